Background: an optimization exercise with open tools, aiming at small area. Do not read the settings as production practice. Function was checked by simulation only, so behaviour that the tests miss may differ from the original. Order is by start time. A run may have started before the one above it ended, and the first run may already hold edits. Some runs may be left out. An edit can pass the tests and still lose a function that they never use. Power and IR drop assume default switching activity.

## design/flow/run.sh

```bash
#!/bin/bash
# synth_recipe.tcl (not shown) runs the flow's synth.tcl, then flattens the netlist and writes it again
# the make line also repeats each setting of config.mk as NAME=value (left out here)
make -C /OpenROAD-flow-scripts/flow DESIGN_CONFIG=/design/flow/config.mk WORK_HOME=/design/flow/orfs CLKGATE_MAP_FILE= SYNTH_SCRIPT=/design/flow/synth_recipe.tcl finish
```

## design/flow/config.mk

```make
export PLATFORM = sky130hd
export DESIGN_NAME = CPU
export DESIGN_NICKNAME = CPU
export VERILOG_FILES = /design/flow/design.v
export SDC_FILE = /design/flow/constraint.sdc
export NUM_CORES = 4
export LEC_CHECK = 0
export CAP_MARGIN = 20
export CORE_MARGIN = 2
export CORE_UTILIZATION = 40
export SLEW_MARGIN = 20
```

## design/flow/constraint.sdc

```tcl
create_clock -name core_clock -period 35.0 [get_ports {clk}]
set_input_delay 7.0000 -clock core_clock [delete_from_list [all_inputs] [get_ports {clk}]]
set_output_delay 7.0000 -clock core_clock [all_outputs]
set_load 0.01 [all_outputs]
```

## design/flow/design.v

```verilog
`timescale 1ns / 1ps
module CPU (
    input         clk,
    input         reset,
    output [15:0] imem_addr,
    input  [15:0] imem_data,
    output [15:0] dmem_addr,
    output [15:0] dmem_wdata,
    output        dmem_we,
    output        dmem_re,
    input  [15:0] dmem_rdata,
    output        halt
);
    reg [3:0] ph;        
    reg [1:0] pn;        
    reg       init;      
    reg       halted;
    wire first = (ph == 4'd0);
    wire lastc = (ph == 4'd15);
    reg [15:0] g1, g2, g3, g4, g5, g6, g7;
    reg [15:0] ra, at, hi, lo;
    reg [15:0] pc;
    reg [15:0] w;
    reg [15:0] m;
    reg [3:0]  kreg;
    reg        rtop;
    reg        c, nz, cp;
    reg        sga, sgb, sa, sb, dly;
    wire [15:0] ins = imem_data;
    wire [3:0] op  = ins[15:12];
    wire [2:0] rsI = ins[11:9];
    wire [2:0] rtI = ins[8:6];
    wire [2:0] rdI = ins[5:3];
    wire [2:0] fn  = ins[2:0];
    wire isR     = (op == 4'd0) | (op == 4'd1);
    wire sgnop   = (op == 4'd1);
    wire isMD    = isR & (fn[2:1] == 2'b01);
    wire isMul   = isMD & ~fn[0];
    wire isDiv   = isMD & fn[0];
    wire isJR    = sgnop & (fn == 3'd7);
    wire isSlti  = (op == 4'd4);
    wire isCmp   = (sgnop & (fn == 3'd4 | fn == 3'd5 | fn == 3'd6)) | isSlti;
    wire isALU   = isR & ~isMD & ~isJR & ~(sgnop & fn[2]);
    wire isShift = (op == 4'd2);
    wire isAddi  = (op == 4'd3);
    wire isBneq  = (op == 4'd5);
    wire isBgtz  = (op == 4'd6);
    wire isBr    = isBneq | isBgtz;
    wire isJ     = (op == 4'd7);
    wire isLH    = (op == 4'd8);
    wire isSH    = (op == 4'd9);
    wire isMF    = (op == 4'd10);
    wire isMT    = (op == 4'd11);
    wire isHalt  = (op == 4'd15);
    wire [1:0] lastpn = (isMD | isShift) ? 2'd2 :
                        (isCmp | isBr | isLH | isSH) ? 2'd1 : 2'd0;
    wire pass0 = (pn == 2'd0);
    wire pass1 = (pn == 2'd1);
    wire pass2 = (pn == 2'd2);
    function sel8(input [2:0] s, input b1, input b2, input b3, input b4,
                  input b5, input b6, input b7);
        case (s)
            3'd1: sel8 = b1;
            3'd2: sel8 = b2;
            3'd3: sel8 = b3;
            3'd4: sel8 = b4;
            3'd5: sel8 = b5;
            3'd6: sel8 = b6;
            3'd7: sel8 = b7;
            default: sel8 = 1'b0;
        endcase
    endfunction
    wire a   = sel8(rsI, g1[0], g2[0], g3[0], g4[0], g5[0], g6[0], g7[0]);
    wire b   = sel8(rtI, g1[0], g2[0], g3[0], g4[0], g5[0], g6[0], g7[0]);
    wire a15 = sel8(rsI, g1[15], g2[15], g3[15], g4[15], g5[15], g6[15], g7[15]);
    wire b15 = sel8(rtI, g1[15], g2[15], g3[15], g4[15], g5[15], g6[15], g7[15]);
    wire [3:0] q    = (isBr | isJ) ? ph - 4'd1 : ph;
    wire [3:0] fidx = (~isJ & (q > 4'd5)) ? 4'd5 : q;
    wire       fbit = ins[fidx];
    wire useImm = isAddi | isSlti | isLH | isSH;
    wire b2     = useImm ? fbit : isBgtz ? 1'b0 : b;
    wire sub    = (isR & (fn == 3'd1)) | isCmp | isBneq;
    wire b2x    = b2 ^ sub;
    wire cin    = first ? sub : c;
    wire sum    = a ^ b2x ^ cin;
    wire cout   = (a & b2x) | (a & cin) | (b2x & cin);
    wire nzall  = nz | sum;
    reg alu_res;
    always @(*) begin
        case (fn)
            3'd4:    alu_res = a & b;
            3'd5:    alu_res = a | b;
            3'd6:    alu_res = ~(a | b);
            3'd7:    alu_res = a ^ b;
            default: alu_res = sum;
        endcase
    end
    reg fval;
    always @(*) begin
        if (isBneq)                 fval = nzall;
        else if (isBgtz)            fval = ~a & nzall;
        else if (isSlti | fn == 3'd4) fval = (a != b2) ? a : sum;
        else if (fn == 3'd5)        fval = ~nzall;
        else                        fval = ~cout;
    end
    wire pcb     = pc[ph];
    wire cinp    = (ph == 4'd1) ? 1'b1 : (first ? 1'b0 : cp);
    wire offb    = isBr & nz & ~first & fbit;
    wire npc_sum = pcb ^ offb ^ cinp;
    wire npc_cy  = (pcb & offb) | (pcb & cinp) | (offb & cinp);
    wire npc_out = isJR ? a :
                   (isJ & (ph <= 4'd12)) ? (~first & fbit) : npc_sum;
    wire npcpass = (isBr | isSH) ? pass1 : pass0;
    wire w_in = init ? 1'b0 :
                npcpass ? npc_out :
                (isSH & pass0) ? b : w[0];
    wire lastpass = (pn == lastpn);
    wire pc_load  = lastc & (init | (lastpass & ~isHalt));
    wire [3:0] cmp_in = (pass2 & ~fn[0]) ? ~ph : ph;
    wire       lt     = cmp_in < kreg;
    wire       rot    = pass1 & (lt ^ fn[0]);
    wire       sh_res = m[0] & ~(fn[2] | (~fn[1] & lt));
    wire sa_e = first ? 1'b0 : sa;
    wire sb_e = first ? 1'b0 : sb;
    wire nga  = sgnop & (first ? a15 : sga);
    wire ngb  = sgnop & (first ? b15 : sgb);
    wire da   = a ^ (nga & sa_e);           
    wire db   = b ^ (ngb & sb_e);           
    wire rstr = lastc ? rtop : hi[1];       
    wire qstr = lo[0];                      
    wire rfix = nz & (rstr ^ (sga & sa_e));
    wire qfix = nz & (qstr ^ ((sga ^ sgb) & sb_e));
    wire divp0 = ~init & isDiv & pass0;
    wire divp2 = ~init & isDiv & pass2;
    wire mulc = ~init & isMul & pass1;
    wire divc = ~init & isDiv & pass1;
    wire aen  = divc | (mulc & a);
    wire ainv = divc | (mulc & sgnop & lastc);
    wire [15:0] addb = (m ^ {16{ainv}}) & {16{aen}};
    wire [16:0] hc;
    wire [15:0] hsum;
    assign hc[0] = ainv & aen;
    genvar gi;
    generate
        for (gi = 0; gi < 16; gi = gi + 1) begin : hadd
            assign hsum[gi]    = hi[gi] ^ addb[gi] ^ hc[gi];
            assign hc[gi + 1]  = (hi[gi] & addb[gi]) | (hc[gi] & (hi[gi] ^ addb[gi]));
        end
    endgenerate
    wire        hcy  = hc[16];
    wire        s16  = sgnop ? (hi[15] ^ addb[15] ^ hcy) : hcy;
    wire        ge   = rtop | hcy;
    reg sp_str;
    always @(*) begin
        case (fn)
            3'd1:    sp_str = npc_sum;
            3'd2:    sp_str = ra[0];
            3'd3:    sp_str = at[0];
            3'd4:    sp_str = hi[0];
            3'd5:    sp_str = lo[0];
            default: sp_str = 1'b0;
        endcase
    end
    wire rbit = dmem_rdata[ph];
    wire wb = isALU   ? alu_res :
              isAddi  ? sum :
              isCmp   ? (first & nz) :
              isShift ? sh_res :
              isLH    ? rbit :
              isMF    ? sp_str : 1'b0;
    wire wpass = ((isALU | isAddi | isMF) & pass0) |
                 ((isCmp | isLH) & pass1) |
                 ((isMD | isShift) & pass2);
    wire wen   = ~init & wpass;
    wire [2:0] dest = (isAddi | isSlti | isLH) ? rtI : rdI;
    wire wbit  = ~init & wb;
    wire we1 = init | (wen & dest == 3'd1);
    wire we2 = init | (wen & dest == 3'd2);
    wire we3 = init | (wen & dest == 3'd3);
    wire we4 = init | (wen & dest == 3'd4);
    wire we5 = init | (wen & dest == 3'd5);
    wire we6 = init | (wen & dest == 3'd6);
    wire we7 = init | (wen & dest == 3'd7);
    wire mtp = ~init & isMT & pass0;
    wire ra_in = init ? 1'b0 : (mtp & fn == 3'd2) ? b : ra[0];
    wire at_in = init ? 1'b0 : (mtp & fn == 3'd3) ? b : at[0];
    wire hi_in = init ? 1'b0 :
                 (mtp & fn == 3'd4) ? b :
                 (isMD & pass0) ? 1'b0 :
                 divp2 ? rfix : hi[0];
    wire lo_in = init ? 1'b0 :
                 (mtp & fn == 3'd5) ? b :
                 divp0 ? (~first & dly) :
                 divp2 ? qfix : lo[0];
    wire m_en = pass0 | (isShift & (pass2 | rot));
    wire m_in = ~pass0 ? m[0] :
                (isLH | isSH) ? sum :
                isDiv ? db : b;
    always @(posedge clk or posedge reset) begin
        if (reset) begin
            ph     <= 4'd0;
            pn     <= 2'd0;
            init   <= 1'b1;
            halted <= 1'b0;
        end else begin
            ph <= ph + 4'd1;
            if (init) begin
                if (lastc) init <= 1'b0;
            end else begin
                if (lastc) pn <= lastpass ? 2'd0 : pn + 2'd1;
                if (isHalt) halted <= 1'b1;
            end
        end
    end
    always @(posedge clk) begin
        g1 <= {we1 ? wbit : g1[0], g1[15:1]};
        g2 <= {we2 ? wbit : g2[0], g2[15:1]};
        g3 <= {we3 ? wbit : g3[0], g3[15:1]};
        g4 <= {we4 ? wbit : g4[0], g4[15:1]};
        g5 <= {we5 ? wbit : g5[0], g5[15:1]};
        g6 <= {we6 ? wbit : g6[0], g6[15:1]};
        g7 <= {we7 ? wbit : g7[0], g7[15:1]};
        ra <= {ra_in, ra[15:1]};
        at <= {at_in, at[15:1]};
        w <= {w_in, w[15:1]};
        if (pc_load) pc <= {w_in, w[15:1]};
        if (m_en) m <= {m_in, m[15:1]};
        if (pass0 & (ph < 4'd4)) kreg <= {a, kreg[3:1]};
        c <= cout;
        if (pass0) begin
            if (isDiv)      nz <= (~first & nz) | b;
            else if (lastc) nz <= fval;
            else            nz <= (~first & nz) | sum;
        end
        cp <= npc_cy;
        if (divp0 & first) begin
            sga <= sgnop & a15;
            sgb <= sgnop & b15;
        end
        if (divp0) begin
            sa  <= sa_e | a;
            sb  <= sb_e | b;
            dly <= da;
        end else if (divp2) begin
            sa  <= sa_e | rstr;
            sb  <= sb_e | qstr;
        end
        if (divc) begin
            hi   <= {ge ? hsum[14:0] : hi[14:0], lo[15]};
            rtop <= ge ? hsum[15] : hi[15];
            lo   <= {lo[14:0], ge};
        end else begin
            hi   <= {mulc ? s16 : hi_in, hsum[15:2],
                     (divp0 & lastc) ? da : hsum[1]};
            lo   <= {mulc ? hsum[0] : lo_in, lo[15:1]};
            if (pass0) rtop <= 1'b0;
        end
    end
    assign imem_addr  = pc;
    assign dmem_addr  = m;
    assign dmem_wdata = w;
    assign dmem_we    = ~init & isSH & pass1 & first;
    assign dmem_re    = ~init & isLH & pass1;
    assign halt       = halted;
endmodule
```

==> flow_summary.html, run 1 <==
<table>
<tr><th>Metric</th><th>Value</th></tr>
<tr><th colspan="2">Run status</th></tr>
<tr><td>Outcome</td><td>finished clean</td></tr>
<tr><th colspan="2">Clock network</th></tr>
<tr><td>Clock input transition at the sequential cells of the worst setup and hold paths</td><td>0.06 ns</td></tr>
<tr><td>CTS tree</td><td>built</td></tr>
<tr><td>Clock latency on the worst-skew pair</td><td>0.55 ns</td></tr>
<tr><td>Post CTS Setup Buffer Count</td><td>0</td></tr>
<tr><td>Post-cts hold buffer count</td><td>0</td></tr>
<tr><td>Post-CTS Resized</td><td>0</td></tr>
<tr><td>Number of CTS-inserted buffers</td><td>25</td></tr>
<tr><td>H-tree Lvls</td><td>1</td></tr>
<tr><td>Total clock sinks</td><td>245</td></tr>
<tr><td>Clock root buffer</td><td>sky130_fd_sc_hd__clkbuf_16</td></tr>
<tr><td>Max Root-Sink Buffers</td><td>3</td></tr>
<tr><th colspan="2">Synthesis</th></tr>
<tr><td>Register area share after synthesis</td><td>~57%</td></tr>
<tr><td>Post-synth ARST share</td><td>between 3 and 4%</td></tr>
<tr><td>Post-synthesis instance area</td><td>roughly 9500 sq um</td></tr>
<tr><td>Cell variety after synth</td><td>76</td></tr>
<tr><td>Most used DFF post-synth</td><td>sky130_fd_sc_hd__dfxtp_1</td></tr>
<tr><td>Cells after Synth</td><td>between 800 and 900</td></tr>
<tr><td>Count of state elements after synthesis</td><td>between 200 and 250</td></tr>
<tr><td>Number of enable-type register cells in the synthesized netlist</td><td>43</td></tr>
<tr><td>Syn_area_per_cell</td><td>approximately 12 sq um</td></tr>
<tr><td>Total nets after synthesis</td><td>884</td></tr>
<tr><td>Synth warnings</td><td>1</td></tr>
<tr><th colspan="2">Hold path</th></tr>
<tr><td>Hold wc startpoint</td><td>g4[4]$_DFF_P_</td></tr>
<tr><td>Destination of the worst hold path</td><td>g4[3]$_DFF_P_</td></tr>
<tr><td>Hold/Removal Path Class</td><td>reg2reg</td></tr>
<tr><td>Cell depth of the worst min-delay path</td><td>0</td></tr>
<tr><th colspan="2">STA</th></tr>
<tr><td>Final Slew Violations</td><td>0</td></tr>
<tr><td>RSZ-0062 raised after global routing</td><td>no</td></tr>
<tr><td>Total count of hold-check failures in the final report</td><td>0</td></tr>
<tr><td>Final clock period utilization by the worst path</td><td>between 40% and 50%</td></tr>
<tr><td>Final setup skew</td><td>between 0.02 and 0.025 ns</td></tr>
<tr><td>Period minus WS final</td><td>17.10 ns</td></tr>
<tr><td>Total negative setup slack</td><td>0 ns</td></tr>
<tr><td>Final setup viols</td><td>0</td></tr>
<tr><td>Maximum clock rate</td><td>between 50 and 60 MHz</td></tr>
<tr><td>Least setup slack across all paths after layout</td><td>roughly 18 ns</td></tr>
<tr><td>Measured slew at the worst slew-check pin</td><td>between 0.8 and 0.9 ns</td></tr>
<tr><td>Relative slew slack</td><td>between 40% and 50%</td></tr>
<tr><th colspan="2">Floorplan</th></tr>
<tr><td>Initial standard-cell utilization of the core</td><td>roughly two fifths</td></tr>
<tr><td>Core Rows</td><td>56</td></tr>
<tr><td>Area of the die</td><td>approximately 25000 sq um</td></tr>
<tr><td>Die height</td><td>approximately 160 um</td></tr>
<tr><td>Core Region</td><td>about 23000 sq um</td></tr>
<tr><td>Die Wd</td><td>around 160 um</td></tr>
<tr><td>Io pins</td><td>85</td></tr>
<tr><th colspan="2">Layout</th></tr>
<tr><td>Final Instance Count excl. Fillers</td><td>1224</td></tr>
<tr><td>Area growth from synthesis to layout</td><td>20.5%</td></tr>
<tr><td>Nets</td><td>between 900 and 1000</td></tr>
<tr><td>Number of antenna repair diodes</td><td>0</td></tr>
<tr><td>Fraction of layout cells with a size suffix above 1</td><td>11.8%</td></tr>
<tr><td>Highest-count cells in the layout ignoring fill and taps</td><td>sky130_fd_sc_hd__dfxtp_1 (194), sky130_fd_sc_hd__clkdlybuf4s50_1 (84), sky130_fd_sc_hd__nand2_1 (75)</td></tr>
<tr><td>Commonest non-fill, non-tap cell in the layout</td><td>sky130_fd_sc_hd__dfxtp_1</td></tr>
<tr><th colspan="2">Power and ir drop</th></tr>
<tr><td>Power density over the cells</td><td>60.9 nW/um^2</td></tr>
<tr><td>Internal power consumption</td><td>0.000523 W</td></tr>
<tr><td>Combinational fraction of design power</td><td>between 10 and 15%</td></tr>
<tr><td>Seq pwr share</td><td>46.8%</td></tr>
<tr><td>Worst IR drop on VDD</td><td>between 40 and 50 uV</td></tr>
<tr><td>Static power due to leakage</td><td>4.35 nW</td></tr>
<tr><td>Switch share</td><td>25.0%</td></tr>
<tr><td>Switching power total</td><td>between 0.00015 and 0.0002 W</td></tr>
<tr><td>Part of the total power dissipated in the clock network</td><td>40.4%</td></tr>
<tr><th colspan="2">Global route</th></tr>
<tr><td>Initial antenna violation count</td><td>0</td></tr>
<tr><td>Congestion Overflow GR</td><td>0</td></tr>
<tr><td>Wire length of the first global-routing pass</td><td>between 30000 and 40000 um</td></tr>
<tr><td>Overall fraction of global-route tracks in use</td><td>16.6%</td></tr>
<tr><td>Number of global-route vias before repair</td><td>about 6000</td></tr>
<tr><td>Maximum number of pins on one net before global-route repair</td><td>between 50 and 60</td></tr>
<tr><th colspan="2">Setup path</th></tr>
<tr><td>Worst setup path category</td><td>in2reg</td></tr>
<tr><td>Source of the worst register-to-register timing path</td><td>ph[1]$_DFF_PP0_</td></tr>
<tr><td>Crit Reg-Reg Endpoint</td><td>rtop$_SDFFCE_PP0P_</td></tr>
<tr><td>Slack of the worst reg-to-reg path</td><td>approximately 25 ns</td></tr>
<tr><td>Worst setup EP type</td><td>flop</td></tr>
<tr><td>Startpoint type of the worst setup path</td><td>input pin</td></tr>
<tr><td>Number of cells on the worst reg-to-reg path</td><td>25</td></tr>
<tr><td>Worst Path Required</td><td>around 35 ns</td></tr>
<tr><td>Largest driver fanout on the critical path</td><td>33</td></tr>
<tr><td>Critical path arrival</td><td>between 15 and 20 ns</td></tr>
<tr><th colspan="2">Placement</th></tr>
<tr><td>HPWL Detailed</td><td>roughly 14000 um</td></tr>
<tr><td>Count of input and output buffers</td><td>between 80 and 90</td></tr>
<tr><td>RD Place Congestion</td><td>0.914</td></tr>
<tr><td>DP Cell Count</td><td>between 1000 and 1500</td></tr>
<tr><td>Pre-CTS setup slack</td><td>16.63 ns</td></tr>
<tr><th colspan="2">Route</th></tr>
<tr><td>Routed wire length per instance</td><td>between 15 and 20 um</td></tr>
<tr><td>Number of detailed-route iterations in the first pass</td><td>6</td></tr>
<tr><td>Total length of routed wires</td><td>approximately 20000 um</td></tr>
<tr><td>1st-iter DRT viols</td><td>slightly below 500</td></tr>
<tr><td>DRC violations left</td><td>0</td></tr>
<tr><td>Remaining number of nets flagged by the antenna check after routing</td><td>0</td></tr>
<tr><td>Via count</td><td>just over 6000</td></tr>
<tr><td>Average vias per placed instance</td><td>just over 5</td></tr>
<tr><th colspan="2">Flow run</th></tr>
<tr><td>Max-capacitance violation count</td><td>0</td></tr>
</table>
[Yosys cell counts, types with 6 or more instances]
library cell	count	area (sq um)
sky130_fd_sc_hd__dfxtp_1	194	3880
sky130_fd_sc_hd__nand2_1	75	282
sky130_fd_sc_hd__edfxtp_1	43	1290
sky130_fd_sc_hd__inv_1	38	143
sky130_fd_sc_hd__o21ai_0	38	190
sky130_fd_sc_hd__nor2_1	36	135
sky130_fd_sc_hd__a21oi_1	33	165
sky130_fd_sc_hd__clkbuf_1	27	101
sky130_fd_sc_hd__xor2_1	21	184
sky130_fd_sc_hd__mux2_2	20	225
sky130_fd_sc_hd__o211ai_1	20	150
sky130_fd_sc_hd__fa_1	19	380
sky130_fd_sc_hd__buf_2	15	75.1
sky130_fd_sc_hd__nand2b_1	15	93.8
sky130_fd_sc_hd__nand3_1	15	75.1
sky130_fd_sc_hd__nor3_1	15	75.1
sky130_fd_sc_hd__mux2i_1	14	140
sky130_fd_sc_hd__xnor2_1	14	123
sky130_fd_sc_hd__mux4_2	12	270
sky130_fd_sc_hd__ha_1	11	138
sky130_fd_sc_hd__nor2b_1	10	62.6
sky130_fd_sc_hd__a21o_1	7	52.6
sky130_fd_sc_hd__dfrtp_1	7	175
sky130_fd_sc_hd__a211oi_1	6	45.0
sky130_fd_sc_hd__a31o_2	6	52.6
sky130_fd_sc_hd__buf_6	6	67.6
sky130_fd_sc_hd__o22ai_1	6	37.5
[final cells by class]
type                    count  area [sq um]
multi-input cells         485          3720
clock buffers              38           778
repair buffers             90           898
well taps                 319           399
inverters                  39           146
clock inverters             8           126
fillers                  2139         12000
flip-flops and latches    245          5380
[cells by family after synthesis]
family	Yosys count	synth area share (%)
AO/OA/AOI/OAI	165	12.4
XOR/XNOR	35	3.23
adder cells (fa/ha/maj)	30	5.45
buffers and inverters	90	4.35
flip-flops	245	56.6
multiplexers	48	6.95
AND/OR/NAND/NOR	207	11.0
[critical path: stages]
cell and delay, ns:
sky130_fd_sc_hd__clkdlybuf4s50_1 0.86, sky130_fd_sc_hd__nor2b_1 0.48, sky130_fd_sc_hd__nand2_1 0.14, sky130_fd_sc_hd__nor3_1 0.56, sky130_fd_sc_hd__a21o_1 0.71, sky130_fd_sc_hd__xor2_1 0.19, sky130_fd_sc_hd__nand2_1 0.10, sky130_fd_sc_hd__fa_1 0.44
sky130_fd_sc_hd__fa_1 0.39, sky130_fd_sc_hd__fa_1 0.38, sky130_fd_sc_hd__fa_1 0.39, sky130_fd_sc_hd__fa_1 0.39, sky130_fd_sc_hd__fa_1 0.39, sky130_fd_sc_hd__fa_1 0.39, sky130_fd_sc_hd__fa_1 0.41, sky130_fd_sc_hd__fa_1 0.40
sky130_fd_sc_hd__fa_1 0.39, sky130_fd_sc_hd__fa_1 0.39, sky130_fd_sc_hd__fa_1 0.39, sky130_fd_sc_hd__fa_1 0.39, sky130_fd_sc_hd__fa_1 0.41, sky130_fd_sc_hd__fa_1 0.42, sky130_fd_sc_hd__fa_1 0.42, sky130_fd_sc_hd__nand2b_2 0.46
sky130_fd_sc_hd__nor2_1 0.08, sky130_fd_sc_hd__a2111oi_0 0.42
[per-stage QoR]
stage	hold WS (ns)	total power [W]	util [%]	cell area [sq um]
final	0.314	0.000697	48.9	11400
after detailed placement	0.312	0.000419	44.9	10500
after global placement	0.310	0.000419	44.9	10500
after CTS	0.322	0.000704	48.8	11400
after global routing	0.323	0.000726	48.9	11400
after floorplan	0.310	0.000379	-	9500
[routing by layer]
| layer | track usage, % | share of wire [%] | vias to the layer above |
|---|---|---|---|
| met5 | 0 | 0 | - |
| met4 | 4.38 | 1.7 | 0 |
| met3 | 4.27 | 8.2 | 31 |
| met2 | 23.9 | 41 | 208 |
| met1 | 24.8 | 49 | 2977 |
| li1 | - | - | 3020 |
[worst max-delay path by stage]
| stage | endpoint | cells past startpoint | slack [ns] | start |
|---|---|---|---|---|
| 2_1_floorplan | hi[5]$_DFF_P_ | 31 | 19.30 | imem_data[15] |
| 3_3_place_gp | rtop$_SDFFCE_PP0P_ | 26 | 16.99 | imem_data[14] |
| 3_5_place_dp | rtop$_SDFFCE_PP0P_ | 26 | 16.63 | imem_data[14] |
| 4_1_cts | rtop$_SDFFCE_PP0P_ | 26 | 17.23 | imem_data[14] |
| 5_1_grt | rtop$_SDFFCE_PP0P_ | 26 | 17.30 | imem_data[1] |
| 6_report | rtop$_SDFFCE_PP0P_ | 26 | 17.90 | imem_data[1] |
[power groups by stage]
stage                     clock network, W  registers [W]   logic, W
after floorplan                          0       0.000331  0.0000486
after global placement                   0       0.000332  0.0000876
after detailed placement                 0       0.000332  0.0000873
after CTS                         0.000289       0.000326  0.0000889
after global routing              0.000300       0.000328  0.0000984
final                             0.000282       0.000326  0.0000892
==> inputs of run 2 (changes only) <==
--- a/design/flow/config.mk
+++ b/design/flow/config.mk
@@ -6,6 +6,7 @@
 export NUM_CORES = 4
 export LEC_CHECK = 0
+export ABC_AREA = 1
 export CAP_MARGIN = 20
 export CORE_MARGIN = 2
-export CORE_UTILIZATION = 40
+export CORE_UTILIZATION = 60
 export SLEW_MARGIN = 20
==> run 2 against run 1 <==
- still clean on timing, DRC and antenna
- via count grew 9.7%
- sequential cell count stayed put
- global-route usage increased by 10 points
- synthesized cell count grew 14%
- non-clock buffer count fell by 2
- combinational power rose by 18%
- synthesized area decreased by 3.5%
- wire length is 4.7% higher
- clock skew decreased by 0.015 ns
- core utilization up 24 points
- count of clock-buffer cells in the layout decreased by 4
- critical endpoint is now hi[4]$_DFF_P_
==> flow_summary.html, run 2 <==
<table>
<tr><th>Metric</th><th>Value</th></tr>
<tr><th colspan="2">STA</th></tr>
<tr><td>Relative slew slack</td><td>48.1% (+6.4 points)</td></tr>
<tr><td>Maximum clock rate</td><td>61.1 MHz (+4.5%)</td></tr>
<tr><td>Final setup skew</td><td>0.00968 ns (-0.0148 ns)</td></tr>
<tr><td>Total negative setup slack</td><td>0 ns (unchanged)</td></tr>
<tr><td>Least setup slack across all paths after layout</td><td>18.64 ns (+0.743 ns)</td></tr>
<tr><td>Final Slew Violations</td><td>0 (unchanged)</td></tr>
<tr><td>Final setup viols</td><td>0 (unchanged)</td></tr>
<tr><td>Final clock period utilization by the worst path</td><td>46.7% (-2.1 points)</td></tr>
<tr><td>Measured slew at the worst slew-check pin</td><td>0.777 ns (-0.0811 ns)</td></tr>
<tr><td>Total count of hold-check failures in the final report</td><td>0 (unchanged)</td></tr>
<tr><td>RSZ-0062 raised after global routing</td><td>no</td></tr>
<tr><td>Period minus WS final</td><td>16.36 ns (-0.743 ns)</td></tr>
<tr><th colspan="2">Setup path</th></tr>
<tr><td>Worst setup EP type</td><td>flop</td></tr>
<tr><td>Most frequent cell on the critical path</td><td>sky130_fd_sc_hd__fa_1</td></tr>
<tr><td>Crit path max-delay family</td><td>adder cells</td></tr>
<tr><td>Largest stage delay on the critical path</td><td>0.64 ns (-0.22 ns)</td></tr>
<tr><td>Startpoint type of the worst setup path</td><td>input pin</td></tr>
<tr><td>Source of the worst register-to-register timing path</td><td>pn[1]$_DFFE_PP0P_</td></tr>
<tr><td>Largest driver fanout on the critical path</td><td>31 (-6.1%)</td></tr>
<tr><td>Crit Reg-Reg Endpoint</td><td>hi[4]$_DFF_P_</td></tr>
<tr><td>Worst setup path category</td><td>in2reg</td></tr>
<tr><td>Worst Path Required</td><td>35.42 ns (+0.12 ns)</td></tr>
<tr><td>Critical path arrival</td><td>16.78 ns (-0.62 ns)</td></tr>
<tr><td>Number of cells on the worst reg-to-reg path</td><td>31 (+24%)</td></tr>
<tr><td>Standard cell with the maximum stage delay on the critical path</td><td>sky130_fd_sc_hd__clkdlybuf4s50_1</td></tr>
<tr><td>Worst Path Buf+Inv</td><td>7 (+6)</td></tr>
<tr><td>Slack of the worst reg-to-reg path</td><td>25.20 ns (+0.49 ns)</td></tr>
<tr><th colspan="2">Clock network</th></tr>
<tr><td>Total clock sinks</td><td>245 (unchanged)</td></tr>
<tr><td>Number of CTS-inserted buffers</td><td>23 (-8.0%)</td></tr>
<tr><td>Post-cts hold buffer count</td><td>0 (unchanged)</td></tr>
<tr><td>Clock root buffer</td><td>sky130_fd_sc_hd__clkbuf_16</td></tr>
<tr><td>Max Root-Sink Buffers</td><td>3 (unchanged)</td></tr>
<tr><td>Post CTS Setup Buffer Count</td><td>0 (unchanged)</td></tr>
<tr><td>Post-CTS Resized</td><td>0 (unchanged)</td></tr>
<tr><td>Clock input transition at the sequential cells of the worst setup and hold paths</td><td>0.06 ns (about the same)</td></tr>
<tr><td>CTS tree</td><td>built</td></tr>
<tr><td>H-tree Lvls</td><td>1 (unchanged)</td></tr>
<tr><td>Clock latency on the worst-skew pair</td><td>0.52 ns (-0.03 ns)</td></tr>
<tr><th colspan="2">Synthesis</th></tr>
<tr><td>Most common library cells after synthesis</td><td>sky130_fd_sc_hd__dfxtp_1 (194), sky130_fd_sc_hd__nand2_1 (148), sky130_fd_sc_hd__inv_1 (115), sky130_fd_sc_hd__nor2_1 (67), sky130_fd_sc_hd__o21ai_0 (66)</td></tr>
<tr><td>Register area share after synthesis</td><td>58.6% (+2.0 points)</td></tr>
<tr><td>Portion of synthesized cell area occupied by the leading cell type</td><td>42.4% (+1.5 points)</td></tr>
<tr><td>Cell variety after synth</td><td>51 (-33%)</td></tr>
<tr><td>Syn_area_per_cell</td><td>9.83 sq um (-15%)</td></tr>
<tr><td>Most used DFF post-synth</td><td>sky130_fd_sc_hd__dfxtp_1</td></tr>
<tr><td>Cells after Synth</td><td>933 (+14%)</td></tr>
<tr><td>Leading post-synthesis cells by cell area</td><td>sky130_fd_sc_hd__dfxtp_1 (42%), sky130_fd_sc_hd__edfxtp_1 (14%), sky130_fd_sc_hd__nand2_1 (6.1%)</td></tr>
<tr><td>Synth warnings</td><td>1 (unchanged)</td></tr>
<tr><td>Post-synthesis instance area</td><td>9170 sq um (-3.5%)</td></tr>
<tr><td>Post-synth ARST share</td><td>3.27% (unchanged)</td></tr>
<tr><td>Total nets after synthesis</td><td>997 (+13%)</td></tr>
<tr><td>Count of state elements after synthesis</td><td>245 (unchanged)</td></tr>
<tr><td>Top-count cell post-synth</td><td>sky130_fd_sc_hd__dfxtp_1</td></tr>
<tr><td>Biggest area consumer among synthesized cells</td><td>sky130_fd_sc_hd__dfxtp_1</td></tr>
<tr><td>Number of enable-type register cells in the synthesized netlist</td><td>43 (unchanged)</td></tr>
<tr><th colspan="2">Hold path</th></tr>
<tr><td>Destination of the worst hold path</td><td>g5[5]$_DFF_P_</td></tr>
<tr><td>Cell depth of the worst min-delay path</td><td>0 (unchanged)</td></tr>
<tr><td>Hold/Removal Path Class</td><td>reg2reg</td></tr>
<tr><td>Hold wc startpoint</td><td>g5[6]$_DFF_P_</td></tr>
<tr><th colspan="2">Route</th></tr>
<tr><td>DRC violations left</td><td>0 (unchanged)</td></tr>
<tr><td>Total length of routed wires</td><td>21400 um (+4.7%)</td></tr>
<tr><td>Remaining number of nets flagged by the antenna check after routing</td><td>0 (unchanged)</td></tr>
<tr><td>Average vias per placed instance</td><td>5.60 (+9.9%)</td></tr>
<tr><td>Number of detailed-route iterations in the first pass</td><td>5 (-1)</td></tr>
<tr><td>1st-iter DRT viols</td><td>556 (+13%)</td></tr>
<tr><td>Routed wire length per instance</td><td>17.5 um (+4.8%)</td></tr>
<tr><td>Via count</td><td>6843 (+9.7%)</td></tr>
<tr><th colspan="2">Layout</th></tr>
<tr><td>Commonest non-fill, non-tap cell in the layout</td><td>sky130_fd_sc_hd__dfxtp_1</td></tr>
<tr><td>Final Instance Count excl. Fillers</td><td>1222 (-0.16%)</td></tr>
<tr><td>Area of combinational cells with multiple inputs</td><td>3210 sq um (-14%)</td></tr>
<tr><td>Fraction of layout cells with a size suffix above 1</td><td>10.5% (-1.3 points)</td></tr>
<tr><td>Number of antenna repair diodes</td><td>0 (unchanged)</td></tr>
<tr><td>Util after Layout</td><td>72.7% (+24 points)</td></tr>
<tr><td>Storage element area</td><td>5380 sq um (unchanged)</td></tr>
<tr><td>Nets</td><td>1083 (+14%)</td></tr>
<tr><td>Area growth from synthesis to layout</td><td>19.6%</td></tr>
<tr><td>Highest-count cells in the layout ignoring fill and taps</td><td>sky130_fd_sc_hd__dfxtp_1 (194), sky130_fd_sc_hd__nand2_1 (148), sky130_fd_sc_hd__inv_1 (115)</td></tr>
<tr><td>Number of filler instances in the final layout</td><td>1022 (-52%)</td></tr>
<tr><th colspan="2">Placement</th></tr>
<tr><td>Count of input and output buffers</td><td>84 (unchanged)</td></tr>
<tr><td>HPWL Detailed</td><td>15000 um (+5.8%)</td></tr>
<tr><td>RD Place Congestion</td><td>0.973 (+6.5%)</td></tr>
<tr><td>Pre-CTS setup slack</td><td>18.27 ns (+1.65 ns)</td></tr>
<tr><td>DP Cell Count</td><td>1182 (+0.42%)</td></tr>
<tr><th colspan="2">Floorplan</th></tr>
<tr><td>Io pins</td><td>85 (unchanged)</td></tr>
<tr><td>Area of the die</td><td>16300 sq um (-35%)</td></tr>
<tr><td>Core Region</td><td>15100 sq um (-36%)</td></tr>
<tr><td>Die height</td><td>128 um (-19%)</td></tr>
<tr><td>Die Wd</td><td>128 um (-19%)</td></tr>
<tr><td>Initial standard-cell utilization of the core</td><td>60.8% (+20 points)</td></tr>
<tr><td>Core Rows</td><td>45 (-20%)</td></tr>
<tr><th colspan="2">Power and ir drop</th></tr>
<tr><td>Worst IR drop on VDD</td><td>51.3 uV (+13%)</td></tr>
<tr><td>Static power due to leakage</td><td>4.59 nW (+5.6%)</td></tr>
<tr><td>Power density over the cells</td><td>63.1 nW/um^2 (+3.7%)</td></tr>
<tr><th colspan="2">Global route</th></tr>
<tr><td>Maximum number of pins on one net before global-route repair</td><td>54 (+1.9%)</td></tr>
<tr><td>Congestion Overflow GR</td><td>0 (unchanged)</td></tr>
<tr><td>Initial antenna violation count</td><td>0 (unchanged)</td></tr>
<tr><td>Wire length of the first global-routing pass</td><td>34300 um (+4.9%)</td></tr>
<tr><td>Number of global-route vias before repair</td><td>6762 (+13%)</td></tr>
<tr><td>Overall fraction of global-route tracks in use</td><td>26.6% (+10 points)</td></tr>
<tr><th colspan="2">Run status</th></tr>
<tr><td>Outcome</td><td>finished clean</td></tr>
<tr><th colspan="2">Flow run</th></tr>
<tr><td>Max-capacitance violation count</td><td>0 (unchanged)</td></tr>
</table>
==> run 2: cell count changes in the layout (fill, tap and decap cells not counted), moves of 11 or more <==
cell,change
sky130_fd_sc_hd__a21oi_1,-20
sky130_fd_sc_hd__nand2b_1,-14
sky130_fd_sc_hd__inv_1,+77
sky130_fd_sc_hd__xor2_1,-12
sky130_fd_sc_hd__mux4_2,-12
sky130_fd_sc_hd__nand3_1,+41
sky130_fd_sc_hd__nand4_1,+11
sky130_fd_sc_hd__o21ai_0,+28
sky130_fd_sc_hd__nor2_1,+32
sky130_fd_sc_hd__or2_2,+16
sky130_fd_sc_hd__nand2_1,+73
sky130_fd_sc_hd__o211ai_1,-16
==> run 2: kinds of logic (layout without fill, tap and decap cells) <==
family	after synthesis	after routing	synth area share (%)
DFF	245	245	58.6
buffers and inverters	153	254	6.39
adders and majority gates	30	30	5.65
and+or+nand+nor	339	339	16.8
AOI/OAI and AO/OA	135	135	9.14
muxes	18	18	2.14
xor gates and xnor gates	13	13	1.24
==> run 2: metrics by stage <==
| step | hold WS (ns) | area (sq um) | power [W] |
|---|---|---|---|
| 3_3_place_gp | 0.310 | 10200 | 0.000433 |
| 6_report | 0.322 | 11000 | 0.000693 |
| 5_1_grt | 0.320 | 11000 | 0.000721 |
| 4_1_cts | 0.321 | 11000 | 0.000697 |
| 3_5_place_dp | 0.312 | 10200 | 0.000439 |
| 2_1_floorplan | 0.310 | 9170 | 0.000394 |
==> run 2: area by class of cell <==
class                      instances  area share, %
sequential                       245           49.0
multi-input combinational        535           29.3
timing repair buffer              88           7.94
clock buffer                      34           6.58
inverter                         126           4.31
tap                              188           2.14
clock inverter                     6          0.696
==> run 2: where the power goes <==
part	switching [W]	total (W)	internal, W
clock	0.000105	0.000257	0.000152
combinational	0.0000614	0.000105	0.0000437
sequential	0.0000144	0.000330	0.000316
total	0.000181	0.000693	0.000511
==> run 2: worst register-to-register path, delay by kind of cell, from the launching register on <==
| kind | cells | cell delay (ns) |
|---|---|---|
| adders and majority gates | 17 | 6.67 |
| buffers and inverters | 6 | 0.74 |
| DFF | 1 | 0.40 |
| AOI/OAI and AO/OA | 3 | 0.94 |
| and+or+nand+nor | 5 | 0.94 |
==> run 2: metal layers <==
| layer | routed length, um | vias to the layer above | GRT usage [%] |
|---|---|---|---|
| met4 | 736 | 0 | 10.1 |
| met3 | 1310 | 66 | 3.60 |
| met1 | 8730 | 3267 | 33.2 |
| met5 | 0 | - | 0 |
| li1 | - | 3235 | - |
| met2 | 10700 | 275 | 47.1 |
==> run 2: how the worst max path moves through the flow <==
stage                             start             end  slack, ns  cells after the start
after floorplan           imem_data[10]  hi[15]$_DFF_P_      19.75                     30
after global placement     imem_data[1]  hi[15]$_DFF_P_      18.47                     31
after detailed placement  imem_data[10]  hi[15]$_DFF_P_      18.27                     29
after CTS                 imem_data[15]         dmem_we      18.75                     10
after global routing       imem_data[1]   hi[5]$_DFF_P_      18.14                     32
final                      imem_data[1]   hi[4]$_DFF_P_      18.64                     32
==> inputs of run 3 (changes only) <==
==> design/flow/flow/run.sh (new file) <==
#!/bin/bash
set -euo pipefail
export BUFFER_PORTS_ARGS="-buffer_cell sky130_fd_sc_hd__buf_1"
export CTS_ARGS="-sink_clustering_enable -repair_clock_nets -buf_list sky130_fd_sc_hd__clkbuf_4 -dont_use_dummy_load"
bash standard.sh > standard.log 2>&1
==> design/flow/standard.sh (new file) <==
#!/bin/bash
# synth_recipe.tcl (not shown) runs the flow's synth.tcl, then flattens the netlist and writes it again
# the make line also repeats each setting of config.mk as NAME=value (left out here)
make -C /OpenROAD-flow-scripts/flow DESIGN_CONFIG=/design/flow/config.mk WORK_HOME=/design/flow/orfs CLKGATE_MAP_FILE= SYNTH_SCRIPT=/design/flow/synth_recipe.tcl "${@:-finish}"
removed: design/flow/run.sh
==> run 3 against run 2 <==
- count of clock-buffer cells in the layout increased by 24
- global-route usage decreased by 0.46 points
- die area unchanged
- critical path depth increased by 1
- register-to-register slack got worse by 0.12 ns
- sequential cell count unchanged
- first-iteration DRC count increased by 1.4%
- cell count increased by 1.6%
- non-clock buffer count increased by 1
- critical endpoint is now rtop$_SDFFCE_PP0P_
==> flow_summary.html, run 3 <==
<table>
<tr><th>Metric</th><th>Value</th></tr>
<tr><th colspan="2">Route</th></tr>
<tr><td>1st-iter DRT viols</td><td>564 (+1.4%)</td></tr>
<tr><td>Number of detailed-route iterations in the first pass</td><td>5 (unchanged)</td></tr>
<tr><td>Via count</td><td>6830 (-0.19%)</td></tr>
<tr><td>Remaining number of nets flagged by the antenna check after routing</td><td>0 (unchanged)</td></tr>
<tr><td>Total length of routed wires</td><td>20600 um (-3.9%)</td></tr>
<tr><td>Average vias per placed instance</td><td>5.50 (-1.8%)</td></tr>
<tr><td>Routed wire length per instance</td><td>16.6 um (-5.5%)</td></tr>
<tr><td>DRC violations left</td><td>0 (unchanged)</td></tr>
<tr><th colspan="2">Power and ir drop</th></tr>
<tr><td>Part of the total power dissipated in the clock network</td><td>28.2% (-9.0 points)</td></tr>
<tr><td>Worst IR drop on VDD</td><td>43.1 uV (-16%)</td></tr>
<tr><td>Internal power consumption</td><td>0.000422 W (-18%)</td></tr>
<tr><td>Seq pwr share</td><td>56.3% (+8.6 points)</td></tr>
<tr><td>Combinational fraction of design power</td><td>15.6% (+0.4 points)</td></tr>
<tr><td>Switching power total</td><td>0.000164 W (-9.4%)</td></tr>
<tr><td>Static power due to leakage</td><td>4.24 nW (-7.6%)</td></tr>
<tr><td>Total power of the final layout</td><td>0.000586 W (-15%)</td></tr>
<tr><td>Switch share</td><td>28.0% (+1.9 points)</td></tr>
<tr><td>Power density over the cells</td><td>58.1 nW/um^2 (-8.0%)</td></tr>
<tr><th colspan="2">Layout</th></tr>
<tr><td>Highest-count cells in the layout ignoring fill and taps</td><td>sky130_fd_sc_hd__dfxtp_1 (194), sky130_fd_sc_hd__nand2_1 (148), sky130_fd_sc_hd__inv_1 (115)</td></tr>
<tr><td>Area growth from synthesis to layout</td><td>10.0%</td></tr>
<tr><td>Fraction of layout cells with a size suffix above 1</td><td>12.6% (+2.1 points)</td></tr>
<tr><td>Number of filler instances in the final layout</td><td>1210 (+18%)</td></tr>
<tr><td>Commonest non-fill, non-tap cell in the layout</td><td>sky130_fd_sc_hd__dfxtp_1</td></tr>
<tr><td>Nets</td><td>1119 (+3.3%)</td></tr>
<tr><td>Util after Layout</td><td>66.9% (-5.8 points)</td></tr>
<tr><th colspan="2">Global route</th></tr>
<tr><td>Initial antenna violation count</td><td>1 (+1)</td></tr>
<tr><td>Congestion Overflow GR</td><td>0 (unchanged)</td></tr>
<tr><td>Wire length of the first global-routing pass</td><td>33400 um (-2.6%)</td></tr>
<tr><td>Overall fraction of global-route tracks in use</td><td>26.1% (-0.46 points)</td></tr>
<tr><td>Number of global-route vias before repair</td><td>6796 (+0.50%)</td></tr>
<tr><td>Maximum number of pins on one net before global-route repair</td><td>34 (-37%)</td></tr>
<tr><th colspan="2">Clock network</th></tr>
<tr><td>Number of CTS-inserted buffers</td><td>58 (+150%)</td></tr>
<tr><td>Post-cts hold buffer count</td><td>0 (unchanged)</td></tr>
<tr><td>Clock latency on the worst-skew pair</td><td>0.67 ns (+0.15 ns)</td></tr>
<tr><td>Clock root buffer</td><td>sky130_fd_sc_hd__clkbuf_4</td></tr>
<tr><td>Post-CTS Resized</td><td>0 (unchanged)</td></tr>
<tr><td>Total clock sinks</td><td>245 (unchanged)</td></tr>
<tr><td>Clock input transition at the sequential cells of the worst setup and hold paths</td><td>0.06 ns (about the same)</td></tr>
<tr><td>H-tree Lvls</td><td>2 (+1)</td></tr>
<tr><td>Post CTS Setup Buffer Count</td><td>0 (unchanged)</td></tr>
<tr><td>Max Root-Sink Buffers</td><td>3 (unchanged)</td></tr>
<tr><td>CTS tree</td><td>built</td></tr>
<tr><th colspan="2">STA</th></tr>
<tr><td>Final Slew Violations</td><td>0 (unchanged)</td></tr>
<tr><td>Total negative setup slack</td><td>0 ns (unchanged)</td></tr>
<tr><td>Maximum clock rate</td><td>61.1 MHz (about the same)</td></tr>
<tr><td>Period minus WS final</td><td>16.38 ns (+0.0162 ns)</td></tr>
<tr><td>Measured slew at the worst slew-check pin</td><td>0.729 ns (-0.0483 ns)</td></tr>
<tr><td>Final setup viols</td><td>0 (unchanged)</td></tr>
<tr><td>Relative slew slack</td><td>51.3% (+3.2 points)</td></tr>
<tr><td>RSZ-0062 raised after global routing</td><td>no</td></tr>
<tr><td>Final hold slack</td><td>0.270 ns (-0.0529 ns)</td></tr>
<tr><td>Total count of hold-check failures in the final report</td><td>0 (unchanged)</td></tr>
<tr><td>Final setup skew</td><td>0.0756 ns (+0.0659 ns)</td></tr>
<tr><td>Final clock period utilization by the worst path</td><td>46.8% (about the same)</td></tr>
<tr><th colspan="2">Hold path</th></tr>
<tr><td>Cell depth of the worst min-delay path</td><td>0 (unchanged)</td></tr>
<tr><td>Hold/Removal Path Class</td><td>reg2reg</td></tr>
<tr><td>Hold wc startpoint</td><td>g5[3]$_DFF_P_</td></tr>
<tr><td>Destination of the worst hold path</td><td>g5[2]$_DFF_P_</td></tr>
<tr><th colspan="2">Setup path</th></tr>
<tr><td>Startpoint type of the worst setup path</td><td>input pin</td></tr>
<tr><td>Crit Reg-Reg Endpoint</td><td>rtop$_SDFFCE_PP0P_</td></tr>
<tr><td>Standard cell with the maximum stage delay on the critical path</td><td>sky130_fd_sc_hd__nand2_1</td></tr>
<tr><td>Most frequent cell on the critical path</td><td>sky130_fd_sc_hd__fa_1</td></tr>
<tr><td>Largest stage delay on the critical path</td><td>0.50 ns (-0.14 ns)</td></tr>
<tr><td>Slack of the worst reg-to-reg path</td><td>25.08 ns (-0.12 ns)</td></tr>
<tr><td>Crit. Startpoint</td><td>imem_data[0]</td></tr>
<tr><td>Critical path arrival</td><td>16.81 ns (+0.03 ns)</td></tr>
<tr><td>Worst setup EP type</td><td>flop</td></tr>
<tr><td>Worst Path Required</td><td>35.44 ns (+0.02 ns)</td></tr>
<tr><td>Number of cells on the worst reg-to-reg path</td><td>32 (+3.2%)</td></tr>
<tr><td>Largest driver fanout on the critical path</td><td>33 (+6.5%)</td></tr>
<tr><td>Worst setup path category</td><td>in2reg</td></tr>
<tr><td>Source of the worst register-to-register timing path</td><td>pn[1]$_DFFE_PP0P_</td></tr>
<tr><th colspan="2">Placement</th></tr>
<tr><td>RD Place Congestion</td><td>0.935 (-3.9%)</td></tr>
<tr><td>HPWL Detailed</td><td>15000 um (-0.52%)</td></tr>
<tr><td>Count of input and output buffers</td><td>84 (unchanged)</td></tr>
<tr><th colspan="2">Synthesis</th></tr>
<tr><td>Adder-cell share of the synthesized area</td><td>5.65% (unchanged)</td></tr>
<tr><td>Total nets after synthesis</td><td>997 (unchanged)</td></tr>
<tr><td>Most common library cells after synthesis</td><td>sky130_fd_sc_hd__dfxtp_1 (194), sky130_fd_sc_hd__nand2_1 (148), sky130_fd_sc_hd__inv_1 (115), sky130_fd_sc_hd__nor2_1 (67), sky130_fd_sc_hd__o21ai_0 (66)</td></tr>
<tr><td>Multiplexer share of the synthesized area</td><td>2.14% (unchanged)</td></tr>
<tr><td>Number of enable-type register cells in the synthesized netlist</td><td>43 (unchanged)</td></tr>
<tr><td>Portion of synthesized cell area occupied by the leading cell type</td><td>42.4% (unchanged)</td></tr>
<tr><td>Dominant combinational cell family by area after synthesis</td><td>simple AND/OR/NAND/NOR gates</td></tr>
<tr><td>Cells after Synth</td><td>933 (unchanged)</td></tr>
<tr><td>Simple-gate area share of the yosys netlist</td><td>16.8% (unchanged)</td></tr>
<tr><td>Share of the synthesized netlist area taken by xor and xnor gates</td><td>1.24% (unchanged)</td></tr>
<tr><td>Compound-gate portion of the synthesized area</td><td>9.14% (unchanged)</td></tr>
<tr><td>Cell variety after synth</td><td>51 (unchanged)</td></tr>
<tr><td>Top-count cell post-synth</td><td>sky130_fd_sc_hd__dfxtp_1</td></tr>
<tr><td>Biggest area consumer among synthesized cells</td><td>sky130_fd_sc_hd__dfxtp_1</td></tr>
<tr><td>Syn_area_per_cell</td><td>9.83 sq um (unchanged)</td></tr>
<tr><td>Post-synth ARST share</td><td>3.27% (unchanged)</td></tr>
<tr><td>Leading post-synthesis cells by cell area</td><td>sky130_fd_sc_hd__dfxtp_1 (42%), sky130_fd_sc_hd__edfxtp_1 (14%), sky130_fd_sc_hd__nand2_1 (6.1%)</td></tr>
<tr><td>Most used DFF post-synth</td><td>sky130_fd_sc_hd__dfxtp_1</td></tr>
<tr><td>Count of state elements after synthesis</td><td>245 (unchanged)</td></tr>
<tr><td>Synth warnings</td><td>1 (unchanged)</td></tr>
<tr><td>Register area share after synthesis</td><td>58.6% (unchanged)</td></tr>
<tr><td>Post-synthesis instance area</td><td>9170 sq um (unchanged)</td></tr>
<tr><th colspan="2">Floorplan</th></tr>
<tr><td>Initial standard-cell utilization of the core</td><td>60.8% (unchanged)</td></tr>
<tr><td>Area of the die</td><td>16300 sq um (unchanged)</td></tr>
<tr><td>Core Rows</td><td>45 (unchanged)</td></tr>
<tr><td>Io pins</td><td>85 (unchanged)</td></tr>
<tr><td>Die Wd</td><td>128 um (unchanged)</td></tr>
<tr><td>Core Region</td><td>15100 sq um (unchanged)</td></tr>
<tr><td>Die height</td><td>128 um (unchanged)</td></tr>
<tr><th colspan="2">Flow run</th></tr>
<tr><td>Max-capacitance violation count</td><td>0 (unchanged)</td></tr>
<tr><th colspan="2">Run status</th></tr>
<tr><td>Outcome</td><td>finished clean</td></tr>
</table>
[run 3: worst max path at each step]
| stage | to | slack (ns) |
|---|---|---|
| finish | rtop$_SDFFCE_PP0P_ | 18.62 |
| global route | rtop$_SDFFCE_PP0P_ | 18.16 |
| CTS | rtop$_SDFFCE_PP0P_ | 18.73 |
| detailed placement | rtop$_SDFFCE_PP0P_ | 18.14 |
| global placement | hi[15]$_DFF_P_ | 18.44 |
| floorplan | hi[15]$_DFF_P_ | 19.75 |
[run 3: layer usage]
metal	part of all wire (%)	GRT usage, %	routed length (um)	vias up
li1	-	-	-	3301
met1	41	32.2	8520	3221
met2	50	45.2	10300	257
met3	6.1	5.49	1250	51
met4	2.8	10.1	580	0
met5	0	0	0	-
[run 3: final cells by class]
class | count | area, sq um | share of cell area (%)
Tap cell | 188 | 235 | 2.33
Timing Repair Buffer | 89 | 353 | 3.50
Sequential cell | 245 | 5380 | 53.3
Multi-Input combinational cell | 535 | 3210 | 31.8
Inverter | 126 | 473 | 4.69
Antenna cell | 1 | 2.50 | 0.0248
Clock buffer | 58 | 435 | 4.32
[run 3: power groups by stage]
stage,Sequential [W],Combinational [W],Clock (W)
finish,0.000330,0.0000912,0.000165
global route,0.000332,0.000103,0.000185
CTS,0.000330,0.0000907,0.000171
detailed placement,0.000336,0.0000902,0
global placement,0.000334,0.0000863,0
floorplan,0.000335,0.0000594,0
[run 3: critical path, delay by kind of cell]
kind                       cells  cell delay, ns
buffers and inverters          7            1.56
and+or+nand+nor                8            1.54
AOI/OAI and AO/OA              2            0.26
adders and majority gates     16            6.43
[run 3: kinds of logic after synthesis]
group	count (synthesis)
simple gates	339
flops	245
fa+ha+maj	30
mux	18
buf+inv	153
xor+xnor	13
compound gates	135
[run 3: through the flow]
step           worst slack, ns  cell area (sq um)  std cells
6_report                 18.62              10100       1242
5_1_grt                  18.16              10100       1242
4_1_cts                  18.73              10100       1241
3_5_place_dp             18.14               9650       1183
3_3_place_gp             18.44               9650       1183
2_1_floorplan            19.75               9170        933
==> inputs of run 4 (changes only) <==
--- a/design/flow/design.v
+++ b/design/flow/design.v
@@ -26,5 +26,5 @@
     reg        rtop;
     reg        c, nz, cp;
-    reg        sga, sgb, sa, sb, dly;
+    reg        sga, sgb, sa, sb, dly, rsg;
     wire [15:0] ins = imem_data;
     wire [3:0] op  = ins[15:12];
@@ -53,9 +53,10 @@
     wire isMT    = (op == 4'd11);
     wire isHalt  = (op == 4'd15);
-    wire [1:0] lastpn = (isMD | isShift) ? 2'd2 :
+    wire [1:0] lastpn = isDiv ? 2'd3 : (isMul | isShift) ? 2'd2 :
                         (isCmp | isBr | isLH | isSH) ? 2'd1 : 2'd0;
     wire pass0 = (pn == 2'd0);
     wire pass1 = (pn == 2'd1);
     wire pass2 = (pn == 2'd2);
+    wire pass3 = (pn == 2'd3);
     function sel8(input [2:0] s, input b1, input b2, input b3, input b4,
                   input b5, input b6, input b7);
@@ -73,6 +74,4 @@
     wire a   = sel8(rsI, g1[0], g2[0], g3[0], g4[0], g5[0], g6[0], g7[0]);
     wire b   = sel8(rtI, g1[0], g2[0], g3[0], g4[0], g5[0], g6[0], g7[0]);
-    wire a15 = sel8(rsI, g1[15], g2[15], g3[15], g4[15], g5[15], g6[15], g7[15]);
-    wire b15 = sel8(rtI, g1[15], g2[15], g3[15], g4[15], g5[15], g6[15], g7[15]);
     wire [3:0] q    = (isBr | isJ) ? ph - 4'd1 : ph;
     wire [3:0] fidx = (~isJ & (q > 4'd5)) ? 4'd5 : q;
@@ -121,20 +120,23 @@
     wire       rot    = pass1 & (lt ^ fn[0]);
     wire       sh_res = m[0] & ~(fn[2] | (~fn[1] & lt));
+    wire divp0 = ~init & isDiv & pass0;
+    wire divp1 = ~init & isDiv & pass1;
+    wire divp3 = ~init & isDiv & pass3;
     wire sa_e = first ? 1'b0 : sa;
     wire sb_e = first ? 1'b0 : sb;
-    wire nga  = sgnop & (first ? a15 : sga);
-    wire ngb  = sgnop & (first ? b15 : sgb);
-    wire da   = a ^ (nga & sa_e);           
-    wire db   = b ^ (ngb & sb_e);           
+    wire da   = lo[0] ^ (sga & sa_e);       
+    wire dbm  = m[0] ^ (sgb & sb_e);        
     wire rstr = lastc ? rtop : hi[1];       
+    wire radd = rsg & m[0];                 
+    wire cc_e = first ? 1'b0 : c;
+    wire rc   = rstr ^ radd ^ cc_e;
+    wire rcy  = (rstr & radd) | (rstr & cc_e) | (radd & cc_e);
     wire qstr = lo[0];                      
-    wire rfix = nz & (rstr ^ (sga & sa_e));
+    wire rfix = nz & (rc ^ (sga & sa_e));
     wire qfix = nz & (qstr ^ ((sga ^ sgb) & sb_e));
-    wire divp0 = ~init & isDiv & pass0;
-    wire divp2 = ~init & isDiv & pass2;
     wire mulc = ~init & isMul & pass1;
-    wire divc = ~init & isDiv & pass1;
+    wire divc = ~init & isDiv & pass2;
     wire aen  = divc | (mulc & a);
-    wire ainv = divc | (mulc & sgnop & lastc);
+    wire ainv = divc ? ~rsg : (mulc & sgnop & lastc);
     wire [15:0] addb = (m ^ {16{ainv}}) & {16{aen}};
     wire [16:0] hc;
@@ -150,5 +152,5 @@
     wire        hcy  = hc[16];
     wire        s16  = sgnop ? (hi[15] ^ addb[15] ^ hcy) : hcy;
-    wire        ge   = rtop | hcy;
+    wire        t16  = rtop ^ ainv ^ hcy;    
     reg sp_str;
     always @(*) begin
@@ -171,5 +173,5 @@
     wire wpass = ((isALU | isAddi | isMF) & pass0) |
                  ((isCmp | isLH) & pass1) |
-                 ((isMD | isShift) & pass2);
+                 ((isMul | isShift) & pass2) | (isDiv & pass3);
     wire wen   = ~init & wpass;
     wire [2:0] dest = (isAddi | isSlti | isLH) ? rtI : rdI;
@@ -188,13 +190,15 @@
                  (mtp & fn == 3'd4) ? b :
                  (isMD & pass0) ? 1'b0 :
-                 divp2 ? rfix : hi[0];
+                 divp3 ? rfix : hi[0];
     wire lo_in = init ? 1'b0 :
                  (mtp & fn == 3'd5) ? b :
-                 divp0 ? (~first & dly) :
-                 divp2 ? qfix : lo[0];
-    wire m_en = pass0 | (isShift & (pass2 | rot));
-    wire m_in = ~pass0 ? m[0] :
+                 divp0 ? a :
+                 divp1 ? (~first & dly) :
+                 divp3 ? qfix : lo[0];
+    wire m_en = pass0 | (isShift & (pass2 | rot)) | (isDiv & (pass1 | pass3));
+    wire m_in = divp1 ? dbm :
+                ~pass0 ? m[0] :
                 (isLH | isSH) ? sum :
-                isDiv ? db : b;
+                b;
     always @(posedge clk or posedge reset) begin
         if (reset) begin
@@ -227,5 +231,5 @@
         if (m_en) m <= {m_in, m[15:1]};
         if (pass0 & (ph < 4'd4)) kreg <= {a, kreg[3:1]};
-        c <= cout;
+        c <= divp3 ? rcy : cout;
         if (pass0) begin
             if (isDiv)      nz <= (~first & nz) | b;
@@ -234,25 +238,29 @@
         end
         cp <= npc_cy;
-        if (divp0 & first) begin
-            sga <= sgnop & a15;
-            sgb <= sgnop & b15;
-        end
-        if (divp0) begin
-            sa  <= sa_e | a;
-            sb  <= sb_e | b;
+        if (divp0 & lastc) begin
+            sga <= sgnop & a;
+            sgb <= sgnop & b;
+        end
+        if (divp1) begin
+            sa  <= sa_e | lo[0];
+            sb  <= sb_e | m[0];
             dly <= da;
-        end else if (divp2) begin
-            sa  <= sa_e | rstr;
+        end else if (divp3) begin
+            sa  <= sa_e | rc;
             sb  <= sb_e | qstr;
         end
         if (divc) begin
-            hi   <= {ge ? hsum[14:0] : hi[14:0], lo[15]};
-            rtop <= ge ? hsum[15] : hi[15];
-            lo   <= {lo[14:0], ge};
+            hi   <= {hsum[14:0], lo[15]};
+            rtop <= hsum[15];
+            rsg  <= t16;
+            lo   <= {lo[14:0], ~t16};
         end else begin
             hi   <= {mulc ? s16 : hi_in, hsum[15:2],
-                     (divp0 & lastc) ? da : hsum[1]};
+                     (divp1 & lastc) ? da : hsum[1]};
             lo   <= {mulc ? hsum[0] : lo_in, lo[15:1]};
-            if (pass0) rtop <= 1'b0;
+            if (pass0) begin
+                rtop <= 1'b0;
+                rsg  <= 1'b0;
+            end
         end
     end
==> design/flow/flow/run.sh (replaced) <==
#!/bin/bash
set -euo pipefail
export BUFFER_PORTS_ARGS="-buffer_cell sky130_fd_sc_hd__buf_1"
export CTS_ARGS="-sink_clustering_enable -repair_clock_nets -buf_list sky130_fd_sc_hd__clkbuf_4 -dont_use_dummy_load -sink_clustering_size 10 -sink_clustering_max_diameter 60"
bash standard.sh > standard.log 2>&1
==> run 4 against run 3 <==
- non-clock buffer count fell by 3
- largest power group unchanged
- via count fell by 11%
- die area fell by 2.9%
- register-to-register slack worse by 0.71 ns
- synthesized area down 3.0%
- wire length shrank 8.4%
- maximum frequency decreased by 1.8%
==> flow_summary.html, run 4 <==
<table>
<tr><th>Metric</th><th>Value</th></tr>
<tr><th colspan="2">Run status</th></tr>
<tr><td>Outcome</td><td>finished clean</td></tr>
<tr><th colspan="2">Setup path</th></tr>
<tr><td>Most frequent cell on the critical path</td><td>sky130_fd_sc_hd__fa_1</td></tr>
<tr><td>Largest driver fanout on the critical path</td><td>34 (+3.0%)</td></tr>
<tr><td>Crit. Startpoint</td><td>imem_data[0]</td></tr>
<tr><td>Source of the worst register-to-register timing path</td><td>init$_DFF_PP1_</td></tr>
<tr><td>Slack of the worst reg-to-reg path</td><td>24.37 ns (-0.71 ns)</td></tr>
<tr><td>Largest stage delay on the critical path</td><td>0.80 ns (+0.30 ns)</td></tr>
<tr><td>Startpoint type of the worst setup path</td><td>input pin</td></tr>
<tr><td>Worst setup EP type</td><td>flop</td></tr>
<tr><td>Critical path arrival</td><td>17.20 ns (+0.39 ns)</td></tr>
<tr><td>Standard cell with the maximum stage delay on the critical path</td><td>sky130_fd_sc_hd__clkinv_1</td></tr>
<tr><td>Worst Path Required</td><td>35.53 ns (+0.09 ns)</td></tr>
<tr><td>Worst setup path category</td><td>in2reg</td></tr>
<tr><th colspan="2">STA</th></tr>
<tr><td>Final setup skew</td><td>0.0364 ns (-0.0392 ns)</td></tr>
<tr><td>Period minus WS final</td><td>16.67 ns (+0.299 ns)</td></tr>
<tr><td>Measured slew at the worst slew-check pin</td><td>0.879 ns (+0.150 ns)</td></tr>
<tr><td>Final clock period utilization by the worst path</td><td>47.6% (+0.85 points)</td></tr>
<tr><td>RSZ-0062 raised after global routing</td><td>no</td></tr>
<tr><td>Final Slew Violations</td><td>0 (unchanged)</td></tr>
<tr><td>Relative slew slack</td><td>41.3% (-10 points)</td></tr>
<tr><td>Maximum clock rate</td><td>60.0 MHz (-1.8%)</td></tr>
<tr><td>Least setup slack across all paths after layout</td><td>18.33 ns (-0.299 ns)</td></tr>
<tr><td>Final hold slack</td><td>0.308 ns (+0.0383 ns)</td></tr>
<tr><td>Total negative setup slack</td><td>0 ns (unchanged)</td></tr>
<tr><td>Total count of hold-check failures in the final report</td><td>0 (unchanged)</td></tr>
<tr><td>Final setup viols</td><td>0 (unchanged)</td></tr>
<tr><th colspan="2">Clock network</th></tr>
<tr><td>Total clock sinks</td><td>246 (+0.41%)</td></tr>
<tr><td>Post CTS Setup Buffer Count</td><td>0 (unchanged)</td></tr>
<tr><td>Number of CTS-inserted buffers</td><td>28 (-52%)</td></tr>
<tr><td>H-tree Lvls</td><td>1 (-1)</td></tr>
<tr><td>Clock input transition at the sequential cells of the worst setup and hold paths</td><td>0.11 ns (+0.05 ns)</td></tr>
<tr><td>Clock latency on the worst-skew pair</td><td>0.64 ns (-0.03 ns)</td></tr>
<tr><td>Max Root-Sink Buffers</td><td>3 (unchanged)</td></tr>
<tr><td>Post-cts hold buffer count</td><td>0 (unchanged)</td></tr>
<tr><td>Clock root buffer</td><td>sky130_fd_sc_hd__clkbuf_4</td></tr>
<tr><td>CTS tree</td><td>built</td></tr>
<tr><td>Post-CTS Resized</td><td>0 (unchanged)</td></tr>
<tr><th colspan="2">Route</th></tr>
<tr><td>1st-iter DRT viols</td><td>500 (-11%)</td></tr>
<tr><td>Average vias per placed instance</td><td>5.32 (-3.3%)</td></tr>
<tr><td>Remaining number of nets flagged by the antenna check after routing</td><td>0 (unchanged)</td></tr>
<tr><td>Number of detailed-route iterations in the first pass</td><td>5 (unchanged)</td></tr>
<tr><td>Via count</td><td>6076 (-11%)</td></tr>
<tr><td>Total length of routed wires</td><td>18900 um (-8.4%)</td></tr>
<tr><td>Routed wire length per instance</td><td>16.5 um (-0.48%)</td></tr>
<tr><td>DRC violations left</td><td>0 (unchanged)</td></tr>
<tr><th colspan="2">Global route</th></tr>
<tr><td>Wire length of the first global-routing pass</td><td>30700 um (-7.9%)</td></tr>
<tr><td>Initial antenna violation count</td><td>1 (unchanged)</td></tr>
<tr><td>Overall fraction of global-route tracks in use</td><td>23.9% (-2.2 points)</td></tr>
<tr><td>Number of global-route vias before repair</td><td>5984 (-12%)</td></tr>
<tr><td>Congestion Overflow GR</td><td>0 (unchanged)</td></tr>
<tr><td>Maximum number of pins on one net before global-route repair</td><td>35 (+2.9%)</td></tr>
<tr><th colspan="2">Synthesis</th></tr>
<tr><td>Cells after Synth</td><td>864 (-7.4%)</td></tr>
<tr><td>Synth warnings</td><td>1 (unchanged)</td></tr>
<tr><td>Syn_area_per_cell</td><td>10.3 sq um (+4.7%)</td></tr>
<tr><td>Register area share after synthesis</td><td>60.8% (+2.2 points)</td></tr>
<tr><td>Most used DFF post-synth</td><td>sky130_fd_sc_hd__dfxtp_1</td></tr>
<tr><td>Biggest area consumer among synthesized cells</td><td>sky130_fd_sc_hd__dfxtp_1</td></tr>
<tr><td>Number of enable-type register cells in the synthesized netlist</td><td>44 (+2.3%)</td></tr>
<tr><td>Cell variety after synth</td><td>50 (-2.0%)</td></tr>
<tr><td>Top-count cell post-synth</td><td>sky130_fd_sc_hd__dfxtp_1</td></tr>
<tr><td>Portion of synthesized cell area occupied by the leading cell type</td><td>43.7% (+1.3 points)</td></tr>
<tr><td>Count of state elements after synthesis</td><td>246 (+0.41%)</td></tr>
<tr><td>Leading post-synthesis cells by cell area</td><td>sky130_fd_sc_hd__dfxtp_1 (44%), sky130_fd_sc_hd__edfxtp_1 (15%), sky130_fd_sc_hd__nand2_1 (7.4%)</td></tr>
<tr><td>Post-synth ARST share</td><td>3.25% (-0.013 points)</td></tr>
<tr><td>Most common library cells after synthesis</td><td>sky130_fd_sc_hd__dfxtp_1 (194), sky130_fd_sc_hd__nand2_1 (175), sky130_fd_sc_hd__inv_1 (81), sky130_fd_sc_hd__nor2_1 (64), sky130_fd_sc_hd__o21ai_0 (53)</td></tr>
<tr><td>Total nets after synthesis</td><td>930 (-6.7%)</td></tr>
<tr><td>Post-synthesis instance area</td><td>8890 sq um (-3.0%)</td></tr>
<tr><th colspan="2">Placement</th></tr>
<tr><td>Pre-CTS setup slack</td><td>17.70 ns (-0.441 ns)</td></tr>
<tr><td>RD Place Congestion</td><td>0.924 (-1.2%)</td></tr>
<tr><td>DP Cell Count</td><td>1114 (-5.8%)</td></tr>
<tr><td>Count of input and output buffers</td><td>84 (unchanged)</td></tr>
<tr><td>HPWL Detailed</td><td>14000 um (-6.8%)</td></tr>
<tr><th colspan="2">Layout</th></tr>
<tr><td>Final Instance Count excl. Fillers</td><td>1143 (-8.0%)</td></tr>
<tr><td>Storage element area</td><td>5410 sq um (+0.56%)</td></tr>
<tr><td>Highest-count cells in the layout ignoring fill and taps</td><td>sky130_fd_sc_hd__dfxtp_1 (194), sky130_fd_sc_hd__nand2_1 (175), sky130_fd_sc_hd__buf_1 (84)</td></tr>
<tr><td>Number of filler instances in the final layout</td><td>1146 (-5.3%)</td></tr>
<tr><td>Commonest non-fill, non-tap cell in the layout</td><td>sky130_fd_sc_hd__dfxtp_1</td></tr>
<tr><td>Area of combinational cells with multiple inputs</td><td>3060 sq um (-4.7%)</td></tr>
<tr><td>Nets</td><td>1026 (-8.3%)</td></tr>
<tr><td>Fraction of layout cells with a size suffix above 1</td><td>6.99% (-5.6 points)</td></tr>
<tr><td>Area growth from synthesis to layout</td><td>7.71%</td></tr>
<tr><th colspan="2">Power and ir drop</th></tr>
<tr><td>Static power due to leakage</td><td>4.01 nW (-5.4%)</td></tr>
<tr><td>Power density over the cells</td><td>53.5 nW/um^2 (-7.9%)</td></tr>
<tr><td>Worst IR drop on VDD</td><td>48.0 uV (+11%)</td></tr>
<tr><td>Total power of the final layout</td><td>0.000512 W (-13%)</td></tr>
<tr><th colspan="2">Floorplan</th></tr>
<tr><td>Core Rows</td><td>44 (-2.2%)</td></tr>
<tr><td>Initial standard-cell utilization of the core</td><td>61.4% (+0.64 points)</td></tr>
<tr><td>Area of the die</td><td>15800 sq um (-2.9%)</td></tr>
<tr><td>Die height</td><td>126 um (-1.5%)</td></tr>
<tr><td>Die Wd</td><td>126 um (-1.5%)</td></tr>
<tr><td>Io pins</td><td>85 (unchanged)</td></tr>
<tr><td>Core Region</td><td>14500 sq um (-4.0%)</td></tr>
<tr><th colspan="2">Hold path</th></tr>
<tr><td>Hold wc startpoint</td><td>g2[2]$_DFF_P_</td></tr>
<tr><td>Hold/Removal Path Class</td><td>reg2reg</td></tr>
<tr><th colspan="2">Flow run</th></tr>
<tr><td>Max-capacitance violation count</td><td>0 (unchanged)</td></tr>
</table>
==> run 4: cell count changes after synthesis, sizes merged, moves of 9 or more <==
cell,previous run,this run
inv,125,87
mux2,13,0
nand2,158,189
nand3,60,49
nand4,15,6
o21ai,74,56
or2,18,2
xor2,9,27
==> run 4: power by group <==
group,switching (W),internal (W)
combinational,0.0000461,0.0000239
clock,0.0000809,0.0000368
sequential,0.0000122,0.000312
==> run 4: path summary, 6_finish.rpt <==
path	end	cells past startpoint
worst max-delay path	lo[0]$_DFF_P_	30
worst max register to register	lo[0]$_DFF_P_	28
worst min register to register	g2[1]$_DFF_P_	0
worst min-delay path	g2[1]$_DFF_P_	0
min in group asynchronous	ph[0]$_DFF_PP0_	2
max in group asynchronous	init$_DFF_PP1_	2
==> run 4: kinds of logic (layout without fill, tap and decap cells) <==
| group | Yosys count | in the layout | synth area share [%] |
|---|---|---|---|
| AND/OR/NAND/NOR | 324 | 324 | 16.4 |
| flip-flops | 246 | 246 | 60.8 |
| AO/OA/AOI/OAI | 110 | 110 | 7.40 |
| buffers and inverters | 109 | 203 | 4.81 |
| adder cells (fa/ha/maj) | 32 | 32 | 6.19 |
| XOR/XNOR | 32 | 32 | 3.15 |
| multiplexers | 11 | 11 | 1.24 |
| other | 0 | 1 | 0 |
==> run 4: per-layer routing <==
metal,wire (um),GRT usage (%),share of wire [%],up-vias
met5,0,0,0,-
met4,227,4.01,1.2,0
met2,8680,38.4,46,169
li1,-,-,-,2985
met1,8990,35.4,48,2895
met3,974,3.78,5.2,27
==> run 4: worst max-delay path: cells and delay by family <==
kind                       cells  cell delay (ns)
adders and majority gates     16             6.43
and+or+nand+nor                6             1.60
buffers and inverters          4             1.41
AOI/OAI and AO/OA              3             0.57
xor gates and xnor gates       1             0.17
==> run 4: layout make-up <==
cell class / instances / share of cell area [%]
Tap cell: 184 / 2.40
Antenna cell: 1 / 0.0261
Timing Repair Buffer: 86 / 3.45
Multi-Input combinational cell: 509 / 32.0
Sequential cell: 246 / 56.5
Clock buffer: 28 / 2.19
Inverter: 89 / 3.50
==> run 4: stage by stage <==
step / util (%) / instance area [sq um]
floorplan: - / 8890
global placement: 64.6 / 9360
detailed placement: 64.7 / 9360
CTS: 66.1 / 9570
global route: 66.1 / 9570
finish: 66.1 / 9580
==> inputs of run 5 (changes only) <==
==> design/flow/flow/run.sh (replaced) <==
#!/bin/bash
# The standard layout (standard.sh), with three changes:
#  1. after the standard synthesis, the combinational logic between the
#     flip-flops is re-mapped by ABC for area (reabc.ys); the flip-flops keep
#     their instances, names and cell types;
#  2. port buffers use the smallest buffer;
#  3. CTS uses small clock buffers in clusters of at most 8 sinks, without
#     dummy loads.
set -euo pipefail
export BUFFER_PORTS_ARGS="-buffer_cell sky130_fd_sc_hd__buf_1"
export CTS_ARGS="-sink_clustering_enable -repair_clock_nets -buf_list sky130_fd_sc_hd__clkbuf_4 -dont_use_dummy_load -sink_clustering_size 8 -sink_clustering_max_diameter 60"
W=$PWD
R=$W/orfs/results/$FLOW_PLATFORM/CPU/base
bash standard.sh $R/1_2_yosys.v > synth.log 2>&1
mkdir -p $W/reabc
cp $R/1_2_yosys.v $W/reabc/1_2_yosys_std.v
cp $W/flow/reabc.ys $W/flow/reabc.abc $W/reabc/
cp $FLOW_HOME/platforms/$FLOW_PLATFORM/lib/sky130_fd_sc_hd__tt_025C_1v80.lib $W/reabc/
(cd $W/reabc && $FLOW_HOME/../tools/install/yosys/bin/yosys -s reabc.ys > $W/reabc.log 2>&1)
cp $W/reabc/1_2_yosys.v $R/1_2_yosys.v
rm -f $W/reabc/sky130_fd_sc_hd__tt_025C_1v80.lib
bash standard.sh > standard.log 2>&1
==> design/flow/flow/reabc.abc (new file) <==
strash
&get -n
&deepsyn -T 30
&put
dch -f
amap
topo
==> design/flow/flow/reabc.ys (new file) <==
# Re-map the combinational logic of the standard synthesis for area.
# Flip-flops (and tie cells) are kept as they are: same instances, names and
# cell types; only the logic between them is re-optimised by ABC.
read_liberty -ignore_miss_func sky130_fd_sc_hd__tt_025C_1v80.lib
read_verilog 1_2_yosys_std.v
hierarchy -top CPU
blackbox sky130_fd_sc_hd__df* sky130_fd_sc_hd__edf* sky130_fd_sc_hd__conb*
flatten
hierarchy -top CPU
rename -hide w:*.*
opt_clean
abc -script reabc.abc -liberty sky130_fd_sc_hd__tt_025C_1v80.lib -dont_use sky130_fd_sc_hd__probe_p_8 -dont_use sky130_fd_sc_hd__probec_p_8 -dont_use sky130_fd_sc_hd__lpflow_bleeder_1 -dont_use sky130_fd_sc_hd__lpflow_clkbufkapwr_1 -dont_use sky130_fd_sc_hd__lpflow_clkbufkapwr_16 -dont_use sky130_fd_sc_hd__lpflow_clkbufkapwr_2 -dont_use sky130_fd_sc_hd__lpflow_clkbufkapwr_4 -dont_use sky130_fd_sc_hd__lpflow_clkbufkapwr_8 -dont_use sky130_fd_sc_hd__lpflow_clkinvkapwr_1 -dont_use sky130_fd_sc_hd__lpflow_clkinvkapwr_16 -dont_use sky130_fd_sc_hd__lpflow_clkinvkapwr_2 -dont_use sky130_fd_sc_hd__lpflow_clkinvkapwr_4 -dont_use sky130_fd_sc_hd__lpflow_clkinvkapwr_8 -dont_use sky130_fd_sc_hd__lpflow_decapkapwr_12 -dont_use sky130_fd_sc_hd__lpflow_decapkapwr_3 -dont_use sky130_fd_sc_hd__lpflow_decapkapwr_4 -dont_use sky130_fd_sc_hd__lpflow_decapkapwr_6 -dont_use sky130_fd_sc_hd__lpflow_decapkapwr_8 -dont_use sky130_fd_sc_hd__lpflow_inputiso0n_1 -dont_use sky130_fd_sc_hd__lpflow_inputiso0p_1 -dont_use sky130_fd_sc_hd__lpflow_inputiso1n_1 -dont_use sky130_fd_sc_hd__lpflow_inputiso1p_1 -dont_use sky130_fd_sc_hd__lpflow_inputisolatch_1 -dont_use sky130_fd_sc_hd__lpflow_isobufsrc_1 -dont_use sky130_fd_sc_hd__lpflow_isobufsrc_16 -dont_use sky130_fd_sc_hd__lpflow_isobufsrc_2 -dont_use sky130_fd_sc_hd__lpflow_isobufsrc_4 -dont_use sky130_fd_sc_hd__lpflow_isobufsrc_8 -dont_use sky130_fd_sc_hd__lpflow_isobufsrckapwr_16 -dont_use sky130_fd_sc_hd__lpflow_lsbuf_lh_hl_isowell_tap_1 -dont_use sky130_fd_sc_hd__lpflow_lsbuf_lh_hl_isowell_tap_2 -dont_use sky130_fd_sc_hd__lpflow_lsbuf_lh_hl_isowell_tap_4 -dont_use sky130_fd_sc_hd__lpflow_lsbuf_lh_isowell_4 -dont_use sky130_fd_sc_hd__lpflow_lsbuf_lh_isowell_tap_1 -dont_use sky130_fd_sc_hd__lpflow_lsbuf_lh_isowell_tap_2 -dont_use sky130_fd_sc_hd__lpflow_lsbuf_lh_isowell_tap_4 
stat -liberty sky130_fd_sc_hd__tt_025C_1v80.lib
setundef -zero
opt_clean -purge
hilomap -singleton -hicell sky130_fd_sc_hd__conb_1 HI -locell sky130_fd_sc_hd__conb_1 LO
insbuf -buf sky130_fd_sc_hd__buf_1 A X
opt_clean -purge
stat -liberty sky130_fd_sc_hd__tt_025C_1v80.lib
write_verilog -noattr -nohex -nodec 1_2_yosys.v
==> run 5 against run 4 <==
- combinational power rose by 49%
- core utilization increased by 2.0 points
- synthesized cell count down 8.2%
==> flow_summary.html, run 5 <==
<table>
<tr><th>Metric</th><th>Value</th></tr>
<tr><th colspan="2">Route</th></tr>
<tr><td>Remaining number of nets flagged by the antenna check after routing</td><td>0 (unchanged)</td></tr>
<tr><td>Detailed-routing wirelength on met1</td><td>8340 um (-7.3%)</td></tr>
<tr><td>Uppermost layer routed</td><td>met4</td></tr>
<tr><td>Number of detailed-route iterations in the first pass</td><td>5 (unchanged)</td></tr>
<tr><td>1st-iter DRT viols</td><td>511 (+2.2%)</td></tr>
<tr><td>DR WL met2</td><td>9220 um (+6.2%)</td></tr>
<tr><td>Via count</td><td>6381 (+5.0%)</td></tr>
<tr><td>Met3 Routed Length</td><td>1180 um (+21%)</td></tr>
<tr><td>DRC violations left</td><td>0 (unchanged)</td></tr>
<tr><td>Total length of routed wires</td><td>19200 um (+1.8%)</td></tr>
<tr><td>Average vias per placed instance</td><td>5.83 (+9.7%)</td></tr>
<tr><td>Routed wire length per instance</td><td>17.6 um (+6.4%)</td></tr>
<tr><th colspan="2">Clock network</th></tr>
<tr><td>Post-CTS Resized</td><td>0 (unchanged)</td></tr>
<tr><td>H-tree Lvls</td><td>2 (+1)</td></tr>
<tr><td>Clock latency on the worst-skew pair</td><td>0.61 ns (-0.03 ns)</td></tr>
<tr><td>Number of CTS-inserted buffers</td><td>36 (+29%)</td></tr>
<tr><td>Total clock sinks</td><td>246 (unchanged)</td></tr>
<tr><td>CTS tree</td><td>built</td></tr>
<tr><td>Clock input transition at the sequential cells of the worst setup and hold paths</td><td>0.09 ns (-0.02 ns)</td></tr>
<tr><td>Clock root buffer</td><td>sky130_fd_sc_hd__clkbuf_4</td></tr>
<tr><td>Post CTS Setup Buffer Count</td><td>0 (unchanged)</td></tr>
<tr><td>Max Root-Sink Buffers</td><td>3 (unchanged)</td></tr>
<tr><td>Post-cts hold buffer count</td><td>0 (unchanged)</td></tr>
<tr><th colspan="2">Synthesis</th></tr>
<tr><td>Cells after Synth</td><td>793 (-8.2%)</td></tr>
<tr><td>Synth warnings</td><td>1 (unchanged)</td></tr>
<tr><td>Total nets after synthesis</td><td>827 (-11%)</td></tr>
<tr><td>Syn_area_per_cell</td><td>10.4 sq um (+0.58%)</td></tr>
<tr><td>Post-synthesis instance area</td><td>8210 sq um (-7.7%)</td></tr>
<tr><th colspan="2">Setup path</th></tr>
<tr><td>Largest stage delay on the critical path</td><td>0.48 ns (-0.32 ns)</td></tr>
<tr><td>Crit Reg-Reg Endpoint</td><td>rtop$_SDFFCE_PN0P_</td></tr>
<tr><td>Critical path arrival</td><td>8.67 ns (-8.53 ns)</td></tr>
<tr><td>Worst setup path category</td><td>in2out</td></tr>
<tr><td>Standard cell with the maximum stage delay on the critical path</td><td>sky130_fd_sc_hd__nor3_1</td></tr>
<tr><td>Worst setup path endpoint</td><td>dmem_we</td></tr>
<tr><td>Slack of the worst reg-to-reg path</td><td>26.64 ns (+2.27 ns)</td></tr>
<tr><td>Largest driver fanout on the critical path</td><td>6 (-82%)</td></tr>
<tr><td>Source of the worst register-to-register timing path</td><td>init$_DFF_PP1_</td></tr>
<tr><td>Worst Path Required</td><td>28.00 ns (-7.53 ns)</td></tr>
<tr><td>Number of cells on the worst reg-to-reg path</td><td>39 (+39%)</td></tr>
<tr><td>Crit path max-delay family</td><td>simple AND/OR/NAND/NOR gates</td></tr>
<tr><td>Cells along the critical path</td><td>buf_1 -&gt; clkinv_1 -&gt; nor3_1 -&gt; clkinv_1 -&gt; nor4_1 -&gt; buf_1</td></tr>
<tr><td>Crit. Startpoint</td><td>imem_data[15]</td></tr>
<tr><td>Levels on crit path</td><td>6 (-80%)</td></tr>
<tr><td>Worst Path Buf+Inv</td><td>4 (unchanged)</td></tr>
<tr><td>Worst setup EP type</td><td>output port</td></tr>
<tr><td>Startpoint type of the worst setup path</td><td>input pin</td></tr>
<tr><th colspan="2">Global route</th></tr>
<tr><td>Initial antenna violation count</td><td>1 (unchanged)</td></tr>
<tr><td>Number of global-route vias before repair</td><td>6280 (+4.9%)</td></tr>
<tr><td>Maximum number of pins on one net before global-route repair</td><td>38 (+8.6%)</td></tr>
<tr><td>Congestion Overflow GR</td><td>0 (unchanged)</td></tr>
<tr><td>Overall fraction of global-route tracks in use</td><td>27.2% (+3.3 points)</td></tr>
<tr><td>Wire length of the first global-routing pass</td><td>31100 um (+1.3%)</td></tr>
<tr><th colspan="2">Layout</th></tr>
<tr><td>Highest-count cells in the layout ignoring fill and taps</td><td>sky130_fd_sc_hd__dfxtp_1 (194), sky130_fd_sc_hd__nor2_1 (111), sky130_fd_sc_hd__buf_1 (84)</td></tr>
<tr><td>Number of filler instances in the final layout</td><td>985 (-14%)</td></tr>
<tr><td>Commonest non-fill, non-tap cell in the layout</td><td>sky130_fd_sc_hd__dfxtp_1</td></tr>
<tr><td>Util after Layout</td><td>68.2% (+2.0 points)</td></tr>
<tr><td>Final Instance Count excl. Fillers</td><td>1094 (-4.3%)</td></tr>
<tr><td>Nets</td><td>952 (-7.2%)</td></tr>
<tr><td>Area growth from synthesis to layout</td><td>10.4%</td></tr>
<tr><td>Fraction of layout cells with a size suffix above 1</td><td>4.69% (-2.3 points)</td></tr>
<tr><th colspan="2">Placement</th></tr>
<tr><td>DP Cell Count</td><td>1056 (-5.2%)</td></tr>
<tr><td>RD Place Congestion</td><td>0.971 (+5.1%)</td></tr>
<tr><td>Pre-CTS setup slack</td><td>19.44 ns (+1.73 ns)</td></tr>
<tr><td>HPWL Detailed</td><td>13700 um (-1.5%)</td></tr>
<tr><td>Count of input and output buffers</td><td>84 (unchanged)</td></tr>
<tr><th colspan="2">STA</th></tr>
<tr><td>Final clock period utilization by the worst path</td><td>44.8% (-2.9 points)</td></tr>
<tr><td>Measured slew at the worst slew-check pin</td><td>0.957 ns (+0.0787 ns)</td></tr>
<tr><td>Final hold slack</td><td>0.305 ns (-0.00303 ns)</td></tr>
<tr><td>Final setup skew</td><td>0.0503 ns (+0.0139 ns)</td></tr>
<tr><td>Maximum clock rate</td><td>63.8 MHz (+6.4%)</td></tr>
<tr><td>Relative slew slack</td><td>35.9% (-5.4 points)</td></tr>
<tr><td>Total count of hold-check failures in the final report</td><td>0 (unchanged)</td></tr>
<tr><td>Final Slew Violations</td><td>0 (unchanged)</td></tr>
<tr><td>Final setup viols</td><td>0 (unchanged)</td></tr>
<tr><td>Total negative setup slack</td><td>0 ns (unchanged)</td></tr>
<tr><td>Period minus WS final</td><td>15.67 ns (-1.01 ns)</td></tr>
<tr><td>Least setup slack across all paths after layout</td><td>19.33 ns (+1.01 ns)</td></tr>
<tr><td>RSZ-0062 raised after global routing</td><td>no</td></tr>
<tr><th colspan="2">Floorplan</th></tr>
<tr><td>Core Region</td><td>13300 sq um (-8.2%)</td></tr>
<tr><td>Io pins</td><td>85 (unchanged)</td></tr>
<tr><td>Die height</td><td>121 um (-3.8%)</td></tr>
<tr><td>Initial standard-cell utilization of the core</td><td>61.7% (+0.33 points)</td></tr>
<tr><td>Core Rows</td><td>42 (-4.5%)</td></tr>
<tr><td>Area of the die</td><td>14600 sq um (-7.4%)</td></tr>
<tr><td>Die Wd</td><td>121 um (-3.8%)</td></tr>
<tr><th colspan="2">Power and ir drop</th></tr>
<tr><td>Internal power consumption</td><td>0.000407 W (+9.2%)</td></tr>
<tr><td>Power density over the cells</td><td>63.4 nW/um^2 (+19%)</td></tr>
<tr><td>Static power due to leakage</td><td>3.27 nW (-18%)</td></tr>
<tr><td>Part of the total power dissipated in the clock network</td><td>22.6% (-0.4 points)</td></tr>
<tr><td>Switch share</td><td>29.1% (+2.0 points)</td></tr>
<tr><td>Combinational fraction of design power</td><td>18.1% (+4.4 points)</td></tr>
<tr><td>Switching power total</td><td>0.000167 W (+20%)</td></tr>
<tr><td>Seq pwr share</td><td>59.3% (-4.0 points)</td></tr>
<tr><td>Worst IR drop on VDD</td><td>36.9 uV (-23%)</td></tr>
<tr><th colspan="2">Flow run</th></tr>
<tr><td>Max-capacitance violation count</td><td>0 (unchanged)</td></tr>
<tr><th colspan="2">Hold path</th></tr>
<tr><td>Hold/Removal Path Class</td><td>reg2reg</td></tr>
<tr><th colspan="2">Run status</th></tr>
<tr><td>Outcome</td><td>finished clean</td></tr>
</table>
-- run 5: layout make-up --
class	instances	area (sq um)	area share [%]
Multi-Input combinational cell	469	2520	27.9
Inverter	77	289	3.19
Sequential cell	246	5410	59.7
Clock buffer	36	270	2.98
Timing Repair Buffer	88	345	3.81
Tap cell	176	220	2.43
Antenna cell	2	5.00	0.0552
-- run 5: how the worst min path moves through the flow --
stage / start / end / slack, ns / depth (start not counted)
final: g1[11]$_DFF_P_ / g1[10]$_DFF_P_ / 0.30 / 0
after global routing: g3[12]$_DFF_P_ / g3[11]$_DFF_P_ / 0.33 / 0
after CTS: g1[11]$_DFF_P_ / g1[10]$_DFF_P_ / 0.32 / 0
after detailed placement: g6[8]$_DFF_P_ / g6[7]$_DFF_P_ / 0.31 / 0
after global placement: g4[15]$_DFF_P_ / g4[14]$_DFF_P_ / 0.31 / 0
after floorplan: at[1]$_DFF_P_ / at[0]$_DFF_P_ / 0.31 / 0
-- run 5: per-layer routing --
layer	track usage, %	vias up
li1	-	3087
met1	35.2	2999
met2	45.3	251
met3	5.40	44
met4	10.1	0
met5	0	-
-- run 5: power by group through the flow --
stage | Sequential [W] | Combinational [W] | Clock [W]
2_1_floorplan | 0.000343 | 0.0000704 | 0
5_1_grt | 0.000343 | 0.000116 | 0.000145
4_1_cts | 0.000340 | 0.000102 | 0.000135
3_3_place_gp | 0.000343 | 0.0000963 | 0
3_5_place_dp | 0.000346 | 0.000101 | 0
6_report | 0.000340 | 0.000104 | 0.000130
-- run 5: metrics by stage --
step / power (W) / area (sq um)
CTS: 0.000577 / 9050
global route: 0.000604 / 9060
finish: 0.000574 / 9060
floorplan: 0.000413 / 8210
global placement: 0.000439 / 8770
detailed placement: 0.000447 / 8780
==> inputs of run 6 (changes only) <==
--- a/design/flow/design.v
+++ b/design/flow/design.v
@@ -26,5 +26,5 @@
     reg        rtop;
     reg        c, nz, cp;
-    reg        sga, sgb, sa, sb, dly, rsg;
+    reg        sga, sgb, sa, sb, dly, rsg, fdel;
     wire [15:0] ins = imem_data;
     wire [3:0] op  = ins[15:12];
@@ -74,6 +74,5 @@
     wire a   = sel8(rsI, g1[0], g2[0], g3[0], g4[0], g5[0], g6[0], g7[0]);
     wire b   = sel8(rtI, g1[0], g2[0], g3[0], g4[0], g5[0], g6[0], g7[0]);
-    wire [3:0] q    = (isBr | isJ) ? ph - 4'd1 : ph;
-    wire [3:0] fidx = (~isJ & (q > 4'd5)) ? 4'd5 : q;
+    wire [3:0] fidx = (~isJ & (ph > 4'd5)) ? 4'd5 : ph;
     wire       fbit = ins[fidx];
     wire useImm = isAddi | isSlti | isLH | isSH;
@@ -103,11 +102,13 @@
         else                        fval = ~cout;
     end
-    wire pcb     = pc[ph];
+    wire [15:0] selbus = dmem_re ? dmem_rdata : pc;
+    wire        selbit = selbus[ph];
+    wire pcb     = selbit;
     wire cinp    = (ph == 4'd1) ? 1'b1 : (first ? 1'b0 : cp);
-    wire offb    = isBr & nz & ~first & fbit;
+    wire offb    = isBr & nz & ~first & fdel;
     wire npc_sum = pcb ^ offb ^ cinp;
     wire npc_cy  = (pcb & offb) | (pcb & cinp) | (offb & cinp);
     wire npc_out = isJR ? a :
-                   (isJ & (ph <= 4'd12)) ? (~first & fbit) : npc_sum;
+                   (isJ & (ph <= 4'd12)) ? (~first & fdel) : npc_sum;
     wire npcpass = (isBr | isSH) ? pass1 : pass0;
     wire w_in = init ? 1'b0 :
@@ -164,5 +165,5 @@
         endcase
     end
-    wire rbit = dmem_rdata[ph];
+    wire rbit = selbit;
     wire wb = isALU   ? alu_res :
               isAddi  ? sum :
@@ -238,4 +239,5 @@
         end
         cp <= npc_cy;
+        fdel <= fbit;
         if (divp0 & lastc) begin
             sga <= sgnop & a;
==> run 6 against run 5 <==
- still clean
- sequential share of layout area up 0.25 points
- synthesized cell count is 1.9% lower
- global-route usage decreased by 2.2 points
- count of clock-buffer cells in the layout is the same
- worst setup slack got worse by 0.45 ns
- core utilization hardly changed
- wire length fell by 7.7%
- cell area hardly changed
- critical path depth is 2 higher
- critical path type unchanged
- critical endpoint is now dmem_re
- largest power group unchanged
==> flow_summary.html, run 6 <==
<table>
<tr><th>Metric</th><th>Value</th></tr>
<tr><th colspan="2">Run status</th></tr>
<tr><td>Outcome</td><td>finished clean</td></tr>
<tr><th colspan="2">STA</th></tr>
<tr><td>RSZ-0062 raised after global routing</td><td>no</td></tr>
<tr><td>Maximum clock rate</td><td>62.1 MHz (-2.8%)</td></tr>
<tr><td>Relative slew slack</td><td>29.1% (-6.8 points)</td></tr>
<tr><td>Total count of hold-check failures in the final report</td><td>0 (unchanged)</td></tr>
<tr><td>Final clock period utilization by the worst path</td><td>46.0% (+1.3 points)</td></tr>
<tr><td>Least setup slack across all paths after layout</td><td>18.89 ns (-0.448 ns)</td></tr>
<tr><td>Final Slew Violations</td><td>0 (unchanged)</td></tr>
<tr><td>Period minus WS final</td><td>16.11 ns (+0.448 ns)</td></tr>
<tr><td>Total negative setup slack</td><td>0 ns (unchanged)</td></tr>
<tr><td>Final setup skew</td><td>0.0360 ns (-0.0144 ns)</td></tr>
<tr><td>Final setup viols</td><td>0 (unchanged)</td></tr>
<tr><td>Final hold slack</td><td>0.316 ns (+0.0107 ns)</td></tr>
<tr><td>Measured slew at the worst slew-check pin</td><td>1.06 ns (+0.106 ns)</td></tr>
<tr><th colspan="2">Global route</th></tr>
<tr><td>Number of global-route vias before repair</td><td>6200 (-1.3%)</td></tr>
<tr><td>Initial antenna violation count</td><td>1 (unchanged)</td></tr>
<tr><td>Maximum number of pins on one net before global-route repair</td><td>36 (-5.3%)</td></tr>
<tr><td>Congestion Overflow GR</td><td>0 (unchanged)</td></tr>
<tr><td>Overall fraction of global-route tracks in use</td><td>25.0% (-2.2 points)</td></tr>
<tr><td>Wire length of the first global-routing pass</td><td>29000 um (-6.9%)</td></tr>
<tr><th colspan="2">Clock network</th></tr>
<tr><td>Post CTS Setup Buffer Count</td><td>0 (unchanged)</td></tr>
<tr><td>Clock input transition at the sequential cells of the worst setup and hold paths</td><td>0.11 ns (+0.02 ns)</td></tr>
<tr><td>Clock latency on the worst-skew pair</td><td>0.60 ns (about the same)</td></tr>
<tr><td>CTS tree</td><td>built</td></tr>
<tr><td>Number of CTS-inserted buffers</td><td>36 (unchanged)</td></tr>
<tr><td>Post-CTS Resized</td><td>0 (unchanged)</td></tr>
<tr><td>Post-cts hold buffer count</td><td>0 (unchanged)</td></tr>
<tr><td>Clock root buffer</td><td>sky130_fd_sc_hd__clkbuf_4</td></tr>
<tr><td>Total clock sinks</td><td>247 (+0.41%)</td></tr>
<tr><td>H-tree Lvls</td><td>2 (unchanged)</td></tr>
<tr><td>Max Root-Sink Buffers</td><td>3 (unchanged)</td></tr>
<tr><th colspan="2">Placement</th></tr>
<tr><td>HPWL Detailed</td><td>12600 um (-8.4%)</td></tr>
<tr><td>RD Place Congestion</td><td>0.992 (+2.1%)</td></tr>
<tr><td>Pre-CTS setup slack</td><td>18.98 ns (-0.459 ns)</td></tr>
<tr><td>Count of input and output buffers</td><td>84 (unchanged)</td></tr>
<tr><th colspan="2">Route</th></tr>
<tr><td>DRC violations left</td><td>0 (unchanged)</td></tr>
<tr><td>Routed wire length per instance</td><td>16.4 um (-6.6%)</td></tr>
<tr><td>Remaining number of nets flagged by the antenna check after routing</td><td>0 (unchanged)</td></tr>
<tr><td>Number of detailed-route iterations in the first pass</td><td>5 (unchanged)</td></tr>
<tr><td>Total length of routed wires</td><td>17700 um (-7.7%)</td></tr>
<tr><td>Via count</td><td>6237 (-2.3%)</td></tr>
<tr><td>1st-iter DRT viols</td><td>442 (-14%)</td></tr>
<tr><td>Average vias per placed instance</td><td>5.77 (-1.1%)</td></tr>
<tr><th colspan="2">Synthesis</th></tr>
<tr><td>Synth warnings</td><td>1 (unchanged)</td></tr>
<tr><td>Post-synthesis instance area</td><td>8190 sq um (-0.24%)</td></tr>
<tr><td>Cells after Synth</td><td>778 (-1.9%)</td></tr>
<tr><td>Total nets after synthesis</td><td>812 (-1.8%)</td></tr>
<tr><td>Syn_area_per_cell</td><td>10.5 sq um (+1.7%)</td></tr>
<tr><th colspan="2">Flow run</th></tr>
<tr><td>Max-capacitance violation count</td><td>0 (unchanged)</td></tr>
<tr><th colspan="2">Layout</th></tr>
<tr><td>Nets</td><td>940 (-1.3%)</td></tr>
<tr><td>Highest-count cells in the layout ignoring fill and taps</td><td>sky130_fd_sc_hd__dfxtp_1 (195), sky130_fd_sc_hd__nor2_1 (102), sky130_fd_sc_hd__buf_1 (84)</td></tr>
<tr><td>Area growth from synthesis to layout</td><td>10.6%</td></tr>
<tr><td>Commonest non-fill, non-tap cell in the layout</td><td>sky130_fd_sc_hd__dfxtp_1</td></tr>
<tr><td>Fraction of layout cells with a size suffix above 1</td><td>5.09% (+0.39 points)</td></tr>
<tr><th colspan="2">Setup path</th></tr>
<tr><td>Cells along the critical path</td><td>buf_1 -&gt; clkinv_1 -&gt; nor3_1 -&gt; clkinv_1 -&gt; nor2_1 -&gt; nand3_1 -&gt; clkinv_1 -&gt; buf_1</td></tr>
<tr><td>Worst Path Buf+Inv</td><td>5 (+1)</td></tr>
<tr><td>Most frequent cell on the critical path</td><td>sky130_fd_sc_hd__clkinv_1</td></tr>
<tr><td>Startpoint type of the worst setup path</td><td>input pin</td></tr>
<tr><td>Worst setup EP type</td><td>output port</td></tr>
<tr><td>Largest driver fanout on the critical path</td><td>18 (+12)</td></tr>
<tr><td>Standard cell with the maximum stage delay on the critical path</td><td>sky130_fd_sc_hd__nand3_1</td></tr>
<tr><td>Largest stage delay on the critical path</td><td>0.43 ns (-0.05 ns)</td></tr>
<tr><td>Crit path max-delay family</td><td>buffers and inverters</td></tr>
<tr><td>Critical path arrival</td><td>9.11 ns (+0.44 ns)</td></tr>
<tr><td>Worst setup path category</td><td>in2out</td></tr>
<tr><td>Worst Path Required</td><td>28.00 ns (about the same)</td></tr>
<tr><th colspan="2">Power and ir drop</th></tr>
<tr><td>Switching power total</td><td>0.000164 W (-2.3%)</td></tr>
<tr><td>Worst IR drop on VDD</td><td>41.3 uV (+12%)</td></tr>
<tr><td>Part of the total power dissipated in the clock network</td><td>22.9% (+0.3 points)</td></tr>
<tr><td>Static power due to leakage</td><td>3.30 nW (+0.91%)</td></tr>
<tr><td>Combinational fraction of design power</td><td>17.9% (-0.2 points)</td></tr>
<tr><td>Switch share</td><td>28.6% (-0.56 points)</td></tr>
<tr><td>Power density over the cells</td><td>63.2 nW/um^2 (-0.29%)</td></tr>
<tr><td>Total power of the final layout</td><td>0.000572 W (-0.35%)</td></tr>
<tr><td>Seq pwr share</td><td>59.2% (about the same)</td></tr>
<tr><td>Internal power consumption</td><td>0.000409 W (+0.45%)</td></tr>
<tr><th colspan="2">Hold path</th></tr>
<tr><td>Hold/Removal Path Class</td><td>reg2reg</td></tr>
<tr><th colspan="2">Floorplan</th></tr>
<tr><td>Die Wd</td><td>121 um (-0.12%)</td></tr>
<tr><td>Initial standard-cell utilization of the core</td><td>61.6% (-0.15 points)</td></tr>
<tr><td>Core Region</td><td>13300 sq um (unchanged)</td></tr>
<tr><td>Core Rows</td><td>42 (unchanged)</td></tr>
<tr><td>Io pins</td><td>85 (unchanged)</td></tr>
<tr><td>Die height</td><td>121 um (-0.12%)</td></tr>
<tr><td>Area of the die</td><td>14600 sq um (-0.24%)</td></tr>
</table>
run 6: layer usage:
metal  vias to the layer above  wire (um)  GRT usage [%]
li1                       3057          -              -
met1                      2895       7520           30.9
met2                       240       8410           41.1
met3                        45       1350           6.65
met4                         0        463           11.3
met5                         -          0              0
run 6: through the flow:
step | instance area [sq um] | util (%) | std cells
after floorplan | 8190 | - | 778
after global placement | 8780 | 66.1 | 1044
after detailed placement | 8780 | 66.1 | 1044
after CTS | 9050 | 68.1 | 1080
after global routing | 9060 | 68.1 | 1081
final | 9060 | 68.1 | 1081
run 6: final timing paths:
path	from	to	slack [ns]	cells after the start
max in group asynchronous	reset	init$_DFF_PP1_	28.44	2
max reg2reg	ph[0]$_DFF_PP0_	lo[0]$_DFF_P_	27.38	41
min	g1[2]$_DFF_P_	g1[1]$_DFF_P_	0.32	0
max	imem_data[15]	dmem_re	18.89	8
min in group asynchronous	reset	ph[1]$_DFF_PP0_	6.28	2
min reg2reg	g1[2]$_DFF_P_	g1[1]$_DFF_P_	0.32	0
run 6: final cells by class:
cell class,count,area [sq um]
Antenna cell,1,2.50
Multi-Input combinational cell,455,2490
Timing Repair Buffer,91,368
Tap cell,176,220
Inverter,75,282
Sequential cell,247,5430
Clock buffer,36,270
Fill cell,1048,4240
run 6: power by group through the flow:
stage | clock network, W | registers [W] | logic [W]
floorplan | 0 | 0.000345 | 0.0000706
global placement | 0 | 0.000344 | 0.0000980
detailed placement | 0 | 0.000345 | 0.000101
CTS | 0.000136 | 0.000339 | 0.000102
global route | 0.000148 | 0.000343 | 0.000116
finish | 0.000131 | 0.000339 | 0.000102
run 6: worst register-to-register path: cells and delay by family, from the launching register on:
| family | cells | cell delay [ns] |
|---|---|---|
| AOI/OAI and AO/OA | 18 | 3.00 |
| buffers and inverters | 4 | 1.26 |
| DFF | 1 | 0.72 |
| and+or+nand+nor | 19 | 2.54 |
==> inputs of run 7 (changes only) <==
==> design/flow/flow/reabc.abc (replaced) <==
strash
&get -n
&deepsyn -T 40
&put
dch -f
amap -F 50 -A 50 -C 1000
topo
==> run 7 against run 6 <==
- critical path depth is the same
- cell count shrank 3.1%
- first-iteration DRC count grew 60%
- worst setup slack gained 0.35 ns
- sequential share of layout area grew 0.75 points
- non-clock buffer count shrank 1
- critical endpoint is now dmem_we
- core utilization shrank 0.31 points
- largest cell class unchanged
- highest routed layer unchanged
==> flow_summary.html, run 7 <==
<table>
<tr><th>Metric</th><th>Value</th></tr>
<tr><th colspan="2">Run status</th></tr>
<tr><td>Outcome</td><td>finished clean</td></tr>
<tr><th colspan="2">Global route</th></tr>
<tr><td>Initial antenna violation count</td><td>1 (unchanged)</td></tr>
<tr><td>Number of global-route vias before repair</td><td>6056 (-2.3%)</td></tr>
<tr><td>Overall fraction of global-route tracks in use</td><td>26.8% (+1.9 points)</td></tr>
<tr><td>Wire length of the first global-routing pass</td><td>30300 um (+4.7%)</td></tr>
<tr><td>Maximum number of pins on one net before global-route repair</td><td>36 (unchanged)</td></tr>
<tr><td>Congestion Overflow GR</td><td>0 (unchanged)</td></tr>
<tr><th colspan="2">Synthesis</th></tr>
<tr><td>Synth warnings</td><td>1 (unchanged)</td></tr>
<tr><td>Total nets after synthesis</td><td>780 (-3.9%)</td></tr>
<tr><td>Post-synthesis instance area</td><td>8080 sq um (-1.3%)</td></tr>
<tr><td>Syn_area_per_cell</td><td>10.8 sq um (+2.9%)</td></tr>
<tr><td>Cells after Synth</td><td>746 (-4.1%)</td></tr>
<tr><th colspan="2">STA</th></tr>
<tr><td>Final Slew Violations</td><td>0 (unchanged)</td></tr>
<tr><td>Period minus WS final</td><td>15.76 ns (-0.353 ns)</td></tr>
<tr><td>Final hold slack</td><td>0.319 ns (+0.00322 ns)</td></tr>
<tr><td>Maximum clock rate</td><td>63.4 MHz (+2.2%)</td></tr>
<tr><td>Final clock period utilization by the worst path</td><td>45.0% (-1.0 points)</td></tr>
<tr><td>Total negative setup slack</td><td>0 ns (unchanged)</td></tr>
<tr><td>RSZ-0062 raised after global routing</td><td>no</td></tr>
<tr><td>Final setup viols</td><td>0 (unchanged)</td></tr>
<tr><td>Measured slew at the worst slew-check pin</td><td>0.960 ns (-0.103 ns)</td></tr>
<tr><td>Relative slew slack</td><td>35.7% (+6.6 points)</td></tr>
<tr><td>Final setup skew</td><td>0.0430 ns (+0.00708 ns)</td></tr>
<tr><td>Total count of hold-check failures in the final report</td><td>0 (unchanged)</td></tr>
<tr><th colspan="2">Power and ir drop</th></tr>
<tr><td>Seq pwr share</td><td>58.3% (-0.9 points)</td></tr>
<tr><td>Total power of the final layout</td><td>0.000581 W (+1.5%)</td></tr>
<tr><td>Static power due to leakage</td><td>3.26 nW (-1.3%)</td></tr>
<tr><td>Combinational fraction of design power</td><td>18.3% (+0.4 points)</td></tr>
<tr><td>Worst IR drop on VDD</td><td>45.2 uV (+9.4%)</td></tr>
<tr><td>Switch share</td><td>29.5% (+0.95 points)</td></tr>
<tr><td>Power density over the cells</td><td>65.0 nW/um^2 (+2.8%)</td></tr>
<tr><td>Internal power consumption</td><td>0.000409 W (+0.17%)</td></tr>
<tr><td>Part of the total power dissipated in the clock network</td><td>23.4% (+0.5 points)</td></tr>
<tr><td>Switching power total</td><td>0.000172 W (+4.9%)</td></tr>
<tr><th colspan="2">Route</th></tr>
<tr><td>Total length of routed wires</td><td>19300 um (+8.9%)</td></tr>
<tr><td>Number of detailed-route iterations in the first pass</td><td>6 (+1)</td></tr>
<tr><td>1st-iter DRT viols</td><td>705 (+60%)</td></tr>
<tr><td>Remaining number of nets flagged by the antenna check after routing</td><td>0 (unchanged)</td></tr>
<tr><td>DRC violations left</td><td>0 (unchanged)</td></tr>
<tr><td>Routed wire length per instance</td><td>18.4 um (+12%)</td></tr>
<tr><td>Via count</td><td>6294 (+0.91%)</td></tr>
<tr><td>Average vias per placed instance</td><td>6.01 (+4.1%)</td></tr>
<tr><th colspan="2">Layout</th></tr>
<tr><td>Number of antenna repair diodes</td><td>0 (-1)</td></tr>
<tr><td>Fraction of layout cells with a size suffix above 1</td><td>5.28% (+0.19 points)</td></tr>
<tr><td>Commonest non-fill, non-tap cell in the layout</td><td>sky130_fd_sc_hd__dfxtp_1</td></tr>
<tr><td>Number of filler instances in the final layout</td><td>1002 (-4.4%)</td></tr>
<tr><td>Area growth from synthesis to layout</td><td>10.7% (about the same)</td></tr>
<tr><td>Final Cell Area</td><td>8940 sq um (-1.2%)</td></tr>
<tr><td>Nets</td><td>908 (-3.4%)</td></tr>
<tr><td>Final Instance Count excl. Fillers</td><td>1048 (-3.1%)</td></tr>
<tr><td>Highest-count cells in the layout ignoring fill and taps</td><td>sky130_fd_sc_hd__dfxtp_1 (195), sky130_fd_sc_hd__nor2_1 (108), sky130_fd_sc_hd__buf_1 (84)</td></tr>
<tr><th colspan="2">Clock network</th></tr>
<tr><td>Total clock sinks</td><td>247 (unchanged)</td></tr>
<tr><td>Clock input transition at the sequential cells of the worst setup and hold paths</td><td>0.09 ns (-0.02 ns)</td></tr>
<tr><td>Post-cts hold buffer count</td><td>0 (unchanged)</td></tr>
<tr><td>CTS tree</td><td>built</td></tr>
<tr><td>Post-CTS Resized</td><td>0 (unchanged)</td></tr>
<tr><td>Post CTS Setup Buffer Count</td><td>0 (unchanged)</td></tr>
<tr><td>H-tree Lvls</td><td>2 (unchanged)</td></tr>
<tr><td>Clock latency on the worst-skew pair</td><td>0.60 ns (about the same)</td></tr>
<tr><td>Clock root buffer</td><td>sky130_fd_sc_hd__clkbuf_4</td></tr>
<tr><td>Number of CTS-inserted buffers</td><td>37 (+2.8%)</td></tr>
<tr><td>Max Root-Sink Buffers</td><td>3 (unchanged)</td></tr>
<tr><th colspan="2">Setup path</th></tr>
<tr><td>Number of cells on the worst reg-to-reg path</td><td>42 (+2.4%)</td></tr>
<tr><td>Worst setup path endpoint</td><td>dmem_we</td></tr>
<tr><td>Largest driver fanout on the critical path</td><td>6 (-12)</td></tr>
<tr><td>Crit Reg-Reg Endpoint</td><td>hi[15]$_DFF_P_</td></tr>
<tr><td>Crit. Startpoint</td><td>imem_data[15]</td></tr>
<tr><td>Worst setup EP type</td><td>output port</td></tr>
<tr><td>Startpoint type of the worst setup path</td><td>input pin</td></tr>
<tr><td>Slack of the worst reg-to-reg path</td><td>27.72 ns (+0.34 ns)</td></tr>
<tr><td>Worst Path Required</td><td>28.00 ns (about the same)</td></tr>
<tr><td>Source of the worst register-to-register timing path</td><td>ph[2]$_DFF_PP0_</td></tr>
<tr><td>Worst setup path category</td><td>in2out</td></tr>
<tr><td>Critical path arrival</td><td>8.76 ns (-0.35 ns)</td></tr>
<tr><th colspan="2">Hold path</th></tr>
<tr><td>Hold/Removal Path Class</td><td>reg2reg</td></tr>
<tr><td>Hold wc startpoint</td><td>g1[4]$_DFF_P_</td></tr>
<tr><th colspan="2">Floorplan</th></tr>
<tr><td>Area of the die</td><td>14400 sq um (-1.3%)</td></tr>
<tr><td>Core Region</td><td>13200 sq um (-0.79%)</td></tr>
<tr><td>Io pins</td><td>85 (unchanged)</td></tr>
<tr><td>Die height</td><td>120 um (-0.64%)</td></tr>
<tr><td>Initial standard-cell utilization of the core</td><td>61.3% (-0.33 points)</td></tr>
<tr><td>Die Wd</td><td>120 um (-0.64%)</td></tr>
<tr><td>Core Rows</td><td>42 (unchanged)</td></tr>
<tr><th colspan="2">Placement</th></tr>
<tr><td>Count of input and output buffers</td><td>84 (unchanged)</td></tr>
<tr><td>RD Place Congestion</td><td>0.937 (-5.5%)</td></tr>
<tr><td>DP Cell Count</td><td>1011 (-3.2%)</td></tr>
<tr><td>Total placed instance area</td><td>8670 sq um (-1.3%)</td></tr>
<tr><td>HPWL Detailed</td><td>13400 um (+6.7%)</td></tr>
<tr><th colspan="2">Flow run</th></tr>
<tr><td>Max-capacitance violation count</td><td>0 (unchanged)</td></tr>
</table>
[run 7: critical path, cell delays in order]
cell	delay [ns]
sky130_fd_sc_hd__buf_1	0.21
sky130_fd_sc_hd__clkinv_1	0.23
sky130_fd_sc_hd__nor3_1	0.39
sky130_fd_sc_hd__clkinv_1	0.22
sky130_fd_sc_hd__nor2_1	0.23
sky130_fd_sc_hd__clkinv_1	0.11
sky130_fd_sc_hd__nor3_1	0.18
sky130_fd_sc_hd__buf_1	0.19
[run 7: area by class of cell]
type | instances | area (sq um) | share of cell area [%]
Sequential cell | 247 | 5430 | 60.7
Timing Repair Buffer | 90 | 360 | 4.03
Clock buffer | 37 | 278 | 3.11
Inverter | 66 | 248 | 2.77
Tap cell | 176 | 220 | 2.46
Multi-Input combinational cell | 432 | 2410 | 27.0
[run 7: worst min path at each step]
stage,end,slack (ns),depth (start not counted)
2_1_floorplan,at[0]$_DFF_P_,0.31,0
3_3_place_gp,g3[4]$_DFF_P_,0.31,0
3_5_place_dp,g3[7]$_DFF_P_,0.31,0
4_1_cts,g5[2]$_DFF_P_,0.32,0
5_1_grt,g5[2]$_DFF_P_,0.31,0
6_report,g1[3]$_DFF_P_,0.32,0
[run 7: metal layers]
metal  track usage (%)  up-vias  wire length (um)
met5                 0        -                 0
met4              11.3        0               689
met3              6.04       68              1340
met2              45.2      326              9430
met1              33.4     2935              7860
li1                  -     2965                 -
[run 7: metrics by stage]
step / util [%] / worst slack (ns)
3_5_place_dp: 65.7 / 19.32
4_1_cts: 67.8 / 19.31
3_3_place_gp: 65.7 / 19.41
6_report: 67.8 / 19.24
2_1_floorplan: - / 19.64
5_1_grt: 67.8 / 19.07
[run 7: power groups by stage]
| stage | logic, W | clock network, W | registers (W) |
|---|---|---|---|
| global placement | 0.000102 | 0 | 0.000343 |
| detailed placement | 0.000105 | 0 | 0.000345 |
| CTS | 0.000105 | 0.000141 | 0.000339 |
| global route | 0.000117 | 0.000150 | 0.000342 |
| floorplan | 0.0000724 | 0 | 0.000344 |
| finish | 0.000106 | 0.000136 | 0.000339 |
==> inputs of run 8 (changes only) <==
--- a/design/flow/config.mk
+++ b/design/flow/config.mk
@@ -10,3 +10,4 @@
 export CORE_MARGIN = 2
 export CORE_UTILIZATION = 60
+export GPL_TIMING_DRIVEN = 0
 export SLEW_MARGIN = 20
==> run 8 against run 7 <==
- first-iteration DRC count is 31% lower
- core utilization hardly changed
- wire length is 8.3% lower
- sequential power hardly changed
- clock skew is 0.021 ns higher
- via count is 3.4% lower
- non-clock buffer count stayed put
- sequential share of layout area hardly changed
- largest cell class unchanged
- largest power group unchanged
- highest routed layer unchanged
==> flow_summary.html, run 8 <==
<table>
<tr><th>Metric</th><th>Value</th></tr>
<tr><th colspan="2">Global route</th></tr>
<tr><td>Initial antenna violation count</td><td>1 (unchanged)</td></tr>
<tr><td>Wire length of the first global-routing pass</td><td>28200 um (-7.0%)</td></tr>
<tr><td>Number of global-route vias before repair</td><td>5734 (-5.3%)</td></tr>
<tr><td>Overall fraction of global-route tracks in use</td><td>24.8% (-2.0 points)</td></tr>
<tr><td>Maximum number of pins on one net before global-route repair</td><td>36 (unchanged)</td></tr>
<tr><td>Congestion Overflow GR</td><td>0 (unchanged)</td></tr>
<tr><th colspan="2">STA</th></tr>
<tr><td>Final setup viols</td><td>0 (unchanged)</td></tr>
<tr><td>RSZ-0062 raised after global routing</td><td>no</td></tr>
<tr><td>Final setup skew</td><td>0.0637 ns (+0.0207 ns)</td></tr>
<tr><td>Measured slew at the worst slew-check pin</td><td>1.14 ns (+0.183 ns)</td></tr>
<tr><td>Total count of hold-check failures in the final report</td><td>0 (unchanged)</td></tr>
<tr><td>Least setup slack across all paths after layout</td><td>19.15 ns (-0.0896 ns)</td></tr>
<tr><td>Total negative setup slack</td><td>0 ns (unchanged)</td></tr>
<tr><td>Final clock period utilization by the worst path</td><td>45.3% (+0.26 points)</td></tr>
<tr><td>Period minus WS final</td><td>15.85 ns (+0.0896 ns)</td></tr>
<tr><td>Final hold slack</td><td>0.293 ns (-0.0255 ns)</td></tr>
<tr><td>Final Slew Violations</td><td>0 (unchanged)</td></tr>
<tr><td>Maximum clock rate</td><td>63.1 MHz (-0.57%)</td></tr>
<tr><td>Relative slew slack</td><td>21.8% (-14 points)</td></tr>
<tr><th colspan="2">Synthesis</th></tr>
<tr><td>Cells after Synth</td><td>746 (unchanged)</td></tr>
<tr><td>Syn_area_per_cell</td><td>10.8 sq um (unchanged)</td></tr>
<tr><td>Post-synthesis instance area</td><td>8080 sq um (unchanged)</td></tr>
<tr><td>Synth warnings</td><td>1 (unchanged)</td></tr>
<tr><td>Total nets after synthesis</td><td>780 (unchanged)</td></tr>
<tr><th colspan="2">Route</th></tr>
<tr><td>Average vias per placed instance</td><td>5.80 (-3.4%)</td></tr>
<tr><td>Number of detailed-route iterations in the first pass</td><td>5 (-1)</td></tr>
<tr><td>Total length of routed wires</td><td>17700 um (-8.3%)</td></tr>
<tr><td>1st-iter DRT viols</td><td>489 (-31%)</td></tr>
<tr><td>Routed wire length per instance</td><td>16.9 um (-8.4%)</td></tr>
<tr><td>DRC violations left</td><td>0 (unchanged)</td></tr>
<tr><td>Remaining number of nets flagged by the antenna check after routing</td><td>0 (unchanged)</td></tr>
<tr><td>Via count</td><td>6083 (-3.4%)</td></tr>
<tr><th colspan="2">Power and ir drop</th></tr>
<tr><td>Static power due to leakage</td><td>3.26 nW (about the same)</td></tr>
<tr><td>Total power of the final layout</td><td>0.000576 W (-0.89%)</td></tr>
<tr><td>Power density over the cells</td><td>64.4 nW/um^2 (-0.93%)</td></tr>
<tr><td>Worst IR drop on VDD</td><td>50.1 uV (+11%)</td></tr>
<tr><th colspan="2">Floorplan</th></tr>
<tr><td>Core Rows</td><td>42 (unchanged)</td></tr>
<tr><td>Io pins</td><td>85 (unchanged)</td></tr>
<tr><td>Core Region</td><td>13200 sq um (unchanged)</td></tr>
<tr><td>Die height</td><td>120 um (unchanged)</td></tr>
<tr><td>Area of the die</td><td>14400 sq um (unchanged)</td></tr>
<tr><td>Initial standard-cell utilization of the core</td><td>61.3% (unchanged)</td></tr>
<tr><td>Die Wd</td><td>120 um (unchanged)</td></tr>
<tr><th colspan="2">Placement</th></tr>
<tr><td>HPWL Detailed</td><td>12800 um (-4.9%)</td></tr>
<tr><td>Count of input and output buffers</td><td>84 (unchanged)</td></tr>
<tr><td>Total placed instance area</td><td>8670 sq um (about the same)</td></tr>
<tr><td>Pre-CTS setup slack</td><td>19.22 ns (-0.103 ns)</td></tr>
<tr><td>RD Place Congestion</td><td>0.991 (+5.8%)</td></tr>
<tr><th colspan="2">Clock network</th></tr>
<tr><td>Total clock sinks</td><td>247 (unchanged)</td></tr>
<tr><td>Clock root buffer</td><td>sky130_fd_sc_hd__clkbuf_4</td></tr>
<tr><td>CTS tree</td><td>built</td></tr>
<tr><td>Number of CTS-inserted buffers</td><td>37 (unchanged)</td></tr>
<tr><td>Clock latency on the worst-skew pair</td><td>0.62 ns (+0.02 ns)</td></tr>
<tr><td>Post CTS Setup Buffer Count</td><td>0 (unchanged)</td></tr>
<tr><td>H-tree Lvls</td><td>2 (unchanged)</td></tr>
<tr><td>Max Root-Sink Buffers</td><td>3 (unchanged)</td></tr>
<tr><td>Clock input transition at the sequential cells of the worst setup and hold paths</td><td>0.09 ns (about the same)</td></tr>
<tr><td>Post-CTS Resized</td><td>0 (unchanged)</td></tr>
<tr><td>Post-cts hold buffer count</td><td>0 (unchanged)</td></tr>
<tr><th colspan="2">Hold path</th></tr>
<tr><td>Hold/Removal Path Class</td><td>reg2reg</td></tr>
<tr><th colspan="2">Layout</th></tr>
<tr><td>Highest-count cells in the layout ignoring fill and taps</td><td>sky130_fd_sc_hd__dfxtp_1 (195), sky130_fd_sc_hd__nor2_1 (107), sky130_fd_sc_hd__buf_1 (85)</td></tr>
<tr><td>Commonest non-fill, non-tap cell in the layout</td><td>sky130_fd_sc_hd__dfxtp_1</td></tr>
<tr><td>Final Cell Area</td><td>8950 sq um (about the same)</td></tr>
<tr><td>Area growth from synthesis to layout</td><td>10.7% (about the same)</td></tr>
<tr><td>Fraction of layout cells with a size suffix above 1</td><td>5.16% (-0.11 points)</td></tr>
<tr><td>Number of filler instances in the final layout</td><td>1007 (+0.50%)</td></tr>
<tr><td>Nets</td><td>908 (unchanged)</td></tr>
<tr><th colspan="2">Setup path</th></tr>
<tr><td>Startpoint type of the worst setup path</td><td>input pin</td></tr>
<tr><td>Largest driver fanout on the critical path</td><td>6 (unchanged)</td></tr>
<tr><td>Worst setup EP type</td><td>output port</td></tr>
<tr><td>Worst setup path category</td><td>in2out</td></tr>
<tr><td>Worst Path Required</td><td>28.00 ns (about the same)</td></tr>
<tr><td>Critical path arrival</td><td>8.85 ns (+0.09 ns)</td></tr>
<tr><th colspan="2">Flow run</th></tr>
<tr><td>Max-capacitance violation count</td><td>0 (unchanged)</td></tr>
<tr><th colspan="2">Run status</th></tr>
<tr><td>Outcome</td><td>finished clean</td></tr>
</table>
==> run 8: cell count changes in the layout (fill, tap and decap cells not counted), sizes merged <==
cell,before,now
diode,0,1
==> run 8: critical path, stage by stage <==
cell and delay, ns:
sky130_fd_sc_hd__buf_1 0.22, sky130_fd_sc_hd__clkinv_1 0.23, sky130_fd_sc_hd__nor3_1 0.39, sky130_fd_sc_hd__clkinv_1 0.24
sky130_fd_sc_hd__nor3_1 0.55, sky130_fd_sc_hd__buf_1 0.21
==> run 8: worst paths after layout <==
check	from	endpoint	slack, ns	depth (start not counted)
worst min register to register	at[1]$_DFF_P_	at[0]$_DFF_P_	0.29	0
worst max register to register	init$_DFF_PP1_	hi[15]$_DFF_P_	27.54	44
worst min-delay path	at[1]$_DFF_P_	at[0]$_DFF_P_	0.29	0
min in group asynchronous	reset	pn[1]$_DFFE_PP0P_	6.25	2
worst max-delay path	imem_data[15]	dmem_re	19.15	6
max in group asynchronous	reset	init$_DFF_PP1_	28.49	2
==> run 8: per-layer routing <==
layer	vias to the layer above	part of all wire [%]	global-route usage, %
met1	2829	44	33.7
li1	2978	-	-
met2	238	47	39.1
met3	38	6.5	4.90
met5	-	0	0
met4	0	2.3	10.7
==> run 8: report_power, final <==
| part | leakage (nW) | switching (W) | internal (W) |
|---|---|---|---|
| logic | 0.980 | 0.0000665 | 0.0000390 |
| registers | 2.11 | 0.0000167 | 0.000322 |
| clock network | 0.170 | 0.0000831 | 0.0000489 |
==> run 8: final cells by class <==
class	instances	area, sq um	share of cell area [%]
buffer	1	3.75	0.0420
multi-input combinational	432	2410	26.9
inverter	66	248	2.77
tap	176	220	2.46
sequential	247	5430	60.6
clock buffer	37	278	3.10
timing repair buffer	89	360	4.03
antenna	1	2.50	0.0280
==> run 8: stage by stage <==
step / instances / util, %
3_3_place_gp: 1006 / 65.3
4_1_cts: 1048 / 67.8
5_1_grt: 1049 / 67.8
6_report: 1049 / 67.8
2_1_floorplan: 746 / -
3_5_place_dp: 1011 / 65.7
==> inputs of run 9 (changes only) <==
--- a/design/flow/design.v
+++ b/design/flow/design.v
@@ -15,5 +15,4 @@
     reg [1:0] pn;        
     reg       init;      
-    reg       halted;
     wire first = (ph == 4'd0);
     wire lastc = (ph == 4'd15);
@@ -111,5 +110,5 @@
     wire npc_out = isJR ? a :
                    (isJ & (ph <= 4'd12)) ? (~first & fdel) : npc_sum;
-    wire npcpass = (isBr | isSH) ? pass1 : pass0;
+    wire npcpass = isLH ? pass0 : lastpass;
     wire w_in = init ? 1'b0 :
                 npcpass ? npc_out :
@@ -207,5 +206,4 @@
             pn     <= 2'd0;
             init   <= 1'b1;
-            halted <= 1'b0;
         end else begin
             ph <= ph + 4'd1;
@@ -214,5 +212,4 @@
             end else begin
                 if (lastc) pn <= lastpass ? 2'd0 : pn + 2'd1;
-                if (isHalt) halted <= 1'b1;
             end
         end
@@ -272,4 +269,4 @@
     assign dmem_we    = ~init & isSH & pass1 & first;
     assign dmem_re    = ~init & isLH & pass1;
-    assign halt       = halted;
+    assign halt       = ~init & isHalt;
 endmodule
--- a/design/flow/config.mk
+++ b/design/flow/config.mk
@@ -10,4 +10,3 @@
 export CORE_MARGIN = 2
 export CORE_UTILIZATION = 60
-export GPL_TIMING_DRIVEN = 0
 export SLEW_MARGIN = 20
==> run 9 against run 8 <==
- synthesized area decreased by 0.68%
- sequential power about the same
- global-route usage up 0.33 points
- core utilization shrank 0.12 points
- first-iteration DRC count unchanged
- die area is 0.67% lower
- still clean
- clock power about the same
- register-to-register slack better by 0.06 ns
==> flow_summary.html, run 9 <==
<table>
<tr><th>Metric</th><th>Value</th></tr>
<tr><th colspan="2">Hold path</th></tr>
<tr><td>Cell depth of the worst min-delay path</td><td>0 (unchanged)</td></tr>
<tr><td>Destination of the worst hold path</td><td>ra[13]$_DFF_P_</td></tr>
<tr><td>Hold wc startpoint</td><td>ra[14]$_DFF_P_</td></tr>
<tr><td>Hold/Removal Path Class</td><td>reg2reg</td></tr>
<tr><th colspan="2">Clock network</th></tr>
<tr><td>Number of CTS-inserted buffers</td><td>36 (-2.7%)</td></tr>
<tr><td>H-tree Lvls</td><td>2 (unchanged)</td></tr>
<tr><td>Clock input transition at the sequential cells of the worst setup and hold paths</td><td>0.10 ns (about the same)</td></tr>
<tr><td>CTS tree</td><td>built</td></tr>
<tr><td>Post-CTS Resized</td><td>0 (unchanged)</td></tr>
<tr><td>Clock root buffer</td><td>sky130_fd_sc_hd__clkbuf_4</td></tr>
<tr><td>Post CTS Setup Buffer Count</td><td>0 (unchanged)</td></tr>
<tr><td>Max Root-Sink Buffers</td><td>3 (unchanged)</td></tr>
<tr><td>Total clock sinks</td><td>246 (-0.40%)</td></tr>
<tr><td>Post-cts hold buffer count</td><td>0 (unchanged)</td></tr>
<tr><td>Clock latency on the worst-skew pair</td><td>0.62 ns (about the same)</td></tr>
<tr><th colspan="2">STA</th></tr>
<tr><td>Relative slew slack</td><td>43.2% (+21 points)</td></tr>
<tr><td>Final clock period utilization by the worst path</td><td>45.9% (+0.63 points)</td></tr>
<tr><td>Maximum clock rate</td><td>62.2 MHz (-1.4%)</td></tr>
<tr><td>RSZ-0062 raised after global routing</td><td>no</td></tr>
<tr><td>Final setup skew</td><td>0.0693 ns (+0.00560 ns)</td></tr>
<tr><td>Final Slew Violations</td><td>0 (unchanged)</td></tr>
<tr><td>Total negative setup slack</td><td>0 ns (unchanged)</td></tr>
<tr><td>Period minus WS final</td><td>16.07 ns (+0.220 ns)</td></tr>
<tr><td>Measured slew at the worst slew-check pin</td><td>0.846 ns (-0.297 ns)</td></tr>
<tr><td>Final setup viols</td><td>0 (unchanged)</td></tr>
<tr><td>Total count of hold-check failures in the final report</td><td>0 (unchanged)</td></tr>
<tr><th colspan="2">Power and ir drop</th></tr>
<tr><td>Static power due to leakage</td><td>3.21 nW (-1.6%)</td></tr>
<tr><td>Switching power total</td><td>0.000169 W (+1.4%)</td></tr>
<tr><td>Power density over the cells</td><td>64.7 nW/um^2 (+0.57%)</td></tr>
<tr><td>Switch share</td><td>29.3% (+0.42 points)</td></tr>
<tr><td>Part of the total power dissipated in the clock network</td><td>22.5% (-0.4 points)</td></tr>
<tr><td>Seq pwr share</td><td>59.0% (+0.2 points)</td></tr>
<tr><td>Internal power consumption</td><td>0.000407 W (-0.60%)</td></tr>
<tr><td>Combinational fraction of design power</td><td>18.5% (+0.2 points)</td></tr>
<tr><td>Worst IR drop on VDD</td><td>47.3 uV (-5.6%)</td></tr>
<tr><th colspan="2">Synthesis</th></tr>
<tr><td>Syn_area_per_cell</td><td>10.7 sq um (-1.2%)</td></tr>
<tr><td>Post-synthesis instance area</td><td>8020 sq um (-0.68%)</td></tr>
<tr><td>Total nets after synthesis</td><td>784 (+0.51%)</td></tr>
<tr><td>Cells after Synth</td><td>750 (+0.54%)</td></tr>
<tr><td>Synth warnings</td><td>1 (unchanged)</td></tr>
<tr><th colspan="2">Route</th></tr>
<tr><td>DRC violations left</td><td>0 (unchanged)</td></tr>
<tr><td>Met3 Routed Length</td><td>1250 um (+8.0%)</td></tr>
<tr><td>Number of detailed-route iterations in the first pass</td><td>5 (unchanged)</td></tr>
<tr><td>Via count</td><td>6135 (+0.85%)</td></tr>
<tr><td>Routed wire length per instance</td><td>16.9 um (about the same)</td></tr>
<tr><td>Total length of routed wires</td><td>17800 um (+0.39%)</td></tr>
<tr><td>1st-iter DRT viols</td><td>489 (unchanged)</td></tr>
<tr><td>Average vias per placed instance</td><td>5.82 (+0.38%)</td></tr>
<tr><td>Detailed-routing wirelength on met1</td><td>8180 um (+4.8%)</td></tr>
<tr><td>DR WL met2</td><td>7960 um (-4.7%)</td></tr>
<tr><td>Uppermost layer routed</td><td>met4</td></tr>
<tr><td>Remaining number of nets flagged by the antenna check after routing</td><td>0 (unchanged)</td></tr>
<tr><th colspan="2">Global route</th></tr>
<tr><td>Congestion Overflow GR</td><td>0 (unchanged)</td></tr>
<tr><td>Overall fraction of global-route tracks in use</td><td>25.2% (+0.33 points)</td></tr>
<tr><td>Wire length of the first global-routing pass</td><td>28400 um (+0.71%)</td></tr>
<tr><td>Maximum number of pins on one net before global-route repair</td><td>37 (+2.8%)</td></tr>
<tr><td>Initial antenna violation count</td><td>1 (unchanged)</td></tr>
<tr><td>Number of global-route vias before repair</td><td>5739 (+0.087%)</td></tr>
<tr><th colspan="2">Floorplan</th></tr>
<tr><td>Area of the die</td><td>14300 sq um (-0.67%)</td></tr>
<tr><td>Io pins</td><td>85 (unchanged)</td></tr>
<tr><td>Die height</td><td>120 um (-0.33%)</td></tr>
<tr><td>Core Region</td><td>13100 sq um (-0.40%)</td></tr>
<tr><td>Initial standard-cell utilization of the core</td><td>61.1% (-0.17 points)</td></tr>
<tr><td>Core Rows</td><td>42 (unchanged)</td></tr>
<tr><td>Die Wd</td><td>120 um (-0.33%)</td></tr>
<tr><th colspan="2">Placement</th></tr>
<tr><td>RD Place Congestion</td><td>0.901 (-9.1%)</td></tr>
<tr><td>HPWL Detailed</td><td>13000 um (+1.7%)</td></tr>
<tr><td>Count of input and output buffers</td><td>84 (unchanged)</td></tr>
<tr><td>DP Cell Count</td><td>1017 (+0.59%)</td></tr>
<tr><th colspan="2">Layout</th></tr>
<tr><td>Commonest non-fill, non-tap cell in the layout</td><td>sky130_fd_sc_hd__dfxtp_1</td></tr>
<tr><td>Nets</td><td>913 (+0.55%)</td></tr>
<tr><td>Highest-count cells in the layout ignoring fill and taps</td><td>sky130_fd_sc_hd__dfxtp_1 (195), sky130_fd_sc_hd__nor2_1 (103), sky130_fd_sc_hd__buf_1 (84)</td></tr>
<tr><td>Fraction of layout cells with a size suffix above 1</td><td>5.25% (+0.085 points)</td></tr>
<tr><td>Area growth from synthesis to layout</td><td>10.9%</td></tr>
<tr><td>Util after Layout</td><td>67.7% (-0.12 points)</td></tr>
<tr><td>Final Instance Count excl. Fillers</td><td>1054 (+0.48%)</td></tr>
<tr><th colspan="2">Setup path</th></tr>
<tr><td>Worst Path Buf+Inv</td><td>4 (unchanged)</td></tr>
<tr><td>Crit path max-delay family</td><td>simple AND/OR/NAND/NOR gates</td></tr>
<tr><td>Slack of the worst reg-to-reg path</td><td>27.60 ns (+0.06 ns)</td></tr>
<tr><td>Worst setup path category</td><td>in2out</td></tr>
<tr><td>Source of the worst register-to-register timing path</td><td>init$_DFF_PP1_</td></tr>
<tr><td>Worst setup EP type</td><td>output port</td></tr>
<tr><td>Critical path arrival</td><td>9.07 ns (+0.22 ns)</td></tr>
<tr><td>Number of cells on the worst reg-to-reg path</td><td>43 (-2.3%)</td></tr>
<tr><td>Standard cell with the maximum stage delay on the critical path</td><td>sky130_fd_sc_hd__nor3_1</td></tr>
<tr><td>Worst Path Required</td><td>28.00 ns (about the same)</td></tr>
<tr><td>Crit Reg-Reg Endpoint</td><td>rsg$_SDFFCE_PN0P_</td></tr>
<tr><td>Startpoint type of the worst setup path</td><td>input pin</td></tr>
<tr><td>Largest stage delay on the critical path</td><td>0.68 ns (+0.13 ns)</td></tr>
<tr><td>Largest driver fanout on the critical path</td><td>6 (unchanged)</td></tr>
<tr><td>Cells along the critical path</td><td>buf_1 -&gt; clkinv_1 -&gt; nor3_1 -&gt; clkinv_1 -&gt; nor3_1 -&gt; buf_1</td></tr>
<tr><th colspan="2">Run status</th></tr>
<tr><td>Outcome</td><td>finished clean</td></tr>
<tr><th colspan="2">Flow run</th></tr>
<tr><td>Max-capacitance violation count</td><td>0 (unchanged)</td></tr>
</table>
==> run 9: per-layer routing <==
| layer | GRT usage, % | up-vias |
|---|---|---|
| met2 | 38.5 | 235 |
| met3 | 5.56 | 36 |
| li1 | - | 2980 |
| met1 | 35.6 | 2884 |
| met4 | 8.97 | 0 |
| met5 | 0 | - |
==> run 9: per-stage QoR <==
stage               power, W  hold slack (ns)  area [sq um]  setup slack [ns]
floorplan           0.000417            0.310          8020             18.71
global placement    0.000445            0.309          8620             19.14
detailed placement  0.000451            0.312          8620             19.02
CTS                 0.000580            0.284          8890             19.02
global route        0.000610            0.289          8900             18.74
finish              0.000576            0.279          8900             18.93
==> run 9: worst max path at each step <==
stage	slack (ns)	end	startpoint	depth (start not counted)
floorplan	18.71	rsg$_SDFFCE_PN0P_	imem_data[13]	43
global placement	19.14	dmem_re	imem_data[15]	6
detailed placement	19.02	dmem_re	imem_data[15]	6
CTS	19.02	dmem_re	imem_data[15]	6
global route	18.74	dmem_re	imem_data[15]	6
finish	18.93	dmem_re	imem_data[15]	6
==> run 9: power groups by stage <==
stage	Sequential (W)	Clock, W	Combinational, W
floorplan	0.000345	0	0.0000719
global placement	0.000344	0	0.000101
detailed placement	0.000346	0	0.000105
CTS	0.000340	0.000135	0.000105
global route	0.000343	0.000147	0.000120
finish	0.000340	0.000130	0.000107
==> run 9: area by class of cell <==
type	instances	area [sq um]
inverter	73	274
multi-input combinational	431	2360
timing repair buffer	91	368
clock buffer	36	270
fill	1066	4240
sequential	246	5400
antenna	1	2.50
tap	176	220
==> inputs of run 10 (changes only) <==
--- a/design/flow/config.mk
+++ b/design/flow/config.mk
@@ -7,6 +7,6 @@
 export LEC_CHECK = 0
 export ABC_AREA = 1
-export CAP_MARGIN = 20
+export CAP_MARGIN = 0
 export CORE_MARGIN = 2
 export CORE_UTILIZATION = 60
-export SLEW_MARGIN = 20
+export SLEW_MARGIN = 0
==> run 10 against run 9 <==
- core utilization unchanged
- synthesized area is the same
- maximum frequency is the same
- worst hold slack unchanged
- non-clock buffer count unchanged
- via count unchanged
- register-to-register slack about the same
- still clean on timing, DRC and antenna
- power unchanged
- clock skew unchanged
- first-iteration DRC count unchanged
- critical path type unchanged
- sequential power hardly changed
- largest cell class unchanged
==> flow_summary.html, run 10 <==
<table>
<tr><th>Metric</th><th>Value</th></tr>
<tr><th colspan="2">Power and ir drop</th></tr>
<tr><td>Worst IR drop on VDD</td><td>47.3 uV (unchanged)</td></tr>
<tr><td>Total power of the final layout</td><td>0.000576 W (unchanged)</td></tr>
<tr><td>Power density over the cells</td><td>64.7 nW/um^2 (unchanged)</td></tr>
<tr><td>Static power due to leakage</td><td>3.21 nW (unchanged)</td></tr>
<tr><th colspan="2">Placement</th></tr>
<tr><td>Total placed instance area</td><td>8620 sq um (unchanged)</td></tr>
<tr><td>DP Cell Count</td><td>1017 (unchanged)</td></tr>
<tr><td>RD Place Congestion</td><td>0.901 (unchanged)</td></tr>
<tr><td>Count of input and output buffers</td><td>84 (unchanged)</td></tr>
<tr><td>HPWL Detailed</td><td>13000 um (unchanged)</td></tr>
<tr><th colspan="2">Floorplan</th></tr>
<tr><td>Core Region</td><td>13100 sq um (unchanged)</td></tr>
<tr><td>Die height</td><td>120 um (unchanged)</td></tr>
<tr><td>Core Rows</td><td>42 (unchanged)</td></tr>
<tr><td>Die Wd</td><td>120 um (unchanged)</td></tr>
<tr><td>Io pins</td><td>85 (unchanged)</td></tr>
<tr><td>Initial standard-cell utilization of the core</td><td>61.1% (unchanged)</td></tr>
<tr><td>Area of the die</td><td>14300 sq um (unchanged)</td></tr>
<tr><th colspan="2">Synthesis</th></tr>
<tr><td>Synth warnings</td><td>1 (unchanged)</td></tr>
<tr><td>Total nets after synthesis</td><td>784 (unchanged)</td></tr>
<tr><td>Cells after Synth</td><td>750 (unchanged)</td></tr>
<tr><td>Post-synthesis instance area</td><td>8020 sq um (unchanged)</td></tr>
<tr><td>Syn_area_per_cell</td><td>10.7 sq um (unchanged)</td></tr>
<tr><th colspan="2">Route</th></tr>
<tr><td>Routed wire length per instance</td><td>16.9 um (unchanged)</td></tr>
<tr><td>DRC violations left</td><td>0 (unchanged)</td></tr>
<tr><td>1st-iter DRT viols</td><td>489 (unchanged)</td></tr>
<tr><td>Remaining number of nets flagged by the antenna check after routing</td><td>0 (unchanged)</td></tr>
<tr><td>Via count</td><td>6135 (unchanged)</td></tr>
<tr><td>Average vias per placed instance</td><td>5.82 (unchanged)</td></tr>
<tr><td>Total length of routed wires</td><td>17800 um (unchanged)</td></tr>
<tr><td>Number of detailed-route iterations in the first pass</td><td>5 (unchanged)</td></tr>
<tr><th colspan="2">STA</th></tr>
<tr><td>Total negative setup slack</td><td>0 ns (unchanged)</td></tr>
<tr><td>Measured slew at the worst slew-check pin</td><td>0.846 ns (unchanged)</td></tr>
<tr><td>Final hold slack</td><td>0.279 ns (unchanged)</td></tr>
<tr><td>Period minus WS final</td><td>16.07 ns (unchanged)</td></tr>
<tr><td>Total count of hold-check failures in the final report</td><td>0 (unchanged)</td></tr>
<tr><td>RSZ-0062 raised after global routing</td><td>no</td></tr>
<tr><td>Maximum clock rate</td><td>62.2 MHz (unchanged)</td></tr>
<tr><td>Final setup viols</td><td>0 (unchanged)</td></tr>
<tr><td>Final Slew Violations</td><td>0 (unchanged)</td></tr>
<tr><td>Final clock period utilization by the worst path</td><td>45.9% (unchanged)</td></tr>
<tr><td>Relative slew slack</td><td>43.2% (unchanged)</td></tr>
<tr><td>Final setup skew</td><td>0.0693 ns (unchanged)</td></tr>
<tr><th colspan="2">Flow run</th></tr>
<tr><td>Max-capacitance violation count</td><td>0 (unchanged)</td></tr>
<tr><th colspan="2">Layout</th></tr>
<tr><td>Highest-count cells in the layout ignoring fill and taps</td><td>sky130_fd_sc_hd__dfxtp_1 (195), sky130_fd_sc_hd__nor2_1 (103), sky130_fd_sc_hd__buf_1 (84)</td></tr>
<tr><td>Nets</td><td>913 (unchanged)</td></tr>
<tr><td>Commonest non-fill, non-tap cell in the layout</td><td>sky130_fd_sc_hd__dfxtp_1</td></tr>
<tr><td>Final Cell Area</td><td>8900 sq um (unchanged)</td></tr>
<tr><td>Area growth from synthesis to layout</td><td>10.9% (unchanged)</td></tr>
<tr><td>Fraction of layout cells with a size suffix above 1</td><td>5.25% (unchanged)</td></tr>
<tr><td>Final Instance Count excl. Fillers</td><td>1054 (unchanged)</td></tr>
<tr><th colspan="2">Setup path</th></tr>
<tr><td>Startpoint type of the worst setup path</td><td>input pin</td></tr>
<tr><td>Worst setup path category</td><td>in2out</td></tr>
<tr><td>Source of the worst register-to-register timing path</td><td>init$_DFF_PP1_</td></tr>
<tr><td>Largest driver fanout on the critical path</td><td>6 (unchanged)</td></tr>
<tr><td>Worst Path Required</td><td>28.00 ns (about the same)</td></tr>
<tr><td>Crit. Startpoint</td><td>imem_data[15]</td></tr>
<tr><td>Worst setup EP type</td><td>output port</td></tr>
<tr><td>Critical path arrival</td><td>9.07 ns (about the same)</td></tr>
<tr><th colspan="2">Global route</th></tr>
<tr><td>Number of global-route vias before repair</td><td>5739 (unchanged)</td></tr>
<tr><td>Congestion Overflow GR</td><td>0 (unchanged)</td></tr>
<tr><td>Overall fraction of global-route tracks in use</td><td>25.2% (unchanged)</td></tr>
<tr><td>Initial antenna violation count</td><td>1 (unchanged)</td></tr>
<tr><td>Maximum number of pins on one net before global-route repair</td><td>37 (unchanged)</td></tr>
<tr><td>Wire length of the first global-routing pass</td><td>28400 um (unchanged)</td></tr>
<tr><th colspan="2">Clock network</th></tr>
<tr><td>Post-cts hold buffer count</td><td>0 (unchanged)</td></tr>
<tr><td>Post CTS Setup Buffer Count</td><td>0 (unchanged)</td></tr>
<tr><td>Post-CTS Resized</td><td>0 (unchanged)</td></tr>
<tr><td>H-tree Lvls</td><td>2 (unchanged)</td></tr>
<tr><td>CTS tree</td><td>built</td></tr>
<tr><td>Max Root-Sink Buffers</td><td>3 (unchanged)</td></tr>
<tr><td>Clock latency on the worst-skew pair</td><td>0.62 ns (about the same)</td></tr>
<tr><td>Clock root buffer</td><td>sky130_fd_sc_hd__clkbuf_4</td></tr>
<tr><td>Clock input transition at the sequential cells of the worst setup and hold paths</td><td>0.10 ns (about the same)</td></tr>
<tr><td>Number of CTS-inserted buffers</td><td>36 (unchanged)</td></tr>
<tr><td>Total clock sinks</td><td>246 (unchanged)</td></tr>
<tr><th colspan="2">Run status</th></tr>
<tr><td>Outcome</td><td>finished clean</td></tr>
<tr><th colspan="2">Hold path</th></tr>
<tr><td>Hold wc startpoint</td><td>ra[14]$_DFF_P_</td></tr>
<tr><td>Hold/Removal Path Class</td><td>reg2reg</td></tr>
</table>
run 10: layer usage:
metal	track usage [%]	vias to the layer above	wire length (um)
li1	-	2980	-
met1	35.6	2884	8180
met2	38.5	235	7960
met3	5.56	36	1250
met4	8.97	0	403
met5	0	-	0
run 10: layout make-up:
cell class / instances / area (sq um)
flip-flops and latches: 246 / 5400
multi-input cells: 431 / 2360
repair buffers: 91 / 368
diodes: 1 / 2.50
well taps: 176 / 220
inverters: 73 / 274
clock buffers: 36 / 270
fillers: 1066 / 4240
run 10: report_power, final:
group / internal, W / switching, W / total [W]
Combinational: 0.0000374 / 0.0000693 / 0.000107
Sequential: 0.000322 / 0.0000174 / 0.000340
Clock: 0.0000476 / 0.0000819 / 0.000130
run 10: through the flow:
stage	util, %	setup slack (ns)
2_1_floorplan	-	18.71
3_3_place_gp	65.6	19.14
5_1_grt	67.7	18.74
4_1_cts	67.7	19.02
6_report	67.7	18.93
3_5_place_dp	65.6	19.02
run 10: worst paths after layout:
check | endpoint | slack (ns) | depth (start not counted)
hold reg to reg | ra[13]$_DFF_P_ | 0.28 | 0
setup reg to reg | rsg$_SDFFCE_PN0P_ | 27.60 | 43
min in group asynchronous | ph[0]$_DFF_PP0_ | 6.27 | 2
setup / recovery | dmem_re | 18.93 | 6
max in group asynchronous | init$_DFF_PP1_ | 28.51 | 2
hold / removal | ra[13]$_DFF_P_ | 0.28 | 0
run 10: critical path, stage by stage:
cell and delay (ns):
sky130_fd_sc_hd__buf_1 0.19, sky130_fd_sc_hd__clkinv_1 0.19, sky130_fd_sc_hd__nor3_1 0.50, sky130_fd_sc_hd__clkinv_1 0.30, sky130_fd_sc_hd__nor3_1 0.68, sky130_fd_sc_hd__buf_1 0.21
==> inputs of run 11 (changes only) <==
--- a/design/flow/config.mk
+++ b/design/flow/config.mk
@@ -7,6 +7,6 @@
 export LEC_CHECK = 0
 export ABC_AREA = 1
-export CAP_MARGIN = 0
+export CAP_MARGIN = 20
 export CORE_MARGIN = 2
-export CORE_UTILIZATION = 60
-export SLEW_MARGIN = 0
+export CORE_UTILIZATION = 75
+export SLEW_MARGIN = 20
==> run 11 against run 10 <==
- global-route usage is 10 points higher
- sequential power hardly changed
- register-to-register slack worse by 0.46 ns
- sequential cell count stayed put
- via count is 8.9% higher
- die area is 19% lower
- wire length is 14% higher
- cell area is 0.59% lower
- maximum frequency is 0.26% lower
==> flow_summary.html, run 11 <==
<table>
<tr><th>Metric</th><th>Value</th></tr>
<tr><th colspan="2">Run status</th></tr>
<tr><td>Outcome</td><td>finished clean</td></tr>
<tr><th colspan="2">Layout</th></tr>
<tr><td>Final Instance Count excl. Fillers</td><td>1013 (-3.9%)</td></tr>
<tr><td>Commonest non-fill, non-tap cell in the layout</td><td>sky130_fd_sc_hd__dfxtp_1</td></tr>
<tr><td>Area growth from synthesis to layout</td><td>10.2%</td></tr>
<tr><td>Final Cell Area</td><td>8840 sq um (-0.59%)</td></tr>
<tr><td>Number of antenna repair diodes</td><td>0 (-1)</td></tr>
<tr><td>Nets</td><td>913 (unchanged)</td></tr>
<tr><td>Fraction of layout cells with a size suffix above 1</td><td>5.25% (unchanged)</td></tr>
<tr><td>Highest-count cells in the layout ignoring fill and taps</td><td>sky130_fd_sc_hd__dfxtp_1 (195), sky130_fd_sc_hd__nor2_1 (103), sky130_fd_sc_hd__buf_1 (84)</td></tr>
<tr><td>Number of filler instances in the final layout</td><td>509 (-52%)</td></tr>
<tr><th colspan="2">Hold path</th></tr>
<tr><td>Cell depth of the worst min-delay path</td><td>0 (unchanged)</td></tr>
<tr><td>Hold/Removal Path Class</td><td>reg2reg</td></tr>
<tr><th colspan="2">Flow run</th></tr>
<tr><td>Max-capacitance violation count</td><td>0 (unchanged)</td></tr>
<tr><th colspan="2">STA</th></tr>
<tr><td>Final setup skew</td><td>0.0511 ns (-0.0182 ns)</td></tr>
<tr><td>Final clock period utilization by the worst path</td><td>46.0% (+0.12 points)</td></tr>
<tr><td>Final Slew Violations</td><td>0 (unchanged)</td></tr>
<tr><td>Total negative setup slack</td><td>0 ns (unchanged)</td></tr>
<tr><td>Final setup viols</td><td>0 (unchanged)</td></tr>
<tr><td>Maximum clock rate</td><td>62.1 MHz (-0.26%)</td></tr>
<tr><td>Relative slew slack</td><td>43.9% (+0.64 points)</td></tr>
<tr><td>Total count of hold-check failures in the final report</td><td>0 (unchanged)</td></tr>
<tr><td>Measured slew at the worst slew-check pin</td><td>0.837 ns (-0.00961 ns)</td></tr>
<tr><td>Period minus WS final</td><td>16.11 ns (+0.0413 ns)</td></tr>
<tr><td>RSZ-0062 raised after global routing</td><td>no</td></tr>
<tr><th colspan="2">Global route</th></tr>
<tr><td>Global routing met1 resource utilization</td><td>45.4% (+9.8 points)</td></tr>
<tr><td>Overall fraction of global-route tracks in use</td><td>35.6% (+10 points)</td></tr>
<tr><td>Most used routing layer</td><td>met2</td></tr>
<tr><td>Wire length of the first global-routing pass</td><td>31600 um (+11%)</td></tr>
<tr><td>Maximum number of pins on one net before global-route repair</td><td>37 (unchanged)</td></tr>
<tr><td>Fraction of met2 tracks used by global routing</td><td>58.2% (+20 points)</td></tr>
<tr><td>Met3 track demand over resource</td><td>8.66% (+3.1 points)</td></tr>
<tr><td>Initial antenna violation count</td><td>1 (unchanged)</td></tr>
<tr><td>Number of global-route vias before repair</td><td>6275 (+9.3%)</td></tr>
<tr><td>Congestion Overflow GR</td><td>0 (unchanged)</td></tr>
<tr><th colspan="2">Route</th></tr>
<tr><td>Via count</td><td>6680 (+8.9%)</td></tr>
<tr><td>Total length of routed wires</td><td>20300 um (+14%)</td></tr>
<tr><td>DRC violations left</td><td>0 (unchanged)</td></tr>
<tr><td>Number of detailed-route iterations in the first pass</td><td>6 (+1)</td></tr>
<tr><td>Remaining number of nets flagged by the antenna check after routing</td><td>0 (unchanged)</td></tr>
<tr><td>Routed wire length per instance</td><td>20.1 um (+19%)</td></tr>
<tr><td>Average vias per placed instance</td><td>6.59 (+13%)</td></tr>
<tr><td>1st-iter DRT viols</td><td>1146 (+130%)</td></tr>
<tr><th colspan="2">Floorplan</th></tr>
<tr><td>Core Rows</td><td>37 (-12%)</td></tr>
<tr><td>Area of the die</td><td>11500 sq um (-19%)</td></tr>
<tr><td>Core Region</td><td>10400 sq um (-21%)</td></tr>
<tr><td>Die Wd</td><td>107 um (-10%)</td></tr>
<tr><td>Initial standard-cell utilization of the core</td><td>77.4% (+16 points)</td></tr>
<tr><td>Die height</td><td>107 um (-10%)</td></tr>
<tr><td>Io pins</td><td>85 (unchanged)</td></tr>
<tr><th colspan="2">Clock network</th></tr>
<tr><td>Total clock sinks</td><td>246 (unchanged)</td></tr>
<tr><td>H-tree Lvls</td><td>2 (unchanged)</td></tr>
<tr><td>CTS tree</td><td>built</td></tr>
<tr><td>Number of CTS-inserted buffers</td><td>36 (unchanged)</td></tr>
<tr><td>Max Root-Sink Buffers</td><td>3 (unchanged)</td></tr>
<tr><td>Clock input transition at the sequential cells of the worst setup and hold paths</td><td>0.11 ns (about the same)</td></tr>
<tr><td>Clock latency on the worst-skew pair</td><td>0.58 ns (-0.04 ns)</td></tr>
<tr><td>Clock root buffer</td><td>sky130_fd_sc_hd__clkbuf_4</td></tr>
<tr><td>Post-CTS Resized</td><td>0 (unchanged)</td></tr>
<tr><td>Post CTS Setup Buffer Count</td><td>0 (unchanged)</td></tr>
<tr><td>Post-cts hold buffer count</td><td>0 (unchanged)</td></tr>
<tr><th colspan="2">Power and ir drop</th></tr>
<tr><td>Static power due to leakage</td><td>3.21 nW (about the same)</td></tr>
<tr><td>Worst IR drop on VDD</td><td>50.9 uV (+7.6%)</td></tr>
<tr><td>Power density over the cells</td><td>66.1 nW/um^2 (+2.1%)</td></tr>
<tr><th colspan="2">Setup path</th></tr>
<tr><td>Cells along the critical path</td><td>buf_1 -&gt; clkinv_1 -&gt; nor3_1 -&gt; clkinv_1 -&gt; nor3_1 -&gt; buf_1</td></tr>
<tr><td>Worst setup EP type</td><td>output port</td></tr>
<tr><td>Worst setup path category</td><td>in2out</td></tr>
<tr><td>Startpoint type of the worst setup path</td><td>input pin</td></tr>
<tr><td>Critical path arrival</td><td>9.11 ns (+0.04 ns)</td></tr>
<tr><td>Worst Path Required</td><td>28.00 ns (about the same)</td></tr>
<tr><td>Largest stage delay on the critical path</td><td>0.68 ns (about the same)</td></tr>
<tr><td>Largest driver fanout on the critical path</td><td>6 (unchanged)</td></tr>
<tr><td>Number of cells on the worst reg-to-reg path</td><td>45 (+4.7%)</td></tr>
<tr><td>Standard cell with the maximum stage delay on the critical path</td><td>sky130_fd_sc_hd__nor3_1</td></tr>
<tr><th colspan="2">Placement</th></tr>
<tr><td>DP Cell Count</td><td>977 (-3.9%)</td></tr>
<tr><td>Count of input and output buffers</td><td>84 (unchanged)</td></tr>
<tr><td>Total placed instance area</td><td>8570 sq um (-0.58%)</td></tr>
<tr><td>HPWL Detailed</td><td>14200 um (+9.2%)</td></tr>
<tr><td>RD Place Congestion</td><td>0.971 (+7.8%)</td></tr>
<tr><th colspan="2">Synthesis</th></tr>
<tr><td>Cells after Synth</td><td>750 (unchanged)</td></tr>
<tr><td>Total nets after synthesis</td><td>784 (unchanged)</td></tr>
<tr><td>Post-synthesis instance area</td><td>8020 sq um (unchanged)</td></tr>
<tr><td>Syn_area_per_cell</td><td>10.7 sq um (unchanged)</td></tr>
<tr><td>Synth warnings</td><td>1 (unchanged)</td></tr>
</table>
## run 11: path summary, 6_finish.rpt
| check | slack, ns | to | start |
|---|---|---|---|
| setup / recovery | 18.89 | dmem_re | imem_data[15] |
| hold / removal | 0.30 | g1[6]$_DFF_P_ | g1[7]$_DFF_P_ |
| setup reg to reg | 27.14 | lo[0]$_DFF_P_ | ph[1]$_DFF_PP0_ |
| hold reg to reg | 0.30 | g1[6]$_DFF_P_ | g1[7]$_DFF_P_ |
| max in group asynchronous | 28.45 | init$_DFF_PP1_ | reset |
| min in group asynchronous | 6.31 | ph[1]$_DFF_PP0_ | reset |
## run 11: per-stage QoR
step	hold WS [ns]	total power, W	setup WS (ns)	util, %
6_report	0.296	0.000584	18.89	85.3
5_1_grt	0.301	0.000608	18.77	85.3
4_1_cts	0.295	0.000582	19.02	85.3
3_5_place_dp	0.312	0.000453	19.01	82.7
3_3_place_gp	0.311	0.000443	19.24	82.7
2_1_floorplan	0.310	0.000417	18.71	-
## run 11: layer usage
metal	wire, um	part of all wire, %
met2	9410	46
met3	2260	11
met1	7650	38
met4	981	4.8
met5	9	0.044
## run 11: layout make-up
class	instances	area, sq um	area share (%)
inverters	73	274	3.10
multi-input cells	431	2360	26.7
flip-flops and latches	246	5400	61.1
well taps	136	170	1.92
repair buffers	91	368	4.16
clock buffers	36	270	3.06
## run 11: report_power, final
group          leakage, nW  switching, W  internal (W)
registers             2.10     0.0000188      0.000322
logic                0.943     0.0000740     0.0000374
clock network        0.166     0.0000842     0.0000477
## run 11: critical path, delay by kind of cell
family                 cells  cell delay (ns)
buffers and inverters      4             0.92
AND/OR/NAND/NOR            2             1.19
==> inputs of run 12 (changes only) <==
==> design/flow/flow/run.sh (replaced) <==
#!/bin/bash
# The standard layout (standard.sh, unchanged synthesis), with two changes
# made through ORFS variables: port buffers use the smallest buffer, and CTS
# uses small clock buffers in clusters of at most 8 sinks, without dummy loads.
set -euo pipefail
export BUFFER_PORTS_ARGS="-buffer_cell sky130_fd_sc_hd__buf_1"
export CTS_ARGS="-sink_clustering_enable -repair_clock_nets -buf_list sky130_fd_sc_hd__clkbuf_4 -dont_use_dummy_load -sink_clustering_size 8 -sink_clustering_max_diameter 60"
bash standard.sh > standard.log 2>&1
--- a/design/flow/config.mk
+++ b/design/flow/config.mk
@@ -9,4 +9,4 @@
 export CAP_MARGIN = 20
 export CORE_MARGIN = 2
-export CORE_UTILIZATION = 75
+export CORE_UTILIZATION = 60
 export SLEW_MARGIN = 20
removed: design/flow/flow/reabc.abc
removed: design/flow/flow/reabc.ys
==> run 12 against run 11 <==
- worst hold slack lost 0.016 ns
- sequential power is 3% lower
- die area grew 41%
- maximum frequency fell by 5.5%
- synthesized cell count is 23% higher
- power fell by 7.2%
- sequential share of layout area is 6.3 points lower
- cell count is 19% higher
- largest cell class unchanged
- highest routed layer is now met4
==> flow_summary.html, run 12 <==
<table>
<tr><th>Metric</th><th>Value</th></tr>
<tr><th colspan="2">Synthesis</th></tr>
<tr><td>Cell variety after synth</td><td>54</td></tr>
<tr><td>Register area share after synthesis</td><td>between 50% and 60%</td></tr>
<tr><td>Count of state elements after synthesis</td><td>around 250</td></tr>
<tr><td>Top-count cell post-synth</td><td>sky130_fd_sc_hd__nand2_1</td></tr>
<tr><td>Synth warnings</td><td>1 (unchanged)</td></tr>
<tr><td>Most common library cells after synthesis</td><td>sky130_fd_sc_hd__nand2_1 (196), sky130_fd_sc_hd__dfxtp_1 (195), sky130_fd_sc_hd__inv_1 (95), sky130_fd_sc_hd__nand3_1 (72), sky130_fd_sc_hd__nor2_1 (53)</td></tr>
<tr><td>Cells after Synth</td><td>921 (+23%)</td></tr>
<tr><td>Biggest area consumer among synthesized cells</td><td>sky130_fd_sc_hd__dfxtp_1</td></tr>
<tr><td>Portion of synthesized cell area occupied by the leading cell type</td><td>42.8%</td></tr>
<tr><td>Post-synth ARST share</td><td>under 10%</td></tr>
<tr><td>Syn_area_per_cell</td><td>9.91 sq um (-7.3%)</td></tr>
<tr><td>Total nets after synthesis</td><td>987 (+26%)</td></tr>
<tr><td>Most used DFF post-synth</td><td>sky130_fd_sc_hd__dfxtp_1</td></tr>
<tr><td>Number of enable-type register cells in the synthesized netlist</td><td>between 40 and 50</td></tr>
<tr><td>Post-synthesis instance area</td><td>9130 sq um (+14%)</td></tr>
<tr><td>Leading post-synthesis cells by cell area</td><td>sky130_fd_sc_hd__dfxtp_1 (43%), sky130_fd_sc_hd__edfxtp_1 (14%), sky130_fd_sc_hd__nand2_1 (8.1%)</td></tr>
<tr><th colspan="2">Clock network</th></tr>
<tr><td>H-tree Lvls</td><td>2 (unchanged)</td></tr>
<tr><td>Max Root-Sink Buffers</td><td>3 (unchanged)</td></tr>
<tr><td>Post CTS Setup Buffer Count</td><td>0 (unchanged)</td></tr>
<tr><td>Post-cts hold buffer count</td><td>0 (unchanged)</td></tr>
<tr><td>Number of CTS-inserted buffers</td><td>37 (+2.8%)</td></tr>
<tr><td>Clock root buffer</td><td>sky130_fd_sc_hd__clkbuf_4</td></tr>
<tr><td>Clock input transition at the sequential cells of the worst setup and hold paths</td><td>0.08 ns (-0.03 ns)</td></tr>
<tr><td>CTS tree</td><td>built</td></tr>
<tr><td>Total clock sinks</td><td>246 (unchanged)</td></tr>
<tr><td>Post-CTS Resized</td><td>0 (unchanged)</td></tr>
<tr><td>Clock latency on the worst-skew pair</td><td>0.63 ns (+0.05 ns)</td></tr>
<tr><th colspan="2">Setup path</th></tr>
<tr><td>Standard cell with the maximum stage delay on the critical path</td><td>sky130_fd_sc_hd__o21ai_2</td></tr>
<tr><td>Crit path max-delay family</td><td>adder cells</td></tr>
<tr><td>Source of the worst register-to-register timing path</td><td>pn[0]$_DFFE_PP0P_</td></tr>
<tr><td>Largest stage delay on the critical path</td><td>0.83 ns (+0.15 ns)</td></tr>
<tr><td>Startpoint type of the worst setup path</td><td>input pin</td></tr>
<tr><td>Slack of the worst reg-to-reg path</td><td>24.39 ns (-2.75 ns)</td></tr>
<tr><td>Crit Reg-Reg Endpoint</td><td>lo[0]$_DFF_P_</td></tr>
<tr><td>Worst setup EP type</td><td>flop</td></tr>
<tr><td>Worst Path Required</td><td>35.50 ns (+7.50 ns)</td></tr>
<tr><td>Worst setup path category</td><td>in2reg</td></tr>
<tr><td>Largest driver fanout on the critical path</td><td>33 (+27)</td></tr>
<tr><td>Critical path arrival</td><td>17.55 ns (+8.44 ns)</td></tr>
<tr><td>Worst Path Buf+Inv</td><td>4 (unchanged)</td></tr>
<tr><td>Number of cells on the worst reg-to-reg path</td><td>29 (-36%)</td></tr>
<tr><td>Most frequent cell on the critical path</td><td>sky130_fd_sc_hd__fa_1</td></tr>
<tr><th colspan="2">Global route</th></tr>
<tr><td>Overall fraction of global-route tracks in use</td><td>26.7% (-8.9 points)</td></tr>
<tr><td>Initial antenna violation count</td><td>1 (unchanged)</td></tr>
<tr><td>Congestion Overflow GR</td><td>0 (unchanged)</td></tr>
<tr><td>Number of global-route vias before repair</td><td>6446 (+2.7%)</td></tr>
<tr><td>Maximum number of pins on one net before global-route repair</td><td>34 (-8.1%)</td></tr>
<tr><td>Wire length of the first global-routing pass</td><td>33400 um (+5.6%)</td></tr>
<tr><th colspan="2">Run status</th></tr>
<tr><td>Outcome</td><td>finished clean</td></tr>
<tr><th colspan="2">Floorplan</th></tr>
<tr><td>Initial standard-cell utilization of the core</td><td>60.7% (-17 points)</td></tr>
<tr><td>Io pins</td><td>85 (unchanged)</td></tr>
<tr><td>Die height</td><td>127 um (+19%)</td></tr>
<tr><td>Core Rows</td><td>45 (+22%)</td></tr>
<tr><td>Area of the die</td><td>16200 sq um (+41%)</td></tr>
<tr><td>Die Wd</td><td>127 um (+19%)</td></tr>
<tr><td>Core Region</td><td>15000 sq um (+45%)</td></tr>
<tr><th colspan="2">Layout</th></tr>
<tr><td>Number of filler instances in the final layout</td><td>1169 (+130%)</td></tr>
<tr><td>Commonest non-fill, non-tap cell in the layout</td><td>sky130_fd_sc_hd__nand2_1</td></tr>
<tr><td>Area growth from synthesis to layout</td><td>7.92%</td></tr>
<tr><td>Fraction of layout cells with a size suffix above 1</td><td>11.2% (+5.9 points)</td></tr>
<tr><td>Nets</td><td>1087 (+19%)</td></tr>
<tr><td>Highest-count cells in the layout ignoring fill and taps</td><td>sky130_fd_sc_hd__nand2_1 (196), sky130_fd_sc_hd__dfxtp_1 (195), sky130_fd_sc_hd__inv_1 (95)</td></tr>
<tr><th colspan="2">STA</th></tr>
<tr><td>Final setup viols</td><td>0 (unchanged)</td></tr>
<tr><td>Final clock period utilization by the worst path</td><td>48.7% (+2.7 points)</td></tr>
<tr><td>Period minus WS final</td><td>17.06 ns (+0.945 ns)</td></tr>
<tr><td>RSZ-0062 raised after global routing</td><td>no</td></tr>
<tr><td>Final Slew Violations</td><td>0 (unchanged)</td></tr>
<tr><td>Maximum clock rate</td><td>58.6 MHz (-5.5%)</td></tr>
<tr><td>Final setup skew</td><td>0.0790 ns (+0.0279 ns)</td></tr>
<tr><td>Total negative setup slack</td><td>0 ns (unchanged)</td></tr>
<tr><td>Total count of hold-check failures in the final report</td><td>0 (unchanged)</td></tr>
<tr><td>Relative slew slack</td><td>37.9% (-5.9 points)</td></tr>
<tr><td>Measured slew at the worst slew-check pin</td><td>0.931 ns (+0.0942 ns)</td></tr>
<tr><th colspan="2">Power and ir drop</th></tr>
<tr><td>Switch share</td><td>27.8% (-2.5 points)</td></tr>
<tr><td>Seq pwr share</td><td>61.2% (+2.8 points)</td></tr>
<tr><td>Static power due to leakage</td><td>4.29 nW (+34%)</td></tr>
<tr><td>Worst IR drop on VDD</td><td>45.3 uV (-11%)</td></tr>
<tr><td>Part of the total power dissipated in the clock network</td><td>24.8% (+2.2 points)</td></tr>
<tr><td>Power density over the cells</td><td>55.0 nW/um^2 (-17%)</td></tr>
<tr><td>Total power of the final layout</td><td>0.000542 W (-7.2%)</td></tr>
<tr><td>Internal power consumption</td><td>0.000391 W (-4.0%)</td></tr>
<tr><td>Combinational fraction of design power</td><td>14.0% (-5.1 points)</td></tr>
<tr><td>Switching power total</td><td>0.000151 W (-15%)</td></tr>
<tr><th colspan="2">Route</th></tr>
<tr><td>Number of detailed-route iterations in the first pass</td><td>5 (-1)</td></tr>
<tr><td>Total length of routed wires</td><td>21000 um (+3.2%)</td></tr>
<tr><td>Via count</td><td>6467 (-3.2%)</td></tr>
<tr><td>1st-iter DRT viols</td><td>433 (-62%)</td></tr>
<tr><td>Routed wire length per instance</td><td>17.3 um (-13%)</td></tr>
<tr><td>Remaining number of nets flagged by the antenna check after routing</td><td>0 (unchanged)</td></tr>
<tr><td>DRC violations left</td><td>0 (unchanged)</td></tr>
<tr><td>Average vias per placed instance</td><td>5.35 (-19%)</td></tr>
<tr><th colspan="2">Hold path</th></tr>
<tr><td>Hold/Removal Path Class</td><td>reg2reg</td></tr>
<tr><td>Hold wc startpoint</td><td>g4[8]$_DFF_P_</td></tr>
<tr><td>Cell depth of the worst min-delay path</td><td>0 (unchanged)</td></tr>
<tr><td>Destination of the worst hold path</td><td>g4[7]$_DFF_P_</td></tr>
<tr><th colspan="2">Placement</th></tr>
<tr><td>Count of input and output buffers</td><td>84 (unchanged)</td></tr>
<tr><td>RD Place Congestion</td><td>0.935 (-3.7%)</td></tr>
<tr><td>HPWL Detailed</td><td>15600 um (+9.7%)</td></tr>
<tr><th colspan="2">Flow run</th></tr>
<tr><td>Max-capacitance violation count</td><td>0 (unchanged)</td></tr>
</table>
## run 12: cell count changes in the layout (fill, tap and decap cells not counted), sizes merged, moves of 13 or more
cell / previous run / this run
a21oi: 63 / 24
a31oi: 19 / 2
clkinv: 73 / 3
fa: 0 / 20
inv: 0 / 104
nand2: 38 / 214
nand3: 10 / 76
nor2: 103 / 63
o21ai: 54 / 41
o22a: 16 / 0
o22ai: 32 / 2
or2: 4 / 17
## run 12: metrics by stage
stage,setup slack [ns],instances,hold WS [ns],instance area (sq um),util (%)
after global routing,17.36,1208,0.275,9850,65.6
final,17.94,1208,0.280,9850,65.6
after detailed placement,17.37,1170,0.312,9570,63.7
after floorplan,19.58,921,0.310,9130,-
after global placement,17.76,1170,0.311,9570,63.7
after CTS,18.03,1207,0.263,9850,65.5
## run 12: kinds of logic after synthesis
family,after synthesis,synth area share [%]
muxes,10,1.10
AOI/OAI and AO/OA,96,6.80
buffers and inverters,131,5.71
adders and majority gates,32,6.03
and+or+nand+nor,392,19.9
xor gates and xnor gates,14,1.34
DFF,246,59.2
## run 12: worst max-delay path by stage
stage	from	end	slack, ns	cells past startpoint
detailed placement	imem_data[1]	lo[0]$_DFF_P_	17.37	32
global route	imem_data[1]	lo[0]$_DFF_P_	17.36	32
finish	imem_data[1]	lo[0]$_DFF_P_	17.94	32
CTS	imem_data[1]	lo[0]$_DFF_P_	18.03	32
global placement	imem_data[1]	lo[0]$_DFF_P_	17.76	32
floorplan	imem_data[1]	lo[0]$_DFF_P_	19.58	33
## run 12: cell type report
class | instances | area, sq um | area share (%)
repair buffers | 85 | 323 | 3.28
well taps | 188 | 235 | 2.39
inverters | 107 | 402 | 4.08
clock buffers | 37 | 278 | 2.82
multi-input cells | 544 | 3210 | 32.6
flip-flops and latches | 246 | 5400 | 54.8
diodes | 1 | 2.50 | 0.0254
## run 12: power groups by stage
| stage | Sequential [W] | Clock, W | Combinational (W) |
|---|---|---|---|
| 4_1_cts | 0.000332 | 0.000140 | 0.0000761 |
| 5_1_grt | 0.000334 | 0.000149 | 0.0000847 |
| 6_report | 0.000332 | 0.000134 | 0.0000761 |
| 3_3_place_gp | 0.000336 | 0 | 0.0000739 |
| 2_1_floorplan | 0.000338 | 0 | 0.0000453 |
| 3_5_place_dp | 0.000338 | 0 | 0.0000757 |
## run 12: routing by layer
metal	up-vias	track usage, %	wire length [um]
met4	0	11.0	710
met3	53	5.61	1280
met1	3033	35.3	9180
met5	-	0	0
li1	3154	-	-
met2	227	43.1	9790
==> inputs of run 13 (changes only) <==
==> design/flow/flow/run.sh (replaced) <==
#!/bin/bash
# The standard layout (standard.sh), with three changes:
#  1. after the standard synthesis, the combinational logic between the
#     flip-flops is re-mapped by ABC for area (reabc.ys); the flip-flops keep
#     their instances, names and cell types;
#  2. port buffers use the smallest buffer;
#  3. CTS uses small clock buffers in clusters of at most 8 sinks, without
#     dummy loads.
set -euo pipefail
export BUFFER_PORTS_ARGS="-buffer_cell sky130_fd_sc_hd__buf_1"
export CTS_ARGS="-sink_clustering_enable -repair_clock_nets -buf_list sky130_fd_sc_hd__clkbuf_4 -dont_use_dummy_load -sink_clustering_size 8 -sink_clustering_max_diameter 60"
W=$PWD
R=$W/orfs/results/$FLOW_PLATFORM/CPU/base
bash standard.sh $R/1_2_yosys.v > synth.log 2>&1
mkdir -p $W/reabc
cp $R/1_2_yosys.v $W/reabc/1_2_yosys_std.v
cp $W/flow/reabc.ys $W/flow/reabc.abc $W/reabc/
cp $FLOW_HOME/platforms/$FLOW_PLATFORM/lib/sky130_fd_sc_hd__tt_025C_1v80.lib $W/reabc/
(cd $W/reabc && $FLOW_HOME/../tools/install/yosys/bin/yosys -s reabc.ys > $W/reabc.log 2>&1)
cp $W/reabc/1_2_yosys.v $R/1_2_yosys.v
rm -f $W/reabc/sky130_fd_sc_hd__tt_025C_1v80.lib
bash standard.sh > standard.log 2>&1
==> design/flow/flow/reabc.abc (new file) <==
strash
&get -n
&deepsyn -T 40
&put
dch -f
amap -F 50 -A 50 -C 1000
strash
&get -n
&deepsyn -T 40
&put
dch -f
amap -F 50 -A 50 -C 1000
topo
==> design/flow/flow/reabc.ys: back to that of run 5 <==
==> run 13 against run 12 <==
- die area down 12%
- core utilization rose by 2.0 points
- still clean
- synthesized area down 12%
- via count is 4.8% lower
- count of clock-buffer cells in the layout fell by 1
- sequential power is 4% higher
- clock power about the same
- cell count shrank 14%
- critical path depth shrank 26
- highest routed layer unchanged
- combinational power is 52% higher
- largest cell class unchanged
- worst hold slack improved by 0.028 ns
==> flow_summary.html, run 13 <==
<table>
<tr><th>Metric</th><th>Value</th></tr>
<tr><th colspan="2">Run status</th></tr>
<tr><td>Outcome</td><td>finished clean</td></tr>
<tr><th colspan="2">STA</th></tr>
<tr><td>Final Slew Violations</td><td>0 (unchanged)</td></tr>
<tr><td>Maximum clock rate</td><td>62.0 MHz (+5.7%)</td></tr>
<tr><td>Total count of hold-check failures in the final report</td><td>0 (unchanged)</td></tr>
<tr><td>Total negative setup slack</td><td>0 ns (unchanged)</td></tr>
<tr><td>Measured slew at the worst slew-check pin</td><td>1.06 ns (+0.125 ns)</td></tr>
<tr><td>Final hold slack</td><td>0.308 ns (+0.0279 ns)</td></tr>
<tr><td>Final setup skew</td><td>0.0430 ns (-0.0360 ns)</td></tr>
<tr><td>Final setup viols</td><td>0 (unchanged)</td></tr>
<tr><td>RSZ-0062 raised after global routing</td><td>no</td></tr>
<tr><td>Relative slew slack</td><td>29.1% (-8.8 points)</td></tr>
<tr><td>Period minus WS final</td><td>16.13 ns (-0.924 ns)</td></tr>
<tr><td>Final clock period utilization by the worst path</td><td>46.1% (-2.6 points)</td></tr>
<tr><th colspan="2">Hold path</th></tr>
<tr><td>Hold wc startpoint</td><td>g4[4]$_DFF_P_</td></tr>
<tr><td>Hold/Removal Path Class</td><td>reg2reg</td></tr>
<tr><td>Destination of the worst hold path</td><td>g4[3]$_DFF_P_</td></tr>
<tr><td>Cell depth of the worst min-delay path</td><td>0 (unchanged)</td></tr>
<tr><th colspan="2">Clock network</th></tr>
<tr><td>Post-cts hold buffer count</td><td>0 (unchanged)</td></tr>
<tr><td>Total clock sinks</td><td>246 (unchanged)</td></tr>
<tr><td>H-tree Lvls</td><td>2 (unchanged)</td></tr>
<tr><td>Clock root buffer</td><td>sky130_fd_sc_hd__clkbuf_4</td></tr>
<tr><td>CTS tree</td><td>built</td></tr>
<tr><td>Clock input transition at the sequential cells of the worst setup and hold paths</td><td>0.08 ns (about the same)</td></tr>
<tr><td>Max Root-Sink Buffers</td><td>3 (unchanged)</td></tr>
<tr><td>Post-CTS Resized</td><td>0 (unchanged)</td></tr>
<tr><td>Number of CTS-inserted buffers</td><td>36 (-2.7%)</td></tr>
<tr><td>Clock latency on the worst-skew pair</td><td>0.60 ns (-0.03 ns)</td></tr>
<tr><td>Post CTS Setup Buffer Count</td><td>0 (unchanged)</td></tr>
<tr><th colspan="2">Synthesis</th></tr>
<tr><td>Post-synthesis instance area</td><td>8000 sq um (-12%)</td></tr>
<tr><td>Synth warnings</td><td>1 (unchanged)</td></tr>
<tr><td>Total nets after synthesis</td><td>776 (-21%)</td></tr>
<tr><td>Syn_area_per_cell</td><td>10.8 sq um (+8.7%)</td></tr>
<tr><td>Cells after Synth</td><td>742 (-19%)</td></tr>
<tr><th colspan="2">Route</th></tr>
<tr><td>Routed wire length per instance</td><td>17.7 um (+2.2%)</td></tr>
<tr><td>1st-iter DRT viols</td><td>613 (+42%)</td></tr>
<tr><td>Number of detailed-route iterations in the first pass</td><td>5 (unchanged)</td></tr>
<tr><td>Via count</td><td>6159 (-4.8%)</td></tr>
<tr><td>Remaining number of nets flagged by the antenna check after routing</td><td>0 (unchanged)</td></tr>
<tr><td>Total length of routed wires</td><td>18500 um (-12%)</td></tr>
<tr><td>DRC violations left</td><td>0 (unchanged)</td></tr>
<tr><td>Average vias per placed instance</td><td>5.90 (+10%)</td></tr>
<tr><th colspan="2">Setup path</th></tr>
<tr><td>Crit Reg-Reg Endpoint</td><td>rsg$_SDFFCE_PN0P_</td></tr>
<tr><td>Source of the worst register-to-register timing path</td><td>ph[1]$_DFF_PP0_</td></tr>
<tr><td>Startpoint type of the worst setup path</td><td>input pin</td></tr>
<tr><td>Slack of the worst reg-to-reg path</td><td>27.31 ns (+2.92 ns)</td></tr>
<tr><td>Critical path arrival</td><td>9.13 ns (-8.42 ns)</td></tr>
<tr><td>Cells along the critical path</td><td>buf_1 -&gt; clkinv_1 -&gt; nor3_1 -&gt; clkinv_1 -&gt; nor3_1 -&gt; buf_1</td></tr>
<tr><td>Largest driver fanout on the critical path</td><td>7 (-79%)</td></tr>
<tr><td>Worst setup path category</td><td>in2out</td></tr>
<tr><td>Standard cell with the maximum stage delay on the critical path</td><td>sky130_fd_sc_hd__nor3_1</td></tr>
<tr><td>Worst setup EP type</td><td>output port</td></tr>
<tr><td>Largest stage delay on the critical path</td><td>0.68 ns (-0.15 ns)</td></tr>
<tr><td>Number of cells on the worst reg-to-reg path</td><td>41 (+41%)</td></tr>
<tr><td>Worst Path Required</td><td>28.00 ns (-7.50 ns)</td></tr>
<tr><th colspan="2">Floorplan</th></tr>
<tr><td>Die height</td><td>119 um (-6.2%)</td></tr>
<tr><td>Die Wd</td><td>119 um (-6.2%)</td></tr>
<tr><td>Core Region</td><td>13100 sq um (-13%)</td></tr>
<tr><td>Io pins</td><td>85 (unchanged)</td></tr>
<tr><td>Core Rows</td><td>42 (-6.7%)</td></tr>
<tr><td>Area of the die</td><td>14300 sq um (-12%)</td></tr>
<tr><td>Initial standard-cell utilization of the core</td><td>60.9% (+0.15 points)</td></tr>
<tr><th colspan="2">Layout</th></tr>
<tr><td>Final Instance Count excl. Fillers</td><td>1044 (-14%)</td></tr>
<tr><td>Area growth from synthesis to layout</td><td>10.9%</td></tr>
<tr><td>Highest-count cells in the layout ignoring fill and taps</td><td>sky130_fd_sc_hd__dfxtp_1 (195), sky130_fd_sc_hd__nor2_1 (115), sky130_fd_sc_hd__buf_1 (84)</td></tr>
<tr><td>Fraction of layout cells with a size suffix above 1</td><td>5.19% (-6.0 points)</td></tr>
<tr><td>Commonest non-fill, non-tap cell in the layout</td><td>sky130_fd_sc_hd__dfxtp_1</td></tr>
<tr><td>Nets</td><td>903 (-17%)</td></tr>
<tr><td>Final Cell Area</td><td>8870 sq um (-10%)</td></tr>
<tr><td>Number of filler instances in the final layout</td><td>1034 (-12%)</td></tr>
<tr><th colspan="2">Power and ir drop</th></tr>
<tr><td>Total power of the final layout</td><td>0.000591 W (+9.1%)</td></tr>
<tr><td>Static power due to leakage</td><td>3.24 nW (-24%)</td></tr>
<tr><td>Power density over the cells</td><td>66.7 nW/um^2 (+21%)</td></tr>
<tr><td>Worst IR drop on VDD</td><td>42.2 uV (-6.9%)</td></tr>
<tr><th colspan="2">Global route</th></tr>
<tr><td>Overall fraction of global-route tracks in use</td><td>26.3% (-0.39 points)</td></tr>
<tr><td>Congestion Overflow GR</td><td>0 (unchanged)</td></tr>
<tr><td>Initial antenna violation count</td><td>1 (unchanged)</td></tr>
<tr><td>Wire length of the first global-routing pass</td><td>29600 um (-11%)</td></tr>
<tr><td>Maximum number of pins on one net before global-route repair</td><td>35 (+2.9%)</td></tr>
<tr><td>Number of global-route vias before repair</td><td>6111 (-5.2%)</td></tr>
<tr><th colspan="2">Placement</th></tr>
<tr><td>RD Place Congestion</td><td>0.925 (-1.1%)</td></tr>
<tr><td>Count of input and output buffers</td><td>84 (unchanged)</td></tr>
<tr><td>DP Cell Count</td><td>1007 (-14%)</td></tr>
<tr><td>HPWL Detailed</td><td>13300 um (-15%)</td></tr>
<tr><td>Total placed instance area</td><td>8590 sq um (-10%)</td></tr>
<tr><th colspan="2">Flow run</th></tr>
<tr><td>Max-capacitance violation count</td><td>0 (unchanged)</td></tr>
</table>
## run 13: cell types whose count changed in the layout (fill, tap and decap cells not counted), moves of 20 or more
cell	delta
sky130_fd_sc_hd__nand2_1	-157
sky130_fd_sc_hd__inv_1	-95
sky130_fd_sc_hd__clkinv_1	+65
sky130_fd_sc_hd__nand3_1	-62
sky130_fd_sc_hd__nor2_1	+62
sky130_fd_sc_hd__o22ai_1	+39
sky130_fd_sc_hd__a21oi_1	+26
sky130_fd_sc_hd__fa_1	-20
## run 13: where the power goes
part | internal [W] | total, W | switching, W
registers | 0.000324 | 0.000344 | 0.0000194
clock network | 0.0000476 | 0.000132 | 0.0000840
logic | 0.0000431 | 0.000116 | 0.0000729
total | 0.000415 | 0.000591 | 0.000176
## run 13: critical path, delay by kind of cell
family,cells,cell delay (ns)
and+or+nand+nor,2,1.17
buffers and inverters,4,0.96
## run 13: per-layer routing
metal  vias up  GRT usage, %  wire (um)
met1      2883          33.7       7950
met4         0          11.4        513
li1       2947             -          -
met3        51          5.70       1280
met2       278          43.1       8780
met5         -             0          0
## run 13: stage by stage
stage                     util (%)  worst slack [ns]
final                         67.5             18.87
after global routing          67.5             18.71
after CTS                     67.4             18.92
after detailed placement      65.4             18.94
after global placement        65.4             19.10
after floorplan                  -             19.05
## run 13: worst max-delay path by stage
stage | to | start | slack [ns]
final | dmem_re | imem_data[15] | 18.87
after global routing | dmem_re | imem_data[15] | 18.71
after global placement | dmem_re | imem_data[15] | 19.10
after CTS | dmem_re | imem_data[15] | 18.92
after detailed placement | dmem_re | imem_data[15] | 18.94
after floorplan | rsg$_SDFFCE_PN0P_ | imem_data[13] | 19.05
## run 13: final cells by class
class / instances / area [sq um] / area share, %
antenna: 1 / 2.50 / 0.0282
clock buffer: 36 / 270 / 3.05
inverter: 68 / 255 / 2.88
multi-input combinational: 428 / 2370 / 26.7
sequential: 246 / 5400 / 60.9
tap: 176 / 220 / 2.48
timing repair buffer: 89 / 353 / 3.98
==> inputs of run 14 (changes only) <==
==> design/flow/flow/reabc.abc (replaced) <==
strash
&get -n
&deepsyn -T 30
&put
dch -f
amap -F 50 -A 50 -C 1000
strash
&get -n
&deepsyn -T 30
&put
dch -f
amap -F 50 -A 50 -C 1000
strash
&get -n
&deepsyn -T 30
&put
dch -f
amap -F 50 -A 50 -C 1000
topo
==> run 14 against run 13 <==
- still clean
- synthesized cell count decreased by 1.6%
- sequential power about the same
- cell count decreased by 1.3%
- critical path type unchanged
==> flow_summary.html, run 14 <==
<table>
<tr><th>Metric</th><th>Value</th></tr>
<tr><th colspan="2">Run status</th></tr>
<tr><td>Outcome</td><td>finished clean</td></tr>
<tr><th colspan="2">STA</th></tr>
<tr><td>Final setup skew</td><td>0.0404 ns (-0.00263 ns)</td></tr>
<tr><td>Measured slew at the worst slew-check pin</td><td>1.03 ns (-0.0229 ns)</td></tr>
<tr><td>Period minus WS final</td><td>16.03 ns (-0.106 ns)</td></tr>
<tr><td>RSZ-0062 raised after global routing</td><td>no</td></tr>
<tr><td>Total count of hold-check failures in the final report</td><td>0 (unchanged)</td></tr>
<tr><td>Total negative setup slack</td><td>0 ns (unchanged)</td></tr>
<tr><td>Relative slew slack</td><td>31.1% (+2.0 points)</td></tr>
<tr><td>Maximum clock rate</td><td>62.4 MHz (+0.66%)</td></tr>
<tr><td>Final setup viols</td><td>0 (unchanged)</td></tr>
<tr><td>Final Slew Violations</td><td>0 (unchanged)</td></tr>
<tr><td>Final clock period utilization by the worst path</td><td>45.8% (-0.30 points)</td></tr>
<tr><th colspan="2">Clock network</th></tr>
<tr><td>Total clock sinks</td><td>246 (unchanged)</td></tr>
<tr><td>Clock latency on the worst-skew pair</td><td>0.63 ns (+0.03 ns)</td></tr>
<tr><td>Clock input transition at the sequential cells of the worst setup and hold paths</td><td>0.08 ns (about the same)</td></tr>
<tr><td>Post-CTS Resized</td><td>0 (unchanged)</td></tr>
<tr><td>Number of CTS-inserted buffers</td><td>36 (unchanged)</td></tr>
<tr><td>Post-cts hold buffer count</td><td>0 (unchanged)</td></tr>
<tr><td>H-tree Lvls</td><td>2 (unchanged)</td></tr>
<tr><td>Post CTS Setup Buffer Count</td><td>0 (unchanged)</td></tr>
<tr><td>CTS tree</td><td>built</td></tr>
<tr><td>Max Root-Sink Buffers</td><td>3 (unchanged)</td></tr>
<tr><td>Clock root buffer</td><td>sky130_fd_sc_hd__clkbuf_4</td></tr>
<tr><th colspan="2">Setup path</th></tr>
<tr><td>Cells along the critical path</td><td>buf_1 -&gt; clkinv_1 -&gt; nor3_1 -&gt; clkinv_1 -&gt; nor3_1 -&gt; buf_1</td></tr>
<tr><td>Worst Path Required</td><td>28.00 ns (about the same)</td></tr>
<tr><td>Startpoint type of the worst setup path</td><td>input pin</td></tr>
<tr><td>Largest stage delay on the critical path</td><td>0.57 ns (-0.11 ns)</td></tr>
<tr><td>Standard cell with the maximum stage delay on the critical path</td><td>sky130_fd_sc_hd__nor3_1</td></tr>
<tr><td>Worst setup EP type</td><td>output port</td></tr>
<tr><td>Worst setup path category</td><td>in2out</td></tr>
<tr><td>Critical path arrival</td><td>9.03 ns (-0.10 ns)</td></tr>
<tr><td>Largest driver fanout on the critical path</td><td>6 (-1)</td></tr>
<tr><th colspan="2">Power and ir drop</th></tr>
<tr><td>Worst IR drop on VDD</td><td>40.8 uV (-3.4%)</td></tr>
<tr><td>Static power due to leakage</td><td>3.24 nW (-0.14%)</td></tr>
<tr><td>Power density over the cells</td><td>67.6 nW/um^2 (+1.4%)</td></tr>
<tr><th colspan="2">Global route</th></tr>
<tr><td>Congestion Overflow GR</td><td>0 (unchanged)</td></tr>
<tr><td>Initial antenna violation count</td><td>0 (-1)</td></tr>
<tr><td>Number of global-route vias before repair</td><td>5841 (-4.4%)</td></tr>
<tr><td>Wire length of the first global-routing pass</td><td>29300 um (-1.0%)</td></tr>
<tr><td>Maximum number of pins on one net before global-route repair</td><td>38 (+8.6%)</td></tr>
<tr><td>Overall fraction of global-route tracks in use</td><td>25.9% (-0.39 points)</td></tr>
<tr><th colspan="2">Synthesis</th></tr>
<tr><td>Total nets after synthesis</td><td>764 (-1.5%)</td></tr>
<tr><td>Syn_area_per_cell</td><td>10.9 sq um (+0.98%)</td></tr>
<tr><td>Synth warnings</td><td>1 (unchanged)</td></tr>
<tr><td>Cells after Synth</td><td>730 (-1.6%)</td></tr>
<tr><td>Post-synthesis instance area</td><td>7950 sq um (-0.66%)</td></tr>
<tr><th colspan="2">Layout</th></tr>
<tr><td>Highest-count cells in the layout ignoring fill and taps</td><td>sky130_fd_sc_hd__dfxtp_1 (195), sky130_fd_sc_hd__nor2_1 (131), sky130_fd_sc_hd__buf_1 (84)</td></tr>
<tr><td>Fraction of layout cells with a size suffix above 1</td><td>5.04% (-0.16 points)</td></tr>
<tr><td>Area of combinational cells with multiple inputs</td><td>2340 sq um (-1.1%)</td></tr>
<tr><td>Util after Layout</td><td>67.3% (-0.26 points)</td></tr>
<tr><td>Number of antenna repair diodes</td><td>0 (-1)</td></tr>
<tr><td>Storage element area</td><td>5400 sq um (unchanged)</td></tr>
<tr><td>Number of filler instances in the final layout</td><td>1029 (-0.48%)</td></tr>
<tr><td>Area growth from synthesis to layout</td><td>10.7%</td></tr>
<tr><td>Nets</td><td>890 (-1.4%)</td></tr>
<tr><td>Commonest non-fill, non-tap cell in the layout</td><td>sky130_fd_sc_hd__dfxtp_1</td></tr>
<tr><th colspan="2">Flow run</th></tr>
<tr><td>Max-capacitance violation count</td><td>0 (unchanged)</td></tr>
<tr><th colspan="2">Route</th></tr>
<tr><td>Number of detailed-route iterations in the first pass</td><td>6 (+1)</td></tr>
<tr><td>DRC violations left</td><td>0 (unchanged)</td></tr>
<tr><td>Remaining number of nets flagged by the antenna check after routing</td><td>0 (unchanged)</td></tr>
<tr><td>Total length of routed wires</td><td>18000 um (-2.8%)</td></tr>
<tr><td>Routed wire length per instance</td><td>17.5 um (-1.5%)</td></tr>
<tr><td>1st-iter DRT viols</td><td>497 (-19%)</td></tr>
<tr><td>Via count</td><td>6048 (-1.8%)</td></tr>
<tr><td>Average vias per placed instance</td><td>5.87 (-0.47%)</td></tr>
<tr><th colspan="2">Floorplan</th></tr>
<tr><td>Core Rows</td><td>42 (unchanged)</td></tr>
<tr><td>Die Wd</td><td>119 um (-0.32%)</td></tr>
<tr><td>Io pins</td><td>85 (unchanged)</td></tr>
<tr><td>Core Region</td><td>13100 sq um (-0.40%)</td></tr>
<tr><td>Die height</td><td>119 um (-0.32%)</td></tr>
<tr><td>Area of the die</td><td>14200 sq um (-0.64%)</td></tr>
<tr><td>Initial standard-cell utilization of the core</td><td>60.7% (-0.16 points)</td></tr>
<tr><th colspan="2">Placement</th></tr>
<tr><td>RD Place Congestion</td><td>0.938 (+1.4%)</td></tr>
<tr><td>Count of input and output buffers</td><td>84 (unchanged)</td></tr>
<tr><td>HPWL Detailed</td><td>12800 um (-3.6%)</td></tr>
<tr><th colspan="2">Hold path</th></tr>
<tr><td>Hold/Removal Path Class</td><td>reg2reg</td></tr>
</table>
run 14: area by class of cell:
| type | count | share of cell area (%) |
|---|---|---|
| flip-flops and latches | 246 | 61.4 |
| multi-input cells | 425 | 26.6 |
| repair buffers | 88 | 3.92 |
| clock buffers | 36 | 3.07 |
| inverters | 59 | 2.52 |
| well taps | 176 | 2.50 |
run 14: worst paths after layout:
| check | from | end | slack, ns | cells past startpoint |
|---|---|---|---|---|
| worst max register to register | pn[1]$_DFFE_PP0P_ | lo[0]$_DFF_P_ | 27.89 | 43 |
| max in group asynchronous | reset | init$_DFF_PP1_ | 28.43 | 2 |
| worst min-delay path | g2[12]$_DFF_P_ | g2[11]$_DFF_P_ | 0.32 | 0 |
| worst max-delay path | imem_data[15] | dmem_re | 18.97 | 6 |
| worst min register to register | g2[12]$_DFF_P_ | g2[11]$_DFF_P_ | 0.32 | 0 |
| min in group asynchronous | reset | ph[1]$_DFF_PP0_ | 6.31 | 2 |
run 14: per-stage QoR:
stage	hold WS (ns)	setup slack, ns	instances	cell area, sq um	power, W
2_1_floorplan	0.310	19.82	730	7950	0.000431
3_5_place_dp	0.312	19.02	994	8520	0.000466
5_1_grt	0.310	18.72	1030	8800	0.000627
6_report	0.322	18.97	1030	8800	0.000595
4_1_cts	0.307	19.00	1030	8790	0.000597
3_3_place_gp	0.310	19.22	994	8520	0.000460
run 14: power by group:
group / leakage [nW] / switching, W / internal [W]
logic: 0.960 / 0.0000717 / 0.0000444
clock network: 0.166 / 0.0000851 / 0.0000476
registers: 2.11 / 0.0000205 / 0.000325
run 14: metal layers:
metal  global-route usage [%]  vias to the layer above  share of wire [%]
met5                        0                        -                  0
met4                     9.15                        0                2.4
met3                     6.23                       40                7.4
met2                     41.1                      272                 46
met1                     35.0                     2832                 44
li1                         -                     2904                  -
run 14: critical path, delay by kind of cell:
kind          cells  cell delay [ns]
buf+inv           4             0.92
simple gates      2             1.10

re-timing with driven ports:
The results above use ideal ports. As a check the final layouts listed here were re-extracted and re-timed, cells and wires unchanged.
Step 1 (the two cells are an assumption about what drives the block):
set clk [get_ports {clk}]
set_driving_cell -lib_cell sky130_fd_sc_hd__clkbuf_16 $clk
set_driving_cell -lib_cell sky130_fd_sc_hd__buf_2 [delete_from_list [all_inputs] $clk]
Step 2 moves the port delays by t, midway between the first and last clock arrival at a register: inputs arrive t later, outputs are due t later. That takes back most of the time a late clock gives input paths.
a / b / c = ideal ports / drivers / drivers and shift; a / b = the first two.
run | t (ns) | setup WS [ns] | pins driven straight from the clock port
run 1 | 0.581 | 17.897 / 17.921 / 17.339 | 1
run 2 | 0.561 | 18.641 / 18.663 / 18.102 | 1
run 3 | 0.668 | 18.625 / 18.637 / 17.969 | 1
run 4 | 0.657 | 18.326 / 18.331 / 17.675 | 1
run 5 | 0.620 | 19.334 / 19.310 / 19.310 | 1
run 6 | 0.617 | 18.886 / 18.865 / 18.865 | 1
run 7 | 0.617 | 19.239 / 19.217 / 19.217 | 1
run 8 | 0.620 | 19.149 / 19.127 / 19.127 | 1
run 9 | 0.622 | 18.930 / 18.899 / 18.899 | 1
run 10 | 0.622 | 18.930 / 18.899 / 18.899 | 1
run 11 | 0.589 | 18.888 / 18.846 / 18.846 | 1
run 12 | 0.627 | 17.943 / 17.935 / 17.307 | 1
run 13 | 0.617 | 18.868 / 18.837 / 18.837 | 1
run 14 | 0.639 | 18.973 / 18.944 / 18.944 | 1
After both steps setup and hold are still met in every run listed. For run 3, which loses most, drivers alone change the setup slack by +0.012 ns; drivers and shift together by -0.656 ns.
